From an optimization exercise on the open Yosys and OpenROAD flow, aimed at small area; shortcuts taken in it are not production practice. At most, simulation tests tie the RTL to the original design; equivalence was not proved. Runs are listed by start time; runs that overlapped did not see each other's results, and the first one shown may already differ from the original design. The series may have gaps, and a smaller design here may also do less where the tests do not look. Only the layout flow was run in run 4; the RTL was not checked for function there. No activity file was given, so power comes from the tool's default toggle rates.

==> flow/design.v <==
module SRTlut(
    input  logic [3:0] b,       
    input  logic signed [5:0] p,   
    output logic signed [2:0] q    
);
    always_comb begin
        q = 'b0;
        case(b)
            8: begin
                if (p >= -2 && p <= 1) q = 0;
                else if (p >= -12 && p <= -7) q = -2;
                else if (p >= -6 && p <= -3) q = -1;
                else if (p >= 2 && p <= 5) q = 1;
                else if (p >= 6 && p <= 11) q = 2;
            end
            9: begin
                if (p >= -3 && p <= 2) q = 0;
                else if (p >= -14 && p <= -8) q = -2;
                else if (p >= -7 && p <= -4) q = -1;
                else if (p >= 3 && p <= 6) q = 1;
                else if (p >= 7 && p <= 13) q = 2;
            end
            10: begin
                if (p >= -3 && p <= 2) q = 0;
                else if (p >= -15 && p <= -9) q = -2;
                else if (p >= -8 && p <= -4) q = -1;
                else if (p >= 3 && p <= 7) q = 1;
                else if (p >= 8 && p <= 14) q = 2;
            end
            11: begin
                if (p >= -3 && p <= 2) q = 0;
                else if (p >= -16 && p <= -9) q = -2;
                else if (p >= -9 && p <= -4) q = -1;
                else if (p >= 3 && p <= 8) q = 1;
                else if (p >= 8 && p <= 15) q = 2;
            end
            12: begin
                if (p >= -4 && p <= 3) q = 0;
                else if (p >= -18 && p <= -10) q = -2;
                else if (p >= -10 && p <= -5) q = -1;
                else if (p >= 4 && p <= 9) q = 1;
                else if (p >= 9 && p <= 17) q = 2;
            end
            13: begin
                if (p >= -4 && p <= 3) q = 0;
                else if (p >= -19 && p <= -11) q = -2;
                else if (p >= -10 && p <= -5) q = -1;
                else if (p >= 4 && p <= 9) q = 1;
                else if (p >= 10 && p <= 18) q = 2;
            end
            14: begin
                if (p >= -4 && p <= 3) q = 0;
                else if (p >= -20 && p <= -11) q = -2;
                else if (p >= -11 && p <= -5) q = -1;
                else if (p >= 4 && p <= 10) q = 1;
                else if (p >= 10 && p <= 19) q = 2;
            end
            15: begin
                if (p >= -5 && p <= 4) q = 0;
                else if (p >= -22 && p <= -12) q = -2;
                else if (p >= -12 && p <= -6) q = -1;
                else if (p >= 5 && p <= 11) q = 1;
                else if (p >= 11 && p <= 21) q = 2;
            end
            default: q = 'b0;  
        endcase
    end
endmodule
module leading_zero_count(input logic [31:0] src,
                          output logic [4:0] count);
    always_comb begin
        casez(src)
            32'b1???????????????????????????????: count = 5'b00000;
            32'b01??????????????????????????????: count = 5'b00001;
            32'b001?????????????????????????????: count = 5'b00010;
            32'b0001????????????????????????????: count = 5'b00011;
            32'b00001???????????????????????????: count = 5'b00100;
            32'b000001??????????????????????????: count = 5'b00101;
            32'b0000001?????????????????????????: count = 5'b00110;
            32'b00000001????????????????????????: count = 5'b00111;
            32'b000000001???????????????????????: count = 5'b01000;
            32'b0000000001??????????????????????: count = 5'b01001;
            32'b00000000001?????????????????????: count = 5'b01010;
            32'b000000000001????????????????????: count = 5'b01011;
            32'b0000000000001???????????????????: count = 5'b01100;
            32'b00000000000001??????????????????: count = 5'b01101;
            32'b000000000000001?????????????????: count = 5'b01110;
            32'b0000000000000001????????????????: count = 5'b01111;
            32'b00000000000000001???????????????: count = 5'b10000;
            32'b000000000000000001??????????????: count = 5'b10001;
            32'b0000000000000000001?????????????: count = 5'b10010;
            32'b00000000000000000001????????????: count = 5'b10011;
            32'b000000000000000000001???????????: count = 5'b10100;
            32'b0000000000000000000001??????????: count = 5'b10101;
            32'b00000000000000000000001?????????: count = 5'b10110;
            32'b000000000000000000000001????????: count = 5'b10111;
            32'b0000000000000000000000001???????: count = 5'b11000;
            32'b00000000000000000000000001??????: count = 5'b11001;
            32'b000000000000000000000000001?????: count = 5'b11010;
            32'b0000000000000000000000000001????: count = 5'b11011;
            32'b00000000000000000000000000001???: count = 5'b11100;
            32'b000000000000000000000000000001??: count = 5'b11101;
            32'b0000000000000000000000000000001?: count = 5'b11110;
            32'b0000_0000_0000_0000_0000_0000_0000_0001: count = 5'b11111;
            default: count = 5'b00000;
        endcase
    end
endmodule
`timescale 1ns/1ps
module alu(input logic clk,reset,
           input logic [31:0] srcA, srcB,
           input logic [3:0] aluOP,
           input logic [2:0] mul_div_func,
           input logic mul_div_op,
           output logic ALUbusy,
           output logic [31:0] aluRESULT) ; 
logic [31:0] add_sub_op, shiftL, shiftR, shiftRA, and_op, or_op, xor_op,mult_op; 
logic LessThan,LessThanSigned ;
    assign add_sub_op=aluOP[0]?srcA-srcB:srcA+srcB;
    assign shiftL=srcA<<srcB[4:0];
    assign shiftR=srcA>>srcB[4:0];
    assign shiftRA=$signed(srcA)>>>srcB[4:0];
    assign and_op=srcA&srcB;
    assign or_op=srcA|srcB;
    assign xor_op=srcA^srcB;
    assign LessThan=srcA<srcB;
    assign LessThanSigned=$signed(srcA)<$signed(srcB);
logic [32:0] srcA_reg,srcB_reg;
typedef enum logic [1:0] {IDLE,MULT,FINISH} mult_state_t;
mult_state_t mult_state,next_mult_state;
logic [31:0] mult_result;
logic [65:0] mult_result_reg;
logic mult_busy;
logic mult_assert_busy;
assign mult_assert_busy=(!mult_busy&&mul_div_op==1'b1&&!div_busy)||(mult_state==MULT);
always_ff @(posedge clk) begin
    if(reset) begin
        mult_state<=IDLE;
        next_mult_state<=IDLE;
        mult_result_reg<=66'b0;
        srcA_reg<=33'b0;
        srcB_reg<=33'b0;
        mult_busy<=1'b0;
    end
    else begin
        case(mult_state) 
            IDLE: begin  
                if(mul_div_op&&!mul_div_func[2]) begin 
                    case(mul_div_func[1:0])
                        2'b00,2'b01: begin
                           srcA_reg<={srcA[31],srcA};
                            srcB_reg<={srcB[31],srcB}; 
                        end
                        2'b10: begin
                            srcA_reg<={srcA[31],srcA};
                            srcB_reg<={1'b0,srcB};
                        end
                        2'b11: begin
                            srcA_reg<={1'b0,srcA};
                            srcB_reg<={1'b0,srcB};
                        end
                    endcase
                    mult_state<=MULT; 
                    mult_busy<=1'b1;
                end
                else begin 
                   mult_busy<=1'b0;
                end
            end
            MULT: begin 
                mult_result_reg<=$signed(srcA_reg)*$signed(srcB_reg);
                mult_state<=FINISH;
            end
            FINISH: begin  
                mult_state<=IDLE;
            end
            default: mult_state<=IDLE;
        endcase
    end
end    
always_comb begin
    case(mul_div_func)
        3'b000: mult_result=mult_result_reg[31:0];
        3'b001,3'b010,3'b011: mult_result=mult_result_reg[63:32];
        default: mult_result=32'b0;
    endcase
end
typedef enum logic [1:0] {DIV_IDLE,DIV_COMPUTE,DIV_FINISH} div_state_t;
div_state_t div_state;
logic [31:0] div_result,div_quotient,srcB_reg_div,div_remainder;
logic [31:0] abs_srcA,abs_srcB;
logic [32:0] q_digit_mul_div;
logic [64:0]div_partial_remainder,div_partial_remainder_shift;
logic [2:0] quotient_digit;
logic [4:0] srcB_lzc,div_counter;
logic div_busy,div_assert_busy;
logic div_result_sign,dividend_sign;
assign abs_srcA=(!mul_div_func[0]&&srcA[31])?-srcA:srcA;
assign abs_srcB=(!mul_div_func[0]&&srcB[31])?-srcB:srcB;
assign div_assert_busy=(!div_busy&&mul_div_op==1'b1&&!mult_busy)||(div_state==DIV_COMPUTE);
leading_zero_count lz_count(.src(abs_srcB),.count(srcB_lzc));
SRTlut SRT_LUT(.b(srcB_reg_div[31:28]),.p(div_partial_remainder[64:59]),.q(quotient_digit));
assign ALUbusy=mult_assert_busy|div_assert_busy;
assign div_partial_remainder_shift=div_partial_remainder[64:0]<<2;
logic logictesterif1,logictesterif2;
always_ff @(posedge clk) begin
    if(reset) begin
        div_state<=DIV_IDLE;
        div_quotient<=32'b0;
        div_remainder<=32'b0;
        div_partial_remainder<=65'b0;
        dividend_sign<=1'b0;
        srcB_reg_div<=32'b0;
        div_busy<=1'b0;
        div_result_sign<=1'b0;
        div_counter<=5'd16;
        logictesterif1<=1'b0;
        logictesterif2<=1'b0;
    end
    else begin
        case(div_state)
            DIV_IDLE: begin
                if(mul_div_op&&mul_div_func[2]) begin
                    if(abs_srcB[31:0]==32'b0) begin
                        div_quotient<=32'hFFFFFFFF;
                        div_remainder<=abs_srcA;
                        div_busy<=1'b1;
                        div_state<=DIV_FINISH;
                    end
                    else if(!mul_div_func[0]&&abs_srcA==32'h80000000&&abs_srcB==32'hFFFFFFFF) begin
                        div_quotient<=abs_srcA;
                        div_remainder<=0;
                        div_busy<=1'b1;
                        div_state<=DIV_FINISH;
                    end
                    else begin    
                        srcB_reg_div<=abs_srcB<<(srcB_lzc);
                        div_partial_remainder[64:0]<=abs_srcA<<(srcB_lzc);
                        div_quotient<=32'b0;
                        div_result_sign<=(!mul_div_func[0])&&(srcA[31]^srcB[31]);
                        dividend_sign<=srcA[31];
                        div_remainder<=32'b0;
                        div_busy<=1'b1;
                        div_counter<=5'd16;
                        div_state<=DIV_COMPUTE;
                    end
                end
                else begin
                    div_result_sign<=1'b0;
                    dividend_sign<=1'b0;
                    div_busy<=1'b0;
                    logictesterif1<=1'b0;
                    logictesterif2<=1'b0;
                end
            end
            DIV_COMPUTE: begin
                if(div_counter>0) begin
                    div_partial_remainder <= {
                          div_partial_remainder_shift[64:32] - q_digit_mul_div,div_partial_remainder_shift[31:0]};
                    case(quotient_digit)
                            3'b000: begin
                                div_quotient<=(div_quotient<<2)|quotient_digit[1:0];
                            end
                            3'b001: begin
                                div_quotient<=(div_quotient<<2)|quotient_digit[1:0];
                            end
                            3'b010: begin
                                div_quotient<=(div_quotient<<2)|quotient_digit[1:0];
                            end
                            3'b111: begin
                                div_quotient<=(div_quotient<<2)-2'b01;
                            end
                            3'b110: begin
                                div_quotient<=(div_quotient<<2)-2'b10;
                            end
                    endcase
                    div_counter<=div_counter-1'b1;
                end
                else begin
                    div_state<=DIV_FINISH;
                    if(div_partial_remainder[64]==1'b1) begin
                        div_remainder[31:0]<=(div_partial_remainder[64:32]+srcB_reg_div)>>srcB_lzc;
                        div_quotient<=div_quotient-1;
                        logictesterif1<=1'b1;
                    end
                    else begin
                        div_remainder[31:0]<=(div_partial_remainder[64:32])>>srcB_lzc;
                        logictesterif2<=1'b1;
                    end
                end
            end
            DIV_FINISH: begin
                div_state<=DIV_IDLE;
            end
            default: div_state<=DIV_IDLE;
        endcase
    end
end 
always_comb begin
    case(mul_div_func[1:0])
        2'b00: div_result=div_result_sign?-div_quotient:div_quotient;
        2'b01: div_result=div_quotient;
        2'b10: div_result=dividend_sign?-div_remainder:div_remainder;
        2'b11: div_result=div_remainder;
        default: div_result=32'b0;
    endcase
end
always_comb begin
    case(quotient_digit)
        3'b000: q_digit_mul_div=0;
        3'b001: q_digit_mul_div=srcB_reg_div;
        3'b010: q_digit_mul_div=srcB_reg_div<<1;
        3'b111: q_digit_mul_div=(~srcB_reg_div+1'b1);
        3'b110: q_digit_mul_div=(~srcB_reg_div+1'b1)<<1;
        default: q_digit_mul_div=0;
    endcase
end
   always_comb begin
        casez(aluOP) 
            4'b000?: aluRESULT=add_sub_op;
            4'b0010: aluRESULT=shiftL;
            4'b0011: aluRESULT={31'b0,LessThanSigned};
            4'b0100: aluRESULT={31'b0,LessThan};
            4'b0101: aluRESULT=xor_op;
            4'b0110: aluRESULT=shiftR;
            4'b0111: aluRESULT=shiftRA;
            4'b1000: aluRESULT=or_op;
            4'b1001: aluRESULT=and_op;
            4'b1010: aluRESULT=srcB; 
            4'b1011: aluRESULT=mult_result;
            4'b1100: aluRESULT=div_result;
            default: aluRESULT=32'b0;
   endcase
   end
endmodule
module BranchUnit(
                  input logic [31:0] srcA,srcB,
                  input logic [1:0] BranchAddr,
                  input logic [2:0] branchType,
                  input logic branch,
                  input logic jump,
                  output logic branchTaken,
                  output logic missaligned_exception
                  ) ;
    logic is_aligned;
    logic takeBranch;
    logic valid;
   logic equal,signed_comparison,unsigned_comparison ;
    assign equal=srcA==srcB ;
    assign unsigned_comparison=(srcA<srcB) ; 
    assign signed_comparison=($signed(srcA)<$signed(srcB)) ;
    assign is_aligned=(BranchAddr[1:0]==2'b00);
    assign valid=(takeBranch&branch)|jump;
    assign missaligned_exception=~is_aligned & valid;
    assign branchTaken=is_aligned & valid;
   always_comb begin
       case(branchType) 
           3'b000: takeBranch=equal;
           3'b001: takeBranch=~equal;
           3'b100: takeBranch=signed_comparison;
           3'b101: takeBranch=~signed_comparison;
           3'b110: takeBranch=unsigned_comparison;
           3'b111: takeBranch=~unsigned_comparison;
           default:takeBranch=0;
       endcase
   end
endmodule
localparam C_extension=0;
module AdressAdder(input logic [31:0] srcA,srcB,
             output logic [31:0] BranchAddr) ;
    assign BranchAddr=srcA+srcB;
endmodule
module HazardUnit (
                    input logic [4:0] rs1_ID,rs2_ID,
                   input logic [4:0] rs1_EX,rs2_EX,wd_EX,
                   input logic [4:0] wd_MEM,
                   input logic [4:0] wd_WB,
                   input logic mem_read_EX,
                   input logic reg_write_MEM,
                   input logic reg_write_WB,
                   input logic trapped,
                   input logic branch_taken,
                   input logic ALUbusy,
                   output logic stall,
                   output logic flushID,
                   output logic flushEX,
                   output logic flushMEM,
                   output logic [1:0] forwardA,
                   output logic [1:0] forwardB
                   ) ;
logic load_stall;
assign forwardA=(((rs1_EX==wd_MEM)&reg_write_MEM)&rs1_EX!=0)?2'b10:(((rs1_EX==wd_WB)&reg_write_WB)&rs1_EX!=0)?2'b01:2'b00;
assign forwardB=(((rs2_EX==wd_MEM)&reg_write_MEM)&rs2_EX!=0)?2'b10:(((rs2_EX==wd_WB)&reg_write_WB)&rs2_EX!=0)?2'b01:2'b00;
assign load_stall=mem_read_EX&((rs1_ID==wd_EX)|(rs2_ID==wd_EX));
assign stall=load_stall|ALUbusy;
assign flushID=branch_taken|trapped;
assign flushEX=branch_taken|load_stall|trapped;
assign flushMEM=trapped;
endmodule
`timescale 1ns/1ps
module LoadStoreUnit(input logic [31:0] LoadData,
                     input logic [31:0] StoreData,
                     input logic [1:0] Address, 
                     input logic [2:0] funct3,
                     input logic mem_write,
                     input logic mem_read,
                     output logic [31:0] LoadDataOut,
                     output logic [31:0] StoreDataOut,
                     output logic misaligned_load_exception,
                     output logic misaligned_store_exception,
                     output logic [3:0] mem_write_req,
                     output logic mem_read_req);
    logic [1:0] alignment;
    logic is_aligned;
    logic [1:0] byte_enable;
    logic mem_write_valid;
    always_comb begin
        case(funct3[1:0])
            2'b00: is_aligned=1'b1;  
            2'b01: is_aligned=~Address[0];  
            2'b10: is_aligned=~(|Address[1:0]);  
            default: is_aligned=1'b0;
        endcase
    end
    always_comb begin
        LoadDataOut=32'b0;
        if(mem_read) begin 
            case(funct3)
                3'b000: LoadDataOut={{24{LoadData[7]}},LoadData[7:0]}; 
                3'b001: LoadDataOut={{16{LoadData[15]}},LoadData[15:0]}; 
                3'b010: LoadDataOut=LoadData; 
                3'b100: LoadDataOut={24'b0,LoadData[7:0]}; 
                3'b101: LoadDataOut={16'b0,LoadData[15:0]}; 
            endcase
        end            
    end
    always_comb begin
        StoreDataOut=32'b0;
        mem_write_req=4'b0;
        if(mem_write_valid) begin
            case(funct3)
                3'b000: begin
                    StoreDataOut={24'b0,StoreData[7:0]}; 
                    mem_write_req=4'b0001;
                end
                3'b001: begin
                    StoreDataOut={16'b0,StoreData[15:0]}; 
                    mem_write_req=4'b0011;
                end
                3'b010: begin
                    StoreDataOut=StoreData; 
                    mem_write_req=4'b1111;
                end
            endcase
        end
    end
    assign misaligned_load_exception = ~is_aligned & mem_read;
    assign misaligned_store_exception = ~is_aligned & mem_write;
    assign mem_write_valid=(is_aligned & mem_write);
    assign mem_read_req=is_aligned & mem_read; 
endmodule
`timescale 1ns/1ps
module ProgramCounter(input logic clk,
                      input logic reset,
                      input logic [1:0] pc_src,
                      input logic en_n,
                      input logic [31:0] trap_vector,   
                      input logic [31:0] BranchADDR,
                      output logic [31:0] pc,
                      output logic [31:0] pc_next) ;
    localparam is_compressed=0;
    assign pc_next=pc+4; 
    always_ff @(posedge clk) begin
        if(reset) pc<=32'h00000000; 
        else if(~en_n) 
            casez(pc_src)
                2'b00: pc<=pc_next;
                2'b01: pc<=BranchADDR;
                2'b10: pc<=trap_vector;
            endcase
    end
endmodule
`timescale 1ns/1ps
module ControlUnit( input  logic [31:0] instruction,
                    output logic        branch,
                    output logic        jump,
                    output logic        is_jalr,
                    output logic [3:0]  aluOP,
                    output logic        aluSRCA,
                    output logic        aluSRCB,
                    output logic        reg_write,
                    output logic        mul_div_op,
                    output logic [1:0]  WriteBackSRC,
                    output logic        mem_write,
                    output logic        mem_read,
                    output logic        ill_instr_exception,
                    output logic        ecall_exception,
                    output logic        ebreak_exception,
                    output logic        csr_op,
                    output logic        csr_immd,
                    output logic [2:0]  csr_op_type,
                    output logic [2:0]  immd_type);
    localparam M_EXTENSION=1;
    localparam A_EXTENSION=0;
    localparam C_EXTENSION=0;
    localparam F_EXTENSION=0;
    localparam CSR_ENV=2'b00;
    localparam CSR_RW=2'b01;
    localparam CSR_RS=2'b10;
    localparam CSR_RC=2'b11;
    localparam ECALL=12'h000;
    localparam EBREAK=12'h001;
    localparam MRET=12'h302;
    logic [6:0] opcode;
    logic [2:0] funct3;
    logic [6:0] funct7;
    logic [11:0] funct12;
    assign opcode = instruction[6:0];
    assign funct3 = instruction[14:12];
    assign funct7 = instruction[31:25];
    assign funct12= instruction[31:20];
    always_comb begin 
        ill_instr_exception=(opcode[1:0]!=2'b11)&&~C_EXTENSION;
        branch      = 1'b0;
        jump        = 1'b0;
        is_jalr     = 1'b0;
        aluOP       = 4'b0;
        aluSRCA     = 1'b1;  
        aluSRCB     = 1'b0; 
        reg_write   = 1'b0;
        WriteBackSRC= 2'b00;
        mem_write   = 1'b0;
        mem_read    = 1'b0;
        mul_div_op  = 1'b0;
        immd_type   = 3'b0;
        csr_op      = 1'b0;
        csr_op_type = 3'b0;
        csr_immd    = 1'b0;
        ecall_exception =1'b0;
        ebreak_exception=1'b0;
        casez(opcode[6:2])
            5'b00000: begin  
                WriteBackSRC=2'b01;
                aluSRCB=1'b1;
                immd_type=3'b000;
                reg_write=1'b1;
                mem_read=1'b1;
                aluOP=4'b0000;
            end
            5'b01000: begin  
                mem_write=1'b1;
                aluSRCB=1'b1;
                immd_type=3'b001;
                aluOP=4'b0000;
            end
            5'b00101: begin  
                immd_type=3'b011;
                aluSRCA=1'b0;
                aluSRCB=1'b1;
                aluOP=4'b0000;
                reg_write=1'b1;
                WriteBackSRC=2'b00;
            end
             5'b01101: begin  
                immd_type=3'b011;
                aluSRCB=1'b1;
                aluOP=4'b1010;
                reg_write=1'b1;
            end
            5'b11011: begin  
                jump=1'b1;
                immd_type=3'b100;
                WriteBackSRC=2'b10;
                reg_write=1'b1;
            end
            5'b11001: begin  
                jump=1'b1;
                immd_type=3'b000;
                WriteBackSRC=2'b10;
                reg_write=1'b1;
                is_jalr  = 1'b1;
            end
            5'b11000: begin  
                branch=1'b1;
                immd_type=3'b010;
                case(funct3)
                    3'b000: aluOP=4'b0001;
                    3'b001: aluOP=4'b0001;
                    3'b100: aluOP=4'b0011;
                    3'b101: aluOP=4'b0011;
                    3'b110: aluOP=4'b0100;
                    3'b111: aluOP=4'b0100;
                endcase
            end
            5'b11100: begin  
                csr_immd=funct3[2];
                immd_type=3'b101;
                WriteBackSRC=2'b11;
                case(funct3[1:0])
                    CSR_ENV: begin
                        case(funct12)
                            ECALL: begin
                                csr_op_type=3'b000;
                                ecall_exception=1'b1;
                            end
                            EBREAK: begin
                                csr_op_type=3'b000;
                                ebreak_exception=1'b1;
                            end
                            MRET: begin
                                csr_op_type=3'b110;
                                csr_op=1'b1;
                            end
                            default: begin
                                csr_op=1'b0;
                                ill_instr_exception=1'b1;
                            end
                        endcase
                    end
                    CSR_RW: begin
                        csr_op_type=3'b001;
                        reg_write=1'b1;
                        csr_op=1'b1;
                    end
                    CSR_RS: begin
                        csr_op_type=3'b010;
                        reg_write=1'b1;
                        csr_op=1'b1;
                    end
                    CSR_RC: begin
                        csr_op_type=3'b011;
                        reg_write=1'b1;
                        csr_op=1'b1;
                    end
                    default: begin
                        csr_op=1'b0;
                        ill_instr_exception=1'b1;
                    end
                endcase
            end
            5'b0?100: begin  
                aluSRCB=~opcode[5]; 
                mul_div_op=(M_EXTENSION&&funct7[0]&&opcode[5]); 
                reg_write=1'b1;
                WriteBackSRC=2'b00;
                if(mul_div_op) begin
                    aluOP=funct3[2]?4'b1100:4'b1011; 
                end
                else begin
                    case(funct3)
                        3'b000: aluOP=(funct7[5]&&opcode[5])?4'b0001:4'b0000;  
                        3'b001: aluOP=4'b0010; 
                        3'b010: aluOP=4'b0011; 
                        3'b011: aluOP=4'b0100; 
                        3'b100: aluOP=4'b0101; 
                        3'b101: aluOP=(funct7[5])?4'b0111:4'b0110; 
                        3'b110: aluOP=4'b1000; 
                        3'b111: aluOP=4'b1001; 
                    endcase
                end
            end
        endcase
    end
endmodule
`timescale 1ns/1ps
module CSRUnit(input logic clk,
               input logic reset,
               input logic csr_op,
               input logic [2:0] csr_type,
               input logic [11:0] csr_addr,
               input logic [31:0] csr_in,
               input logic [31:0] pc_on_exception,
               input logic ill_instr_exception,
               input logic ecall_exception,
               input logic ebreak_exception,
               input logic misaligned_store_exception,
               input logic misaligned_load_exception,
               output logic [31:0] csr_out,
               output logic [31:0] trap_vector,
               output logic trap_REQ);
localparam ECALL=3'b000;
localparam EBREAK=3'b000;
localparam MRET=3'b110;
localparam CSRRW=3'b001;
localparam CSRRS=3'b010;
localparam CSRRC=3'b011;
localparam XLEN=32;
localparam MXL=1;
localparam [1:0]U_MODE=2'b00;
localparam [1:0]S_MODE=2'b01;
localparam [1:0]M_MODE=2'b11;
localparam mvendorid_addr=12'hF11; 
localparam marchid_addr=12'hF12;
localparam mimpid_addr=12'hF13;
localparam mhartid_addr=12'hF14;
localparam mconfigptr_addr=12'hF15;
localparam mstatus_addr=12'h300;
localparam misa_addr=12'h301;
localparam medeleg_addr=12'h302;
localparam mideleg_addr=12'h303;
localparam mie_addr=12'h304;
localparam mtvec_addr=12'h305; 
localparam mcounteren_addr=12'h306;
localparam mstatush_addr=12'h310;
localparam mscratch_addr=12'h340;
localparam mepc_addr=12'h341;
localparam mcause_addr=12'h342;
localparam mtval_addr=12'h343;
localparam mip_addr=12'h344;
localparam mtinst_addr=12'h34A;
localparam mtval2_addr=12'h34B;
localparam MISALIGN_INSTR_ADDR_CAUSE=0;
localparam INSTR_ACCESS_FAULT_CAUSE=1;
localparam ILL_INSTR_CAUSE=2;
localparam EBREAK_CAUSE=3;
localparam LOAD_MISALIGN_CAUSE=4;
localparam LOAD_ACCESS_FAULT_CAUSE=5;
localparam STORE_MISALIGN_CAUSE=6;
localparam STORE_ACCESS_FAULT_CAUSE=7;
localparam ECALL_U_CAUSE=8;
localparam ECALL_S_CAUSE=9;
localparam ECALL_M_CAUSE=11;
localparam INSTR_PAGE_FAULT_CAUSE=12;
localparam LOAD_PAGE_FAULT_CAUSE=13;
localparam STORE_PAGE_FAULT_CAUSE=15;
localparam SW_CHECK_CAUSE=18;
localparam HW_ERR_CAUSE=19;
localparam SUPERVISOR_SW_INT_CAUSE=1;
localparam SUPERVISOR_TIMER_INT_CAUSE=5;
localparam SUPERVISOR_EXT_INT_CAUSE=9;
localparam MACHINE_SW_INT=3;
localparam MACHINE_TIMER_INT=7;
localparam MACHINE_EXT_INT=11;
logic exception,trapped;
logic ill_csr,csr_acces_permitted;
logic [1:0] current_privilege,previous_privilege;
logic [31:0] misa,mvendorid,marchid,mimpid,mhartid,mstatus,mstatush,mideleg,medeleg,mie,mtvec,mcounteren,mscratch,mepc,mcause,mtval,mip,mtinst;
assign exception= ecall_exception|ebreak_exception|misaligned_store_exception|misaligned_load_exception;
always_comb begin 
    csr_acces_permitted=current_privilege>=csr_addr[9:8]; 
end
always_comb begin
    csr_out=32'b0;
    ill_csr=1'b0;
    if(csr_acces_permitted)
        case(csr_addr)
            mstatus_addr: csr_out=mstatus;
            misa_addr: csr_out=misa;
            mtvec_addr: csr_out=mtvec;
            mcause_addr: csr_out=mcause;
            mscratch_addr: csr_out=mscratch;
            mepc_addr: csr_out=mepc;
            mtval_addr: csr_out=mtval;
            medeleg_addr: csr_out=medeleg;
            mideleg_addr: csr_out=mideleg;
            mie_addr: csr_out=mie;
            default: ill_csr=1'b1;
        endcase 
    else
        ill_csr=1'b1;
end
logic test;
always_ff @(posedge clk) begin
    if(reset) begin
        misa<=32'b0100_0000_0000_0000_0000_0000_1000_0000;
        mvendorid<=32'b0; 
        marchid<=32'b0; 
        mimpid<=32'b0; 
        mhartid<=32'b0; 
        mcause<=32'b0; 
        current_privilege<=M_MODE; 
        previous_privilege<=M_MODE;
        mstatus<=32'b0;
        mscratch<=32'b0;
        medeleg<=32'b0;
        mideleg<=32'b0;
        mie<=32'b0;
        mepc<=32'b0;
        mtval<=32'b0;
        mtvec<=32'b0;
        trap_vector<=32'b0;
        trapped<=1'b0;
        trap_REQ<=1'b0;
        test<=1'b0;
    end
    else begin
        trap_REQ<=1'b0;
        if(!ill_csr&&csr_op) begin
            case(csr_type)
                CSRRW: begin
                    case(csr_addr)
                        mstatus_addr: mstatus<=csr_in;
                        misa_addr: misa<=csr_in;
                        mtvec_addr: mtvec<=csr_in;
                        mcause_addr: mcause<=csr_in;
                        mscratch_addr: mscratch<=csr_in;
                        mepc_addr: mepc<=csr_in;
                        mtval_addr: mtval<=csr_in;
                    endcase
                end
                CSRRS: begin
                    case(csr_addr)
                        mstatus_addr: mstatus<=mstatus|csr_in;
                        misa_addr: misa<=misa|csr_in;
                        mtvec_addr: mtvec<=mtvec|csr_in;
                        mcause_addr: mcause<=mcause|csr_in;
                        mscratch_addr: mscratch<=mscratch|csr_in;
                        mepc_addr: mepc<=mepc|csr_in;
                        mtval_addr: mtval<=mtval|csr_in;
                    endcase
                end
                CSRRC: begin
                    case(csr_addr)
                        mstatus_addr: mstatus<=mstatus&(~csr_in);
                        misa_addr: misa<=misa&(~csr_in);
                        mtvec_addr: mtvec<=mtvec&(~csr_in);
                        mcause_addr: mcause<=mcause&(~csr_in);
                        mscratch_addr: mscratch<=mscratch&(~csr_in);
                        mepc_addr: mepc<=mepc&(~csr_in);
                        mtval_addr: mtval<=mtval&(~csr_in);
                    endcase
                end
                MRET: begin  
                        trap_REQ<=1'b1;
                        mstatus[3]<=mstatus[7]; 
                        mstatus[7]<=1'b1; 
                        trap_vector<=mepc;
                        trapped<=1'b0;
                end
            endcase
        end
        if(exception&&!trapped) begin
            trapped<=1'b1;
            trap_REQ<=1'b1;
            mepc<=pc_on_exception;
            trap_vector<=mtvec;
            mstatus[7]<=mstatus[3]; 
            mstatus[3]<=1'b0; 
            if(ecall_exception) begin
                mcause<=ECALL_M_CAUSE;
            end
            else if(ebreak_exception) begin
                mcause<=EBREAK_CAUSE;
            end
            else if(misaligned_store_exception) begin
                mcause<=STORE_MISALIGN_CAUSE;
            end
            else if(misaligned_load_exception) begin
                mcause<=LOAD_MISALIGN_CAUSE;
            end
            else 
                mcause<=ILL_INSTR_CAUSE;
        end  
    end
end        
endmodule
`timescale 1ns/1ps
module ImmediateGenerator(input logic  [31:7] instruction,
                          input logic  [2:0]  ImmSrc,
                          output logic [31:0] Immd
                         );
    always_comb begin
        case(ImmSrc)
            3'b000: Immd={{21{instruction[31]}},instruction[30:20]};
            3'b001: Immd={{21{instruction[31]}},instruction[30:25],instruction[11:7]};
            3'b010: Immd={{20{instruction[31]}},instruction[7],instruction[30:25],instruction[11:8],1'b0};
            3'b011: Immd={instruction[31:12],12'b0};
            3'b100: Immd={{12{instruction[31]}},instruction[19:12],instruction[20],instruction[30:21],1'b0};
            3'b101: Immd={27'b0,instruction[19:15]}; 
            default: Immd=32'bx;
        endcase
     end
endmodule
`timescale 1ns/1ps
module mux2to1 #(parameter WIDTH=8)
                (input logic             SEL,
                 input logic [WIDTH-1:0] in_a,in_b,
                 output logic [WIDTH-1:0] out);
assign out=(SEL)?in_b:in_a;
endmodule
`timescale 1ns/1ps
module mux3to1 #(parameter WIDTH=8)
                (input logic [1:0]       SEL,
                 input logic [WIDTH-1:0] in_a,in_b,in_c,in_d,
                 output logic [WIDTH-1:0] out);
assign out=(SEL==2'b00)?in_a:(SEL==2'b01)?in_b:(SEL==2'b10)?in_c:in_d; 
endmodule
module pipeline_reg #(parameter WIDTH=8,INIT_VALUE=0)
                (input logic clk,
                 input logic reset,
                 input logic en_n,
                 input logic [WIDTH-1:0] in,
                 output logic [WIDTH-1:0] out) ;
    logic [WIDTH-1:0] REGISTER ;
    always_ff @(posedge clk )
    begin
        if(reset)
            REGISTER<=INIT_VALUE;
        else if(~en_n)
            REGISTER<=in;
    end
    assign out=REGISTER;
endmodule
`timescale 1ns/1ps
module regfile(input  logic         clk,
               input  logic         WE,
               input  logic [4:0]  readPort1SEL,readPort2SEL,writePortSEL,
               input  logic [31:0] writePort,
               output logic [31:0] readPort1, readPort2) ;
    logic [31:0] regs[31:0];
    always_ff @(posedge clk)
        if(WE&&(writePortSEL!=5'b0)) regs[writePortSEL]<=writePort;
    assign readPort1=(readPort1SEL==5'b0)?32'b0:
                     (WE&&(writePortSEL==readPort1SEL))?writePort:regs[readPort1SEL];
    assign readPort2=(readPort2SEL==5'b0)?32'b0:
                     (WE&&(writePortSEL==readPort2SEL))?writePort:regs[readPort2SEL];
endmodule
`timescale 1ns/1ps
module pipelined_core( input  logic         clk,
             input  logic         reset,
             input  logic [31:0]  instruction,
             input  logic [31:0]  ReadData,
             output logic [31:0]  pc_out,
             output logic [31:0]  DataADDR,WriteData,
             output logic         missaligned_exception,
             output logic         misaligned_load_exception,
             output logic         misaligned_store_exception,
             output logic [3:0]   mem_write_req,
             output logic         mem_read_req,
             output logic         ill_instr_exception
             );
logic [1:0] pc_src;
logic  [31:0] pc_next;
logic branch,jump,aluSRC,is_jalr;
logic reg_write,mul_div_op;
logic mem_read,mem_write;
logic [3:0] aluOP;
logic [2:0] immd_type;
logic [4:0]  readPort1SEL,readPort2SEL,writePortSEL;
logic [1:0] WriteBackSRC;
logic  [31:0] immd_ext,writeBack,readPort1,readPort2,aluPortB,aluPortA,aluRESULT,addrADDERPortA;
logic [31:0] ID_instruction,pc_out_ID,pc_next_ID;
logic [2:0] funct3;
logic [31:0] pc_out_EX,pc_next_EX,readPort2_EX,immd_ext_EX,BranchADDR;
logic [2:0] funct3_EX;
logic [3:0] aluOP_EX;
logic [1:0] WriteBackSRC_EX;
logic [4:0] writePortSEL_EX,readPort1SEL_EX,readPort2SEL_EX;
logic branch_EX,jump_EX,mem_read_EX,mem_write_EX,reg_write_EX,aluSRCB_EX,is_jalr_EX;
logic [31:0] aluPortB_mux_out_EX,aluPortA_mux_out_EX,addrADDERPortA_EX;
logic branchTaken;
logic [31:0] pc_next_MEM,readPort2_MEM,aluRESULT_MEM;
logic [2:0] funct3_MEM;
logic mem_write_MEM;
logic mem_read_MEM,reg_write_MEM;
logic [4:0] writePortSEL_MEM;
logic [1:0] WriteBackSRC_MEM;
logic [31:0] ReadDataLSU_out;
logic [4:0] writePortSEL_WB;
logic [31:0] pc_next_WB,aluRESULT_WB,ReadDataLSU_out_WB;
logic [1:0] WriteBackSRC_WB;
logic reg_write_WB;
logic stall,flushID,flushEX;
logic [1:0] forwardA,forwardB;
logic [31:0] addr_adder_inputA_mux_out,aluPortA_mux_out,aluPortB_mux_out;
logic [31:0] csr_out,csr_out_MEM,csr_out_WB,csr_in,trap_vector;
logic [11:0] csr_addr,csr_addr_EX;
logic [2:0] csr_op_type,csr_op_type_EX;
logic csr_op,csr_op_EX,ebreak_exception,ecall_exception,trap_REQ;
logic [31:0] csr_mux;
logic csr_immd, csr_immd_EX;
logic pc_on_exception;
logic aluSRCA,aluSRCB,ALUbusy,flushMEM,csr_op_MEM;
logic ill_instr_exception_EX,ecall_exception_EX,ebreak_exception_EX,mul_div_op_EX;
assign csr_mux=(csr_immd_EX)?immd_ext_EX:aluPortA_mux_out_EX;  
assign csr_addr=ID_instruction[31:20];
assign csr_in=(forwardA==2'b10)?DataADDR:((forwardA==2'b01)?writeBack:csr_mux);
    assign pc_src[0] = branchTaken&~trap_REQ;
    assign pc_src[1] = trap_REQ;
    ProgramCounter PC(.clk(clk),
                      .reset(reset),
                      .pc_src(pc_src),
                      .en_n(stall),
                      .trap_vector(trap_vector),
                      .BranchADDR(BranchADDR),
                      .pc(pc_out),
                      .pc_next(pc_next)
                     );
    pipeline_reg #(96,32'h00000013) IF_ID_reg(.clk(clk),
                                 .reset(reset|flushID),
                                 .en_n(stall),
                                 .in({pc_out,pc_next,instruction}),
                                 .out({pc_out_ID,pc_next_ID,ID_instruction}));
assign funct3 = ID_instruction[14:12];
assign readPort1SEL=ID_instruction[19:15];
assign readPort2SEL=ID_instruction[24:20];
assign writePortSEL=ID_instruction[11:7];
    ControlUnit CU(.instruction(ID_instruction),
                   .branch(branch),
                   .jump(jump),
                   .is_jalr(is_jalr),
                   .aluOP(aluOP),
                   .aluSRCA(aluSRCA),
                   .aluSRCB(aluSRCB),
                   .reg_write(reg_write),
                   .mul_div_op(mul_div_op),
                   .WriteBackSRC(WriteBackSRC),
                   .mem_write(mem_write),
                   .mem_read(mem_read),
                   .ill_instr_exception(ill_instr_exception),
                   .ecall_exception(ecall_exception),
                   .ebreak_exception(ebreak_exception),
                   .csr_op(csr_op),
                   .csr_immd(csr_immd),
                   .csr_op_type(csr_op_type),
                   .immd_type(immd_type));
    regfile REGFILE(.clk(clk),
                    .WE(reg_write_WB),
                    .readPort1SEL(readPort1SEL),
                    .readPort2SEL(readPort2SEL),
                    .writePortSEL(writePortSEL_WB),
                    .writePort(writeBack),
                    .readPort1(readPort1),
                    .readPort2(readPort2));
    ImmediateGenerator IMMD_GEN(.instruction(ID_instruction[31:7]),
                                .ImmSrc(immd_type),
                                .Immd(immd_ext));
    mux2to1 #(32) alu_portA_mux(.SEL(aluSRCA),
                                .in_a(pc_out_ID),
                                .in_b(readPort1),
                                .out(aluPortA_mux_out));
    mux2to1 #(32) addr_adder_inputA_mux(.SEL(is_jalr),
                                        .in_a(pc_out_ID),
                                        .in_b(readPort1),
                                        .out(addr_adder_inputA_mux_out));                                
    pipeline_reg #(244) ID_EX_reg(.clk(clk),
                                 .reset(reset|flushEX),
                                 .en_n(ALUbusy),
                                 .in({pc_out_ID,pc_next_ID,readPort2,immd_ext,
                                      aluPortA_mux_out,addr_adder_inputA_mux_out,WriteBackSRC,funct3,
                                      branch,jump,mem_read,mem_write,reg_write,writePortSEL,readPort1SEL,readPort2SEL,aluOP,aluSRCB,is_jalr,csr_immd,csr_op,csr_op_type,csr_addr, ill_instr_exception,ecall_exception,ebreak_exception,mul_div_op}),
                                 .out({pc_out_EX,pc_next_EX,readPort2_EX,immd_ext_EX,
         aluPortA_mux_out_EX,addrADDERPortA_EX,WriteBackSRC_EX,funct3_EX,branch_EX,jump_EX,mem_read_EX,mem_write_EX,reg_write_EX,
        writePortSEL_EX,readPort1SEL_EX,readPort2SEL_EX,aluOP_EX,aluSRCB_EX,is_jalr_EX,csr_immd_EX,csr_op_EX,csr_op_type_EX,csr_addr_EX,ill_instr_exception_EX,ecall_exception_EX,ebreak_exception_EX,mul_div_op_EX}));
assign aluPortA= (forwardA==2'b10&&!csr_op_MEM)?DataADDR:(forwardA==2'b10&&csr_op_MEM)?csr_out_MEM:((forwardA==2'b01)?writeBack:aluPortA_mux_out_EX);
assign aluPortB_mux_out_EX= (forwardB==2'b10)?DataADDR:((forwardB==2'b01)?writeBack:readPort2_EX);
mux2to1 #(32) alu_portB_mux(.SEL(aluSRCB_EX),
                                .in_a(aluPortB_mux_out_EX),
                                .in_b(immd_ext_EX),
                                .out(aluPortB));
assign addrADDERPortA= is_jalr_EX?((forwardA==2'b10)?DataADDR:((forwardA==2'b01)?writeBack:addrADDERPortA_EX)):addrADDERPortA_EX;     
    BranchUnit BRANCH_UNIT(.srcA(aluPortA),
                            .srcB(aluPortB),
                            .BranchAddr(BranchADDR[1:0]),
                           .branchType(funct3_EX),
                           .branch(branch_EX),
                           .jump(jump_EX),
                           .branchTaken(branchTaken),
                           .missaligned_exception(missaligned_exception)
                        );
    AdressAdder ADDRESS_ADDER(.srcA(addrADDERPortA),.srcB(immd_ext_EX),.BranchAddr(BranchADDR));
    alu ALU(.clk(clk),
            .reset(reset),
            .srcA(aluPortA),
            .srcB(aluPortB),
            .aluOP(aluOP_EX),
            .mul_div_func(funct3_EX),
            .mul_div_op(mul_div_op_EX),
            .ALUbusy(ALUbusy),
            .aluRESULT(aluRESULT));
    pipeline_reg #(142) EX_MEM_reg(.clk(clk),
                                 .reset(reset|flushMEM),
                                 .en_n(ALUbusy),
                                 .in({pc_next_EX,aluPortB_mux_out_EX ,aluRESULT,funct3_EX,WriteBackSRC_EX,mem_read_EX,mem_write_EX,reg_write_EX,writePortSEL_EX,csr_out,csr_op_EX}),
                                 .out({pc_next_MEM,readPort2_MEM,DataADDR,funct3_MEM,WriteBackSRC_MEM,mem_read_MEM,mem_write_MEM,reg_write_MEM,writePortSEL_MEM,csr_out_MEM,csr_op_MEM}));
    LoadStoreUnit LSU_MEM(.LoadData(ReadData),
                        .StoreData(readPort2_MEM),
                        .Address(DataADDR[1:0]),
                        .funct3(funct3_MEM),
                        .mem_read(mem_read_MEM),
                        .mem_write(mem_write_MEM),
                        .LoadDataOut(ReadDataLSU_out),
                        .StoreDataOut(WriteData),
                        .misaligned_load_exception(misaligned_load_exception),
                        .misaligned_store_exception(misaligned_store_exception),
                        .mem_write_req(mem_write_req),
                        .mem_read_req(mem_read_req));
    pipeline_reg #(136) MEM_WB_reg(.clk(clk),
                                 .reset(reset),
                                 .en_n(1'b0),
                                 .in({pc_next_MEM,DataADDR,ReadDataLSU_out,WriteBackSRC_MEM,reg_write_MEM,writePortSEL_MEM,csr_out_MEM}),
                                 .out({pc_next_WB,aluRESULT_WB,ReadDataLSU_out_WB,WriteBackSRC_WB,reg_write_WB,writePortSEL_WB,csr_out_WB}));
    mux3to1 #(32) regfile_write_src(.SEL(WriteBackSRC_WB),
                                   .in_a(aluRESULT_WB),
                                   .in_b(ReadDataLSU_out_WB),
                                   .in_c(pc_next_WB),
                                   .in_d(csr_out_WB),
                                   .out(writeBack));
    HazardUnit HAZARD_UNIT(
    .rs1_ID(readPort1SEL),
    .rs2_ID(readPort2SEL),
    .rs1_EX(readPort1SEL_EX),
    .rs2_EX(readPort2SEL_EX),
    .wd_EX(writePortSEL_EX),
    .wd_MEM(writePortSEL_MEM),
    .wd_WB(writePortSEL_WB),
    .mem_read_EX(mem_read_EX),
    .reg_write_MEM(reg_write_MEM),
    .reg_write_WB(reg_write_WB),
    .trapped(trap_REQ),
    .branch_taken(branchTaken),
    .ALUbusy(ALUbusy),
    .stall(stall),
    .flushID(flushID),
    .flushEX(flushEX),
    .flushMEM(flushMEM),
    .forwardA(forwardA),
    .forwardB(forwardB)
    );
    CSRUnit CSR_UNIT(.clk(clk),
                     .reset(reset),
                     .csr_op(csr_op_EX),
                     .csr_type(csr_op_type_EX),
                     .csr_addr(csr_addr_EX),
                     .csr_in(csr_in),
                     .pc_on_exception(pc_out_EX),
                     .ill_instr_exception(ill_instr_exception_EX),
                     .ecall_exception(ecall_exception_EX),
                     .ebreak_exception(ebreak_exception_EX),
                     .misaligned_store_exception(misaligned_store_exception),
                     .misaligned_load_exception(misaligned_load_exception),
                     .csr_out(csr_out),
                     .trap_vector(trap_vector),
                     .trap_REQ(trap_REQ));
endmodule
==> flow/run.sh <==
#!/bin/bash
# synth_recipe.tcl (not shown) runs the flow's synth.tcl, then flattens the netlist and writes it again
# the make line also repeats each setting of config.mk as NAME=value (left out here)
make -C /OpenROAD-flow-scripts/flow DESIGN_CONFIG=/design/flow/config.mk WORK_HOME=/design/flow/orfs CLKGATE_MAP_FILE= SYNTH_SCRIPT=/design/flow/synth_recipe.tcl finish
==> flow/config.mk <==
export PLATFORM = sky130hd
export DESIGN_NAME = pipelined_core
export DESIGN_NICKNAME = pipelined_core
export VERILOG_FILES = /design/flow/design.v
export SDC_FILE = /design/flow/constraint.sdc
export NUM_CORES = 4
export LEC_CHECK = 0
export CAP_MARGIN = 20
export CORE_MARGIN = 2
export CORE_UTILIZATION = 40
export SLEW_MARGIN = 20
==> flow/constraint.sdc <==
create_clock -name core_clock -period 15.0 [get_ports {clk}]
set_input_delay 3.0000 -clock core_clock [delete_from_list [all_inputs] [get_ports {clk}]]
set_output_delay 3.0000 -clock core_clock [all_outputs]
set_load 0.01 [all_outputs]
==> results of run 1 <==
[routing by layer]
metal  GRT usage  up-vias  share of wire
met3      0.0578     1516          0.095
met5           0        -        0.00010
li1            -    57100              -
met1       0.396    66700           0.39
met2       0.476     7139           0.45
met4       0.179       10          0.070
[logic make-up after synthesis]
kind of cell / after synthesis
xor+xnor: 397
buf+inv: 2565
flops: 2236
other cells: 1
mux: 1243
fa+ha+maj: 1543
compound gates: 3594
simple gates: 4961
[final cells by class]
| type | instances | area share |
|---|---|---|
| flip-flops and latches | 2236 | 0.309 |
| clock buffers | 306 | 0.0373 |
| clock inverters | 137 | 0.00883 |
| well taps | 5405 | 0.0380 |
| multi-input cells | 11800 | 0.552 |
| diodes | 22 | 0.000309 |
| inverters | 1249 | 0.0264 |
| repair buffers | 588 | 0.0278 |
[Yosys cell counts (all sizes together), types with 109 or more instances]
cell | count | area [sq um]
nand2 | 2121 | 7960
a21oi | 1278 | 6410
inv | 1246 | 4680
dfxtp | 1212 | 24300
nor2 | 1137 | 4270
fa | 1130 | 22600
clkbuf | 1038 | 3900
edfxtp | 1024 | 30700
o21ai | 866 | 4340
mux4 | 676 | 15200
and2 | 664 | 4150
mux2i | 478 | 4790
ha | 413 | 5170
xnor2 | 283 | 2480
buf | 278 | 1470
a211oi | 277 | 2090
nor3 | 242 | 1220
nand3 | 211 | 1070
nor2b | 210 | 1310
a22oi | 131 | 988
xor2 | 114 | 998
a31oi | 111 | 694
o22ai | 109 | 682
[where the power goes]
group	switching, W	internal [W]	leakage [nW]
clock network	0.00269	0.00359	4.00
logic	0.00544	0.00240	44.8
registers	0.000288	0.00672	19.3
total	0.00842	0.0127	68.1
[tightest hold or removal path, cell delays in order, from the launching register on]
cell and delay (ps):
dfxtp_1 310, nand2_1 50, a21oi_1 50
[how the worst max path moves through the flow]
| stage | to | slack [ps] |
|---|---|---|
| after detailed placement | missaligned_exception | 2820 |
| final | missaligned_exception | 1480 |
| after floorplan | missaligned_exception | 6140 |
| after global placement | missaligned_exception | 2830 |
| after global routing | missaligned_exception | 1380 |
| after CTS | missaligned_exception | 1770 |
[metrics by stage]
stage          setup slack [ps]  utilization  cells
6_report                   1480        0.441  21700
5_1_grt                    1380        0.441  21700
4_1_cts                    1770        0.441  21700
3_5_place_dp               2820        0.420  21200
3_3_place_gp               2830        0.420  21200
2_1_floorplan              6140            -  16600
==> impl_metrics.json, run 1 <==
{
  "crit_buf_inv": 6,
  "post_cts_buffers": 0,
  "final_nets": 17700,
  "rows": 233,
  "ir_worst_vdd_mv": 0.216,
  "synthSimpleGateAreaFrac": 0.139,
  "clkLatencyLatePin_ps": 1000,
  "min_to": "EX_MEM_reg.REGISTER[112]",
  "total_power_w": 0.0211,
  "synth_adder_area_share": 0.171,
  "ant_nets": 0,
  "dieArea_sq_um": 411000,
  "core_sq_um": 403000,
  "cp_num_cells": 26,
  "largest_reg_flops": 1024,
  "crit_top_cell": "a21o_1",
  "synth_warnings": 14,
  "grt_max_degree": 171,
  "skew_ps": 118,
  "cts_sinks": 2236,
  "first_pass_iters": 8,
  "final-setup-viol-count": 0,
  "synth-main-ff-cell": "dfxtp_1",
  "first_iter_violations": 16500,
  "crit_fanout": 59,
  "gp_congestion": 1.03,
  "largestRegisters": "REGFILE.regs: 1024 flops, ID_EX_reg.REGISTER: 236 flops, EX_MEM_reg.REGISTER: 142 flops",
  "rsz0062_at_grt": "no",
  "path_delay_family": "compound AO/OA/AOI/OAI gates",
  "p_leak_nw": 68.1,
  "worstMarginPinSlew_ps": 1230,
  "routedWlPerCell_um": 29.4,
  "min_path_type": "reg -> reg",
  "start_kind": "flop",
  "cts_tree": "yes",
  "layout_common_cells": "nand2_1, a21oi_1, inv_1",
  "rr_worst_depth": 30,
  "p_per_area_nw_per_um2": 119,
  "syn_to_final_growth_pct": 9.57,
  "synth_top_family_by_area": "adder cells",
  "synth-compound-area-share": 0.138,
  "whs_ps": 385,
  "synth-seq-cells": 2236,
  "r2r_slack_ps": 3970,
  "startpoint": "MEM_WB_reg.REGISTER[38]",
  "slew-limit-headroom": 0.177,
  "cts_buffers": 241,
  "viasPerCell": 6.10,
  "multi_input_area_sq_um": 98200,
  "dpl.hpwl_mm": 451,
  "start_util": 0.402,
  "dpl-instance-area_sq_um": 170000,
  "maxCapViolations": 0,
  "hold-path-cell-count": 2,
  "worstSetupPathType": "reg -> out",
  "async_flop_share": 0,
  "cp.required_ps": 12000,
  "drive_above_1_share": 0.111,
  "grt_first_pass_wirelength_mm": 920,
  "yosysSeqAreaShare": 0.339,
  "final_common_cell": "nand2_1",
  "period_needed_ps": 13520,
  "synth_mux_area_frac": 0.129,
  "synth_xor_area_frac": 0.0214,
  "synth_edf_count": 1024,
  "hp-start": "ID_EX_reg.REGISTER[182]",
  "regMostFlops": "REGFILE.regs",
  "drc": 0,
  "portBuffers": 170,
  "dieWidth_um": 641,
  "setup_tns_ps": 0,
  "drt-total-wl_mm": 639,
  "fmax_mhz": 74.0,
  "synth_cell_types": 115,
  "dieHeight_um": 641,
  "final_hold_viol_count": 0,
  "regArea_sq_um": 55100,
  "root_buffer": "clkbuf_16",
  "grt_antenna_before_repair": 25,
  "grt_use_total": 0.305,
  "ctsHoldBuffers": 0,
  "final_area_sq_um": 178000,
  "arrival_ps": 10520,
  "grt_overflow": 0,
  "h-tree-depth": 4,
  "cp-end-kind": "output port",
  "status": "complete, no violations",
  "fin_crit_sh": 0.901,
  "cp_slowest_cell": "mux4_2",
  "grt_pass1_vias": 128000,
  "syn_inst": 16500,
  "max_stage_delay_ps": 900,
  "cts_resized": 0,
  "clk_pin_slew_ps": 70,
  "clk_path_buf_depth": 4,
  "r2r_start": "MEM_WB_reg.REGISTER[38]",
  "syn_area_sq_um": 162000,
  "io_pins": 171,
  "syn_avg_cell_area_sq_um": 9.82,
  "dr_total_vias": 132000,
  "finalMaxSlewViolations": 0,
  "reg2reg_to": "ID_EX_reg.REGISTER[230]",
  "fillers": 38800
}
==> run 2: changes to the inputs <==
==> flow/design.v (replaced) <==
module SRTlut(
    input  logic [3:0] b,       
    input  logic signed [5:0] p,   
    output logic signed [2:0] q    
);
    always_comb begin
        q = 'b0;
        case(b)
            8: begin
                if (p >= -2 && p <= 1) q = 0;
                else if (p >= -12 && p <= -7) q = -2;
                else if (p >= -6 && p <= -3) q = -1;
                else if (p >= 2 && p <= 5) q = 1;
                else if (p >= 6 && p <= 11) q = 2;
            end
            9: begin
                if (p >= -3 && p <= 2) q = 0;
                else if (p >= -14 && p <= -8) q = -2;
                else if (p >= -7 && p <= -4) q = -1;
                else if (p >= 3 && p <= 6) q = 1;
                else if (p >= 7 && p <= 13) q = 2;
            end
            10: begin
                if (p >= -3 && p <= 2) q = 0;
                else if (p >= -15 && p <= -9) q = -2;
                else if (p >= -8 && p <= -4) q = -1;
                else if (p >= 3 && p <= 7) q = 1;
                else if (p >= 8 && p <= 14) q = 2;
            end
            11: begin
                if (p >= -3 && p <= 2) q = 0;
                else if (p >= -16 && p <= -9) q = -2;
                else if (p >= -9 && p <= -4) q = -1;
                else if (p >= 3 && p <= 8) q = 1;
                else if (p >= 8 && p <= 15) q = 2;
            end
            12: begin
                if (p >= -4 && p <= 3) q = 0;
                else if (p >= -18 && p <= -10) q = -2;
                else if (p >= -10 && p <= -5) q = -1;
                else if (p >= 4 && p <= 9) q = 1;
                else if (p >= 9 && p <= 17) q = 2;
            end
            13: begin
                if (p >= -4 && p <= 3) q = 0;
                else if (p >= -19 && p <= -11) q = -2;
                else if (p >= -10 && p <= -5) q = -1;
                else if (p >= 4 && p <= 9) q = 1;
                else if (p >= 10 && p <= 18) q = 2;
            end
            14: begin
                if (p >= -4 && p <= 3) q = 0;
                else if (p >= -20 && p <= -11) q = -2;
                else if (p >= -11 && p <= -5) q = -1;
                else if (p >= 4 && p <= 10) q = 1;
                else if (p >= 10 && p <= 19) q = 2;
            end
            15: begin
                if (p >= -5 && p <= 4) q = 0;
                else if (p >= -22 && p <= -12) q = -2;
                else if (p >= -12 && p <= -6) q = -1;
                else if (p >= 5 && p <= 11) q = 1;
                else if (p >= 11 && p <= 21) q = 2;
            end
            default: q = 'b0;  
        endcase
    end
endmodule
module leading_zero_count(input logic [31:0] src,
                          output logic [4:0] count);
    always_comb begin
        casez(src)
            32'b1???????????????????????????????: count = 5'b00000;
            32'b01??????????????????????????????: count = 5'b00001;
            32'b001?????????????????????????????: count = 5'b00010;
            32'b0001????????????????????????????: count = 5'b00011;
            32'b00001???????????????????????????: count = 5'b00100;
            32'b000001??????????????????????????: count = 5'b00101;
            32'b0000001?????????????????????????: count = 5'b00110;
            32'b00000001????????????????????????: count = 5'b00111;
            32'b000000001???????????????????????: count = 5'b01000;
            32'b0000000001??????????????????????: count = 5'b01001;
            32'b00000000001?????????????????????: count = 5'b01010;
            32'b000000000001????????????????????: count = 5'b01011;
            32'b0000000000001???????????????????: count = 5'b01100;
            32'b00000000000001??????????????????: count = 5'b01101;
            32'b000000000000001?????????????????: count = 5'b01110;
            32'b0000000000000001????????????????: count = 5'b01111;
            32'b00000000000000001???????????????: count = 5'b10000;
            32'b000000000000000001??????????????: count = 5'b10001;
            32'b0000000000000000001?????????????: count = 5'b10010;
            32'b00000000000000000001????????????: count = 5'b10011;
            32'b000000000000000000001???????????: count = 5'b10100;
            32'b0000000000000000000001??????????: count = 5'b10101;
            32'b00000000000000000000001?????????: count = 5'b10110;
            32'b000000000000000000000001????????: count = 5'b10111;
            32'b0000000000000000000000001???????: count = 5'b11000;
            32'b00000000000000000000000001??????: count = 5'b11001;
            32'b000000000000000000000000001?????: count = 5'b11010;
            32'b0000000000000000000000000001????: count = 5'b11011;
            32'b00000000000000000000000000001???: count = 5'b11100;
            32'b000000000000000000000000000001??: count = 5'b11101;
            32'b0000000000000000000000000000001?: count = 5'b11110;
            32'b0000_0000_0000_0000_0000_0000_0000_0001: count = 5'b11111;
            default: count = 5'b00000;
        endcase
    end
endmodule
`timescale 1ns/1ps
module pipelined_core( input  logic         clk,
             input  logic         reset,
             input  logic [31:0]  instruction,
             input  logic [31:0]  ReadData,
             output logic [31:0]  pc_out,
             output logic [31:0]  DataADDR,WriteData,
             output logic         missaligned_exception,
             output logic         misaligned_load_exception,
             output logic         misaligned_store_exception,
             output logic [3:0]   mem_write_req,
             output logic         mem_read_req,
             output logic         ill_instr_exception
             );
logic stall, load_stall, flushID, flushEX, flushMEM, ALUbusy;
logic branchTaken, trap_REQ;
logic [31:0] trap_vector, BranchADDR;
logic [31:0] pc_ID, ir_ID;
logic [31:0] pc_EX, a_EX, b_EX;
logic [31:7] ir_EX;
logic [4:0]  ops_EX;
logic [31:0] alt_MEM, sd_MEM;
logic [2:0]  f3_MEM;
logic [1:0]  wbsrc_MEM;
logic        mem_read_MEM, mem_write_MEM, reg_write_MEM, csr_op_MEM;
logic [4:0]  wd_MEM;
logic [31:0] wbval;
logic        reg_write_WB;
logic [4:0]  wd_WB;
logic [31:0] pc;
assign pc_out = pc;
always_ff @(posedge clk) begin
    if (reset) pc <= 32'h0;
    else if (!stall) begin
        if (trap_REQ) pc <= trap_vector;
        else if (branchTaken) pc <= BranchADDR;
        else pc <= {pc[31:2] + 30'd1, pc[1:0]};
    end
end
always_ff @(posedge clk) begin
    if (reset | flushID) begin
        pc_ID <= 32'h0;
        ir_ID <= 32'h00000013;
    end else if (!stall) begin
        pc_ID <= pc;
        ir_ID <= instruction;
    end
end
wire [4:0] rs1_ID = ir_ID[19:15];
wire [4:0] rs2_ID = ir_ID[24:20];
assign ill_instr_exception = (ir_ID[1:0] != 2'b11) |
    ((ir_ID[6:2] == 5'b11100) && (ir_ID[13:12] == 2'b00) &&
     !((ir_ID[31:20] == 12'h000) || (ir_ID[31:20] == 12'h001) || (ir_ID[31:20] == 12'h302)));
logic [31:0] regs [31:0];
always_ff @(posedge clk)
    if (reg_write_WB && (wd_WB != 5'b0)) regs[wd_WB] <= wbval;
wire [31:0] rf1 = (rs1_ID == 5'b0) ? 32'b0 :
                  (reg_write_WB && (wd_WB == rs1_ID)) ? wbval : regs[rs1_ID];
wire [31:0] rf2 = (rs2_ID == 5'b0) ? 32'b0 :
                  (reg_write_WB && (wd_WB == rs2_ID)) ? wbval : regs[rs2_ID];
always_ff @(posedge clk) begin
    if (reset | flushEX) begin
        pc_EX <= 32'h0; a_EX <= 32'h0; b_EX <= 32'h0;
        ir_EX <= 25'h0; ops_EX <= 5'h0;
    end else if (!ALUbusy) begin
        pc_EX <= pc_ID; a_EX <= rf1; b_EX <= rf2;
        ir_EX <= ir_ID[31:7]; ops_EX <= ir_ID[6:2] ^ 5'b00011;
    end
end
wire [4:0] op = ops_EX ^ 5'b00011;
wire [2:0] f3 = ir_EX[14:12];
wire [6:0] f7 = ir_EX[31:25];
wire [11:0] f12 = ir_EX[31:20];
wire [4:0] rs1_EX = ir_EX[19:15];
wire [4:0] rs2_EX = ir_EX[24:20];
wire [4:0] wd_EX  = ir_EX[11:7];
wire isLOAD  = (op == 5'b00000);
wire isSTORE = (op == 5'b01000);
wire isAUIPC = (op == 5'b00101);
wire isLUI   = (op == 5'b01101);
wire isJAL   = (op == 5'b11011);
wire isJALR  = (op == 5'b11001);
wire isBR    = (op == 5'b11000);
wire isSYS   = (op == 5'b11100);
wire isOP    = (op[4] == 1'b0) && (op[2:0] == 3'b100);
wire mul_div_op = isOP & f7[0] & op[3];
wire sys_env = isSYS & (f3[1:0] == 2'b00);
wire ecall_EX  = sys_env & (f12 == 12'h000);
wire ebreak_EX = sys_env & (f12 == 12'h001);
wire mret_EX   = sys_env & (f12 == 12'h302);
wire csrrw_EX  = isSYS & (f3[1:0] == 2'b01);
wire csrrs_EX  = isSYS & (f3[1:0] == 2'b10);
wire csrrc_EX  = isSYS & (f3[1:0] == 2'b11);
wire csr_rmw   = isSYS & (f3[1:0] != 2'b00);
wire csr_op_EX = csr_rmw | mret_EX;
wire jump_EX   = isJAL | isJALR;
wire reg_write_EX = isLOAD | isAUIPC | isLUI | jump_EX | isOP | csr_rmw;
wire [1:0] wbsrc_EX = isLOAD ? 2'b01 : jump_EX ? 2'b10 : isSYS ? 2'b11 : 2'b00;
wire aluSRCB = isLOAD | isSTORE | isAUIPC | isLUI | (isOP & ~op[3]);
logic [3:0] aluOP;
always_comb begin
    aluOP = 4'b0000;
    if (isLUI) aluOP = 4'b1010;
    else if (isBR) begin
        case (f3)
            3'b000, 3'b001: aluOP = 4'b0001;
            3'b100, 3'b101: aluOP = 4'b0011;
            3'b110, 3'b111: aluOP = 4'b0100;
            default: aluOP = 4'b0000;
        endcase
    end else if (isOP) begin
        if (mul_div_op) aluOP = f3[2] ? 4'b1100 : 4'b1011;
        else case (f3)
            3'b000: aluOP = (f7[5] && op[3]) ? 4'b0001 : 4'b0000;
            3'b001: aluOP = 4'b0010;
            3'b010: aluOP = 4'b0011;
            3'b011: aluOP = 4'b0100;
            3'b100: aluOP = 4'b0101;
            3'b101: aluOP = f7[5] ? 4'b0111 : 4'b0110;
            3'b110: aluOP = 4'b1000;
            3'b111: aluOP = 4'b1001;
        endcase
    end
end
logic [31:0] imm;
always_comb begin
    if (isSTORE)            imm = {{21{ir_EX[31]}}, ir_EX[30:25], ir_EX[11:7]};
    else if (isBR)          imm = {{20{ir_EX[31]}}, ir_EX[7], ir_EX[30:25], ir_EX[11:8], 1'b0};
    else if (isAUIPC|isLUI) imm = {ir_EX[31:12], 12'b0};
    else if (isJAL)         imm = {{12{ir_EX[31]}}, ir_EX[19:12], ir_EX[20], ir_EX[30:21], 1'b0};
    else if (isSYS)         imm = {27'b0, ir_EX[19:15]};
    else                    imm = {{21{ir_EX[31]}}, ir_EX[30:20]};
end
wire fA_mem = reg_write_MEM & (rs1_EX == wd_MEM) & (rs1_EX != 5'b0);
wire fA_wb  = reg_write_WB  & (rs1_EX == wd_WB)  & (rs1_EX != 5'b0);
wire fB_mem = reg_write_MEM & (rs2_EX == wd_MEM) & (rs2_EX != 5'b0);
wire fB_wb  = reg_write_WB  & (rs2_EX == wd_WB)  & (rs2_EX != 5'b0);
wire [31:0] fwdA = fA_mem ? DataADDR : fA_wb ? wbval : a_EX;
wire [31:0] fwdB = fB_mem ? DataADDR : fB_wb ? wbval : b_EX;
wire [31:0] srcA = (fA_mem & csr_op_MEM) ? alt_MEM :
                   (!fA_mem & !fA_wb & isAUIPC) ? pc_EX : fwdA;
wire [31:0] srcB = aluSRCB ? imm : fwdB;
wire [31:0] csr_in = (f3[2] & !fA_mem & !fA_wb) ? imm : fwdA;
assign BranchADDR = (isJALR ? fwdA : pc_EX) + imm;
wire sub = (aluOP != 4'b0000);
wire [32:0] addr = {1'b0, srcA} + {1'b0, srcB ^ {32{sub}}} + {32'b0, sub};
wire [31:0] add_sub_op = addr[31:0];
wire [31:0] xor_op = srcA ^ srcB;
wire eq = (xor_op == 32'b0);
wire lt_u = ~addr[32];
wire lt_s = (srcA[31] ^ srcB[31]) ? srcA[31] : addr[31];
typedef enum logic [1:0] {IDLE,MULT,FINISH} mult_state_t;
mult_state_t mult_state;
logic mult_busy;
typedef enum logic [1:0] {DIV_IDLE,DIV_COMPUTE,DIV_FINISH} div_state_t;
div_state_t div_state;
logic div_busy;
logic [4:0] div_counter;
wire mult_assert_busy = (!mult_busy && mul_div_op && !div_busy) || (mult_state == MULT);
wire div_assert_busy  = (!div_busy && mul_div_op && !mult_busy) || (div_state == DIV_COMPUTE);
assign ALUbusy = mult_assert_busy | div_assert_busy;
wire [31:0] abs_srcA = (!f3[0] && srcA[31]) ? -srcA : srcA;
wire [31:0] abs_srcB = (!f3[0] && srcB[31]) ? -srcB : srcB;
logic [4:0] srcB_lzc;
leading_zero_count lz_count(.src(abs_srcB), .count(srcB_lzc));
wire div_start = (div_state == DIV_IDLE) && mul_div_op && f3[2];
wire div_last  = (div_state == DIV_COMPUTE) && (div_counter == 5'd0);
logic [32:0] dv_sum;    
wire sh_left = div_start | ((aluOP == 4'b0010) & ~div_last);
wire [4:0] sh_amt = (div_start | div_last) ? srcB_lzc : srcB[4:0];
logic [31:0] sh_src;
always_comb begin
    sh_src = div_start ? abs_srcB : srcA;
end
wire [31:0] sh_rev;
genvar gi;
generate for (gi = 0; gi < 32; gi = gi + 1) begin : g_rev
    assign sh_rev[gi] = sh_src[31-gi];
end endgenerate
wire sh_fill = (aluOP == 4'b0111) & ~div_last & ~div_start & srcA[31];
wire [32:0] sh_in = div_last ? dv_sum : {sh_fill, sh_left ? sh_rev : sh_src};
wire [32:0] sh_out = $signed({sh_fill, sh_in}) >>> sh_amt;
wire [31:0] sh_out_rev;
generate for (gi = 0; gi < 32; gi = gi + 1) begin : g_rev2
    assign sh_out_rev[gi] = sh_out[31-gi];
end endgenerate
wire [31:0] shift_res = sh_left ? sh_out_rev : sh_out[31:0];
logic [32:0] mA;
logic [21:0] mB;
logic [43:0] mX;
logic [21:0] mY;
wire m_c0 = (mult_state == IDLE);
wire m_c2 = (mult_state == FINISH);
wire mult_start = m_c0 && mul_div_op && !f3[2];
wire [32:0] A33 = {(f3[1:0] != 2'b11) & srcA[31], srcA};
wire [32:0] B33 = {~f3[1] & srcB[31], srcB};
wire [32:0] mAm = m_c0 ? A33 : mA;
wire [10:0] mBs = m_c0 ? B33[10:0] : (mult_state == MULT) ? mB[10:0] : mB[21:11];
wire mneg = m_c2 & mBs[10];
wire [43:0] macc = m_c0 ? 44'd0 : {{11{mX[43]}}, mX[43:11]};
wire [43:0] mrow = {44{mBs[10]}} & {{1{mAm[32]}}, mAm, 10'b0};
wire signed [43:0] mprod = $signed(mAm) * $signed({1'b0, mBs[9:0]});
wire [43:0] mR = mprod + (mrow ^ {44{mneg}}) + {43'b0, mneg} + macc;
wire [31:0] mlo = m_c2 ? {mR[9:0], mX[10:0], mY[10:0]} : {mX[9:0], mY[21:0]};
wire [31:0] mhi = m_c2 ? mR[41:10] : mX[41:10];
wire [31:0] mult_result = (f3[1:0] == 2'b00) ? mlo : mhi;
always_ff @(posedge clk) begin
    if (reset) begin
        mult_state <= IDLE;
        mult_busy <= 1'b0;
        mX <= 44'b0;
        mY <= 22'b0;
    end else begin
        case (mult_state)
            IDLE: begin
                if (mul_div_op && !f3[2]) begin
                    mA <= A33;
                    mB <= B33[32:11];
                    mX <= mR;
                    mult_state <= MULT;
                    mult_busy <= 1'b1;
                end else mult_busy <= 1'b0;
            end
            MULT: begin
                mX <= mR;
                mY[10:0] <= mX[10:0];
                mult_state <= FINISH;
            end
            FINISH: begin
                mX <= mR;
                mY[21:11] <= mX[10:0];
                mult_state <= IDLE;
            end
            default: mult_state <= IDLE;
        endcase
    end
end
logic [64:0] P;           
logic [31:0] D;           
logic div_result_sign, dividend_sign;
logic [2:0] qd;
SRTlut SRT_LUT(.b(D[31:28]), .p(P[64:59]), .q(qd));
wire [62:0] a_norm = {31'b0, abs_srcA} << srcB_lzc;
wire [32:0] dv_a = div_last ? P[64:32] : P[62:30];
wire [2:0]  dq   = div_last ? (P[64] ? 3'b111 : 3'b000) : qd;
logic [32:0] dv_m;
always_comb begin
    case (dq)
        3'b001: dv_m = {1'b0, D};
        3'b010: dv_m = {D, 1'b0};
        3'b111: dv_m = ~{1'b0, D} + 33'd1;
        3'b110: dv_m = {~{1'b0, D} + 33'd1} << 1;
        default: dv_m = 33'd0;
    endcase
end
assign dv_sum = dv_a - dv_m;
wire [4:0] dk = 5'd16 - div_counter;
logic [29:0] q_low;
always_comb begin : qupd
    logic bor;
    bor = qd[2];
    for (int i = 0; i < 30; i++) begin
        logic inq;
        inq = (i < 2*dk);
        q_low[i] = P[i] ^ (bor & inq);
        bor = bor & ~P[i] & inq;
    end
end
wire [31:0] q_dec = P[31:0] - {31'b0, P[64]};
always_ff @(posedge clk) begin
    if (reset) begin
        div_state <= DIV_IDLE;
        P <= 65'b0;
        div_busy <= 1'b0;
        div_result_sign <= 1'b0;
        dividend_sign <= 1'b0;
        div_counter <= 5'd16;
    end else begin
        case (div_state)
            DIV_IDLE: begin
                if (mul_div_op && f3[2]) begin
                    if (abs_srcB == 32'b0) begin
                        P[31:0] <= 32'hFFFFFFFF;
                        P[63:32] <= abs_srcA;
                        div_busy <= 1'b1;
                        div_state <= DIV_FINISH;
                    end else begin
                        D <= shift_res;
                        P <= {2'b0, a_norm};
                        div_result_sign <= (!f3[0]) && (srcA[31] ^ srcB[31]);
                        dividend_sign <= srcA[31];
                        div_busy <= 1'b1;
                        div_counter <= 5'd16;
                        div_state <= DIV_COMPUTE;
                    end
                end else begin
                    div_result_sign <= 1'b0;
                    dividend_sign <= 1'b0;
                    div_busy <= 1'b0;
                end
            end
            DIV_COMPUTE: begin
                if (div_counter != 5'd0) begin
                    P <= {dv_sum, q_low, qd[1:0]};
                    div_counter <= div_counter - 5'd1;
                end else begin
                    div_state <= DIV_FINISH;
                    P[63:32] <= shift_res;
                    P[31:0] <= q_dec;
                end
            end
            DIV_FINISH: div_state <= DIV_IDLE;
            default: div_state <= DIV_IDLE;
        endcase
    end
end
wire [31:0] dsel = f3[1] ? P[63:32] : P[31:0];
wire dneg = !f3[0] & (f3[1] ? dividend_sign : div_result_sign);
wire [31:0] div_result = (dsel ^ {32{dneg}}) + {31'b0, dneg};
logic [31:0] aluRESULT;
always_comb begin
    case (aluOP)
        4'b0000, 4'b0001: aluRESULT = add_sub_op;
        4'b0010: aluRESULT = shift_res;
        4'b0011: aluRESULT = {31'b0, lt_s};
        4'b0100: aluRESULT = {31'b0, lt_u};
        4'b0101: aluRESULT = xor_op;
        4'b0110: aluRESULT = shift_res;
        4'b0111: aluRESULT = shift_res;
        4'b1000: aluRESULT = srcA | srcB;
        4'b1001: aluRESULT = srcA & srcB;
        4'b1010: aluRESULT = srcB;
        4'b1011: aluRESULT = mult_result;
        4'b1100: aluRESULT = div_result;
        default: aluRESULT = 32'b0;
    endcase
end
logic takeBranch;
always_comb begin
    case (f3)
        3'b000: takeBranch = eq;
        3'b001: takeBranch = ~eq;
        3'b100: takeBranch = lt_s;
        3'b101: takeBranch = ~lt_s;
        3'b110: takeBranch = lt_u;
        3'b111: takeBranch = ~lt_u;
        default: takeBranch = 1'b0;
    endcase
end
wire br_valid = (takeBranch & isBR) | jump_EX;
wire br_aligned = (BranchADDR[1:0] == 2'b00);
assign missaligned_exception = ~br_aligned & br_valid;
assign branchTaken = br_aligned & br_valid;
logic [31:0] mstatus, misa, mtvec, mcause, mscratch, mepc, mtval;
logic trapped;
logic [31:0] csr_out;
logic csr_hit;
always_comb begin
    csr_hit = 1'b1;
    case (f12)
        12'h300: csr_out = mstatus;
        12'h301: csr_out = misa;
        12'h305: csr_out = mtvec;
        12'h342: csr_out = mcause;
        12'h340: csr_out = mscratch;
        12'h341: csr_out = mepc;
        12'h343: csr_out = mtval;
        default: begin csr_out = 32'b0; csr_hit = 1'b0; end
    endcase
end
wire [31:0] csr_wdata = csrrw_EX ? csr_in : csrrs_EX ? (csr_out | csr_in) : (csr_out & ~csr_in);
wire csr_we = csr_rmw & csr_hit;
wire exception = ecall_EX | ebreak_EX | misaligned_store_exception | misaligned_load_exception;
wire trap_fire = exception & !trapped;
always_ff @(posedge clk) begin
    if (reset) begin
        misa <= 32'h40000080;
        mcause <= 32'b0;
        mstatus <= 32'b0;
        mscratch <= 32'b0;
        mepc <= 32'b0;
        mtval <= 32'b0;
        mtvec <= 32'b0;
        trapped <= 1'b0;
        trap_REQ <= 1'b0;
    end else begin
        trap_REQ <= 1'b0;
        if (csr_we) begin
            case (f12)
                12'h300: mstatus <= csr_wdata;
                12'h301: misa <= csr_wdata;
                12'h305: mtvec <= csr_wdata;
                12'h342: mcause <= csr_wdata;
                12'h340: mscratch <= csr_wdata;
                12'h341: mepc <= csr_wdata;
                12'h343: mtval <= csr_wdata;
                default: ;
            endcase
        end
        if (mret_EX) begin
            trap_REQ <= 1'b1;
            mstatus[3] <= mstatus[7];
            mstatus[7] <= 1'b1;
            trap_vector <= mepc;
            trapped <= 1'b0;
        end
        if (trap_fire) begin
            trapped <= 1'b1;
            trap_REQ <= 1'b1;
            mepc <= pc_EX;
            trap_vector <= mtvec;
            mstatus[7] <= mstatus[3];
            mstatus[3] <= 1'b0;
            if (ecall_EX) mcause <= 32'd11;
            else if (ebreak_EX) mcause <= 32'd3;
            else if (misaligned_store_exception) mcause <= 32'd6;
            else mcause <= 32'd4;
        end
    end
end
wire [31:0] pc4_EX = {pc_EX[31:2] + 30'd1, pc_EX[1:0]};
always_ff @(posedge clk) begin
    if (reset | flushMEM) begin
        DataADDR <= 32'b0;
        mem_read_MEM <= 1'b0;
        mem_write_MEM <= 1'b0;
        reg_write_MEM <= 1'b0;
    end else if (!ALUbusy) begin
        DataADDR <= aluRESULT;
        mem_read_MEM <= isLOAD;
        mem_write_MEM <= isSTORE;
        reg_write_MEM <= reg_write_EX;
    end
end
always_ff @(posedge clk) begin
    if (!ALUbusy) begin
        alt_MEM <= wbsrc_EX[0] ? csr_out : pc4_EX;
        sd_MEM <= fwdB;
        f3_MEM <= f3;
        wbsrc_MEM <= wbsrc_EX;
        wd_MEM <= wd_EX;
        csr_op_MEM <= csr_op_EX;
    end
end
logic is_aligned;
always_comb begin
    case (f3_MEM[1:0])
        2'b00: is_aligned = 1'b1;
        2'b01: is_aligned = ~DataADDR[0];
        2'b10: is_aligned = ~(|DataADDR[1:0]);
        default: is_aligned = 1'b0;
    endcase
end
assign misaligned_load_exception  = ~is_aligned & mem_read_MEM;
assign misaligned_store_exception = ~is_aligned & mem_write_MEM;
assign mem_read_req = is_aligned & mem_read_MEM;
wire mem_write_valid = is_aligned & mem_write_MEM;
always_comb begin
    WriteData = 32'b0;
    mem_write_req = 4'b0;
    if (mem_write_valid) begin
        case (f3_MEM)
            3'b000: begin WriteData = {24'b0, sd_MEM[7:0]};  mem_write_req = 4'b0001; end
            3'b001: begin WriteData = {16'b0, sd_MEM[15:0]}; mem_write_req = 4'b0011; end
            3'b010: begin WriteData = sd_MEM;                mem_write_req = 4'b1111; end
            default: ;
        endcase
    end
end
logic [31:0] load_val;
always_comb begin
    case (f3_MEM)
        3'b000: load_val = {{24{ReadData[7]}}, ReadData[7:0]};
        3'b001: load_val = {{16{ReadData[15]}}, ReadData[15:0]};
        3'b010: load_val = ReadData;
        3'b100: load_val = {24'b0, ReadData[7:0]};
        3'b101: load_val = {16'b0, ReadData[15:0]};
        default: load_val = 32'b0;
    endcase
end
wire [31:0] wb_next = wbsrc_MEM[1] ? alt_MEM : wbsrc_MEM[0] ? load_val : DataADDR;
always_ff @(posedge clk) begin
    if (reset) reg_write_WB <= 1'b0;
    else reg_write_WB <= reg_write_MEM;
    wbval <= wb_next;
    wd_WB <= wd_MEM;
end
assign load_stall = isLOAD & ((rs1_ID == wd_EX) | (rs2_ID == wd_EX));
assign stall = load_stall | ALUbusy;
assign flushID = branchTaken | trap_REQ;
assign flushEX = branchTaken | load_stall | trap_REQ;
assign flushMEM = trap_REQ;
endmodule
==> run 2 against run 1 <==
  * Sequential power fell by 12%
  * Synthesized cell count fell by 28%
  * Via count decreased by 22%
  * Non-clock buffer count fell by 55
  * Worst hold slack improved by 58 ps
  * Sequential share of layout area up 5.4 points
  * Clock-buffer cell count shrank 21
  * Utilization up 0.92 points
  * Register-to-register slack worse by 1900 ps
  * Die area is 24% lower
  * Largest cell class unchanged
==> impl_metrics.json, run 2 <==
{
  "seq_power_share": 0.377,
  "drive_above_1_share": 0.145,
  "synth_top_area_share": 0.297,
  "drc": 0,
  "final_common_cell": "nand2_1",
  "synth_edf_count": 1218,
  "p_leak_nw": 49.0,
  "arrival_ps": 10420,
  "synth_warnings": 3,
  "period_needed_ps": 13420,
  "pwr-share-clk": 0.337,
  "final_area_sq_um": 138000,
  "p_sw_frac": 0.360,
  "place_ws_ps": 2710,
  "syn_area_sq_um": 123000,
  "dpl.hpwl_mm": 391,
  "synth_top_area_cell": "edfxtp_1",
  "rows": 203,
  "clkLatencyLatePin_ps": 990,
  "yosysSeqAreaShare": 0.406,
  "synth_most_common_cell": "nand2_1",
  "regMostFlops": "regs",
  "power.switching_w": 0.00589,
  "timing.final.ws_setup_ps": 1580,
  "total_power_w": 0.0164,
  "p_per_area_nw_per_um2": 119,
  "cts_sinks": 1893,
  "grt_antenna_before_repair": 42,
  "grt_first_pass_wirelength_mm": 764,
  "first_pass_iters": 8,
  "grt_use_total": 0.340,
  "pwr-share-comb": 0.286,
  "root_buffer": "clkbuf_16",
  "maxCapViolations": 0,
  "skew_ps": 145,
  "worstMarginPinSlew_ps": 1450,
  "syn_to_final_growth_pct": 11.8,
  "final-setup-viol-count": 0,
  "crit_top_cell": "nor2_1",
  "worstSetupPathType": "reg -> out",
  "first_iter_violations": 14700,
  "async_flop_share": 0,
  "io_pins": 171,
  "ant_nets": 0,
  "cts_resized": 0,
  "synth-seq-cells": 1893,
  "routedWlPerCell_um": 34.1,
  "ir_worst_vdd_mv": 0.106,
  "dr_total_vias": 104000,
  "synth_cell_types": 113,
  "cp-end-kind": "output port",
  "grt_overflow": 0,
  "clk_pin_slew_ps": 70,
  "start_util": 0.403,
  "grt_max_degree": 125,
  "synth-main-ff-cell": "edfxtp_1",
  "synth_commonest_cells": "nand2_1, edfxtp_1, nor2_1",
  "ctsHoldBuffers": 0,
  "setup_tns_ps": 0,
  "drt-total-wl_mm": 548,
  "core_sq_um": 306000,
  "post_cts_buffers": 0,
  "dieWidth_um": 559,
  "syn_avg_cell_area_sq_um": 10.4,
  "largest_reg_flops": 1024,
  "start_kind": "flop",
  "rsz0062_at_grt": "no",
  "clk_path_buf_depth": 4,
  "dpl-instance-area_sq_um": 130000,
  "final_hold_viol_count": 0,
  "min_path_type": "reg -> reg",
  "max_stage_delay_ps": 910,
  "largestRegisters": "regs: 1024 flops, P: 65 flops, mX: 44 flops",
  "p_int_w": 0.0105,
  "synthTopCellsByArea": "edfxtp_1, mux4_2, dfxtp_1, fa_1, nand2_1",
  "syn_inst": 11800,
  "h-tree-depth": 4,
  "cts_buffers": 216,
  "layout_common_cells": "nand2_1, edfxtp_1, nor2_1",
  "status": "complete, no violations",
  "dieArea_sq_um": 313000,
  "fmax_mhz": 74.5,
  "dieHeight_um": 559,
  "crit_fanout": 29,
  "slew-limit-headroom": 0.0280,
  "cts_tree": "yes",
  "finalMaxSlewViolations": 0,
  "grt_pass1_vias": 98700,
  "final_nets": 12500,
  "fin_crit_sh": 0.894,
  "viasPerCell": 6.44,
  "cp.required_ps": 12000,
  "portBuffers": 170,
  "gp_congestion": 1.06,
  "cp_slowest_cell": "dfxtp_1"
}
## run 2: cell types whose count changed in the layout (fill, tap and decap cells not counted), moves of 129 or more
cell,delta
inv_1,-731
edfxtp_1,+194
nand2_1,-597
and2_1,-596
fa_1,-769
a21oi_1,-523
nor2b_1,-134
a211oi_1,-129
dfxtp_1,-538
o21ai_0,-387
## run 2: layer usage
metal  routed length [um]  global-route usage  share of wire  up-vias
met5                  226                   0        0.00041        -
li1                     -                   -              -    43400
met4                48700               0.249          0.089       30
met3                53300              0.0683          0.097     1605
met1               206000               0.433           0.38    51900
met2               240000               0.515           0.44     6626
## run 2: per-stage QoR
| step | hold WS [ps] | cells | utilization |
|---|---|---|---|
| floorplan | 406 | 11900 | - |
| global placement | 436 | 15600 | 0.426 |
| detailed placement | 443 | 15600 | 0.426 |
| CTS | 442 | 16000 | 0.450 |
| global route | 459 | 16000 | 0.450 |
| finish | 444 | 16100 | 0.450 |
## run 2: cell type report
type	instances	area, sq um
Inverter	516	1940
Multi-Input combinational cell	8598	68800
Fill cell	28600	168000
Tap cell	4100	5130
Sequential cell	1893	50100
Clock inverter	118	1200
Antenna cell	26	65.1
Clock buffer	285	6080
Timing Repair Buffer	533	4510
## run 2: final timing paths
kind	slack [ps]	depth (start not counted)	from	to
worst max register to register	2060	35	wd_WB[4]	mX[43]
worst min-delay path	440	2	pc_ID[14]	pc_EX[14]
worst min register to register	440	2	pc_ID[14]	pc_EX[14]
worst max-delay path	1580	26	ops_EX[0]	missaligned_exception
## run 2: logic make-up (layout without fill, tap and decap cells)
group,after synthesis,after routing,synth area share
simple gates,3715,3715,0.130
compound gates,2518,2518,0.132
flops,1893,1893,0.406
buf+inv,1386,1452,0.0434
mux,1184,1184,0.164
fa+ha+maj,672,672,0.0902
xor+xnor,477,477,0.0339
other cells,1,58,0.0000304
## run 2: worst max-delay path, delay by kind of cell (launching register included)
kind                     cells  cell delay (ps)
AND/OR/NAND/NOR              8             2450
XOR/XNOR                     1              210
AO/OA/AOI/OAI               13             4140
flip-flops                   1              910
adder cells (fa/ha/maj)      1              470
buffers and inverters        3             1240
## run 2: power groups by stage
stage               Combinational, W  Sequential (W)  Clock [W]
global route                 0.00484         0.00617    0.00575
CTS                          0.00453         0.00616    0.00556
floorplan                    0.00256         0.00616          0
finish                       0.00469         0.00618    0.00552
detailed placement           0.00451         0.00627          0
global placement             0.00448         0.00627          0
==> run 3: changes to the inputs <==
--- a/flow/design.v
+++ b/flow/design.v
@@ -108,2 +108,688 @@
 endmodule
+module booth_mac(input logic [32:0] A, input logic [10:0] S, input logic top_neg,
+                 input logic gate, input logic [32:0] X, output logic [43:0] R);
+    wire [12:0] bx = {top_neg & S[10], S, 1'b0};
+    wire one0 = bx[0] ^ bx[1];
+    wire two0 = (bx[2] & ~bx[1] & ~bx[0]) | (~bx[2] & bx[1] & bx[0]);
+    wire ng0 = bx[2] & ~(bx[1] & bx[0]);
+    wire [34:0] pp0;
+    wire [35:0] x0 = {{2{A[32]}}, A, 1'b0} ^ {36{ng0}};
+    assign pp0[0] = (one0 & x0[1]) | (two0 & x0[0]);
+    assign pp0[1] = (one0 & x0[2]) | (two0 & x0[1]);
+    assign pp0[2] = (one0 & x0[3]) | (two0 & x0[2]);
+    assign pp0[3] = (one0 & x0[4]) | (two0 & x0[3]);
+    assign pp0[4] = (one0 & x0[5]) | (two0 & x0[4]);
+    assign pp0[5] = (one0 & x0[6]) | (two0 & x0[5]);
+    assign pp0[6] = (one0 & x0[7]) | (two0 & x0[6]);
+    assign pp0[7] = (one0 & x0[8]) | (two0 & x0[7]);
+    assign pp0[8] = (one0 & x0[9]) | (two0 & x0[8]);
+    assign pp0[9] = (one0 & x0[10]) | (two0 & x0[9]);
+    assign pp0[10] = (one0 & x0[11]) | (two0 & x0[10]);
+    assign pp0[11] = (one0 & x0[12]) | (two0 & x0[11]);
+    assign pp0[12] = (one0 & x0[13]) | (two0 & x0[12]);
+    assign pp0[13] = (one0 & x0[14]) | (two0 & x0[13]);
+    assign pp0[14] = (one0 & x0[15]) | (two0 & x0[14]);
+    assign pp0[15] = (one0 & x0[16]) | (two0 & x0[15]);
+    assign pp0[16] = (one0 & x0[17]) | (two0 & x0[16]);
+    assign pp0[17] = (one0 & x0[18]) | (two0 & x0[17]);
+    assign pp0[18] = (one0 & x0[19]) | (two0 & x0[18]);
+    assign pp0[19] = (one0 & x0[20]) | (two0 & x0[19]);
+    assign pp0[20] = (one0 & x0[21]) | (two0 & x0[20]);
+    assign pp0[21] = (one0 & x0[22]) | (two0 & x0[21]);
+    assign pp0[22] = (one0 & x0[23]) | (two0 & x0[22]);
+    assign pp0[23] = (one0 & x0[24]) | (two0 & x0[23]);
+    assign pp0[24] = (one0 & x0[25]) | (two0 & x0[24]);
+    assign pp0[25] = (one0 & x0[26]) | (two0 & x0[25]);
+    assign pp0[26] = (one0 & x0[27]) | (two0 & x0[26]);
+    assign pp0[27] = (one0 & x0[28]) | (two0 & x0[27]);
+    assign pp0[28] = (one0 & x0[29]) | (two0 & x0[28]);
+    assign pp0[29] = (one0 & x0[30]) | (two0 & x0[29]);
+    assign pp0[30] = (one0 & x0[31]) | (two0 & x0[30]);
+    assign pp0[31] = (one0 & x0[32]) | (two0 & x0[31]);
+    assign pp0[32] = (one0 & x0[33]) | (two0 & x0[32]);
+    assign pp0[33] = (one0 & x0[34]) | (two0 & x0[33]);
+    assign pp0[34] = (one0 & x0[35]) | (two0 & x0[34]);
+    wire one1 = bx[2] ^ bx[3];
+    wire two1 = (bx[4] & ~bx[3] & ~bx[2]) | (~bx[4] & bx[3] & bx[2]);
+    wire ng1 = bx[4] & ~(bx[3] & bx[2]);
+    wire [34:0] pp1;
+    wire [35:0] x1 = {{2{A[32]}}, A, 1'b0} ^ {36{ng1}};
+    assign pp1[0] = (one1 & x1[1]) | (two1 & x1[0]);
+    assign pp1[1] = (one1 & x1[2]) | (two1 & x1[1]);
+    assign pp1[2] = (one1 & x1[3]) | (two1 & x1[2]);
+    assign pp1[3] = (one1 & x1[4]) | (two1 & x1[3]);
+    assign pp1[4] = (one1 & x1[5]) | (two1 & x1[4]);
+    assign pp1[5] = (one1 & x1[6]) | (two1 & x1[5]);
+    assign pp1[6] = (one1 & x1[7]) | (two1 & x1[6]);
+    assign pp1[7] = (one1 & x1[8]) | (two1 & x1[7]);
+    assign pp1[8] = (one1 & x1[9]) | (two1 & x1[8]);
+    assign pp1[9] = (one1 & x1[10]) | (two1 & x1[9]);
+    assign pp1[10] = (one1 & x1[11]) | (two1 & x1[10]);
+    assign pp1[11] = (one1 & x1[12]) | (two1 & x1[11]);
+    assign pp1[12] = (one1 & x1[13]) | (two1 & x1[12]);
+    assign pp1[13] = (one1 & x1[14]) | (two1 & x1[13]);
+    assign pp1[14] = (one1 & x1[15]) | (two1 & x1[14]);
+    assign pp1[15] = (one1 & x1[16]) | (two1 & x1[15]);
+    assign pp1[16] = (one1 & x1[17]) | (two1 & x1[16]);
+    assign pp1[17] = (one1 & x1[18]) | (two1 & x1[17]);
+    assign pp1[18] = (one1 & x1[19]) | (two1 & x1[18]);
+    assign pp1[19] = (one1 & x1[20]) | (two1 & x1[19]);
+    assign pp1[20] = (one1 & x1[21]) | (two1 & x1[20]);
+    assign pp1[21] = (one1 & x1[22]) | (two1 & x1[21]);
+    assign pp1[22] = (one1 & x1[23]) | (two1 & x1[22]);
+    assign pp1[23] = (one1 & x1[24]) | (two1 & x1[23]);
+    assign pp1[24] = (one1 & x1[25]) | (two1 & x1[24]);
+    assign pp1[25] = (one1 & x1[26]) | (two1 & x1[25]);
+    assign pp1[26] = (one1 & x1[27]) | (two1 & x1[26]);
+    assign pp1[27] = (one1 & x1[28]) | (two1 & x1[27]);
+    assign pp1[28] = (one1 & x1[29]) | (two1 & x1[28]);
+    assign pp1[29] = (one1 & x1[30]) | (two1 & x1[29]);
+    assign pp1[30] = (one1 & x1[31]) | (two1 & x1[30]);
+    assign pp1[31] = (one1 & x1[32]) | (two1 & x1[31]);
+    assign pp1[32] = (one1 & x1[33]) | (two1 & x1[32]);
+    assign pp1[33] = (one1 & x1[34]) | (two1 & x1[33]);
+    assign pp1[34] = (one1 & x1[35]) | (two1 & x1[34]);
+    wire one2 = bx[4] ^ bx[5];
+    wire two2 = (bx[6] & ~bx[5] & ~bx[4]) | (~bx[6] & bx[5] & bx[4]);
+    wire ng2 = bx[6] & ~(bx[5] & bx[4]);
+    wire [34:0] pp2;
+    wire [35:0] x2 = {{2{A[32]}}, A, 1'b0} ^ {36{ng2}};
+    assign pp2[0] = (one2 & x2[1]) | (two2 & x2[0]);
+    assign pp2[1] = (one2 & x2[2]) | (two2 & x2[1]);
+    assign pp2[2] = (one2 & x2[3]) | (two2 & x2[2]);
+    assign pp2[3] = (one2 & x2[4]) | (two2 & x2[3]);
+    assign pp2[4] = (one2 & x2[5]) | (two2 & x2[4]);
+    assign pp2[5] = (one2 & x2[6]) | (two2 & x2[5]);
+    assign pp2[6] = (one2 & x2[7]) | (two2 & x2[6]);
+    assign pp2[7] = (one2 & x2[8]) | (two2 & x2[7]);
+    assign pp2[8] = (one2 & x2[9]) | (two2 & x2[8]);
+    assign pp2[9] = (one2 & x2[10]) | (two2 & x2[9]);
+    assign pp2[10] = (one2 & x2[11]) | (two2 & x2[10]);
+    assign pp2[11] = (one2 & x2[12]) | (two2 & x2[11]);
+    assign pp2[12] = (one2 & x2[13]) | (two2 & x2[12]);
+    assign pp2[13] = (one2 & x2[14]) | (two2 & x2[13]);
+    assign pp2[14] = (one2 & x2[15]) | (two2 & x2[14]);
+    assign pp2[15] = (one2 & x2[16]) | (two2 & x2[15]);
+    assign pp2[16] = (one2 & x2[17]) | (two2 & x2[16]);
+    assign pp2[17] = (one2 & x2[18]) | (two2 & x2[17]);
+    assign pp2[18] = (one2 & x2[19]) | (two2 & x2[18]);
+    assign pp2[19] = (one2 & x2[20]) | (two2 & x2[19]);
+    assign pp2[20] = (one2 & x2[21]) | (two2 & x2[20]);
+    assign pp2[21] = (one2 & x2[22]) | (two2 & x2[21]);
+    assign pp2[22] = (one2 & x2[23]) | (two2 & x2[22]);
+    assign pp2[23] = (one2 & x2[24]) | (two2 & x2[23]);
+    assign pp2[24] = (one2 & x2[25]) | (two2 & x2[24]);
+    assign pp2[25] = (one2 & x2[26]) | (two2 & x2[25]);
+    assign pp2[26] = (one2 & x2[27]) | (two2 & x2[26]);
+    assign pp2[27] = (one2 & x2[28]) | (two2 & x2[27]);
+    assign pp2[28] = (one2 & x2[29]) | (two2 & x2[28]);
+    assign pp2[29] = (one2 & x2[30]) | (two2 & x2[29]);
+    assign pp2[30] = (one2 & x2[31]) | (two2 & x2[30]);
+    assign pp2[31] = (one2 & x2[32]) | (two2 & x2[31]);
+    assign pp2[32] = (one2 & x2[33]) | (two2 & x2[32]);
+    assign pp2[33] = (one2 & x2[34]) | (two2 & x2[33]);
+    assign pp2[34] = (one2 & x2[35]) | (two2 & x2[34]);
+    wire one3 = bx[6] ^ bx[7];
+    wire two3 = (bx[8] & ~bx[7] & ~bx[6]) | (~bx[8] & bx[7] & bx[6]);
+    wire ng3 = bx[8] & ~(bx[7] & bx[6]);
+    wire [34:0] pp3;
+    wire [35:0] x3 = {{2{A[32]}}, A, 1'b0} ^ {36{ng3}};
+    assign pp3[0] = (one3 & x3[1]) | (two3 & x3[0]);
+    assign pp3[1] = (one3 & x3[2]) | (two3 & x3[1]);
+    assign pp3[2] = (one3 & x3[3]) | (two3 & x3[2]);
+    assign pp3[3] = (one3 & x3[4]) | (two3 & x3[3]);
+    assign pp3[4] = (one3 & x3[5]) | (two3 & x3[4]);
+    assign pp3[5] = (one3 & x3[6]) | (two3 & x3[5]);
+    assign pp3[6] = (one3 & x3[7]) | (two3 & x3[6]);
+    assign pp3[7] = (one3 & x3[8]) | (two3 & x3[7]);
+    assign pp3[8] = (one3 & x3[9]) | (two3 & x3[8]);
+    assign pp3[9] = (one3 & x3[10]) | (two3 & x3[9]);
+    assign pp3[10] = (one3 & x3[11]) | (two3 & x3[10]);
+    assign pp3[11] = (one3 & x3[12]) | (two3 & x3[11]);
+    assign pp3[12] = (one3 & x3[13]) | (two3 & x3[12]);
+    assign pp3[13] = (one3 & x3[14]) | (two3 & x3[13]);
+    assign pp3[14] = (one3 & x3[15]) | (two3 & x3[14]);
+    assign pp3[15] = (one3 & x3[16]) | (two3 & x3[15]);
+    assign pp3[16] = (one3 & x3[17]) | (two3 & x3[16]);
+    assign pp3[17] = (one3 & x3[18]) | (two3 & x3[17]);
+    assign pp3[18] = (one3 & x3[19]) | (two3 & x3[18]);
+    assign pp3[19] = (one3 & x3[20]) | (two3 & x3[19]);
+    assign pp3[20] = (one3 & x3[21]) | (two3 & x3[20]);
+    assign pp3[21] = (one3 & x3[22]) | (two3 & x3[21]);
+    assign pp3[22] = (one3 & x3[23]) | (two3 & x3[22]);
+    assign pp3[23] = (one3 & x3[24]) | (two3 & x3[23]);
+    assign pp3[24] = (one3 & x3[25]) | (two3 & x3[24]);
+    assign pp3[25] = (one3 & x3[26]) | (two3 & x3[25]);
+    assign pp3[26] = (one3 & x3[27]) | (two3 & x3[26]);
+    assign pp3[27] = (one3 & x3[28]) | (two3 & x3[27]);
+    assign pp3[28] = (one3 & x3[29]) | (two3 & x3[28]);
+    assign pp3[29] = (one3 & x3[30]) | (two3 & x3[29]);
+    assign pp3[30] = (one3 & x3[31]) | (two3 & x3[30]);
+    assign pp3[31] = (one3 & x3[32]) | (two3 & x3[31]);
+    assign pp3[32] = (one3 & x3[33]) | (two3 & x3[32]);
+    assign pp3[33] = (one3 & x3[34]) | (two3 & x3[33]);
+    assign pp3[34] = (one3 & x3[35]) | (two3 & x3[34]);
+    wire one4 = bx[8] ^ bx[9];
+    wire two4 = (bx[10] & ~bx[9] & ~bx[8]) | (~bx[10] & bx[9] & bx[8]);
+    wire ng4 = bx[10] & ~(bx[9] & bx[8]);
+    wire [34:0] pp4;
+    wire [35:0] x4 = {{2{A[32]}}, A, 1'b0} ^ {36{ng4}};
+    assign pp4[0] = (one4 & x4[1]) | (two4 & x4[0]);
+    assign pp4[1] = (one4 & x4[2]) | (two4 & x4[1]);
+    assign pp4[2] = (one4 & x4[3]) | (two4 & x4[2]);
+    assign pp4[3] = (one4 & x4[4]) | (two4 & x4[3]);
+    assign pp4[4] = (one4 & x4[5]) | (two4 & x4[4]);
+    assign pp4[5] = (one4 & x4[6]) | (two4 & x4[5]);
+    assign pp4[6] = (one4 & x4[7]) | (two4 & x4[6]);
+    assign pp4[7] = (one4 & x4[8]) | (two4 & x4[7]);
+    assign pp4[8] = (one4 & x4[9]) | (two4 & x4[8]);
+    assign pp4[9] = (one4 & x4[10]) | (two4 & x4[9]);
+    assign pp4[10] = (one4 & x4[11]) | (two4 & x4[10]);
+    assign pp4[11] = (one4 & x4[12]) | (two4 & x4[11]);
+    assign pp4[12] = (one4 & x4[13]) | (two4 & x4[12]);
+    assign pp4[13] = (one4 & x4[14]) | (two4 & x4[13]);
+    assign pp4[14] = (one4 & x4[15]) | (two4 & x4[14]);
+    assign pp4[15] = (one4 & x4[16]) | (two4 & x4[15]);
+    assign pp4[16] = (one4 & x4[17]) | (two4 & x4[16]);
+    assign pp4[17] = (one4 & x4[18]) | (two4 & x4[17]);
+    assign pp4[18] = (one4 & x4[19]) | (two4 & x4[18]);
+    assign pp4[19] = (one4 & x4[20]) | (two4 & x4[19]);
+    assign pp4[20] = (one4 & x4[21]) | (two4 & x4[20]);
+    assign pp4[21] = (one4 & x4[22]) | (two4 & x4[21]);
+    assign pp4[22] = (one4 & x4[23]) | (two4 & x4[22]);
+    assign pp4[23] = (one4 & x4[24]) | (two4 & x4[23]);
+    assign pp4[24] = (one4 & x4[25]) | (two4 & x4[24]);
+    assign pp4[25] = (one4 & x4[26]) | (two4 & x4[25]);
+    assign pp4[26] = (one4 & x4[27]) | (two4 & x4[26]);
+    assign pp4[27] = (one4 & x4[28]) | (two4 & x4[27]);
+    assign pp4[28] = (one4 & x4[29]) | (two4 & x4[28]);
+    assign pp4[29] = (one4 & x4[30]) | (two4 & x4[29]);
+    assign pp4[30] = (one4 & x4[31]) | (two4 & x4[30]);
+    assign pp4[31] = (one4 & x4[32]) | (two4 & x4[31]);
+    assign pp4[32] = (one4 & x4[33]) | (two4 & x4[32]);
+    assign pp4[33] = (one4 & x4[34]) | (two4 & x4[33]);
+    assign pp4[34] = (one4 & x4[35]) | (two4 & x4[34]);
+    wire one5 = bx[10] ^ bx[11];
+    wire two5 = (bx[12] & ~bx[11] & ~bx[10]) | (~bx[12] & bx[11] & bx[10]);
+    wire ng5 = bx[12] & ~(bx[11] & bx[10]);
+    wire [34:0] pp5;
+    wire [35:0] x5 = {{2{A[32]}}, A, 1'b0} ^ {36{ng5}};
+    assign pp5[0] = (one5 & x5[1]) | (two5 & x5[0]);
+    assign pp5[1] = (one5 & x5[2]) | (two5 & x5[1]);
+    assign pp5[2] = (one5 & x5[3]) | (two5 & x5[2]);
+    assign pp5[3] = (one5 & x5[4]) | (two5 & x5[3]);
+    assign pp5[4] = (one5 & x5[5]) | (two5 & x5[4]);
+    assign pp5[5] = (one5 & x5[6]) | (two5 & x5[5]);
+    assign pp5[6] = (one5 & x5[7]) | (two5 & x5[6]);
+    assign pp5[7] = (one5 & x5[8]) | (two5 & x5[7]);
+    assign pp5[8] = (one5 & x5[9]) | (two5 & x5[8]);
+    assign pp5[9] = (one5 & x5[10]) | (two5 & x5[9]);
+    assign pp5[10] = (one5 & x5[11]) | (two5 & x5[10]);
+    assign pp5[11] = (one5 & x5[12]) | (two5 & x5[11]);
+    assign pp5[12] = (one5 & x5[13]) | (two5 & x5[12]);
+    assign pp5[13] = (one5 & x5[14]) | (two5 & x5[13]);
+    assign pp5[14] = (one5 & x5[15]) | (two5 & x5[14]);
+    assign pp5[15] = (one5 & x5[16]) | (two5 & x5[15]);
+    assign pp5[16] = (one5 & x5[17]) | (two5 & x5[16]);
+    assign pp5[17] = (one5 & x5[18]) | (two5 & x5[17]);
+    assign pp5[18] = (one5 & x5[19]) | (two5 & x5[18]);
+    assign pp5[19] = (one5 & x5[20]) | (two5 & x5[19]);
+    assign pp5[20] = (one5 & x5[21]) | (two5 & x5[20]);
+    assign pp5[21] = (one5 & x5[22]) | (two5 & x5[21]);
+    assign pp5[22] = (one5 & x5[23]) | (two5 & x5[22]);
+    assign pp5[23] = (one5 & x5[24]) | (two5 & x5[23]);
+    assign pp5[24] = (one5 & x5[25]) | (two5 & x5[24]);
+    assign pp5[25] = (one5 & x5[26]) | (two5 & x5[25]);
+    assign pp5[26] = (one5 & x5[27]) | (two5 & x5[26]);
+    assign pp5[27] = (one5 & x5[28]) | (two5 & x5[27]);
+    assign pp5[28] = (one5 & x5[29]) | (two5 & x5[28]);
+    assign pp5[29] = (one5 & x5[30]) | (two5 & x5[29]);
+    assign pp5[30] = (one5 & x5[31]) | (two5 & x5[30]);
+    assign pp5[31] = (one5 & x5[32]) | (two5 & x5[31]);
+    assign pp5[32] = (one5 & x5[33]) | (two5 & x5[32]);
+    assign pp5[33] = (one5 & x5[34]) | (two5 & x5[33]);
+    assign pp5[34] = (one5 & x5[35]) | (two5 & x5[34]);
+    wire [32:0] ax = {33{gate}} & X;
+    wire w1 = pp0[8] ^ pp1[6];
+    wire w2 = pp0[8] & pp1[6];
+    wire w3 = pp0[9] ^ pp1[7];
+    wire w4 = pp0[9] & pp1[7];
+    wire w5 = pp0[10] ^ pp1[8] ^ pp2[6];
+    wire w6 = (pp0[10] & pp1[8]) | (pp0[10] & pp2[6]) | (pp1[8] & pp2[6]);
+    wire w7 = pp3[4] ^ pp4[2];
+    wire w8 = pp3[4] & pp4[2];
+    wire w9 = pp0[11] ^ pp1[9] ^ pp2[7];
+    wire w10 = (pp0[11] & pp1[9]) | (pp0[11] & pp2[7]) | (pp1[9] & pp2[7]);
+    wire w11 = pp3[5] ^ pp4[3];
+    wire w12 = pp3[5] & pp4[3];
+    wire w13 = pp0[12] ^ pp1[10] ^ pp2[8];
+    wire w14 = (pp0[12] & pp1[10]) | (pp0[12] & pp2[8]) | (pp1[10] & pp2[8]);
+    wire w15 = pp3[6] ^ pp4[4];
+    wire w16 = pp3[6] & pp4[4];
+    wire w17 = pp0[13] ^ pp1[11] ^ pp2[9];
+    wire w18 = (pp0[13] & pp1[11]) | (pp0[13] & pp2[9]) | (pp1[11] & pp2[9]);
+    wire w19 = pp3[7] ^ pp4[5];
+    wire w20 = pp3[7] & pp4[5];
+    wire w21 = pp0[14] ^ pp1[12] ^ pp2[10];
+    wire w22 = (pp0[14] & pp1[12]) | (pp0[14] & pp2[10]) | (pp1[12] & pp2[10]);
+    wire w23 = pp3[8] ^ pp4[6];
+    wire w24 = pp3[8] & pp4[6];
+    wire w25 = pp0[15] ^ pp1[13] ^ pp2[11];
+    wire w26 = (pp0[15] & pp1[13]) | (pp0[15] & pp2[11]) | (pp1[13] & pp2[11]);
+    wire w27 = pp3[9] ^ pp4[7];
+    wire w28 = pp3[9] & pp4[7];
+    wire w29 = pp0[16] ^ pp1[14] ^ pp2[12];
+    wire w30 = (pp0[16] & pp1[14]) | (pp0[16] & pp2[12]) | (pp1[14] & pp2[12]);
+    wire w31 = pp3[10] ^ pp4[8];
+    wire w32 = pp3[10] & pp4[8];
+    wire w33 = pp0[17] ^ pp1[15] ^ pp2[13];
+    wire w34 = (pp0[17] & pp1[15]) | (pp0[17] & pp2[13]) | (pp1[15] & pp2[13]);
+    wire w35 = pp3[11] ^ pp4[9];
+    wire w36 = pp3[11] & pp4[9];
+    wire w37 = pp0[18] ^ pp1[16] ^ pp2[14];
+    wire w38 = (pp0[18] & pp1[16]) | (pp0[18] & pp2[14]) | (pp1[16] & pp2[14]);
+    wire w39 = pp3[12] ^ pp4[10];
+    wire w40 = pp3[12] & pp4[10];
+    wire w41 = pp0[19] ^ pp1[17] ^ pp2[15];
+    wire w42 = (pp0[19] & pp1[17]) | (pp0[19] & pp2[15]) | (pp1[17] & pp2[15]);
+    wire w43 = pp3[13] ^ pp4[11];
+    wire w44 = pp3[13] & pp4[11];
+    wire w45 = pp0[20] ^ pp1[18] ^ pp2[16];
+    wire w46 = (pp0[20] & pp1[18]) | (pp0[20] & pp2[16]) | (pp1[18] & pp2[16]);
+    wire w47 = pp3[14] ^ pp4[12];
+    wire w48 = pp3[14] & pp4[12];
+    wire w49 = pp0[21] ^ pp1[19] ^ pp2[17];
+    wire w50 = (pp0[21] & pp1[19]) | (pp0[21] & pp2[17]) | (pp1[19] & pp2[17]);
+    wire w51 = pp3[15] ^ pp4[13];
+    wire w52 = pp3[15] & pp4[13];
+    wire w53 = pp0[22] ^ pp1[20] ^ pp2[18];
+    wire w54 = (pp0[22] & pp1[20]) | (pp0[22] & pp2[18]) | (pp1[20] & pp2[18]);
+    wire w55 = pp3[16] ^ pp4[14];
+    wire w56 = pp3[16] & pp4[14];
+    wire w57 = pp0[23] ^ pp1[21] ^ pp2[19];
+    wire w58 = (pp0[23] & pp1[21]) | (pp0[23] & pp2[19]) | (pp1[21] & pp2[19]);
+    wire w59 = pp3[17] ^ pp4[15];
+    wire w60 = pp3[17] & pp4[15];
+    wire w61 = pp0[24] ^ pp1[22] ^ pp2[20];
+    wire w62 = (pp0[24] & pp1[22]) | (pp0[24] & pp2[20]) | (pp1[22] & pp2[20]);
+    wire w63 = pp3[18] ^ pp4[16];
+    wire w64 = pp3[18] & pp4[16];
+    wire w65 = pp0[25] ^ pp1[23] ^ pp2[21];
+    wire w66 = (pp0[25] & pp1[23]) | (pp0[25] & pp2[21]) | (pp1[23] & pp2[21]);
+    wire w67 = pp3[19] ^ pp4[17];
+    wire w68 = pp3[19] & pp4[17];
+    wire w69 = pp0[26] ^ pp1[24] ^ pp2[22];
+    wire w70 = (pp0[26] & pp1[24]) | (pp0[26] & pp2[22]) | (pp1[24] & pp2[22]);
+    wire w71 = pp3[20] ^ pp4[18];
+    wire w72 = pp3[20] & pp4[18];
+    wire w73 = pp0[27] ^ pp1[25] ^ pp2[23];
+    wire w74 = (pp0[27] & pp1[25]) | (pp0[27] & pp2[23]) | (pp1[25] & pp2[23]);
+    wire w75 = pp3[21] ^ pp4[19];
+    wire w76 = pp3[21] & pp4[19];
+    wire w77 = pp0[28] ^ pp1[26] ^ pp2[24];
+    wire w78 = (pp0[28] & pp1[26]) | (pp0[28] & pp2[24]) | (pp1[26] & pp2[24]);
+    wire w79 = pp3[22] ^ pp4[20];
+    wire w80 = pp3[22] & pp4[20];
+    wire w81 = pp0[29] ^ pp1[27] ^ pp2[25];
+    wire w82 = (pp0[29] & pp1[27]) | (pp0[29] & pp2[25]) | (pp1[27] & pp2[25]);
+    wire w83 = pp3[23] ^ pp4[21];
+    wire w84 = pp3[23] & pp4[21];
+    wire w85 = pp0[30] ^ pp1[28] ^ pp2[26];
+    wire w86 = (pp0[30] & pp1[28]) | (pp0[30] & pp2[26]) | (pp1[28] & pp2[26]);
+    wire w87 = pp3[24] ^ pp4[22];
+    wire w88 = pp3[24] & pp4[22];
+    wire w89 = pp0[31] ^ pp1[29] ^ pp2[27];
+    wire w90 = (pp0[31] & pp1[29]) | (pp0[31] & pp2[27]) | (pp1[29] & pp2[27]);
+    wire w91 = pp3[25] ^ pp4[23];
+    wire w92 = pp3[25] & pp4[23];
+    wire w93 = pp0[32] ^ pp1[30] ^ pp2[28];
+    wire w94 = (pp0[32] & pp1[30]) | (pp0[32] & pp2[28]) | (pp1[30] & pp2[28]);
+    wire w95 = pp3[26] ^ pp4[24] ^ pp5[22];
+    wire w96 = (pp3[26] & pp4[24]) | (pp3[26] & pp5[22]) | (pp4[24] & pp5[22]);
+    wire w97 = pp0[33] ^ pp1[31] ^ pp2[29];
+    wire w98 = (pp0[33] & pp1[31]) | (pp0[33] & pp2[29]) | (pp1[31] & pp2[29]);
+    wire w99 = pp3[27] ^ pp4[25];
+    wire w100 = pp3[27] & pp4[25];
+    wire w101 = ~pp0[34] ^ pp1[32] ^ pp2[30];
+    wire w102 = (~pp0[34] & pp1[32]) | (~pp0[34] & pp2[30]) | (pp1[32] & pp2[30]);
+    wire w103 = pp1[33] ^ pp2[31];
+    wire w104 = pp1[33] & pp2[31];
+    wire w105 = pp0[4] ^ pp1[2];
+    wire w106 = pp0[4] & pp1[2];
+    wire w107 = pp0[5] ^ pp1[3];
+    wire w108 = pp0[5] & pp1[3];
+    wire w109 = pp0[6] ^ pp1[4] ^ pp2[2];
+    wire w110 = (pp0[6] & pp1[4]) | (pp0[6] & pp2[2]) | (pp1[4] & pp2[2]);
+    wire w111 = pp3[0] ^ ng3;
+    wire w112 = pp3[0] & ng3;
+    wire w113 = pp0[7] ^ pp1[5] ^ pp2[3];
+    wire w114 = (pp0[7] & pp1[5]) | (pp0[7] & pp2[3]) | (pp1[5] & pp2[3]);
+    wire w115 = pp3[1] ^ ax[7];
+    wire w116 = pp3[1] & ax[7];
+    wire w117 = w1 ^ pp2[4] ^ pp3[2];
+    wire w118 = (w1 & pp2[4]) | (w1 & pp3[2]) | (pp2[4] & pp3[2]);
+    wire w119 = pp4[0] ^ ng4 ^ ax[8];
+    wire w120 = (pp4[0] & ng4) | (pp4[0] & ax[8]) | (ng4 & ax[8]);
+    wire w121 = w3 ^ pp2[5] ^ pp3[3];
+    wire w122 = (w3 & pp2[5]) | (w3 & pp3[3]) | (pp2[5] & pp3[3]);
+    wire w123 = pp4[1] ^ ax[9] ^ w2;
+    wire w124 = (pp4[1] & ax[9]) | (pp4[1] & w2) | (ax[9] & w2);
+    wire w125 = w5 ^ w7 ^ pp5[0];
+    wire w126 = (w5 & w7) | (w5 & pp5[0]) | (w7 & pp5[0]);
+    wire w127 = ng5 ^ ax[10] ^ w4;
+    wire w128 = (ng5 & ax[10]) | (ng5 & w4) | (ax[10] & w4);
+    wire w129 = w9 ^ w11 ^ pp5[1];
+    wire w130 = (w9 & w11) | (w9 & pp5[1]) | (w11 & pp5[1]);
+    wire w131 = ax[11] ^ w6 ^ w8;
+    wire w132 = (ax[11] & w6) | (ax[11] & w8) | (w6 & w8);
+    wire w133 = w13 ^ w15 ^ pp5[2];
+    wire w134 = (w13 & w15) | (w13 & pp5[2]) | (w15 & pp5[2]);
+    wire w135 = ax[12] ^ w10 ^ w12;
+    wire w136 = (ax[12] & w10) | (ax[12] & w12) | (w10 & w12);
+    wire w137 = w17 ^ w19 ^ pp5[3];
+    wire w138 = (w17 & w19) | (w17 & pp5[3]) | (w19 & pp5[3]);
+    wire w139 = ax[13] ^ w14 ^ w16;
+    wire w140 = (ax[13] & w14) | (ax[13] & w16) | (w14 & w16);
+    wire w141 = w21 ^ w23 ^ pp5[4];
+    wire w142 = (w21 & w23) | (w21 & pp5[4]) | (w23 & pp5[4]);
+    wire w143 = ax[14] ^ w18 ^ w20;
+    wire w144 = (ax[14] & w18) | (ax[14] & w20) | (w18 & w20);
+    wire w145 = w25 ^ w27 ^ pp5[5];
+    wire w146 = (w25 & w27) | (w25 & pp5[5]) | (w27 & pp5[5]);
+    wire w147 = ax[15] ^ w22 ^ w24;
+    wire w148 = (ax[15] & w22) | (ax[15] & w24) | (w22 & w24);
+    wire w149 = w29 ^ w31 ^ pp5[6];
+    wire w150 = (w29 & w31) | (w29 & pp5[6]) | (w31 & pp5[6]);
+    wire w151 = ax[16] ^ w26 ^ w28;
+    wire w152 = (ax[16] & w26) | (ax[16] & w28) | (w26 & w28);
+    wire w153 = w33 ^ w35 ^ pp5[7];
+    wire w154 = (w33 & w35) | (w33 & pp5[7]) | (w35 & pp5[7]);
+    wire w155 = ax[17] ^ w30 ^ w32;
+    wire w156 = (ax[17] & w30) | (ax[17] & w32) | (w30 & w32);
+    wire w157 = w37 ^ w39 ^ pp5[8];
+    wire w158 = (w37 & w39) | (w37 & pp5[8]) | (w39 & pp5[8]);
+    wire w159 = ax[18] ^ w34 ^ w36;
+    wire w160 = (ax[18] & w34) | (ax[18] & w36) | (w34 & w36);
+    wire w161 = w41 ^ w43 ^ pp5[9];
+    wire w162 = (w41 & w43) | (w41 & pp5[9]) | (w43 & pp5[9]);
+    wire w163 = ax[19] ^ w38 ^ w40;
+    wire w164 = (ax[19] & w38) | (ax[19] & w40) | (w38 & w40);
+    wire w165 = w45 ^ w47 ^ pp5[10];
+    wire w166 = (w45 & w47) | (w45 & pp5[10]) | (w47 & pp5[10]);
+    wire w167 = ax[20] ^ w42 ^ w44;
+    wire w168 = (ax[20] & w42) | (ax[20] & w44) | (w42 & w44);
+    wire w169 = w49 ^ w51 ^ pp5[11];
+    wire w170 = (w49 & w51) | (w49 & pp5[11]) | (w51 & pp5[11]);
+    wire w171 = ax[21] ^ w46 ^ w48;
+    wire w172 = (ax[21] & w46) | (ax[21] & w48) | (w46 & w48);
+    wire w173 = w53 ^ w55 ^ pp5[12];
+    wire w174 = (w53 & w55) | (w53 & pp5[12]) | (w55 & pp5[12]);
+    wire w175 = ax[22] ^ w50 ^ w52;
+    wire w176 = (ax[22] & w50) | (ax[22] & w52) | (w50 & w52);
+    wire w177 = w57 ^ w59 ^ pp5[13];
+    wire w178 = (w57 & w59) | (w57 & pp5[13]) | (w59 & pp5[13]);
+    wire w179 = ax[23] ^ w54 ^ w56;
+    wire w180 = (ax[23] & w54) | (ax[23] & w56) | (w54 & w56);
+    wire w181 = w61 ^ w63 ^ pp5[14];
+    wire w182 = (w61 & w63) | (w61 & pp5[14]) | (w63 & pp5[14]);
+    wire w183 = ax[24] ^ w58 ^ w60;
+    wire w184 = (ax[24] & w58) | (ax[24] & w60) | (w58 & w60);
+    wire w185 = w65 ^ w67 ^ pp5[15];
+    wire w186 = (w65 & w67) | (w65 & pp5[15]) | (w67 & pp5[15]);
+    wire w187 = ax[25] ^ w62 ^ w64;
+    wire w188 = (ax[25] & w62) | (ax[25] & w64) | (w62 & w64);
+    wire w189 = w69 ^ w71 ^ pp5[16];
+    wire w190 = (w69 & w71) | (w69 & pp5[16]) | (w71 & pp5[16]);
+    wire w191 = ax[26] ^ w66 ^ w68;
+    wire w192 = (ax[26] & w66) | (ax[26] & w68) | (w66 & w68);
+    wire w193 = w73 ^ w75 ^ pp5[17];
+    wire w194 = (w73 & w75) | (w73 & pp5[17]) | (w75 & pp5[17]);
+    wire w195 = ax[27] ^ w70 ^ w72;
+    wire w196 = (ax[27] & w70) | (ax[27] & w72) | (w70 & w72);
+    wire w197 = w77 ^ w79 ^ pp5[18];
+    wire w198 = (w77 & w79) | (w77 & pp5[18]) | (w79 & pp5[18]);
+    wire w199 = ax[28] ^ w74 ^ w76;
+    wire w200 = (ax[28] & w74) | (ax[28] & w76) | (w74 & w76);
+    wire w201 = w81 ^ w83 ^ pp5[19];
+    wire w202 = (w81 & w83) | (w81 & pp5[19]) | (w83 & pp5[19]);
+    wire w203 = ax[29] ^ w78 ^ w80;
+    wire w204 = (ax[29] & w78) | (ax[29] & w80) | (w78 & w80);
+    wire w205 = w85 ^ w87 ^ pp5[20];
+    wire w206 = (w85 & w87) | (w85 & pp5[20]) | (w87 & pp5[20]);
+    wire w207 = ax[30] ^ w82 ^ w84;
+    wire w208 = (ax[30] & w82) | (ax[30] & w84) | (w82 & w84);
+    wire w209 = w89 ^ w91 ^ pp5[21];
+    wire w210 = (w89 & w91) | (w89 & pp5[21]) | (w91 & pp5[21]);
+    wire w211 = ax[31] ^ w86 ^ w88;
+    wire w212 = (ax[31] & w86) | (ax[31] & w88) | (w86 & w88);
+    wire w213 = w93 ^ w95 ^ ~ax[32];
+    wire w214 = (w93 & w95) | (w93 & ~ax[32]) | (w95 & ~ax[32]);
+    wire w215 = 1'b1 ^ w90 ^ w92;
+    wire w216 = (1'b1 & w90) | (1'b1 & w92) | (w90 & w92);
+    wire w217 = w97 ^ w99 ^ pp5[23];
+    wire w218 = (w97 & w99) | (w97 & pp5[23]) | (w99 & pp5[23]);
+    wire w219 = 1'b1 ^ w94 ^ w96;
+    wire w220 = (1'b1 & w94) | (1'b1 & w96) | (w94 & w96);
+    wire w221 = w101 ^ pp3[28] ^ pp4[26];
+    wire w222 = (w101 & pp3[28]) | (w101 & pp4[26]) | (pp3[28] & pp4[26]);
+    wire w223 = pp5[24] ^ w98 ^ w100;
+    wire w224 = (pp5[24] & w98) | (pp5[24] & w100) | (w98 & w100);
+    wire w225 = w103 ^ pp3[29] ^ pp4[27];
+    wire w226 = (w103 & pp3[29]) | (w103 & pp4[27]) | (pp3[29] & pp4[27]);
+    wire w227 = pp5[25] ^ 1'b1 ^ w102;
+    wire w228 = (pp5[25] & 1'b1) | (pp5[25] & w102) | (1'b1 & w102);
+    wire w229 = ~pp1[34] ^ pp2[32] ^ pp3[30];
+    wire w230 = (~pp1[34] & pp2[32]) | (~pp1[34] & pp3[30]) | (pp2[32] & pp3[30]);
+    wire w231 = pp4[28] ^ pp5[26] ^ w104;
+    wire w232 = (pp4[28] & pp5[26]) | (pp4[28] & w104) | (pp5[26] & w104);
+    wire w233 = pp2[33] ^ pp3[31] ^ pp4[29];
+    wire w234 = (pp2[33] & pp3[31]) | (pp2[33] & pp4[29]) | (pp3[31] & pp4[29]);
+    wire w235 = pp5[27] ^ 1'b1;
+    wire w236 = pp5[27] & 1'b1;
+    wire w237 = ~pp2[34] ^ pp3[32] ^ pp4[30];
+    wire w238 = (~pp2[34] & pp3[32]) | (~pp2[34] & pp4[30]) | (pp3[32] & pp4[30]);
+    wire w239 = pp3[33] ^ pp4[31];
+    wire w240 = pp3[33] & pp4[31];
+    wire w241 = pp0[2] ^ pp1[0];
+    wire w242 = pp0[2] & pp1[0];
+    wire w243 = pp0[3] ^ pp1[1];
+    wire w244 = pp0[3] & pp1[1];
+    wire w245 = w105 ^ pp2[0] ^ ng2;
+    wire w246 = (w105 & pp2[0]) | (w105 & ng2) | (pp2[0] & ng2);
+    wire w247 = w107 ^ pp2[1] ^ ax[5];
+    wire w248 = (w107 & pp2[1]) | (w107 & ax[5]) | (pp2[1] & ax[5]);
+    wire w249 = w109 ^ w111 ^ ax[6];
+    wire w250 = (w109 & w111) | (w109 & ax[6]) | (w111 & ax[6]);
+    wire w251 = w113 ^ w115 ^ w110;
+    wire w252 = (w113 & w115) | (w113 & w110) | (w115 & w110);
+    wire w253 = w117 ^ w119 ^ w114;
+    wire w254 = (w117 & w119) | (w117 & w114) | (w119 & w114);
+    wire w255 = w121 ^ w123 ^ w118;
+    wire w256 = (w121 & w123) | (w121 & w118) | (w123 & w118);
+    wire w257 = w125 ^ w127 ^ w122;
+    wire w258 = (w125 & w127) | (w125 & w122) | (w127 & w122);
+    wire w259 = w129 ^ w131 ^ w126;
+    wire w260 = (w129 & w131) | (w129 & w126) | (w131 & w126);
+    wire w261 = w133 ^ w135 ^ w130;
+    wire w262 = (w133 & w135) | (w133 & w130) | (w135 & w130);
+    wire w263 = w137 ^ w139 ^ w134;
+    wire w264 = (w137 & w139) | (w137 & w134) | (w139 & w134);
+    wire w265 = w141 ^ w143 ^ w138;
+    wire w266 = (w141 & w143) | (w141 & w138) | (w143 & w138);
+    wire w267 = w145 ^ w147 ^ w142;
+    wire w268 = (w145 & w147) | (w145 & w142) | (w147 & w142);
+    wire w269 = w149 ^ w151 ^ w146;
+    wire w270 = (w149 & w151) | (w149 & w146) | (w151 & w146);
+    wire w271 = w153 ^ w155 ^ w150;
+    wire w272 = (w153 & w155) | (w153 & w150) | (w155 & w150);
+    wire w273 = w157 ^ w159 ^ w154;
+    wire w274 = (w157 & w159) | (w157 & w154) | (w159 & w154);
+    wire w275 = w161 ^ w163 ^ w158;
+    wire w276 = (w161 & w163) | (w161 & w158) | (w163 & w158);
+    wire w277 = w165 ^ w167 ^ w162;
+    wire w278 = (w165 & w167) | (w165 & w162) | (w167 & w162);
+    wire w279 = w169 ^ w171 ^ w166;
+    wire w280 = (w169 & w171) | (w169 & w166) | (w171 & w166);
+    wire w281 = w173 ^ w175 ^ w170;
+    wire w282 = (w173 & w175) | (w173 & w170) | (w175 & w170);
+    wire w283 = w177 ^ w179 ^ w174;
+    wire w284 = (w177 & w179) | (w177 & w174) | (w179 & w174);
+    wire w285 = w181 ^ w183 ^ w178;
+    wire w286 = (w181 & w183) | (w181 & w178) | (w183 & w178);
+    wire w287 = w185 ^ w187 ^ w182;
+    wire w288 = (w185 & w187) | (w185 & w182) | (w187 & w182);
+    wire w289 = w189 ^ w191 ^ w186;
+    wire w290 = (w189 & w191) | (w189 & w186) | (w191 & w186);
+    wire w291 = w193 ^ w195 ^ w190;
+    wire w292 = (w193 & w195) | (w193 & w190) | (w195 & w190);
+    wire w293 = w197 ^ w199 ^ w194;
+    wire w294 = (w197 & w199) | (w197 & w194) | (w199 & w194);
+    wire w295 = w201 ^ w203 ^ w198;
+    wire w296 = (w201 & w203) | (w201 & w198) | (w203 & w198);
+    wire w297 = w205 ^ w207 ^ w202;
+    wire w298 = (w205 & w207) | (w205 & w202) | (w207 & w202);
+    wire w299 = w209 ^ w211 ^ w206;
+    wire w300 = (w209 & w211) | (w209 & w206) | (w211 & w206);
+    wire w301 = w213 ^ w215 ^ w210;
+    wire w302 = (w213 & w215) | (w213 & w210) | (w215 & w210);
+    wire w303 = w217 ^ w219 ^ w214;
+    wire w304 = (w217 & w219) | (w217 & w214) | (w219 & w214);
+    wire w305 = w221 ^ w223 ^ w218;
+    wire w306 = (w221 & w223) | (w221 & w218) | (w223 & w218);
+    wire w307 = w225 ^ w227 ^ w222;
+    wire w308 = (w225 & w227) | (w225 & w222) | (w227 & w222);
+    wire w309 = w229 ^ w231 ^ w226;
+    wire w310 = (w229 & w231) | (w229 & w226) | (w231 & w226);
+    wire w311 = w233 ^ w235 ^ w230;
+    wire w312 = (w233 & w235) | (w233 & w230) | (w235 & w230);
+    wire w313 = w237 ^ pp5[28] ^ w234;
+    wire w314 = (w237 & pp5[28]) | (w237 & w234) | (pp5[28] & w234);
+    wire w315 = w239 ^ pp5[29] ^ 1'b1;
+    wire w316 = (w239 & pp5[29]) | (w239 & 1'b1) | (pp5[29] & 1'b1);
+    wire w317 = ~pp3[34] ^ pp4[32] ^ pp5[30];
+    wire w318 = (~pp3[34] & pp4[32]) | (~pp3[34] & pp5[30]) | (pp4[32] & pp5[30]);
+    wire w319 = pp4[33] ^ pp5[31];
+    wire w320 = pp4[33] & pp5[31];
+    wire w321 = pp0[0] ^ ng0;
+    wire w322 = pp0[0] & ng0;
+    wire w323 = pp0[1] ^ ax[1];
+    wire w324 = pp0[1] & ax[1];
+    wire w325 = w241 ^ ng1 ^ ax[2];
+    wire w326 = (w241 & ng1) | (w241 & ax[2]) | (ng1 & ax[2]);
+    wire w327 = w243 ^ ax[3] ^ w242;
+    wire w328 = (w243 & ax[3]) | (w243 & w242) | (ax[3] & w242);
+    wire w329 = w245 ^ ax[4] ^ w244;
+    wire w330 = (w245 & ax[4]) | (w245 & w244) | (ax[4] & w244);
+    wire w331 = w247 ^ w106 ^ w246;
+    wire w332 = (w247 & w106) | (w247 & w246) | (w106 & w246);
+    wire w333 = w249 ^ w108 ^ w248;
+    wire w334 = (w249 & w108) | (w249 & w248) | (w108 & w248);
+    wire w335 = w251 ^ w112 ^ w250;
+    wire w336 = (w251 & w112) | (w251 & w250) | (w112 & w250);
+    wire w337 = w253 ^ w116 ^ w252;
+    wire w338 = (w253 & w116) | (w253 & w252) | (w116 & w252);
+    wire w339 = w255 ^ w120 ^ w254;
+    wire w340 = (w255 & w120) | (w255 & w254) | (w120 & w254);
+    wire w341 = w257 ^ w124 ^ w256;
+    wire w342 = (w257 & w124) | (w257 & w256) | (w124 & w256);
+    wire w343 = w259 ^ w128 ^ w258;
+    wire w344 = (w259 & w128) | (w259 & w258) | (w128 & w258);
+    wire w345 = w261 ^ w132 ^ w260;
+    wire w346 = (w261 & w132) | (w261 & w260) | (w132 & w260);
+    wire w347 = w263 ^ w136 ^ w262;
+    wire w348 = (w263 & w136) | (w263 & w262) | (w136 & w262);
+    wire w349 = w265 ^ w140 ^ w264;
+    wire w350 = (w265 & w140) | (w265 & w264) | (w140 & w264);
+    wire w351 = w267 ^ w144 ^ w266;
+    wire w352 = (w267 & w144) | (w267 & w266) | (w144 & w266);
+    wire w353 = w269 ^ w148 ^ w268;
+    wire w354 = (w269 & w148) | (w269 & w268) | (w148 & w268);
+    wire w355 = w271 ^ w152 ^ w270;
+    wire w356 = (w271 & w152) | (w271 & w270) | (w152 & w270);
+    wire w357 = w273 ^ w156 ^ w272;
+    wire w358 = (w273 & w156) | (w273 & w272) | (w156 & w272);
+    wire w359 = w275 ^ w160 ^ w274;
+    wire w360 = (w275 & w160) | (w275 & w274) | (w160 & w274);
+    wire w361 = w277 ^ w164 ^ w276;
+    wire w362 = (w277 & w164) | (w277 & w276) | (w164 & w276);
+    wire w363 = w279 ^ w168 ^ w278;
+    wire w364 = (w279 & w168) | (w279 & w278) | (w168 & w278);
+    wire w365 = w281 ^ w172 ^ w280;
+    wire w366 = (w281 & w172) | (w281 & w280) | (w172 & w280);
+    wire w367 = w283 ^ w176 ^ w282;
+    wire w368 = (w283 & w176) | (w283 & w282) | (w176 & w282);
+    wire w369 = w285 ^ w180 ^ w284;
+    wire w370 = (w285 & w180) | (w285 & w284) | (w180 & w284);
+    wire w371 = w287 ^ w184 ^ w286;
+    wire w372 = (w287 & w184) | (w287 & w286) | (w184 & w286);
+    wire w373 = w289 ^ w188 ^ w288;
+    wire w374 = (w289 & w188) | (w289 & w288) | (w188 & w288);
+    wire w375 = w291 ^ w192 ^ w290;
+    wire w376 = (w291 & w192) | (w291 & w290) | (w192 & w290);
+    wire w377 = w293 ^ w196 ^ w292;
+    wire w378 = (w293 & w196) | (w293 & w292) | (w196 & w292);
+    wire w379 = w295 ^ w200 ^ w294;
+    wire w380 = (w295 & w200) | (w295 & w294) | (w200 & w294);
+    wire w381 = w297 ^ w204 ^ w296;
+    wire w382 = (w297 & w204) | (w297 & w296) | (w204 & w296);
+    wire w383 = w299 ^ w208 ^ w298;
+    wire w384 = (w299 & w208) | (w299 & w298) | (w208 & w298);
+    wire w385 = w301 ^ w212 ^ w300;
+    wire w386 = (w301 & w212) | (w301 & w300) | (w212 & w300);
+    wire w387 = w303 ^ w216 ^ w302;
+    wire w388 = (w303 & w216) | (w303 & w302) | (w216 & w302);
+    wire w389 = w305 ^ w220 ^ w304;
+    wire w390 = (w305 & w220) | (w305 & w304) | (w220 & w304);
+    wire w391 = w307 ^ w224 ^ w306;
+    wire w392 = (w307 & w224) | (w307 & w306) | (w224 & w306);
+    wire w393 = w309 ^ w228 ^ w308;
+    wire w394 = (w309 & w228) | (w309 & w308) | (w228 & w308);
+    wire w395 = w311 ^ w232 ^ w310;
+    wire w396 = (w311 & w232) | (w311 & w310) | (w232 & w310);
+    wire w397 = w313 ^ w236 ^ w312;
+    wire w398 = (w313 & w236) | (w313 & w312) | (w236 & w312);
+    wire w399 = w315 ^ w238 ^ w314;
+    wire w400 = (w315 & w238) | (w315 & w314) | (w238 & w314);
+    wire w401 = w317 ^ w240 ^ w316;
+    wire w402 = (w317 & w240) | (w317 & w316) | (w240 & w316);
+    wire w403 = w319 ^ 1'b1 ^ w318;
+    wire w404 = (w319 & 1'b1) | (w319 & w318) | (1'b1 & w318);
+    wire w405 = ~pp4[34] ^ pp5[32] ^ w320;
+    wire w406 = (~pp4[34] & pp5[32]) | (~pp4[34] & w320) | (pp5[32] & w320);
+    wire w407 = pp5[33] ^ 1'b1;
+    wire w408 = pp5[33] & 1'b1;
+    wire [43:0] r0 = {w407, w405, w403, w401, w399, w397, w395, w393, w391, w389, w387, w385, w383, w381, w379, w377, w375, w373, w371, w369, w367, w365, w363, w361, w359, w357, w355, w353, w351, w349, w347, w345, w343, w341, w339, w337, w335, w333, w331, w329, w327, w325, w323, w321};
+    wire [43:0] r1 = {w406, w404, w402, w400, w398, w396, w394, w392, w390, w388, w386, w384, w382, w380, w378, w376, w374, w372, w370, w368, w366, w364, w362, w360, w358, w356, w354, w352, w350, w348, w346, w344, w342, w340, w338, w336, w334, w332, w330, w328, w326, w324, w322, ax[0]};
+    logic rco;
+    cla_add #(44) CPA(.a(r0), .b(r1), .ci(1'b0), .s(R), .co(rco));
+endmodule
+module cla_add #(parameter N = 32) (input logic [N-1:0] a, b, input logic ci,
+                                   output logic [N-1:0] s, output logic co);
+    localparam NB = (N + 3) / 4;
+    logic [N-1:0] p, g;
+    logic [NB:0] bc;
+    assign p = a ^ b;
+    assign g = a & b;
+    always_comb begin
+        bc[0] = ci;
+        for (int k = 0; k < NB; k++) begin
+            logic G, P;
+            G = 1'b0; P = 1'b1;
+            for (int i = 4*k; i < 4*k+4 && i < N; i++) begin
+                G = g[i] | (p[i] & G);
+                P = P & p[i];
+            end
+            bc[k+1] = G | (P & bc[k]);
+        end
+        for (int k = 0; k < NB; k++) begin
+            logic c;
+            c = bc[k];
+            for (int i = 4*k; i < 4*k+4 && i < N; i++) begin
+                s[i] = p[i] ^ c;
+                c = g[i] | (p[i] & c);
+            end
+        end
+        co = bc[NB];
+    end
+endmodule
 `timescale 1ns/1ps
@@ -137,4 +823,13 @@
 logic [4:0]  wd_WB;
+function automatic [31:0] inc32(input logic [31:0] x, input logic c);
+    logic cc;
+    cc = c;
+    for (int i = 0; i < 32; i++) begin
+        inc32[i] = x[i] ^ cc;
+        cc = cc & x[i];
+    end
+endfunction
 logic [31:0] pc;
 assign pc_out = pc;
+wire [31:0] pc_inc = inc32({2'b0, pc[31:2]}, 1'b1);
 always_ff @(posedge clk) begin
@@ -144,3 +839,3 @@
         else if (branchTaken) pc <= BranchADDR;
-        else pc <= {pc[31:2] + 30'd1, pc[1:0]};
+        else pc <= {pc_inc[29:0], pc[1:0]};
     end
@@ -161,9 +856,17 @@
      !((ir_ID[31:20] == 12'h000) || (ir_ID[31:20] == 12'h001) || (ir_ID[31:20] == 12'h302)));
-logic [31:0] regs [31:0];
+logic [31:0] regs [31:1];
+logic [31:0] rf1, rf2;
+wire byp1 = reg_write_WB && (wd_WB == rs1_ID) && (rs1_ID != 5'b0);
+wire byp2 = reg_write_WB && (wd_WB == rs2_ID) && (rs2_ID != 5'b0);
 always_ff @(posedge clk)
-    if (reg_write_WB && (wd_WB != 5'b0)) regs[wd_WB] <= wbval;
-wire [31:0] rf1 = (rs1_ID == 5'b0) ? 32'b0 :
-                  (reg_write_WB && (wd_WB == rs1_ID)) ? wbval : regs[rs1_ID];
-wire [31:0] rf2 = (rs2_ID == 5'b0) ? 32'b0 :
-                  (reg_write_WB && (wd_WB == rs2_ID)) ? wbval : regs[rs2_ID];
+    for (int r = 1; r < 32; r++)
+        if (reg_write_WB && (wd_WB == r[4:0])) regs[r] <= wbval;
+always_comb begin
+    rf1 = {32{byp1}} & wbval;
+    rf2 = {32{byp2}} & wbval;
+    for (int r = 1; r < 32; r++) begin
+        rf1 = rf1 | ({32{!byp1 && (rs1_ID == r[4:0])}} & regs[r]);
+        rf2 = rf2 | ({32{!byp2 && (rs2_ID == r[4:0])}} & regs[r]);
+    end
+end
 always_ff @(posedge clk) begin
@@ -251,5 +954,7 @@
 wire [31:0] csr_in = (f3[2] & !fA_mem & !fA_wb) ? imm : fwdA;
-assign BranchADDR = (isJALR ? fwdA : pc_EX) + imm;
+logic ba_co;
+cla_add #(32) ADDR_ADD(.a(isJALR ? fwdA : pc_EX), .b(imm), .ci(1'b0), .s(BranchADDR), .co(ba_co));
 wire sub = (aluOP != 4'b0000);
-wire [32:0] addr = {1'b0, srcA} + {1'b0, srcB ^ {32{sub}}} + {32'b0, sub};
+wire [32:0] addr;
+cla_add #(32) ALU_ADD(.a(srcA), .b(srcB ^ {32{sub}}), .ci(sub), .s(addr[31:0]), .co(addr[32]));
 wire [31:0] add_sub_op = addr[31:0];
@@ -269,4 +974,8 @@
 assign ALUbusy = mult_assert_busy | div_assert_busy;
-wire [31:0] abs_srcA = (!f3[0] && srcA[31]) ? -srcA : srcA;
-wire [31:0] abs_srcB = (!f3[0] && srcB[31]) ? -srcB : srcB;
+wire negA = !f3[0] && srcA[31];
+wire [31:0] abs_srcA = inc32(srcA ^ {32{negA}}, negA);
+wire negB = !f3[0] && srcB[31];
+wire [31:0] abs_srcB;
+logic absb_co;
+cla_add #(32) ABSB_ADD(.a(srcB ^ {32{negB}}), .b(32'b0), .ci(negB), .s(abs_srcB), .co(absb_co));
 logic [4:0] srcB_lzc;
@@ -306,7 +1015,4 @@
 wire [10:0] mBs = m_c0 ? B33[10:0] : (mult_state == MULT) ? mB[10:0] : mB[21:11];
-wire mneg = m_c2 & mBs[10];
-wire [43:0] macc = m_c0 ? 44'd0 : {{11{mX[43]}}, mX[43:11]};
-wire [43:0] mrow = {44{mBs[10]}} & {{1{mAm[32]}}, mAm, 10'b0};
-wire signed [43:0] mprod = $signed(mAm) * $signed({1'b0, mBs[9:0]});
-wire [43:0] mR = mprod + (mrow ^ {44{mneg}}) + {43'b0, mneg} + macc;
+wire [43:0] mR;
+booth_mac MULT_ARRAY(.A(mAm), .S(mBs), .top_neg(m_c2), .gate(!m_c0), .X(mX[43:11]), .R(mR));
 wire [31:0] mlo = m_c2 ? {mR[9:0], mX[10:0], mY[10:0]} : {mX[9:0], mY[21:0]};
@@ -353,13 +1059,6 @@
 wire [2:0]  dq   = div_last ? (P[64] ? 3'b111 : 3'b000) : qd;
-logic [32:0] dv_m;
-always_comb begin
-    case (dq)
-        3'b001: dv_m = {1'b0, D};
-        3'b010: dv_m = {D, 1'b0};
-        3'b111: dv_m = ~{1'b0, D} + 33'd1;
-        3'b110: dv_m = {~{1'b0, D} + 33'd1} << 1;
-        default: dv_m = 33'd0;
-    endcase
-end
-assign dv_sum = dv_a - dv_m;
+wire dq_add = dq[2];
+wire [32:0] dv_m = dq[0] ? {1'b0, D} : dq[1] ? {D, 1'b0} : 33'd0;
+logic dv_co;
+cla_add #(33) DIV_ADD(.a(dv_a), .b(dv_m ^ {33{~dq_add}}), .ci(~dq_add), .s(dv_sum), .co(dv_co));
 wire [4:0] dk = 5'd16 - div_counter;
@@ -376,3 +1075,3 @@
 end
-wire [31:0] q_dec = P[31:0] - {31'b0, P[64]};
+wire [31:0] q_dec = ~inc32(~P[31:0], P[64]);
 always_ff @(posedge clk) begin
@@ -426,3 +1125,3 @@
 wire dneg = !f3[0] & (f3[1] ? dividend_sign : div_result_sign);
-wire [31:0] div_result = (dsel ^ {32{dneg}}) + {31'b0, dneg};
+wire [31:0] div_result = inc32(dsel ^ {32{dneg}}, dneg);
 logic [31:0] aluRESULT;
@@ -528,3 +1227,4 @@
 end
-wire [31:0] pc4_EX = {pc_EX[31:2] + 30'd1, pc_EX[1:0]};
+wire [31:0] pc4_inc = inc32({2'b0, pc_EX[31:2]}, 1'b1);
+wire [31:0] pc4_EX = {pc4_inc[29:0], pc_EX[1:0]};
 always_ff @(posedge clk) begin
==> run 3 against run 2 <==
  * Still clean
  * Area after synthesis shrank 11%
  * Sequential power shrank 3.4%
  * Global-route usage grew 5.3 points
  * Utilization grew 0.39 points
  * Clock-buffer cell count grew 14
  * Register-to-register slack lost 520 ps
  * Cell count shrank 8.1%
  * Non-clock buffer count grew 38
  * Synthesized cell count shrank 6.8%
  * Critical endpoint unchanged
  * Highest routed layer unchanged
==> impl_metrics.json, run 3 <==
{
  "post_cts_buffers": 0,
  "synth_commonest_cells": "edfxtp_1, nor2_1, nand2_1",
  "dieWidth_um": 529,
  "h-tree-depth": 4,
  "cts_resized": 0,
  "drc": 0,
  "grt_use_total": 0.393,
  "layout_common_cells": "edfxtp_1, nand2_1, nor2_1",
  "cp_slowest_cell": "or4b_1",
  "drt-total-wl_mm": 569,
  "clkLatencyLatePin_ps": 1010,
  "io_pins": 171,
  "synth_most_common_cell": "edfxtp_1",
  "syn_avg_cell_area_sq_um": 9.98,
  "largest_reg_flops": 992,
  "rr_worst_depth": 49,
  "synth_top_area_share": 0.323,
  "maxCapViolations": 0,
  "synth-seq-cells": 1851,
  "dpl.hpwl_mm": 377,
  "max_stage_delay_ps": 750,
  "fillers": 25800,
  "synthTopCellsByArea": "edfxtp_1, dfxtp_1, fa_1, ha_1, nor2_1",
  "finalMaxSlewViolations": 0,
  "routedWlPerCell_um": 38.5,
  "synth_top_area_cell": "edfxtp_1",
  "largestRegisters": "regs: 992 flops, P: 65 flops, mX: 44 flops",
  "final_hold_viol_count": 0,
  "cts_tree": "yes",
  "place_ws_ps": 1800,
  "dieArea_sq_um": 280000,
  "skew_ps": 149,
  "start_kind": "flop",
  "dr_total_vias": 103000,
  "finalNonFillerCells": 14800,
  "crit_fanout": 26,
  "p_per_area_nw_per_um2": 136,
  "final-setup-viol-count": 0,
  "rows": 192,
  "cts_sinks": 1851,
  "synth_edf_count": 1186,
  "grt_overflow": 0,
  "period_needed_ps": 14460,
  "grt_antenna_before_repair": 42,
  "cp.required_ps": 12000,
  "rsz0062_at_grt": "no",
  "final_nets": 11700,
  "synth-main-ff-cell": "edfxtp_1",
  "ctsHoldBuffers": 0,
  "path_delay_family": "compound AO/OA/AOI/OAI gates",
  "ir_worst_vdd_mv": 0.103,
  "hold-path-cell-count": 0,
  "arrival_ps": 11460,
  "clk_pin_slew_ps": 70,
  "portBuffers": 170,
  "viasPerCell": 6.96,
  "syn_inst": 11000,
  "timing.final.ws_setup_ps": 539,
  "setup_tns_ps": 0,
  "min_path_type": "reg -> reg",
  "worstSetupPathType": "reg -> out",
  "yosysSeqAreaShare": 0.444,
  "regMostFlops": "regs",
  "grt_max_degree": 89,
  "slew-limit-headroom": 0.112,
  "syn_area_sq_um": 110000,
  "ant_nets": 0,
  "crit_buf_inv": 5,
  "grt_pass1_vias": 96100,
  "syn_to_final_growth_pct": 12.8,
  "crit_top_cell": "a21oi_1",
  "drive_above_1_share": 0.0993,
  "first_iter_violations": 18200,
  "cp_num_cells": 33,
  "synth_cell_types": 116,
  "dp.cells": 14300,
  "clk_path_buf_depth": 4,
  "p_leak_nw": 44.7,
  "gp_congestion": 1.07,
  "first_pass_iters": 11,
  "grt_first_pass_wirelength_mm": 776,
  "status": "complete, no violations",
  "async_flop_share": 0,
  "cp-end-kind": "output port",
  "fmax_mhz": 69.2,
  "core_sq_um": 274000,
  "root_buffer": "clkbuf_16",
  "dieHeight_um": 529,
  "fin_crit_sh": 0.964,
  "synth_warnings": 7,
  "worstMarginPinSlew_ps": 1320,
  "cts_buffers": 206,
  "start_util": 0.402,
  "final_common_cell": "edfxtp_1"
}
[run 3: cell types whose count changed after synthesis, sizes merged, moves of 102 or more]
cell / delta
mux4: -652
nand2: -460
a22o: +441
a221oi: +325
a22oi: +262
a21oi: -206
nand4: +149
o21ai: -105
nand3: -103
nor2: -102
[run 3: worst register-to-register path: cells and delay by family, from the launching register on]
family,cells,cell delay [ps]
compound gates,24,5880
xor+xnor,1,200
fa+ha+maj,7,2520
buf+inv,9,1850
flops,1,640
mux,2,840
simple gates,6,1400
[run 3: layer usage]
layer,routed length [um],GRT usage
met1,208000,0.496
met2,237000,0.572
met3,73000,0.115
met4,51200,0.282
met5,244,0.00364
[run 3: cells by family after synthesis]
kind of cell    after synthesis  synth area share
flops                      1851             0.444
simple gates               3078             0.124
buf+inv                    1299            0.0456
mux                         421            0.0403
compound gates             3280             0.217
xor+xnor                    433            0.0345
fa+ha+maj                   676            0.0947
[run 3: final cells by class]
| cell class | count | area, sq um | share of cell area |
|---|---|---|---|
| well taps | 3589 | 4490 | 0.0361 |
| clock buffers | 299 | 5930 | 0.0477 |
| multi-input cells | 7888 | 57400 | 0.462 |
| repair buffers | 571 | 4780 | 0.0384 |
| inverters | 452 | 1700 | 0.0137 |
| clock inverters | 85 | 960 | 0.00772 |
| flip-flops and latches | 1851 | 48900 | 0.394 |
| diodes | 35 | 87.6 | 0.000704 |
[run 3: path summary, 6_finish.rpt]
| check | to | slack, ps | from |
|---|---|---|---|
| worst min-delay path | wd_WB[3] | 430 | wd_MEM[3] |
| worst max-delay path | missaligned_exception | 540 | ir_EX[21] |
| worst max register to register | DataADDR[31] | 1540 | ir_EX[21] |
| worst min register to register | wd_WB[3] | 430 | wd_MEM[3] |
[run 3: metrics by stage]
stage | area (sq um) | utilization | total power [W] | hold WS, ps
2_1_floorplan | 110000 | - | 0.00915 | 406
3_3_place_gp | 117000 | 0.428 | 0.0115 | 423
3_5_place_dp | 117000 | 0.428 | 0.0115 | 421
4_1_cts | 124000 | 0.453 | 0.0167 | 431
5_1_grt | 124000 | 0.454 | 0.0174 | 465
6_report | 124000 | 0.454 | 0.0169 | 432
[run 3: where the power goes]
| part | switching (W) | internal, W |
|---|---|---|
| clock network | 0.00229 | 0.00300 |
| logic | 0.00375 | 0.00192 |
| registers | 0.000279 | 0.00569 |
| total | 0.00633 | 0.0106 |
==> run 4: changes to the inputs <==
--- a/flow/design.v
+++ b/flow/design.v
@@ -811,7 +811,7 @@
 logic [31:0] trap_vector, BranchADDR;
-logic [31:0] pc_ID, ir_ID;
-logic [31:0] pc_EX, a_EX, b_EX;
+logic [31:0] ir_ID;
+logic [31:0] a_EX, b_EX;
 logic [31:7] ir_EX;
 logic [4:0]  ops_EX;
-logic [31:0] alt_MEM, sd_MEM;
+logic [31:0] sd_MEM;    
 logic [2:0]  f3_MEM;
@@ -842,8 +842,9 @@
 end
+logic f_ID, f_EX;
 always_ff @(posedge clk) begin
     if (reset | flushID) begin
-        pc_ID <= 32'h0;
+        f_ID <= 1'b0;
         ir_ID <= 32'h00000013;
     end else if (!stall) begin
-        pc_ID <= pc;
+        f_ID <= 1'b1;
         ir_ID <= instruction;
@@ -858,13 +859,12 @@
 logic [31:0] rf1, rf2;
-wire byp1 = reg_write_WB && (wd_WB == rs1_ID) && (rs1_ID != 5'b0);
-wire byp2 = reg_write_WB && (wd_WB == rs2_ID) && (rs2_ID != 5'b0);
+logic [31:0] wb_next;
 always_ff @(posedge clk)
     for (int r = 1; r < 32; r++)
-        if (reg_write_WB && (wd_WB == r[4:0])) regs[r] <= wbval;
+        if (reg_write_MEM && !reset && (wd_MEM == r[4:0])) regs[r] <= wb_next;
 always_comb begin
-    rf1 = {32{byp1}} & wbval;
-    rf2 = {32{byp2}} & wbval;
+    rf1 = 32'b0;
+    rf2 = 32'b0;
     for (int r = 1; r < 32; r++) begin
-        rf1 = rf1 | ({32{!byp1 && (rs1_ID == r[4:0])}} & regs[r]);
-        rf2 = rf2 | ({32{!byp2 && (rs2_ID == r[4:0])}} & regs[r]);
+        rf1 = rf1 | ({32{rs1_ID == r[4:0]}} & regs[r]);
+        rf2 = rf2 | ({32{rs2_ID == r[4:0]}} & regs[r]);
     end
@@ -873,6 +873,6 @@
     if (reset | flushEX) begin
-        pc_EX <= 32'h0; a_EX <= 32'h0; b_EX <= 32'h0;
+        f_EX <= 1'b0; a_EX <= 32'h0; b_EX <= 32'h0;
         ir_EX <= 25'h0; ops_EX <= 5'h0;
     end else if (!ALUbusy) begin
-        pc_EX <= pc_ID; a_EX <= rf1; b_EX <= rf2;
+        f_EX <= f_ID; a_EX <= rf1; b_EX <= rf2;
         ir_EX <= ir_ID[31:7]; ops_EX <= ir_ID[6:2] ^ 5'b00011;
@@ -880,2 +880,4 @@
 end
+wire [28:0] pc_m8 = pc[31:3] - 29'd1;
+wire [31:0] pc_EX = {32{f_EX}} & {pc_m8, pc[2:0]};
 wire [4:0] op = ops_EX ^ 5'b00011;
@@ -950,3 +952,3 @@
 wire [31:0] fwdB = fB_mem ? DataADDR : fB_wb ? wbval : b_EX;
-wire [31:0] srcA = (fA_mem & csr_op_MEM) ? alt_MEM :
+wire [31:0] srcA = (fA_mem & csr_op_MEM) ? sd_MEM :
                    (!fA_mem & !fA_wb & isAUIPC) ? pc_EX : fwdA;
@@ -1005,5 +1007,4 @@
 logic [32:0] mA;
-logic [21:0] mB;
 logic [43:0] mX;
-logic [21:0] mY;
+logic [32:0] mZ;    
 wire m_c0 = (mult_state == IDLE);
@@ -1014,6 +1015,6 @@
 wire [32:0] mAm = m_c0 ? A33 : mA;
-wire [10:0] mBs = m_c0 ? B33[10:0] : (mult_state == MULT) ? mB[10:0] : mB[21:11];
+wire [10:0] mBs = m_c0 ? B33[10:0] : (mult_state == MULT) ? mZ[21:11] : mZ[32:22];
 wire [43:0] mR;
 booth_mac MULT_ARRAY(.A(mAm), .S(mBs), .top_neg(m_c2), .gate(!m_c0), .X(mX[43:11]), .R(mR));
-wire [31:0] mlo = m_c2 ? {mR[9:0], mX[10:0], mY[10:0]} : {mX[9:0], mY[21:0]};
+wire [31:0] mlo = {m_c2 ? mR[9:0] : mX[9:0], mZ[21:0]};
 wire [31:0] mhi = m_c2 ? mR[41:10] : mX[41:10];
@@ -1025,3 +1026,3 @@
         mX <= 44'b0;
-        mY <= 22'b0;
+        mZ[21:0] <= 22'b0;
     end else begin
@@ -1031,3 +1032,3 @@
                     mA <= A33;
-                    mB <= B33[32:11];
+                    mZ <= {B33[32:11], mR[10:0]};
                     mX <= mR;
@@ -1039,3 +1040,3 @@
                 mX <= mR;
-                mY[10:0] <= mX[10:0];
+                mZ[21:11] <= mR[10:0];
                 mult_state <= FINISH;
@@ -1044,3 +1045,2 @@
                 mX <= mR;
-                mY[21:11] <= mX[10:0];
                 mult_state <= IDLE;
@@ -1052,6 +1052,7 @@
 logic [64:0] P;           
-logic [31:0] D;           
+logic [30:0] Dl;          
+wire [31:0] D = {1'b1, Dl};
 logic div_result_sign, dividend_sign;
 logic [2:0] qd;
-SRTlut SRT_LUT(.b(D[31:28]), .p(P[64:59]), .q(qd));
+SRTlut SRT_LUT(.b({1'b1, D[30:28]}), .p(P[64:59]), .q(qd));
 wire [62:0] a_norm = {31'b0, abs_srcA} << srcB_lzc;
@@ -1088,10 +1089,8 @@
                 if (mul_div_op && f3[2]) begin
+                    P <= {1'b0, (abs_srcB == 32'b0) ? 32'hFFFFFFFF : {1'b0, a_norm[62:32]}, a_norm[31:0]};
+                    div_busy <= 1'b1;
                     if (abs_srcB == 32'b0) begin
-                        P[31:0] <= 32'hFFFFFFFF;
-                        P[63:32] <= abs_srcA;
-                        div_busy <= 1'b1;
                         div_state <= DIV_FINISH;
                     end else begin
-                        D <= shift_res;
-                        P <= {2'b0, a_norm};
+                        Dl <= shift_res[30:0];
                         div_result_sign <= (!f3[0]) && (srcA[31] ^ srcB[31]);
@@ -1114,4 +1113,4 @@
                     div_state <= DIV_FINISH;
-                    P[63:32] <= shift_res;
-                    P[31:0] <= q_dec;
+                    P[63:32] <= q_dec;
+                    P[31:0] <= shift_res;
                 end
@@ -1123,3 +1122,3 @@
 end
-wire [31:0] dsel = f3[1] ? P[63:32] : P[31:0];
+wire [31:0] dsel = f3[1] ? P[31:0] : P[63:32];
 wire dneg = !f3[0] & (f3[1] ? dividend_sign : div_result_sign);
@@ -1181,11 +1180,26 @@
 wire trap_fire = exception & !trapped;
+wire tf = trap_fire & !reset;
+wire mret_f = mret_EX & !reset;
+wire [31:0] wbus = csr_wdata & {32{!reset}};
+wire we_ms = csr_we & (f12 == 12'h300);
+wire [31:0] ms_d = {wbus[31:8], tf ? mstatus[3] : (mret_f | wbus[7] & we_ms), wbus[6:4],
+                    !tf & (mret_f ? mstatus[7] : wbus[3]), wbus[2:0]};
 always_ff @(posedge clk) begin
+    if (reset | (csr_we & (f12 == 12'h301))) misa <= wbus | (reset ? 32'h40000080 : 32'h0);
+    if (reset | (csr_we & (f12 == 12'h305))) mtvec <= wbus;
+    if (reset | (csr_we & (f12 == 12'h340))) mscratch <= wbus;
+    if (reset | (csr_we & (f12 == 12'h343))) mtval <= wbus;
+    if (reset | tf | (csr_we & (f12 == 12'h341))) mepc <= tf ? pc_EX : wbus;
+    if (reset | tf | (csr_we & (f12 == 12'h342)))
+        mcause <= !tf ? wbus : ecall_EX ? 32'd11 : ebreak_EX ? 32'd3 :
+                  misaligned_store_exception ? 32'd6 : 32'd4;
+    if (reset | we_ms) mstatus[31:8] <= ms_d[31:8];
+    if (reset | we_ms) mstatus[6:4] <= ms_d[6:4];
+    if (reset | we_ms) mstatus[2:0] <= ms_d[2:0];
+    if (reset | we_ms | tf | mret_f) begin
+        mstatus[7] <= ms_d[7];
+        mstatus[3] <= ms_d[3];
+    end
+    if (tf | mret_f) trap_vector <= tf ? mtvec : mepc;
     if (reset) begin
-        misa <= 32'h40000080;
-        mcause <= 32'b0;
-        mstatus <= 32'b0;
-        mscratch <= 32'b0;
-        mepc <= 32'b0;
-        mtval <= 32'b0;
-        mtvec <= 32'b0;
         trapped <= 1'b0;
@@ -1193,34 +1207,5 @@
     end else begin
-        trap_REQ <= 1'b0;
-        if (csr_we) begin
-            case (f12)
-                12'h300: mstatus <= csr_wdata;
-                12'h301: misa <= csr_wdata;
-                12'h305: mtvec <= csr_wdata;
-                12'h342: mcause <= csr_wdata;
-                12'h340: mscratch <= csr_wdata;
-                12'h341: mepc <= csr_wdata;
-                12'h343: mtval <= csr_wdata;
-                default: ;
-            endcase
-        end
-        if (mret_EX) begin
-            trap_REQ <= 1'b1;
-            mstatus[3] <= mstatus[7];
-            mstatus[7] <= 1'b1;
-            trap_vector <= mepc;
-            trapped <= 1'b0;
-        end
-        if (trap_fire) begin
-            trapped <= 1'b1;
-            trap_REQ <= 1'b1;
-            mepc <= pc_EX;
-            trap_vector <= mtvec;
-            mstatus[7] <= mstatus[3];
-            mstatus[3] <= 1'b0;
-            if (ecall_EX) mcause <= 32'd11;
-            else if (ebreak_EX) mcause <= 32'd3;
-            else if (misaligned_store_exception) mcause <= 32'd6;
-            else mcause <= 32'd4;
-        end
+        trap_REQ <= mret_EX | trap_fire;
+        if (trap_fire) trapped <= 1'b1;
+        else if (mret_EX) trapped <= 1'b0;
     end
@@ -1244,4 +1229,3 @@
     if (!ALUbusy) begin
-        alt_MEM <= wbsrc_EX[0] ? csr_out : pc4_EX;
-        sd_MEM <= fwdB;
+        sd_MEM <= !wbsrc_EX[1] ? fwdB : wbsrc_EX[0] ? csr_out : pc4_EX;
         f3_MEM <= f3;
@@ -1288,3 +1272,3 @@
 end
-wire [31:0] wb_next = wbsrc_MEM[1] ? alt_MEM : wbsrc_MEM[0] ? load_val : DataADDR;
+assign wb_next = wbsrc_MEM[1] ? sd_MEM : wbsrc_MEM[0] ? load_val : DataADDR;
 always_ff @(posedge clk) begin
==> flow/flow/run.sh (new file) <==
#!/bin/bash
set -o pipefail
export REMOVE_ABC_BUFFERS=1
export CTS_ARGS="-sink_clustering_enable -repair_clock_nets -dont_use_dummy_load -sink_clustering_size 30 -sink_clustering_max_diameter 100"
bash standard.sh 2>&1 | tee standard_flow.log
==> flow/standard.sh (new file) <==
#!/bin/bash
# synth_recipe.tcl (not shown) runs the flow's synth.tcl, then flattens the netlist and writes it again
# the make line also repeats each setting of config.mk as NAME=value (left out here)
make -C /OpenROAD-flow-scripts/flow DESIGN_CONFIG=/design/flow/config.mk WORK_HOME=/design/flow/orfs CLKGATE_MAP_FILE= SYNTH_SCRIPT=/design/flow/synth_recipe.tcl "${@:-finish}"
removed: flow/run.sh
==> run 4 against run 3 <==
  * Die area is 3.1% lower
  * Cell count decreased by 6.6%
  * Sequential power shrank 3.7%
  * Worst setup slack better by 1200 ps
  * Still clean on timing, DRC and antenna
  * Clock-buffer cell count shrank 205
  * Worst hold slack worse by 1.2 ps
  * Maximum frequency is 8.7% higher
  * Critical path depth rose by 7
  * Non-clock buffer count grew 22
  * Critical path type is now reg -> reg
  * Via count down 4.1%
  * Sequential share of layout area rose by 2.2 points
==> impl_metrics.json, run 4 <==
{
  "yosysSeqAreaShare": 0.455,
  "routedWlPerCell_um": 42.3,
  "hold-path-cell-count": 2,
  "cts_buffers": 94,
  "pwr-share-clk": 0.195,
  "dr_total_vias": 98500,
  "cts_tree": "yes",
  "drc": 0,
  "h-tree-depth": 3,
  "core_sq_um": 265000,
  "synth_commonest_cells": "edfxtp_1, nand2_1, nor2_1",
  "first_iter_violations": 19500,
  "r2r_start": "ir_EX[21]",
  "rsz0062_at_grt": "no",
  "drive_above_1_share": 0.0870,
  "gp_congestion": 1.07,
  "rr_worst_depth": 40,
  "timing.final.ws_setup_ps": 1690,
  "root_buffer": "clkbuf_16",
  "r2r_slack_ps": 1690,
  "clkLatencyLatePin_ps": 880,
  "dpl-instance-area_sq_um": 115000,
  "p_sw_frac": 0.404,
  "clk_path_buf_depth": 3,
  "clk_pin_slew_ps": 100,
  "syn_inst": 10300,
  "finalMaxSlewViolations": 0,
  "crit_top_cell": "fa_1",
  "synth-main-ff-cell": "edfxtp_1",
  "synth_edf_count": 1366,
  "final_hold_viol_count": 0,
  "grt_first_pass_wirelength_mm": 784,
  "start_util": 0.403,
  "first_pass_iters": 12,
  "ir_worst_vdd_mv": 0.0969,
  "cp_num_cells": 40,
  "fin_crit_sh": 0.887,
  "startpoint": "ir_EX[21]",
  "power.switching_w": 0.00577,
  "crit_fanout": 25,
  "viasPerCell": 7.15,
  "met2_usage": 0.608,
  "cts_resized": 0,
  "hp-start": "ir_ID[8]",
  "syn_avg_cell_area_sq_um": 10.4,
  "final_area_sq_um": 117000,
  "cts_sinks": 1745,
  "synth_top_area_cell": "edfxtp_1",
  "rows": 189,
  "met3_usage": 0.127,
  "post_cts_buffers": 0,
  "crit_buf_inv": 5,
  "dieArea_sq_um": 271000,
  "maxCapViolations": 0,
  "final-setup-viol-count": 0,
  "synthTopCellsByArea": "edfxtp_1, dfxtp_1, fa_1, ha_1, nand2_1",
  "synth-seq-cells": 1745,
  "slew-limit-headroom": 0.155,
  "synth_most_common_cell": "edfxtp_1",
  "p_int_w": 0.00850,
  "largestRegisters": "regs: 992 flops, P: 65 flops, mX: 44 flops",
  "grt_use_total": 0.415,
  "max_stage_delay_ps": 730,
  "cp.required_ps": 15550,
  "start_kind": "flop",
  "pwr-share-comb": 0.402,
  "ant_nets": 0,
  "synth_cell_types": 112,
  "largest_reg_flops": 992,
  "cp-end-kind": "flop",
  "gr-usage-met1": 0.516,
  "worstMarginPinSlew_ps": 1260,
  "status": "complete, no violations",
  "worstSetupPathType": "reg -> reg",
  "p_per_area_nw_per_um2": 122,
  "path_delay_family": "compound AO/OA/AOI/OAI gates",
  "synth_top_area_share": 0.384,
  "period_needed_ps": 13310,
  "dieHeight_um": 521,
  "cp_slowest_cell": "or4b_1",
  "ctsHoldBuffers": 0,
  "fmax_mhz": 75.1,
  "p_leak_nw": 42.3,
  "final_nets": 11000,
  "final_common_cell": "edfxtp_1",
  "arrival_ps": 13860,
  "dpl.hpwl_mm": 395,
  "layout_common_cells": "edfxtp_1, nand2_1, nor2_1",
  "syn_to_final_growth_pct": 9.54,
  "syn_area_sq_um": 107000,
  "min_path_type": "reg -> reg",
  "synth_warnings": 7,
  "io_pins": 171,
  "grt_pass1_vias": 92300,
  "dieWidth_um": 521,
  "skew_ps": 180,
  "portBuffers": 170,
  "place_ws_ps": 2040,
  "regMostFlops": "regs",
  "async_flop_share": 0,
  "grt_overflow": 0,
  "grt_antenna_before_repair": 50,
  "busiest_layer": "met2",
  "seq_power_share": 0.403,
  "grt_max_degree": 70,
  "drt-total-wl_mm": 584
}
run 4: cell count changes after synthesis, moves of 84 or more:
cell and change:
dfxtp_1 -286, nor2_1 -389, nor3_1 -96, edfxtp_1 +180, a22o_1 -110, inv_1 +84
run 4: power groups by stage:
stage	Combinational, W	Clock (W)	Sequential (W)
final	0.00574	0.00278	0.00575
after global routing	0.00602	0.00289	0.00574
after CTS	0.00556	0.00276	0.00573
after detailed placement	0.00553	0	0.00584
after global placement	0.00550	0	0.00584
after floorplan	0.00317	0	0.00574
run 4: layout make-up:
class | instances | area [sq um]
sequential | 1745 | 48600
clock buffer | 94 | 2350
inverter | 536 | 2020
fill | 25100 | 148000
timing repair buffer | 593 | 4920
multi-input combinational | 7253 | 54600
antenna | 35 | 87.6
tap | 3533 | 4420
run 4: worst reg2reg max path: cells and delay by family (launching register included):
family / cells / cell delay, ps
AO/OA/AOI/OAI: 18 / 4490
XOR/XNOR: 1 / 230
adder cells (fa/ha/maj): 9 / 4280
buffers and inverters: 5 / 1400
flip-flops: 1 / 720
multiplexers: 1 / 120
AND/OR/NAND/NOR: 6 / 1800
run 4: worst paths after layout:
kind             endpoint
max reg2reg  DataADDR[28]
min              ir_EX[8]
max          DataADDR[28]
min reg2reg      ir_EX[8]
run 4: logic make-up (layout without fill, tap and decap cells):
| group | count (synthesis) | count (layout) | synth area share |
|---|---|---|---|
| flops | 1745 | 1745 | 0.455 |
| compound gates | 3163 | 3163 | 0.215 |
| buf+inv | 1298 | 1223 | 0.0463 |
| other cells | 0 | 35 | 0 |
| xor+xnor | 447 | 447 | 0.0366 |
| simple gates | 2543 | 2543 | 0.108 |
| mux | 423 | 423 | 0.0414 |
| fa+ha+maj | 677 | 677 | 0.0978 |
run 4: through the flow:
step | TNS, ps | hold WS [ps] | instances | total power [W] | utilization
2_1_floorplan | -90190 | 421 | 9534 | 0.00891 | -
3_3_place_gp | 0 | 434 | 13700 | 0.0113 | 0.431
3_5_place_dp | 0 | 442 | 13700 | 0.0114 | 0.432
4_1_cts | 0 | 435 | 13800 | 0.0140 | 0.441
5_1_grt | 0 | 462 | 13800 | 0.0147 | 0.441
6_report | 0 | 431 | 13800 | 0.0143 | 0.441
run 4: routing by layer:
layer / wire length [um] / vias up / share of wire
met5: 278 / - / 0.00048
met4: 54700 / 38 / 0.094
met3: 76800 / 2326 / 0.13
met2: 244000 / 8608 / 0.42
met1: 208000 / 48700 / 0.36
li1: - / 38900 / -
==> run 5: changes to the inputs <==
--- a/flow/design.v
+++ b/flow/design.v
@@ -811,3 +811,4 @@
 logic [31:0] trap_vector, BranchADDR;
-logic [31:0] ir_ID;
+logic [31:2] ir_ID;
+logic        ill_lo_ID;    
 logic [31:0] a_EX, b_EX;
@@ -818,3 +819,3 @@
 logic [1:0]  wbsrc_MEM;
-logic        mem_read_MEM, mem_write_MEM, reg_write_MEM, csr_op_MEM;
+logic        mem_read_MEM, mem_write_MEM, reg_write_MEM;
 logic [4:0]  wd_MEM;
@@ -846,6 +847,8 @@
         f_ID <= 1'b0;
-        ir_ID <= 32'h00000013;
+        ir_ID <= 30'h00000004;    
+        ill_lo_ID <= 1'b0;
     end else if (!stall) begin
         f_ID <= 1'b1;
-        ir_ID <= instruction;
+        ir_ID <= instruction[31:2];
+        ill_lo_ID <= (instruction[1:0] != 2'b11);
     end
@@ -854,3 +857,3 @@
 wire [4:0] rs2_ID = ir_ID[24:20];
-assign ill_instr_exception = (ir_ID[1:0] != 2'b11) |
+assign ill_instr_exception = ill_lo_ID |
     ((ir_ID[6:2] == 5'b11100) && (ir_ID[13:12] == 2'b00) &&
@@ -952,3 +955,3 @@
 wire [31:0] fwdB = fB_mem ? DataADDR : fB_wb ? wbval : b_EX;
-wire [31:0] srcA = (fA_mem & csr_op_MEM) ? sd_MEM :
+wire [31:0] srcA = (fA_mem & (wbsrc_MEM == 2'b11)) ? sd_MEM :
                    (!fA_mem & !fA_wb & isAUIPC) ? pc_EX : fwdA;
@@ -1233,3 +1236,2 @@
         wd_MEM <= wd_EX;
-        csr_op_MEM <= csr_op_EX;
     end
==> flow/flow/run.sh (replaced) <==
#!/bin/bash
set -o pipefail
export CTS_ARGS="-sink_clustering_enable -repair_clock_nets -dont_use_dummy_load -sink_clustering_size 25 -sink_clustering_max_diameter 70"
export BUFFER_PORTS_ARGS="-buffer_cell sky130_fd_sc_hd__buf_1"
bash standard.sh 2>&1 | tee standard_flow.log
==> run 5 against run 4 <==
  * Die area about the same
  * Global-route usage is 1.8 points lower
  * Utilization barely moved
  * Critical path depth is 7 higher
  * Sequential cell count fell by 2
  * Power grew 9.6%
  * Largest power group is now combinational logic
  * Worst hold slack improved by 17 ps
==> impl_metrics.json, run 5 <==
{
  "status": "complete, no violations",
  "synthTopCellsByArea": "edfxtp_1, dfxtp_1, fa_1, ha_1, mux2i_1",
  "timing.final.ws_setup_ps": 1380,
  "synth_mux_area_frac": 0.0471,
  "synth-main-ff-cell": "edfxtp_1",
  "synthSimpleGateAreaFrac": 0.104,
  "ctsHoldBuffers": 0,
  "dr_total_vias": 98600,
  "rsz0062_at_grt": "no",
  "synth_most_common_cell": "edfxtp_1",
  "dieArea_sq_um": 271000,
  "first_pass_iters": 13,
  "syn_to_final_growth_pct": 9.48,
  "start_kind": "flop",
  "dieHeight_um": 521,
  "worstMarginPinSlew_ps": 1350,
  "gp_congestion": 1.07,
  "synth_top_area_share": 0.384,
  "layout_common_cells": "edfxtp_1, nand2_1, nor2_1",
  "h-tree-depth": 4,
  "skew_ps": 133,
  "fillers": 25100,
  "dieWidth_um": 521,
  "synth_adder_area_share": 0.0978,
  "drive_above_1_share": 0.0907,
  "place_ws_ps": 1760,
  "clk_pin_slew_ps": 90,
  "crit_fanout": 26,
  "synth_top_area_cell": "edfxtp_1",
  "syn_avg_cell_area_sq_um": 10.4,
  "arrival_ps": 14270,
  "power.switching_w": 0.00635,
  "grt_max_degree": 95,
  "final-setup-viol-count": 0,
  "clk_path_buf_depth": 4,
  "first_iter_violations": 20100,
  "p_per_area_nw_per_um2": 134,
  "cp-end-kind": "flop",
  "io_pins": 171,
  "routedWlPerCell_um": 40.7,
  "r2r_slack_ps": 1380,
  "grt_use_total": 0.398,
  "drt-total-wl_mm": 560,
  "slew-limit-headroom": 0.101,
  "final_area_sq_um": 117000,
  "grt_first_pass_wirelength_mm": 758,
  "min_path_type": "reg -> reg",
  "setup_tns_ps": 0,
  "synth_warnings": 7,
  "worstSetupPathType": "reg -> reg",
  "yosysSeqAreaShare": 0.454,
  "pwr-share-comb": 0.411,
  "cp_slowest_cell": "nor2_4",
  "final_hold_viol_count": 0,
  "root_buffer": "clkbuf_16",
  "synth_top_family_by_area": "compound AO/OA/AOI/OAI gates",
  "start_util": 0.403,
  "maxCapViolations": 0,
  "synth_edf_count": 1365,
  "synth_xor_area_frac": 0.0360,
  "cts_sinks": 1743,
  "finalMaxSlewViolations": 0,
  "cts_resized": 0,
  "async_flop_share": 0,
  "syn_inst": 10200,
  "final_common_cell": "edfxtp_1",
  "dpl-instance-area_sq_um": 113000,
  "ant_nets": 0,
  "fin_crit_sh": 0.908,
  "pwr-share-clk": 0.217,
  "post_cts_buffers": 0,
  "p_sw_frac": 0.406,
  "viasPerCell": 7.16,
  "synth_commonest_cells": "edfxtp_1, nand2_1, nor2_1",
  "cts_tree": "yes",
  "dpl.hpwl_mm": 368,
  "fmax_mhz": 73.4,
  "seq_power_share": 0.372,
  "cts_buffers": 138,
  "grt_antenna_before_repair": 54,
  "synth-seq-cells": 1743,
  "p_leak_nw": 42.2,
  "portBuffers": 170,
  "p_int_w": 0.00928,
  "clkLatencyLatePin_ps": 910,
  "core_sq_um": 265000,
  "synth-compound-area-share": 0.215,
  "rows": 189,
  "final_nets": 10900,
  "cp.required_ps": 15650,
  "largestRegisters": "regs: 992 flops, P: 65 flops, mX: 44 flops",
  "grt_overflow": 0,
  "period_needed_ps": 13620,
  "ir_worst_vdd_mv": 0.0926,
  "drc": 0,
  "grt_pass1_vias": 92200,
  "regMostFlops": "regs",
  "synth_cell_types": 115,
  "max_stage_delay_ps": 810,
  "largest_reg_flops": 992,
  "syn_area_sq_um": 107000
}
==> run 5: critical path: cells and delay by family, from the launching register on <==
kind | cells | cell delay [ps]
compound gates | 21 | 4510
fa+ha+maj | 8 | 3330
simple gates | 8 | 2580
buf+inv | 6 | 1570
flops | 1 | 580
xor+xnor | 3 | 500
mux | 1 | 270
==> run 5: power by group through the flow <==
| stage | logic [W] | clock network (W) | registers (W) |
|---|---|---|---|
| after floorplan | 0.00363 | 0 | 0.00578 |
| after global placement | 0.00610 | 0 | 0.00590 |
| after detailed placement | 0.00615 | 0 | 0.00590 |
| after CTS | 0.00618 | 0.00338 | 0.00580 |
| after global routing | 0.00672 | 0.00354 | 0.00581 |
| final | 0.00642 | 0.00340 | 0.00581 |
==> run 5: routing by layer <==
metal | vias up | part of all wire | wire (um) | GRT usage
met5 | - | 0.00042 | 233 | 0.00140
met4 | 30 | 0.090 | 50300 | 0.276
met3 | 2455 | 0.15 | 81600 | 0.141
met2 | 9091 | 0.40 | 225000 | 0.560
met1 | 48200 | 0.36 | 203000 | 0.508
li1 | 38800 | - | - | -
==> run 5: final cells by class <==
class                      count  area, sq um  area share
multi-input combinational   7209        54600       0.467
sequential                  1743        48600       0.415
tap                         3533         4420      0.0378
timing repair buffer         572         3780      0.0323
clock buffer                 138         3450      0.0295
inverter                     526         1980      0.0169
antenna                       49          123     0.00105
==> run 5: final timing paths <==
kind,start,to,cells after the start
worst min-delay path,ir_ID[7],ir_EX[7],2
worst min register to register,ir_ID[7],ir_EX[7],2
worst max-delay path,ir_EX[21],DataADDR[25],47
worst max register to register,ir_EX[21],DataADDR[25],47
==> run 5: per-stage QoR <==
step	power, W	std cells	utilization	hold slack [ps]
finish	0.0156	13800	0.441	448
global route	0.0161	13700	0.440	462
CTS	0.0154	13700	0.440	453
detailed placement	0.0120	13600	0.427	447
global placement	0.0120	13600	0.427	440
floorplan	0.00941	10200	-	343
==> run 5: kinds of logic after synthesis <==
kind of cell / count (synthesis)
compound gates: 3167
xor+xnor: 439
fa+ha+maj: 677
buf+inv: 1289
flops: 1743
mux: 480
simple gates: 2446
==> run 6: changes to the inputs <==
--- a/flow/config.mk
+++ b/flow/config.mk
@@ -9,3 +9,3 @@
 export CORE_MARGIN = 2
-export CORE_UTILIZATION = 40
+export CORE_UTILIZATION = 55
 export SLEW_MARGIN = 20
==> run 6 against run 5 <==
  * Clock power decreased by 12%
  * Sequential power hardly changed
  * Die area down 27%
  * Clock-buffer cell count fell by 23
  * Critical endpoint is now DataADDR[28]
  * Largest cell class unchanged
==> impl_metrics.json, run 6 <==
{
  "status": "complete, no violations",
  "synthTopCellsByArea": "edfxtp_1, dfxtp_1, fa_1, ha_1, mux2i_1",
  "drt-total-wl_mm": 534,
  "ir_worst_vdd_mv": 0.145,
  "syn_inst": 10200,
  "dp.cells": 12500,
  "finalNonFillerCells": 12700,
  "io_pins": 171,
  "syn_area_sq_um": 107000,
  "min_path_type": "reg -> reg",
  "total_power_w": 0.0152,
  "fmax_mhz": 74.5,
  "regArea_sq_um": 48600,
  "p_per_area_nw_per_um2": 132,
  "rows": 161,
  "r2r_slack_ps": 1570,
  "fin_crit_sh": 0.895,
  "layout_common_cells": "edfxtp_1, nand2_1, nor2_1",
  "worstMarginPinSlew_ps": 1360,
  "portBuffers": 170,
  "cts_buffers": 115,
  "max_stage_delay_ps": 980,
  "synth_cell_types": 115,
  "synth_commonest_cells": "edfxtp_1, nand2_1, nor2_1",
  "post_cts_buffers": 0,
  "setup_tns_ps": 0,
  "gp_congestion": 1.12,
  "grt_antenna_before_repair": 52,
  "path_delay_family": "compound AO/OA/AOI/OAI gates",
  "routedWlPerCell_um": 41.9,
  "drc": 0,
  "final-setup-viol-count": 0,
  "ctsHoldBuffers": 0,
  "skew_ps": 215,
  "dr_total_vias": 99600,
  "grt_first_pass_wirelength_mm": 726,
  "fillers": 16200,
  "dpl.hpwl_mm": 350,
  "cts_tree": "yes",
  "dieArea_sq_um": 198000,
  "yosysSeqAreaShare": 0.454,
  "cp_num_cells": 47,
  "finalMaxSlewViolations": 0,
  "h-tree-depth": 3,
  "synth_most_common_cell": "edfxtp_1",
  "crit_fanout": 51,
  "largest_reg_flops": 992,
  "start_kind": "flop",
  "start_util": 0.554,
  "period_needed_ps": 13430,
  "ant_nets": 0,
  "critPathCapture": "DataADDR[28]",
  "grt_max_degree": 74,
  "syn_to_final_growth_pct": 7.48,
  "regMostFlops": "regs",
  "grt_pass1_vias": 92400,
  "dieWidth_um": 445,
  "root_buffer": "clkbuf_16",
  "slew-limit-headroom": 0.0952,
  "arrival_ps": 14090,
  "multi_input_area_sq_um": 54600,
  "dieHeight_um": 445,
  "cp_slowest_cell": "o311ai_2",
  "syn_avg_cell_area_sq_um": 10.4,
  "synth_edf_count": 1365,
  "maxCapViolations": 0,
  "hp-start": "f_ID",
  "first_pass_iters": 12,
  "first_iter_violations": 21800,
  "clkLatencyLatePin_ps": 920,
  "largestRegisters": "regs: 992 flops, P: 65 flops, mX: 44 flops",
  "synth-main-ff-cell": "edfxtp_1",
  "final_hold_viol_count": 0,
  "synth_warnings": 7,
  "final_nets": 10900,
  "startpoint": "ir_EX[21]",
  "clk_path_buf_depth": 3,
  "clk_pin_slew_ps": 70,
  "viasPerCell": 7.83,
  "core_sq_um": 193000,
  "grt_overflow": 0,
  "r2r_start": "ir_EX[21]",
  "cp-end-kind": "flop",
  "reg2reg_to": "DataADDR[28]",
  "async_flop_share": 0,
  "cts_resized": 0,
  "rr_worst_depth": 47,
  "finish.utilization": 0.596,
  "final_common_cell": "edfxtp_1",
  "rsz0062_at_grt": "no",
  "drive_above_1_share": 0.0867,
  "synth_top_area_share": 0.384,
  "synth_top_area_cell": "edfxtp_1",
  "worstSetupPathType": "reg -> reg",
  "grt_use_total": 0.523,
  "cts_sinks": 1743,
  "crit_buf_inv": 6,
  "synth-seq-cells": 1743,
  "cp.required_ps": 15660,
  "p_leak_nw": 41.8
}
[run 6: cell families after synthesis]
family	synth area share
buffers and inverters	0.0460
DFF	0.454
and+or+nand+nor	0.104
xor gates and xnor gates	0.0360
adders and majority gates	0.0978
muxes	0.0471
AOI/OAI and AO/OA	0.215
[run 6: worst min path at each step]
stage | end | depth (start not counted) | slack (ps)
after floorplan | wd_WB[0] | 0 | 340
after global placement | mX[8] | 2 | 430
after detailed placement | mX[2] | 2 | 450
after CTS | f_EX | 2 | 450
after global routing | f_EX | 2 | 480
final | f_EX | 2 | 450
[run 6: layer usage]
metal	share of wire	up-vias	GRT usage
met1	0.33	47500	0.638
li1	-	38600	-
met5	0.00057	-	0.00611
met4	0.11	36	0.426
met3	0.17	3057	0.220
met2	0.39	10400	0.720
[run 6: per-stage QoR]
| stage | worst slack [ps] | hold slack [ps] | instance area, sq um |
|---|---|---|---|
| after floorplan | 4250 | 343 | 107000 |
| after global placement | 2150 | 435 | 112000 |
| after detailed placement | 1950 | 448 | 112000 |
| after CTS | 1770 | 453 | 115000 |
| after global routing | 1000 | 476 | 115000 |
| final | 1570 | 451 | 115000 |
[run 6: area by class of cell]
cell class                 count  area share
timing repair buffer         549      0.0308
tap                         2526      0.0275
clock buffer                 115      0.0251
multi-input combinational   7209       0.475
sequential                  1743       0.423
inverter                     526      0.0173
antenna                       53     0.00115
[run 6: worst register-to-register path, delay by kind of cell (launching register included)]
family	cells	cell delay, ps
adder cells (fa/ha/maj)	8	3430
AO/OA/AOI/OAI	21	5450
buffers and inverters	6	1640
AND/OR/NAND/NOR	11	2100
flip-flops	1	450
XOR/XNOR	1	200
[run 6: power by group]
| group | total (W) | internal, W | switching [W] |
|---|---|---|---|
| registers | 0.00582 | 0.00559 | 0.000228 |
| logic | 0.00640 | 0.00206 | 0.00435 |
| clock network | 0.00299 | 0.00134 | 0.00165 |
==> run 7: changes to the inputs <==
--- a/flow/config.mk
+++ b/flow/config.mk
@@ -9,3 +9,3 @@
 export CORE_MARGIN = 2
-export CORE_UTILIZATION = 55
+export CORE_UTILIZATION = 48
 export SLEW_MARGIN = 20
==> run 7 against run 6 <==
  * Highest routed layer unchanged
  * Routed wire length is 4.8% higher
  * Global-route usage is 4.3 points lower
  * Non-clock buffer count is 16 higher
  * Sequential share of layout area is 0.30 points lower
  * Clock-buffer cell count is 3 higher
==> impl_metrics.json, run 7 <==
{
  "status": "complete, no violations",
  "final_common_cell": "edfxtp_1",
  "grt_antenna_before_repair": 58,
  "regMostFlops": "regs",
  "arrival_ps": 10010,
  "pwr-share-comb": 0.422,
  "synthTopCellsByArea": "edfxtp_1, dfxtp_1, fa_1, ha_1, mux2i_1",
  "skew_ps": 224,
  "ctsHoldBuffers": 0,
  "portBuffers": 170,
  "rows": 173,
  "worstSetupPathType": "reg -> out",
  "cts_buffers": 118,
  "ir_worst_vdd_mv": 0.115,
  "grt_pass1_vias": 92000,
  "gp_congestion": 1.09,
  "cp.required_ps": 12000,
  "synth_edf_count": 1365,
  "cts_resized": 0,
  "root_buffer": "clkbuf_16",
  "dieArea_sq_um": 226000,
  "drc": 0,
  "synth-seq-cells": 1743,
  "viasPerCell": 7.49,
  "syn_to_final_growth_pct": 8.24,
  "syn_avg_cell_area_sq_um": 10.4,
  "crit_top_cell": "a21oi_1",
  "start_kind": "flop",
  "layout_common_cells": "edfxtp_1, nand2_1, nor2_1",
  "max_stage_delay_ps": 910,
  "async_flop_share": 0,
  "syn_inst": 10200,
  "seq_power_share": 0.379,
  "place_ws_ps": 2350,
  "dpl-instance-area_sq_um": 112000,
  "cts_sinks": 1743,
  "maxCapViolations": 0,
  "setup_tns_ps": 0,
  "clk_path_buf_depth": 3,
  "timing.final.ws_setup_ps": 1990,
  "io_pins": 171,
  "first_pass_iters": 10,
  "p_per_area_nw_per_um2": 133,
  "slew-limit-headroom": 0.139,
  "dr_total_vias": 98700,
  "synth_cell_types": 115,
  "syn_area_sq_um": 107000,
  "p_leak_nw": 41.9,
  "min_path_type": "reg -> reg",
  "grt_overflow": 0,
  "synth_top_area_cell": "edfxtp_1",
  "whs_ps": 457,
  "p_sw_frac": 0.413,
  "post_cts_buffers": 0,
  "cp_slowest_cell": "a21oi_1",
  "grt_first_pass_wirelength_mm": 754,
  "cts_tree": "yes",
  "synth_warnings": 7,
  "synth_top_area_share": 0.384,
  "pwr-share-clk": 0.198,
  "grt_use_total": 0.480,
  "total_power_w": 0.0154,
  "final_area_sq_um": 116000,
  "h-tree-depth": 3,
  "worstMarginPinSlew_ps": 1280,
  "final_nets": 10900,
  "clk_pin_slew_ps": 100,
  "fmax_mhz": 76.8,
  "largestRegisters": "regs: 992 flops, P: 65 flops, mX: 44 flops",
  "grt_max_degree": 123,
  "dieHeight_um": 476,
  "p_int_w": 0.00903,
  "fin_crit_sh": 0.868,
  "start_util": 0.482,
  "core_sq_um": 222000,
  "dieWidth_um": 476,
  "synth_most_common_cell": "edfxtp_1",
  "drive_above_1_share": 0.0886,
  "first_iter_violations": 19400,
  "drt-total-wl_mm": 559,
  "cp-end-kind": "output port",
  "synth-main-ff-cell": "edfxtp_1",
  "ant_nets": 0,
  "finalMaxSlewViolations": 0,
  "final-setup-viol-count": 0,
  "clkLatencyLatePin_ps": 900,
  "routedWlPerCell_um": 42.4,
  "crit_fanout": 16,
  "rsz0062_at_grt": "no",
  "dpl.hpwl_mm": 369,
  "yosysSeqAreaShare": 0.454,
  "largest_reg_flops": 992,
  "final_hold_viol_count": 0,
  "power.switching_w": 0.00636,
  "period_needed_ps": 13010,
  "synth_commonest_cells": "edfxtp_1, nand2_1, nor2_1"
}
## run 7: cell counts after synthesis
No cell type changed its count.
## run 7: per-layer routing
metal  up-vias  track usage  routed length (um)
met5         -      0.00362                 408
met4        42        0.370               54200
met3      2721        0.177               83600
met2      9402        0.677              227000
met1     47900        0.595              194000
li1      38700            -                   -
## run 7: through the flow
step	cells	utilization
3_5_place_dp	13000	0.507
6_report	13200	0.522
2_1_floorplan	10200	-
3_3_place_gp	13000	0.507
5_1_grt	13100	0.521
4_1_cts	13100	0.521
## run 7: cells by family (layout without fill, tap and decap cells)
kind of cell,after synthesis,count (layout),share of synthesized area
AO/OA/AOI/OAI,3167,3167,0.215
AND/OR/NAND/NOR,2446,2446,0.104
flip-flops,1743,1743,0.454
buffers and inverters,1289,1209,0.0460
adder cells (fa/ha/maj),677,677,0.0978
multiplexers,480,480,0.0471
XOR/XNOR,439,439,0.0360
other,0,45,0
## run 7: power by group through the flow
stage | clock network (W) | logic (W) | registers [W]
finish | 0.00305 | 0.00650 | 0.00584
global route | 0.00317 | 0.00679 | 0.00583
CTS | 0.00303 | 0.00623 | 0.00581
detailed placement | 0 | 0.00620 | 0.00592
global placement | 0 | 0.00619 | 0.00592
floorplan | 0 | 0.00363 | 0.00578
## run 7: path summary, 6_finish.rpt
| kind | start | to | slack [ps] | cells after the start |
|---|---|---|---|---|
| worst min-delay path | ir_ID[7] | ir_EX[7] | 460 | 2 |
| worst max-delay path | ir_EX[16] | missaligned_exception | 1990 | 30 |
| worst min register to register | ir_ID[7] | ir_EX[7] | 460 | 2 |
| worst max register to register | ir_EX[21] | DataADDR[31] | 2080 | 46 |
## run 7: layout make-up
| cell class | instances | area (sq um) |
|---|---|---|
| multi-input cells | 7209 | 54600 |
| fillers | 19900 | 106000 |
| repair buffers | 565 | 3670 |
| flip-flops and latches | 1743 | 48600 |
| well taps | 2975 | 3720 |
| clock buffers | 118 | 2950 |
| diodes | 45 | 113 |
| inverters | 526 | 1980 |
## run 7: worst max-delay path: cells and delay by family, from the launching register on
family,cells,cell delay (ps)
multiplexers,1,490
buffers and inverters,3,740
AND/OR/NAND/NOR,10,2500
adder cells (fa/ha/maj),4,1510
flip-flops,1,380
AO/OA/AOI/OAI,11,3340
XOR/XNOR,1,240

## separate check: timing with driven ports
How much do the figures lean on ideal ports? The routed layouts below were timed once more, with nothing changed but the port constraints. Step 1 assumes that a clkbuf_16 drives the clock port and a buf_2 every other input. Step 2 moves the port delays by t, midway between the first and last clock arrival at a register: inputs arrive t later, outputs are due t later. That takes back most of the time a late clock gives input paths. Three values: ideal ports, drivers, drivers and shift; two values: the first two.
run | t, ns | setup slack, ns | slew at the worst register clock pin (ns)
run 1 | 1.056 | 1.484 / 1.374 / 2.430 | 0.08 / 0.08
run 2 | 1.012 | 1.584 / 1.485 / 2.062 | 0.07 / 0.07
run 3 | 1.030 | 0.539 / 0.448 / 1.478 | 0.07 / 0.07
run 4 | 0.895 | 1.691 / 1.670 / 1.691 | 0.12 / 0.12
run 5 | 0.960 | 1.376 / 1.376 / 1.376 | 0.10 / 0.10
run 6 | 0.907 | 1.569 / 1.569 / 1.569 | 0.11 / 0.11
run 7 | 0.888 | 1.987 / 1.886 / 2.081 | 0.11 / 0.11
After both steps every run listed still meets setup and hold.
